Background: an optimization exercise with open tools, aiming at small area, a short achievable clock period and few clock cycles. Do not read the settings as production practice. At most, simulation tests tie the RTL to the original design; equivalence was not proved. Runs are listed by start time; runs that overlapped did not see each other's results, and the first one shown may already differ from the original design. Some runs may be left out. An edit can pass the tests and still lose a function that they never use. The RTL of run 3 was laid out without a check of its function.

--- flow/run.sh ---
#!/bin/bash
# synth_recipe.tcl (not shown) runs the flow's synth.tcl, then flattens the netlist and writes it again
# the make line also repeats each setting of config.mk as NAME=value (left out here)
make -C /OpenROAD-flow-scripts/flow DESIGN_CONFIG=/design/flow/config.mk WORK_HOME=/design/flow/orfs CLKGATE_MAP_FILE= SYNTH_SCRIPT=/design/flow/synth_recipe.tcl finish
--- flow/config.mk ---
export PLATFORM = sky130hd
export DESIGN_NAME = mycpu_top
export DESIGN_NICKNAME = mycpu_top
export VERILOG_FILES = /design/flow/design.v
export SDC_FILE = /design/flow/constraint.sdc
export NUM_CORES = 4
export LEC_CHECK = 0
export CAP_MARGIN = 40
export CORE_MARGIN = 2
export CORE_UTILIZATION = 40
export SLEW_MARGIN = 30
--- flow/design.v ---
`timescale 1ns / 1ps
module mycpu_top(
       input [5:0] ext_int,   
       input aclk,
       input aresetn,    
       output  [3:0] arid,
       output  [31:0] araddr,
       output  [ 7:0] arlen,       
       output  [ 2:0] arsize,
       output  [ 1:0] arburst,     
       output  [ 1:0] arlock,      
       output  [ 3:0] arcache,     
       output  [ 2:0] arprot,      
       output         arvalid,     
       input          arready,     
       input   [ 3:0] rid,         
       input   [31:0] rdata,
       input   [ 1:0] rresp,       
       input          rlast,       
       input          rvalid,      
       output         rready,      
       output  [ 3:0] awid,        
       output  [31:0] awaddr,
       output  [ 7:0] awlen,       
       output  [ 2:0] awsize,
       output  [ 1:0] awburst,     
       output  [ 1:0] awlock,      
       output  [ 3:0] awcache,     
       output  [ 2:0] awprot,      
       output         awvalid,     
       input          awready,     
       output  [ 3:0] wid,         
       output  [31:0] wdata,
       output  [ 3:0] wstrb,
       output         wlast,       
       output         wvalid,      
       input          wready,      
       input   [ 3:0] bid,         
       input   [ 1:0] bresp,       
       input          bvalid,      
       output         bready,      
       output [31:0] debug_wb_pc,
       output [3:0] debug_wb_rf_wen,
       output [4:0] debug_wb_rf_wnum,
       output [31:0] debug_wb_rf_wdata
);    
wire clk, resetn;
assign clk = aclk;
assign resetn = aresetn;
wire inst_req;
wire inst_wr;
wire [1:0]inst_size;
wire [31:0]inst_addr;
wire [31:0]inst_wdata;
wire [31:0] inst_rdata;
wire inst_addr_ok;
wire inst_data_ok;
wire          data_req;
wire          data_wr;
wire   [ 1:0] data_size;
wire   [31:0] data_addr;
wire   [31:0] data_wdata;
wire  [31:0] data_rdata;
wire         data_addr_ok;
wire         data_data_ok;
wire [31:0] Read_data;
wire exception;
wire syscall, reserved_inst_exception, overflow_exception, break_exc, save_addr_error, load_addr_error, inst_addr_error;
wire [7:0]hardware_int;
reg inst_addr_error_mem, inst_addr_error_wb;
wire lw_sw;
wire lh_sh;
reg [31:0]cp0_count;
reg [31:0]cp0_compare;
reg [7:0] cp0_status_im;
reg cp0_status_exl;
reg cp0_status_ie;
wire Delay_fi;
reg [5:0]cp0_cause_ip_72;
reg [1:0]cp0_cause_ip_10;
wire [1:0] RegDst, RegDst_ex, RegDst_mem, RegDst_wb;
wire Branch, Branch_ex, Branch_mem, Branch_wb;
wire MemRead, MemRead_ex, MemRead_mem, MemRead_wb;
wire [2:0] MemtoReg, MemtoReg_ex, MemtoReg_mem, MemtoReg_wb;
wire [2:0] ALUOp, ALUOp_ex, ALUOp_mem, ALUOp_wb;
wire MemWrite, MemWrite_ex, MemWrite_mem, MemWrite_wb;
wire [1:0] ALUSrc, ALUSrc_ex, ALUSrc_mem, ALUSrc_wb;
wire regWrite, regWrite_ex, regWrite_mem, regWrite_wb;
wire Overflow;
reg [31:0] LO, HI;        
wire [31:0] LO_forward, HI_forward;  
wire [63:0]mul_result;    
wire [63:0]div_result;    
wire [31:0] ALU_result;   
wire [31:0] ALUOut_ex;    
reg [1:0] align;          
wire [31:0] read_data10, read_data20;
wire [31:0] read_data1, read_data2;
wire[31:0]               cp0_data_id;
wire CarryOut;
wire [4:0] write_register_id;
wire is_mul_id,  is_div_id, is_mfc0_id, is_mtc0_id;
wire is_eret_id;
wire RegWrite_id;
wire div_done;
reg mul_done;
wire fetch_HILO;
wire [31:0]IR_ID;
reg [1:0]FI_state, MEM_state;
reg [1:0]write_state;
wire write_done;
wire [5:0]i_mem;
reg Delay_fi_reg;
wire Delay_fi_wire;
wire [31:0] PC_exc_fi;
wire [13:0]                 control_id;  
reg [13:0]                                    control_ex,          control_mem,          control_wb;
reg [31:0]  PC_reg,         PC_ID,            PC_EX,               PC_MEM,               PC_WB;
wire        FI_done,        ID_done,          EX_done,             MEM_done,             WB_done;
wire        FI_ready_go,    ID_ready_go,      EX_ready_go,         MEM_ready_go,         WB_ready_go;
reg                         Delay_id,         Delay_ex,            Delay_mem,            Delay_wb;
wire                        ID_allow_in,      EX_allow_in,         MEM_allow_in,         WB_allow_in;
reg                         ID_valid,         EX_valid,            MEM_valid,            WB_valid;
wire [5:0]                  i1,               i1_ex,               i1_mem,               i1_wb;
wire                        cancel_id,        cancel_ex,           cancel_mem,           cancel_wb;
wire                        cancel_id_self,   cancel_ex_self,      cancel_mem_self,      cancel_wb_self;
reg                         cancel_id_reg,    cancel_ex_reg,       cancel_mem_reg,       cancel_wb_reg;
reg                         cancel_id_self_r, cancel_ex_self_r,    cancel_mem_self_r,    cancel_wb_self_r;
wire                        cancel_id_wire,   cancel_ex_wire,      cancel_mem_wire,      cancel_wb_wire;
wire                        cancel_id_self_w, cancel_ex_self_w,    cancel_mem_self_w,    cancel_wb_self_w;
reg                                           exc_block_ex,        exc_block_mem,        exc_block_wb;
reg[31:0]                                     cp0_data_ex,         cp0_data_mem,         cp0_data_wb;
wire[31:0]                                    write_data_ex,       write_data_mem,       write_data_wb;
reg                                           RegWrite_ex,         RegWrite_mem,         RegWrite_wb;
reg                                           is_eret_ex,          is_eret_mem,          is_eret_wb;
reg                                           is_mfc0_ex,          is_mfc0_mem,          is_mfc0_wb;
reg                                           is_mtc0_ex,          is_mtc0_mem,          is_mtc0_wb;
reg                                           is_div_ex,           is_div_mem,           is_div_wb;
reg                                           is_mul_ex,           is_mul_mem,           is_mul_wb;
reg [4:0]                                     write_register_ex,   write_register_mem,   write_register_wb;
reg [31:0]                                    IR_EX,               IR_MEM,               IR_WB;
reg [31:0]                                    read_data1_ex,       read_data1_mem,       read_data1_wb;
reg [31:0]                                    read_data2_ex,       read_data2_mem,       read_data2_wb;
reg [63:0]                                                         div_result_mem,       div_result_wb;
reg                                                                CarryOut_mem,         CarryOut_wb;
reg [31:0]                                                         ALUOut_mem,           ALUOut_wb;
reg [63:0]                                                                               mul_result_wb;
reg [31:0]                                                                              Read_data_wb;
assign WB_done = 1'b1;
assign MEM_done = (~MemRead_mem  | (data_data_ok & (MEM_state == 2'd2))) &
                  (~MemWrite_mem | (write_state==2'd2 && data_data_ok));
assign EX_done = (is_div_ex)? div_done:
                 (is_mul_ex)? mul_done:1'b1;
assign ID_done = ~((EX_valid & MemRead_ex) & (write_register_ex==IR_ID[25:21]||write_register_ex==IR_ID[20:16])) &
                 ~((MEM_valid & MemRead_mem) & (write_register_mem==IR_ID[25:21]||write_register_mem==IR_ID[20:16])) &
                 ~((EX_valid & is_mul_ex) & fetch_HILO);
assign FI_done = (FI_state==2'd3 || (FI_state==2'd2 && inst_data_ok));
assign WB_ready_go = WB_valid & WB_done;
assign WB_allow_in = WB_ready_go | ~WB_valid;
assign MEM_ready_go = MEM_valid & MEM_done & WB_allow_in;
assign MEM_allow_in = ~MEM_valid | MEM_ready_go;
assign EX_ready_go = EX_valid & EX_done & MEM_allow_in;
assign EX_allow_in = ~EX_valid | EX_ready_go;
assign ID_ready_go = ID_valid & ID_done & EX_allow_in;
assign ID_allow_in = ~ID_valid | ID_ready_go;
assign FI_ready_go = FI_done & ID_allow_in;
always @ (posedge clk or negedge resetn)
begin
    if(~resetn)
    begin
        ID_valid<=1'b0;
        EX_valid<=1'b0;
        MEM_valid<=1'b0;
        WB_valid<=1'b0;
    end
    else
    begin
        ID_valid <= (~cancel_id_self_w & cancel_id_wire)? 1'b0:
                    (FI_ready_go)? ~cancel_id_wire:
                    (ID_ready_go)? 1'b0:ID_valid;
        EX_valid <= (~cancel_ex_self_w & cancel_ex_wire)? 1'b0:
                    ((cancel_ex_self_w & ~EX_ready_go & EX_valid))? 1'b1:   
                    (ID_ready_go)? ~cancel_ex_wire:
                    (EX_ready_go)? 1'b0:EX_valid;
        MEM_valid <= (~cancel_mem_self_w & cancel_mem_wire)? 1'b0:
                     ((cancel_mem_self_w & ~MEM_ready_go) | exc_block_mem)? 1'b1:
                     (EX_ready_go)? ~cancel_mem_wire:
                     (MEM_ready_go)? 1'b0:MEM_valid;
        WB_valid <= (~cancel_wb_self_w & cancel_wb_wire)? 1'b0:
                    ((cancel_wb_self_w & ~WB_ready_go) | exc_block_wb)? 1'b1:
                    (MEM_ready_go)? ~cancel_wb_wire:
                    (WB_ready_go)? 1'b0:WB_valid;
    end
end    
reg [31:0] PC_exc_fi_reg;
always @(posedge clk)
begin
    if(FI_ready_go)
    begin
        PC_ID <= PC_reg;
        Delay_id <= Delay_fi;
    end
end
always @(posedge clk)
begin
    if(ID_ready_go)
	begin
        PC_EX <= PC_ID;
        Delay_ex <= Delay_id;
        IR_EX <= IR_ID;
        control_ex <= control_id;
        read_data1_ex <= read_data1;
        read_data2_ex <= read_data2;
		write_register_ex <= write_register_id;
		is_mul_ex <= is_mul_id;
		is_div_ex <= is_div_id;
		is_mfc0_ex <= is_mfc0_id;
		is_mtc0_ex <= is_mtc0_id;
		is_eret_ex <= is_eret_id;
		cp0_data_ex <= cp0_data_id;
		RegWrite_ex <= RegWrite_id;
	end
end
always @(posedge clk)
begin
    if(EX_ready_go)
	begin
        PC_MEM <= PC_EX;
        Delay_mem <= Delay_ex;
        inst_addr_error_mem <= (PC_reg[1:0] != 2'b00);   
        IR_MEM <= IR_EX;
        control_mem <= control_ex;
        read_data1_mem <= read_data1_ex;
        read_data2_mem <= read_data2_ex;
        ALUOut_mem <= ALUOut_ex;
        div_result_mem <= div_result;
        CarryOut_mem <= CarryOut;
		write_register_mem <= write_register_ex;
		is_mul_mem <= is_mul_ex;
        is_div_mem <= is_div_ex;
        is_mfc0_mem <= is_mfc0_ex;
        is_mtc0_mem <= is_mtc0_ex;
        is_eret_mem <= is_eret_ex;
        cp0_data_mem <= cp0_data_ex;
		RegWrite_mem <= RegWrite_ex;
	end
end
always @(posedge clk)
begin
    if(MEM_ready_go)
	begin
        PC_WB <= PC_MEM;
        Delay_wb <= Delay_mem;
        inst_addr_error_wb <= inst_addr_error_mem;
        IR_WB <= IR_MEM;
        control_wb <= control_mem;
        read_data1_wb <= read_data1_mem;
        read_data2_wb <= read_data2_mem;
        align <= ALUOut_mem[1:0];
        ALUOut_wb <= ALUOut_mem;
        div_result_wb <= div_result_mem;
        mul_result_wb <= mul_result;
        CarryOut_wb <= CarryOut_mem;
		write_register_wb <= write_register_mem;
		is_mul_wb <= is_mul_mem;
		is_div_wb <= is_div_mem;
        is_mfc0_wb <= is_mfc0_mem;
        is_mtc0_wb <= is_mtc0_mem;
        is_eret_wb <= is_eret_mem;
        cp0_data_wb <= cp0_data_mem;
		RegWrite_wb <= RegWrite_mem;
		Read_data_wb <= Read_data;
	end
end
wire [3:0]Write_strb;
wire [3:0]true_wstrb;
wire [3:0]false_wstrb;
assign true_wstrb = Write_strb;
assign wstrb = true_wstrb;
wire [31:0] Write_data;
assign inst_req  = resetn & ((FI_state == 2'd0) && ~(MemRead_mem & MEM_valid) && ~(MemWrite_mem & MEM_valid));   
assign inst_wr   = 1'b0;
assign inst_size = 2'd0;
assign inst_addr = PC_reg;
assign data_req = resetn & (((MemRead_mem & MEM_valid) && (FI_state == 2'd0 || FI_state == 2'd3)) | 
                            ((MemWrite_mem & MEM_valid) && (write_state==2'd0)));
assign data_wr = MemWrite_mem;
assign data_size = (Write_strb==4'd1||Write_strb==4'd2||Write_strb==4'd4||Write_strb==4'd8)? 2'b00:
                   (Write_strb==4'b1100||Write_strb==4'b0011)? 2'b01:
                   (Write_strb==4'b1110||Write_strb==4'b0111)? 2'b10:
                   2'b10;
assign data_addr = ALUOut_mem;
assign Read_data = data_rdata;
assign data_wdata = Write_data;
cpu_axi_interface u_axi_ifc(
    .clk           ( clk          ),
    .resetn        ( resetn       ),
    .inst_req      ( inst_req     ),
    .inst_wr       ( inst_wr      ),
    .inst_size     ( inst_size    ),
    .inst_addr     ( inst_addr    ),
    .inst_wdata    ( inst_wdata   ),
    .inst_rdata    ( inst_rdata   ),
    .inst_addr_ok  ( inst_addr_ok ),
    .inst_data_ok  ( inst_data_ok ),
    .data_req      ( data_req     ),
    .data_wr       ( data_wr      ),
    .data_size     ( data_size    ),
    .data_addr     ( data_addr    ),
    .data_wdata    ( data_wdata   ),
    .data_rdata    ( data_rdata   ),
    .data_addr_ok  ( data_addr_ok ),
    .data_data_ok  ( data_data_ok ),
    .arid      ( arid         ),
    .araddr    ( araddr       ),
    .arlen     ( arlen        ),
    .arsize    ( arsize       ),
    .arburst   ( arburst      ),
    .arlock    ( arlock       ),
    .arcache   ( arcache      ),
    .arprot    ( arprot       ),
    .arvalid   ( arvalid      ),
    .arready   ( arready      ),
    .rid       ( rid          ),
    .rdata     ( rdata        ),
    .rresp     ( rresp        ),
    .rlast     ( rlast        ),
    .rvalid    ( rvalid       ),
    .rready    ( rready       ),
    .awid      ( awid         ),
    .awaddr    ( awaddr       ),
    .awlen     ( awlen        ),
    .awsize    ( awsize       ),
    .awburst   ( awburst      ),
    .awlock    ( awlock       ),
    .awcache   ( awcache      ),
    .awprot    ( awprot       ),
    .awvalid   ( awvalid      ),
    .awready   ( awready      ),
    .wid       ( wid          ),
    .wdata     ( wdata        ),
    .wstrb     ( false_wstrb        ),
    .wlast     ( wlast        ),
    .wvalid    ( wvalid       ),
    .wready    ( wready       ),
    .bid       ( bid          ),
    .bresp     ( bresp        ),
    .bvalid    ( bvalid       ),
    .bready    ( bready       )
);
    always @(posedge clk or negedge resetn)
    begin
        if(~resetn)
            MEM_state <= 2'd0;
        else if(MEM_state == 2'd0 && (MemRead_mem & MEM_valid & (FI_state == 2'd0 || FI_state == 2'd3)))
            MEM_state <= (data_addr_ok)? 2'd2 : 2'd1;
        else if(MEM_state == 2'd1 && data_addr_ok)
            MEM_state <= 2'd2;
        else if(MEM_state == 2'd1 && data_data_ok)
            MEM_state <= 2'd0;
    end
    always @(posedge clk or negedge resetn)
    begin
        if(~resetn)
            write_state <= 2'd0;
        else if(MemWrite_mem && MEM_valid && awready && wready)
            write_state <= write_state + 2;
        else if(MemWrite_mem && MEM_valid && awready)
            write_state <= write_state + 1;
        else if(MemWrite_mem && MEM_valid && wready)
            write_state <= write_state + 1;
        else if(data_data_ok)
            write_state <= 2'd0;
    end
	assign i_mem=IR_MEM[31:26];
	assign i1_mem=IR_MEM[5:0];
	wire [3:0] write_strb_sb;   
	assign write_strb_sb=(ALUOut_mem[1:0]==2'b00)? 4'b0001:
		                 (ALUOut_mem[1:0]==2'b01)? 4'b0010:
						 (ALUOut_mem[1:0]==2'b10)? 4'b0100:
						 (ALUOut_mem[1:0]==2'b11)? 4'b1000:
						 4'b1111;
	wire [3:0] write_strb_sh;   
	assign write_strb_sh=(ALUOut_mem[1]==1'b0)? 4'b0011:
		                 (ALUOut_mem[1]==1'b1)? 4'b1100:
						 4'b1111;
	wire [3:0] write_strb_swl;  
	assign write_strb_swl=(ALUOut_mem[1:0]==2'b00)? 4'b0001:     
		                  (ALUOut_mem[1:0]==2'b01)? 4'b0011:     
						  (ALUOut_mem[1:0]==2'b10)? 4'b0111:     
						  (ALUOut_mem[1:0]==2'b11)? 4'b1111:     
						  4'b1111;
	wire [3:0] write_strb_swr;  
	assign write_strb_swr=(ALUOut_mem[1:0]==2'b00)? 4'b1111:     
		                  (ALUOut_mem[1:0]==2'b01)? 4'b1110:     
						  (ALUOut_mem[1:0]==2'b10)? 4'b1100:     
						  (ALUOut_mem[1:0]==2'b11)? 4'b1000:     
						  4'b1111;
    assign Write_strb=(i_mem==6'b101000)? write_strb_sb:   
                    (i_mem==6'b101001)? write_strb_sh:   
                    (i_mem==6'b101010)? write_strb_swl:  
                    (i_mem==6'b101110)? write_strb_swr:  
                    4'b1111;
	wire [31:0] write_data_swl;  
	assign write_data_swl=(ALUOut_mem[1:0]==2'b00)? {24'b0,read_data2_mem[31:24]}:
		                  (ALUOut_mem[1:0]==2'b01)? {16'b0,read_data2_mem[31:16]}:
						  (ALUOut_mem[1:0]==2'b10)? {8'b0,read_data2_mem[31:8]}:
						  (ALUOut_mem[1:0]==2'b11)? read_data2_mem:
						  read_data2_mem;
	wire [31:0] write_data_swr;  
	assign write_data_swr=(ALUOut_mem[1:0]==2'b00)? read_data2_mem:
		                  (ALUOut_mem[1:0]==2'b01)? {read_data2_mem[23:0],8'b0}:
						  (ALUOut_mem[1:0]==2'b10)? {read_data2_mem[15:0],16'b0}:
						  (ALUOut_mem[1:0]==2'b11)? {read_data2_mem[7:0],24'b0}:
						  read_data2_mem;
	wire [31:0] write_data_sb;  
	assign write_data_sb={4{read_data2_mem[7:0]}};
	wire [31:0] write_data_sh;  
	assign write_data_sh={2{read_data2_mem[15:0]}};
	assign Write_data=(i_mem==6'b101010)? write_data_swl:   
		              (i_mem==6'b101110)? write_data_swr:   
		              (i_mem==6'b101000)? write_data_sb:    
					  (i_mem==6'b101001)? write_data_sh:    
					  read_data2_mem;                       
	wire [4:0]i_20_16;
    wire [5:0]i, i_ex;
    assign i=IR_ID[31:26];
    assign i_ex = IR_EX[31:26];
    assign i1=IR_ID[5:0];
    assign i_20_16=IR_ID[20:16];
    assign lw_sw = (i_ex==6'b101011 | i_ex==6'b100011);
    assign lh_sh = (i_ex==6'b100001 | i_ex==6'b100101 | i_ex==6'b101001);
    assign syscall = ID_valid & (i == 6'b000000 && i1 == 6'b001100);
    assign reserved_inst_exception = ID_valid & (&control_id);
    assign overflow_exception = EX_valid & Overflow & ((i_ex==6'b001000) |                         
                                                       (RegDst_ex==2'b01 & (i1_ex==6'b100000 |     
                                                                            i1_ex==6'b100010 )));  
    assign break_exc = ID_valid & (i == 6'b000000 && i1 == 6'b001101);
    assign save_addr_error = MemWrite_ex & ((lw_sw & (ALUOut_ex[1:0] != 2'b00)) | (lh_sh & (ALUOut_ex[0] != 1'b0)));   
    assign load_addr_error = MemRead_ex & ((lw_sw & (ALUOut_ex[1:0] != 2'b00)) | (lh_sh & (ALUOut_ex[0] != 1'b0)));   
    assign inst_addr_error = (FI_ready_go & (PC_reg[1:0] != 2'b00));
    assign hardware_int = {8{cp0_status_ie & ~cp0_status_exl}} & |{cp0_status_im & {cp0_cause_ip_72, cp0_cause_ip_10}};
    assign exception = (~cp0_status_exl) &
                       (syscall |                   
                        break_exc   |                   
                        (|hardware_int) |           
                        save_addr_error |           
                        load_addr_error |           
                        inst_addr_error |           
                        reserved_inst_exception |   
                        overflow_exception          
                       );
    assign cancel_id =  exception | is_eret_id;
    assign cancel_ex  = save_addr_error | load_addr_error | overflow_exception | reserved_inst_exception | syscall | break_exc;
    assign cancel_mem = save_addr_error | load_addr_error | overflow_exception; 
    assign cancel_wb =  1'b0;
    assign cancel_id_self  = is_eret_id | (|hardware_int);
    assign cancel_ex_self  = inst_addr_error | reserved_inst_exception | syscall | break_exc;
    assign cancel_mem_self = 1'b0; 
    assign cancel_wb_self  = 1'b0;
    always @(posedge clk or negedge resetn)
    begin
        if(~resetn)
            cancel_id_reg <= 1'b0;
        else if (cancel_id & ~is_eret_id & ~FI_ready_go)
            cancel_id_reg <= 1'b1;
        else if (FI_ready_go)
            cancel_id_reg <= 1'b0;
    end
    always @(posedge clk or negedge resetn)
    begin
        if(~resetn)
            cancel_ex_reg <= 1'b0;
        else if (cancel_ex & ~ID_ready_go)
            cancel_ex_reg <= 1'b1;
        else if (ID_ready_go)
            cancel_ex_reg <= 1'b0;
    end
    always @(posedge clk or negedge resetn)
    begin
        if(~resetn)
            cancel_mem_reg <= 1'b0;
        else if (cancel_mem & ~EX_ready_go)
            cancel_mem_reg <= 1'b1;
        else if (EX_ready_go)
            cancel_mem_reg <= 1'b0;
    end
    always @(posedge clk or negedge resetn)
    begin
        if(~resetn)
            cancel_id_self_r <= 1'b0;
        else if (cancel_id_self & ~FI_ready_go)
            cancel_id_self_r <= 1'b1;
        else if (FI_ready_go)
            cancel_id_self_r <= 1'b0;
    end
    always @(posedge clk or negedge resetn)
    begin
        if(~resetn)
            cancel_ex_self_r <= 1'b0;
        else if (cancel_ex_self & ~ID_ready_go)
            cancel_ex_self_r <= 1'b1;
        else if (ID_ready_go)
            cancel_ex_self_r <= 1'b0;
    end
    always @(posedge clk or negedge resetn)
    begin
        if(~resetn)
            cancel_mem_self_r <= 1'b0;
        else if (cancel_mem_self & ~EX_ready_go)
            cancel_mem_self_r <= 1'b1;
        else if (EX_ready_go)
            cancel_mem_self_r <= 1'b0;
    end
    assign cancel_id_wire = cancel_id | cancel_id_reg;
    assign cancel_ex_wire = cancel_ex | cancel_ex_reg;
    assign cancel_mem_wire = cancel_mem | cancel_mem_reg;
    assign cancel_wb_wire = 1'b0;
    assign cancel_id_self_w = cancel_id_self | cancel_id_self_r;
    assign cancel_ex_self_w = cancel_ex_self | cancel_ex_self_r;
    assign cancel_mem_self_w = cancel_mem_self | cancel_mem_self_r;
    assign cancel_wb_self_w = 1'b0;
    wire write_cp0;
    assign write_cp0 = ((save_addr_error | load_addr_error | overflow_exception) & inst_addr_error_mem);
    always @(posedge clk or negedge resetn)
    begin
        if(~resetn)
            exc_block_ex <= 1'b0;
        else if(cancel_ex_self & ~EX_ready_go)
            exc_block_ex <= 1'b1;
        else if(EX_ready_go)
            exc_block_ex <= 1'b0;
    end
    always @(posedge clk or negedge resetn)
    begin
        if(~resetn)
            exc_block_mem <= 1'b0;
        else if(cancel_mem_self & ~MEM_ready_go)
            exc_block_mem <= 1'b1;
        else if(MEM_ready_go)
            exc_block_mem <= 1'b0;
    end
    always @(posedge clk or negedge resetn)
    begin
        if(~resetn)
            exc_block_wb <= 1'b0;
        else if(cancel_wb_self & ~WB_ready_go)
            exc_block_wb <= 1'b1;
        else if(WB_ready_go)
            exc_block_wb <= 1'b0;
    end
	assign control_id=  
                       (i==6'b001001)? 14'b00_______0_______0_______000_______000_______0_______01________1:  
                       (i==6'b000101)? 14'b00_______1_______0_______000_______001_______0_______00________0:  
                       (i==6'b100011)? 14'b00_______0_______1_______001_______000_______0_______01________1:  
                       (i==6'b101011)? 14'b00_______0_______0_______000_______000_______1_______01________0:  
                       (i==6'b000000)? 14'b01_______0_______0_______000_______010_______0_______00________1:  
                       (i==6'b000100)? 14'b00_______1_______0_______000_______001_______0_______00________0:  
                       (i==6'b000010)? 14'b00_______0_______0_______000_______000_______0_______00________0:  
                       (i==6'b000011)? 14'b10_______0_______0_______010_______000_______0_______00________1:  
                       (i==6'b001111)? 14'b00_______0_______0_______011_______000_______0_______00________1:  
                       (i==6'b001010)? 14'b00_______0_______0_______000_______011_______0_______01________1:  
                       (i==6'b001011)? 14'b00_______0_______0_______100_______100_______0_______01________1:  
                       (i==6'b001100)? 14'b00_______0_______0_______000_______101_______0_______10________1:  
                       (i==6'b000001)? 14'b00_______1_______0_______000_______000_______0_______11________0:  
                       (i==6'b000111)? 14'b00_______1_______0_______000_______000_______0_______11________0:  
                       (i==6'b000110)? 14'b00_______1_______0_______000_______000_______0_______11________0:  
                       (i==6'b100000)? 14'b00_______0_______1_______101_______000_______0_______01________1:  
                       (i==6'b100100)? 14'b00_______0_______1_______101_______000_______0_______01________1:  
                       (i==6'b100001)? 14'b00_______0_______1_______110_______000_______0_______01________1:  
                       (i==6'b100101)? 14'b00_______0_______1_______110_______000_______0_______01________1:  
                       (i==6'b100010)? 14'b00_______0_______1_______111_______000_______0_______01________1:  
                       (i==6'b100110)? 14'b00_______0_______1_______111_______000_______0_______01________1:  
                       (i==6'b001101)? 14'b00_______0_______0_______000_______110_______0_______10________1:  
                       (i==6'b101000)? 14'b00_______0_______0_______000_______000_______1_______01________0:  
                       (i==6'b101001)? 14'b00_______0_______0_______000_______000_______1_______01________0:  
                       (i==6'b101010)? 14'b00_______0_______0_______000_______000_______1_______01________0:  
                       (i==6'b101110)? 14'b00_______0_______0_______000_______000_______1_______01________0:  
                       (i==6'b001110)? 14'b00_______0_______0_______000_______111_______0_______10________1:  
                       (i==6'b001000)? 14'b00________0______0_______000_______000_______0_______01________1:  
                       (i==6'b010000)? 14'b00________0______0_______000_______000_______0_______00________0:  
                       14'b11_111_111_111_111;
	assign {RegDst,Branch,MemRead,MemtoReg,ALUOp,MemWrite,ALUSrc,regWrite} =                                 control_id  & {14{ID_valid}};
	assign {RegDst_ex,Branch_ex,MemRead_ex,MemtoReg_ex,ALUOp_ex,MemWrite_ex,ALUSrc_ex,regWrite_ex} =         control_ex  & {14{EX_valid}};
	assign {RegDst_mem,Branch_mem,MemRead_mem,MemtoReg_mem,ALUOp_mem,MemWrite_mem,ALUSrc_mem,regWrite_mem} = control_mem & {14{MEM_valid}};
	assign {RegDst_wb,Branch_wb,MemRead_wb,MemtoReg_wb,ALUOp_wb,MemWrite_wb,ALUSrc_wb,regWrite_wb} =         control_wb  & {14{WB_valid}};
	assign write_register_id=(i==6'b000001&&i_20_16==5'b10001)? 5'b11111:     
                             (i==6'b000001&&i_20_16==5'b10000)? 5'b11111:     
	                         (RegDst==2'b01)? {IR_ID[15:11]}:   
	                         (RegDst==2'b00)? {IR_ID[20:16]}:   
					         (RegDst==2'b10)? 5'b11111:         
						     5'b00000;
	assign is_mul_id = (i==6'b000000&&(i1==6'b011000||i1==6'b011001));  
	assign is_div_id = (i==6'b000000&&(i1==6'b011010||i1==6'b011011));  
	assign is_mfc0_id = (i==6'b010000&&IR_ID[25:21]==5'b00000);  
	assign is_mtc0_id = (i==6'b010000&&IR_ID[25:21]==5'b00100);  
	assign is_eret_id = (i==6'b010000&&IR_ID[25]==1'b1&&IR_ID[5:0]==6'b011000);   
    wire reg_write_condition;
    assign reg_write_condition=(is_mul_id)? 1'b0:   
                               (is_div_id)? 1'b0:   
                               (RegDst==2'b01&&i1==6'b001011&&read_data2==0)? 1'b0:   
                               (RegDst==2'b01&&i1==6'b001010&&read_data2!=0)? 1'b0:   
                               (RegDst==2'b01&&i1==6'b010001)? 1'b0:   
                               (RegDst==2'b01&&i1==6'b010011)? 1'b0:   
                               (RegDst==2'b01&&i1==6'b001000)? 1'b0:   
                               (write_register_id==5'b00000)?  1'b0:   
                               1'b1;
    assign RegWrite_id=((regWrite & reg_write_condition & (|IR_ID))
                       |(MemtoReg==3'b010)  
                       |(i==6'b000001&&i_20_16==5'b10001)  
                       |(i==6'b000001&&i_20_16==5'b10000)  
                       |(is_mfc0_id))   
                       ;
    reg [31:0]IR_ID_reg;
    reg [31:0]IR_ID_block;
    reg ID_block;
    reg [31:0]inst_rdata_reg;
    always @(posedge clk or negedge resetn)
    begin
        if(~resetn)
            inst_rdata_reg <= 32'd0;
        else if(inst_data_ok)
            inst_rdata_reg <= inst_rdata;
    end
    always @(posedge clk or negedge resetn)
    begin
        if(~resetn)
            IR_ID_reg <= 32'd0;
        else if(FI_ready_go)
            IR_ID_reg <= (inst_data_ok)? inst_rdata : inst_rdata_reg;
    end
    assign IR_ID =  
                                   IR_ID_reg;
    always @(posedge clk)
    begin
        ID_block <= ~ID_done;
    end
    always @(posedge clk)
    begin
        if(ID_done==1'b0&&ID_block==1'b0)
        begin
            IR_ID_block <= inst_rdata;
        end
    end
    assign fetch_HILO=(RegDst==2'b01&&(i1==6'b010000||i1==6'b010010));                   
    assign HI_forward=(is_div_ex)? div_result[63:32]:
                      (RegDst_ex==2'b01&&i1_ex==6'b010001)? read_data1_ex:   
                      (RegDst_mem==2'b01&&i1_mem==6'b010001)? read_data1_mem:   
                      (is_div_mem)? div_result_mem[63:32]:
                      (is_mul_mem)? mul_result[63:32]:
                      (RegDst_wb==2'b01&&i1_wb==6'b010001)? read_data1_wb:   
                      (is_div_wb)? div_result_wb[63:32]:
                      (is_mul_wb)? mul_result_wb[63:32]:
                      HI;
    assign LO_forward=(is_div_ex)? div_result[31:0]:
                      (RegDst_ex==2'b01&&i1_ex==6'b010011)? read_data1_ex:   
                      (RegDst_mem==2'b01&&i1_mem==6'b010011)? read_data1_mem:   
                      (is_div_mem)? div_result_mem[31:0]:
                      (is_mul_mem)? mul_result[31:0]:
                      (RegDst_wb==2'b01&&i1_wb==6'b010011)? read_data1_wb:   
                      (is_div_wb)? div_result_wb[31:0]:
                      (is_mul_wb)? mul_result_wb[31:0]:
                      LO;
    assign write_data_ex=(RegDst_ex==2'b01&&i1_ex==6'b001001)? PC_EX+8:               
                         (RegDst_ex==2'b01&&i1_ex==6'b001011)? read_data1_ex:         
                         (RegDst_ex==2'b01&&i1_ex==6'b101011)? {31'b0,CarryOut}:      
                         (RegDst_ex==2'b01&&i1_ex==6'b010000)? HI_forward:            
                         (RegDst_ex==2'b01&&i1_ex==6'b010010)? LO_forward:            
                         (is_mfc0_ex)? cp0_data_ex:                                   
                         (IR_EX[31:26]==6'b000001&&IR_EX[20:16]==5'b10001)? PC_EX+8:  
                         (IR_EX[31:26]==6'b000001&&IR_EX[20:16]==5'b10000)? PC_EX+8:  
                         (MemtoReg_ex==3'b000)? ALUOut_ex:                            
                         (MemtoReg_ex==3'b010)? PC_EX+8:                              
                         (MemtoReg_ex==3'b100)? {31'b0,CarryOut}:                     
                         (MemtoReg_ex==3'b011)? {IR_EX[15:0],16'b0}:                  
                          0;
    assign write_data_mem=(RegDst_mem==2'b01&&i1_mem==6'b001001)? PC_MEM+8:              
                          (RegDst_mem==2'b01&&i1_mem==6'b001011)? read_data1_mem:        
                          (RegDst_mem==2'b01&&i1_mem==6'b101011)? {31'b0,CarryOut_mem}:  
                          (RegDst_mem==2'b01&&i1_mem==6'b010000)? HI_forward:            
                          (RegDst_mem==2'b01&&i1_mem==6'b010010)? LO_forward:            
                          (is_mfc0_mem)? cp0_data_mem:                                   
                          (IR_MEM[31:26]==6'b000001&&IR_MEM[20:16]==5'b10001)? PC_MEM+8: 
                          (IR_MEM[31:26]==6'b000001&&IR_MEM[20:16]==5'b10000)? PC_MEM+8: 
                          (MemtoReg_mem==3'b000)? ALUOut_mem:                            
                          (MemtoReg_mem==3'b010)? PC_MEM+8:                              
                          (MemtoReg_mem==3'b100)? {31'b0,CarryOut_mem}:                  
                          (MemtoReg_mem==3'b011)? {IR_MEM[15:0],16'b0}:                  
                           0;
   assign read_data1 = (EX_valid & RegWrite_ex & (write_register_ex==IR_ID[25:21]))? write_data_ex:
                       (MEM_valid & RegWrite_mem & (write_register_mem==IR_ID[25:21]))? write_data_mem:
                       (WB_valid & RegWrite_wb & (write_register_wb==IR_ID[25:21]))? write_data_wb:
                       read_data10;
   assign read_data2 = (EX_valid & RegWrite_ex & (write_register_ex==IR_ID[20:16]))? write_data_ex:
                       (MEM_valid & RegWrite_mem & (write_register_mem==IR_ID[20:16]))? write_data_mem:
                       (WB_valid & RegWrite_wb & (write_register_wb==IR_ID[20:16]))? write_data_wb:
                       read_data20;
wire[31:0] cp0_status;
wire cp0_status_bev;
assign cp0_status_bev = 1'b1;
assign cp0_status = {9'd0, cp0_status_bev, 6'd0, cp0_status_im, 6'd0, cp0_status_exl, cp0_status_ie};
always @(posedge clk or negedge resetn)
begin
    if(~resetn)
        cp0_status_im <= 8'd0;
    else if(is_mtc0_id && IR_ID[15:11]==5'd12)
        cp0_status_im <= read_data2[15:8];
end
always @(posedge clk or negedge resetn)
begin
    if(~resetn)
        cp0_status_ie <= 1'b1;
    else if(is_mtc0_id && IR_ID[15:11]==5'd12)
        cp0_status_ie <= read_data2[0];
end
always @(posedge clk or negedge resetn)
begin
    if(~resetn)
        cp0_status_exl <= 1'b0;
    else if(is_mtc0_id && IR_ID[15:11]==5'd12)
        cp0_status_exl <= read_data2[1];
    else if(exception)
        cp0_status_exl <= 1'b1;
    else if(is_eret_id)
        cp0_status_exl <= 1'b0;
end
wire[31:0] cp0_cause;
reg cp0_cause_bd;
reg cp0_cause_ti;
reg [1:0]cp0_cause_ce;
reg [4:0]cp0_cause_exccode;
wire clk_int_cond;
assign cp0_cause = {cp0_cause_bd, cp0_cause_ti, cp0_cause_ce, 12'b0, cp0_cause_ip_72, cp0_cause_ip_10, 1'b0, cp0_cause_exccode, 2'b0};
always @(posedge clk or negedge resetn)
begin
    if(~resetn)
    begin
        cp0_cause_ti <= 1'b0;
        cp0_cause_ce <= 2'd0;
    end
end
always @(posedge clk or negedge resetn)
begin
    if(~resetn)
        cp0_cause_bd <= 1'b0;
    else if(exception | write_cp0)
    begin
        cp0_cause_bd <= (inst_addr_error & (syscall | break_exc))? Delay_id:
                        (inst_addr_error)? Delay_fi:    
                        (cancel_wb)? Delay_mem:
                        (cancel_mem)? Delay_ex:
                        (cancel_ex)? Delay_id:
                        (cancel_id)? Delay_fi:
                        1'b0;
    end
end
always @(posedge clk or negedge resetn)
begin
    if(~resetn)
        cp0_cause_ip_72 <= 6'd0;
    else if(ID_valid && is_mtc0_id && IR_ID[15:11]==5'd11)   
        cp0_cause_ip_72[5] <= 1'b0;
    else if(clk_int_cond & cp0_status_im[7] & ~cp0_status_exl & cp0_status_ie)   
        cp0_cause_ip_72[5] <= 1'b1;
end
always @(posedge clk or negedge resetn)
begin
    if(~resetn)
        cp0_cause_ip_10 <= 2'd0;
    else if(ID_valid && is_mtc0_id && IR_ID[15:11]==5'd13)   
        cp0_cause_ip_10 <= read_data2[9:8];
end
always @(posedge clk)
begin
    if(syscall)                        
        cp0_cause_exccode <= 5'd8;
    else if(break_exc)                     
        cp0_cause_exccode <= 5'd9;
    else if(reserved_inst_exception)   
        cp0_cause_exccode <= 5'd10;
    else if(overflow_exception)        
        cp0_cause_exccode <= 5'd12;
    else if(save_addr_error)           
        cp0_cause_exccode <= 5'd5;
    else if(load_addr_error | inst_addr_error)   
        cp0_cause_exccode <= 5'd4;
    else if(|cp0_cause_ip_72)          
        cp0_cause_exccode <= 5'd0; 
end
reg[31:0] cp0_epc;
wire [31:0]exception_pc;
wire id_exc;
assign id_exc = (syscall | break_exc | reserved_inst_exception);
assign exception_pc = (inst_addr_error & id_exc)? PC_ID:
                      (inst_addr_error)? PC_exc_fi:    
                      (cancel_wb)? (Delay_mem)? PC_MEM - 4 : PC_MEM:
                      (cancel_mem)? (Delay_ex)? PC_EX - 4 : PC_EX:
                      (cancel_ex)? (Delay_id)? PC_ID - 4 : PC_ID:
                      (cancel_id)? (Delay_fi_reg)? PC_reg - 4 : PC_reg:  
                      PC_ID;
always @(posedge clk)
begin
    if(exception | write_cp0)
        cp0_epc <= exception_pc;
    else if(ID_valid && is_mtc0_id && IR_ID[15:11]==5'd14)
        cp0_epc <= read_data2;
end
 reg [31:0] cp0_badvaddr;
 always @(posedge clk)
 begin
    if(save_addr_error | load_addr_error)
        cp0_badvaddr <= ALUOut_ex;
    else if(inst_addr_error)
        cp0_badvaddr <= inst_addr;
 end
 reg count_step;
 assign clk_int_cond = (cp0_count == cp0_compare);
 always @(posedge clk or negedge resetn)
 begin
    if(~resetn)
        count_step <= 1'b0;
    else if(ID_valid && is_mtc0_id && IR_ID[15:11]==5'd9)   
        count_step <= 1'b0;
    else
        count_step <= ~count_step;
 end
 always @(posedge clk or negedge resetn)
 begin
    if(~resetn)
        cp0_count <= 32'd0;
    else if(ID_valid && is_mtc0_id && IR_ID[15:11]==5'd9)   
        cp0_count <= read_data2;
    else if(count_step)
        cp0_count <= cp0_count + 1;
 end
 always @(posedge clk or negedge resetn)
 begin
    if(~resetn)
        cp0_compare <= 32'hffffffff;  
    else if(ID_valid && is_mtc0_id && IR_ID[15:11]==5'd11)   
        cp0_compare <= read_data2;
 end
assign cp0_data_id = (IR_ID[15:11]== 5'd8)? cp0_badvaddr:
                     (IR_ID[15:11]== 5'd9)? cp0_count:
                     (IR_ID[15:11]==5'd11)? cp0_compare:
                     (IR_ID[15:11]==5'd12)? cp0_status:
                     (IR_ID[15:11]==5'd13)? cp0_cause:
                     (IR_ID[15:11]==5'd14)? cp0_epc:
                     32'd0;
	always @(posedge clk or negedge resetn)
	begin
	   if(~resetn)
	       FI_state <= 2'd0;
	   else
	   begin
	       case(FI_state)
	           2'd0:
	           begin
                   if(~(MemRead_mem & MEM_valid) && ~(MemWrite_mem & MEM_valid))
                       FI_state <= (inst_addr_ok)? 2'd2 : 2'd1;
	           end
	           2'd1:
	           begin
                   if(inst_addr_ok)
                       FI_state <= 2'd2;
	           end
	           2'd2:
	           begin
                   if(FI_ready_go | (data_data_ok & MemRead_mem))  
                       FI_state <= 2'd0;     
                   else if(FI_done & ~ID_allow_in)
                       FI_state <= 2'd3;
	           end
	           2'd3:
	           begin
                   if(FI_ready_go)
                       FI_state <= 2'd0;
	           end
	       endcase
	   end
	end
    wire [31:0] PC;
    assign PC=PC_reg;
	wire [31:0] PC_next;         
	wire [31:0] PC_j_condition;  
	wire [31:0] PC_j;            
	wire [31:0] PC_no_j;         
	wire [31:0] PC_jr;           
	wire [31:0] offset;
	wire jump_condition;   
	wire jump;             
	wire jump_reg;         
	assign jump_reg=(RegDst==2'b01&&(i1==6'b001000||i1==6'b001001));   
	assign jump=(i==6'b000010)? 1'b1:   
	            (i==6'b000011)? 1'b1:   
				1'b0;
	assign jump_condition=(i==6'b000100&&(read_data1==read_data2))? 1'b1:             
		                  (i==6'b000101&&(read_data1!=read_data2))? 1'b1:             
						  (i==6'b000001&&i_20_16==5'b00001&&read_data1[31]==1'b0)? 1'b1:     
						  (i==6'b000001&&i_20_16==5'b10001&&read_data1[31]==1'b0)? 1'b1:     
						  (i==6'b000001&&i_20_16==5'b00000&&read_data1[31]==1'b1)? 1'b1:     
						  (i==6'b000001&&i_20_16==5'b10000&&read_data1[31]==1'b1)? 1'b1:     
						  (i==6'b000110&&(read_data1[31]==1'b1||read_data1==32'b0))? 1'b1:   
						  (i==6'b000111&&read_data1[31]==1'b0&&(|read_data1))? 1'b1:         
						  1'b0;
	assign offset={{14{IR_ID[15]}},IR_ID[15:0],2'b00};
	assign PC_j_condition=PC_ID+4+offset;
	assign PC_j={PC_no_j[31:28],IR_ID[25:0],2'b00};
	assign PC_no_j=PC+4;
	assign PC_jr=read_data1;
	wire PC_invalid;
	assign PC_invalid = PC_reg[31:20] != 12'hbfc || PC_reg[1:0]!=2'd0;
	assign PC_next= 
                   (exception)? 32'hbfc00380:                             
	               (~ID_valid)? PC_no_j:                                  
	               (is_eret_id)? cp0_epc:                                 
	               (jump)? PC_j:                                          
		           (Branch==1'b1&&jump_condition==1'b1)? PC_j_condition:  
				   (jump_reg)? PC_jr:                                     
				   PC_no_j;                                               
    reg [31:0] PC_next_reg;
    always @(posedge clk or negedge resetn)
    begin
        if(~resetn)
            PC_next_reg<=32'hbfc00004;
        else if(ID_valid | cancel_id)
            PC_next_reg<=PC_next;
    end
	always @(posedge clk or negedge resetn)
	begin
		if(~resetn)
		    PC_reg<=32'hbfc00000;
		else if(FI_ready_go | cancel_id)
			PC_reg<=(cancel_id  & ~is_eret_id)?  32'hbfc00380:
			        (PC_invalid & is_eret_id)?  32'hbfc00380:
			        (is_eret_id)? cp0_epc:
			        (ID_valid)? PC_next : 
			        PC_next_reg;
    end
    always @(posedge clk or negedge resetn)
    begin
        if(~resetn)
            PC_exc_fi_reg <= 32'hbfc00000;
        else if(inst_data_ok)
            PC_exc_fi_reg <= (Delay_fi)? PC_exc_fi-4 : PC_exc_fi;
    end
    always @(posedge clk or negedge resetn)
    begin
        if(~resetn)
            Delay_fi_reg <= 1'b0;
        else if(Delay_fi_wire)
            Delay_fi_reg <= 1'b1;
        else if(FI_ready_go)
            Delay_fi_reg <= 1'b0;
    end
	assign PC_exc_fi = (jump | (Branch==1'b1) | jump_reg)? PC_ID : PC_reg;
	assign Delay_fi_wire = (jump | (Branch==1'b1) | jump_reg);
	assign Delay_fi = Delay_fi_reg | Delay_fi_wire;
    assign i1_wb = IR_WB[5:0];
	wire [5:0]i_wb;
	assign i_wb = IR_WB[31:26];
	wire [7:0] Read_data_bit;
	wire [15:0] Read_data_half;
	assign Read_data_bit=(align==2'b00)? Read_data_wb[7:0]:     
		                 (align==2'b01)? Read_data_wb[15:8]:
						 (align==2'b10)? Read_data_wb[23:16]:
						 (align==2'b11)? Read_data_wb[31:24]:
						 0;
	assign Read_data_half=(align[1]==1'b0)? Read_data_wb[15:0]:      
		                  (align[1]==1'b1)? Read_data_wb[31:16]:
						  0;
	wire [31:0] RB_extend;
	assign RB_extend[31:0]=(i_wb==6'b100000)? {{24{Read_data_bit[7]}},Read_data_bit[7:0]}:  
		                   (i_wb==6'b100100)? {24'b0,Read_data_bit[7:0]}:                 
						   0;
	wire [31:0] RH_extend;
	assign RH_extend[31:0]=(i_wb==6'b100001)? {{16{Read_data_half[15]}},Read_data_half[15:0]}:  
		                   (i_wb==6'b100101)? {16'b0,Read_data_half[15:0]}:                   
						   0;
	wire [31:0] word_left;                                                       
	assign word_left=(align==2'b00)? {Read_data_wb[7:0],read_data2_wb[23:0]}:       
		             (align==2'b01)? {Read_data_wb[15:0],read_data2_wb[15:0]}:      
					 (align==2'b10)? {Read_data_wb[23:0],read_data2_wb[7:0]}:       
					 (align==2'b11)? Read_data_wb:                               
					 0;
	wire [31:0] word_right;                                                         
	assign word_right=(align==2'b00)? Read_data_wb:                                 
		              (align==2'b01)? {read_data2_wb[31:24],Read_data_wb[31:8]}:    
					  (align==2'b10)? {read_data2_wb[31:16],Read_data_wb[31:16]}:   
					  (align==2'b11)? {read_data2_wb[31:8],Read_data_wb[31:24]}:    
					  0;
	wire [31:0] LW_lr;
	assign LW_lr=(i_wb==6'b100010)? word_left:
		         (i_wb==6'b100110)? word_right:
				 0;
	wire [31:0] not_ALUOut_wb; assign not_ALUOut_wb=~ALUOut_wb;
	assign write_data_wb=(MemtoReg_wb==3'b001)? Read_data_wb:                         
   					     (RegDst_wb==2'b01&&i1_wb==6'b001001)? PC_WB+8:               
					     (RegDst_wb==2'b01&&i1_wb==6'b001011)? read_data1_wb:         
					     (RegDst_wb==2'b01&&i1_wb==6'b101011)? {31'b0,CarryOut_wb}:   
					     (RegDst_wb==2'b01&&i1_wb==6'b010000)? HI:                    
					     (RegDst_wb==2'b01&&i1_wb==6'b010010)? LO:                    
                         (is_mfc0_wb)? cp0_data_wb:                                   
					     (IR_WB[31:26]==6'b000001&&IR_WB[20:16]==5'b10001)? PC_WB+8:  
                         (IR_WB[31:26]==6'b000001&&IR_WB[20:16]==5'b10000)? PC_WB+8:  
		                 (MemtoReg_wb==3'b000)? ALUOut_wb:                            
					     (MemtoReg_wb==3'b010)? PC_WB+8:                              
					     (MemtoReg_wb==3'b100)? {31'b0,CarryOut_wb}:                  
					     (MemtoReg_wb==3'b011)? {IR_WB[15:0],16'b0}:                  
					     (MemtoReg_wb==3'b101)? RB_extend:                            
					     (MemtoReg_wb==3'b110)? RH_extend:                            
					     (MemtoReg_wb==3'b111)? LW_lr:                                
					     0;
	reg_file Registers(.clk(clk),.rst(~resetn),
		               .waddr(write_register_wb),
					   .raddr1(IR_ID[25:21]),
		               .raddr2(IR_ID[20:16]),
		               .wen(RegWrite_wb & WB_valid),
					   .wdata(write_data_wb),
					   .rdata1(read_data10),
					   .rdata2(read_data20));
   wire write_HI;
   wire write_LO;
   assign write_HI = (RegDst_wb==2'b01&&i1_wb==6'b010001);
   assign write_LO = (RegDst_wb==2'b01&&i1_wb==6'b010011);
   always @(posedge clk)
   begin
    if(is_mul_wb)
        HI <= mul_result_wb[63:32];
    else if(is_div_wb)
        HI <= div_result_wb[63:32];
    else if(write_HI)
        HI <= read_data1_wb;
   end
   always @(posedge clk)
   begin
    if(is_mul_wb)
        LO <= mul_result_wb[31:0];
    else if(is_div_wb)
        LO <= div_result_wb[31:0];
    else if(write_LO)
        LO <= read_data1_wb;
   end
    wire [31:0] alu_op1;
    assign i1_ex=IR_EX[5:0];
	wire [3:0]alf;
	assign alf=(i1_ex==6'b100001)? 4'b0010:   
	           (i1_ex==6'b100000)? 4'b0010:   
		       (i1_ex==6'b100101)? 4'b0001:   
			   (i1_ex==6'b101010)? 4'b0111:   
			   (i1_ex==6'b100011)? 4'b0110:   
			   (i1_ex==6'b100010)? 4'b0110:   
			   (i1_ex==6'b001000)? 4'b0001:   
			   (i1_ex==6'b000000)? 4'b0011:   
			   (i1_ex==6'b100100)? 4'b0000:   
			   (i1_ex==6'b001001)? 4'b0001:   
			   (i1_ex==6'b001010)? 4'b0001:   
			   (i1_ex==6'b100111)? 4'b0001:   
			   (i1_ex==6'b000100)? 4'b0011:   
			   (i1_ex==6'b101011)? 4'b0110:   
			   (i1_ex==6'b000011)? 4'b0100:   
			   (i1_ex==6'b000111)? 4'b0100:   
			   (i1_ex==6'b000010)? 4'b0101:   
			   (i1_ex==6'b000110)? 4'b0101:   
			   (i1_ex==6'b100110)? 4'b1000:   
		       4'b0000;                     
	wire [3:0] ALU_control;
	assign ALU_control=(ALUOp_ex==3'b000)? 4'b0010:   
		               (ALUOp_ex==3'b011)? 4'b0111:   
					   (ALUOp_ex==3'b100)? 4'b0110:   
					   (ALUOp_ex==3'b101)? 4'b0000:   
					   (ALUOp_ex==3'b110)? 4'b0001:   
					   (ALUOp_ex==3'b111)? 4'b1000:   
		               (ALUOp_ex==3'b001)? 4'b0110:   
					   (ALUOp_ex==3'b010)? alf:       
					   3'b010;
	assign alu_op1=(RegDst_ex==2'b01&&i1_ex==6'b000000)? {27'b0,IR_EX[10:6]}:   
		           (RegDst_ex==2'b01&&i1_ex==6'b000011)? {27'b0,IR_EX[10:6]}:   
				   (RegDst_ex==2'b01&&i1_ex==6'b000010)? {27'b0,IR_EX[10:6]}:   
		           read_data1_ex;      
	wire [31:0] alu_op2;
	wire [31:0] sign_extend;
	wire [15:0] sign;
	wire [31:0] zero_extend;
	assign sign={16{IR_EX[15]}};
	assign sign_extend={sign,IR_EX[15:0]};   
	assign zero_extend={16'b0,IR_EX[15:0]};  
	assign alu_op2=(ALUSrc_ex==2'b01)? sign_extend:
		           (ALUSrc_ex==2'b10)? zero_extend:
				   read_data2_ex;   
   assign ALUOut_ex=(RegDst_ex==2'b01&&i1_ex==6'b100111)? ~ALU_result:   
                     ALU_result;
	wire Zero;
	alu alu0(.A(alu_op1),
		     .B(alu_op2),
			 .ALUop(ALU_control),
             .Overflow(Overflow),
			 .CarryOut(CarryOut),
			 .Zero(Zero),
			 .Result(ALU_result));
	wire mul_signed = is_mul_ex & ~IR_EX[0];
	multiplier mul(.mul_clk(clk),
				   .resetn(resetn),
				   .mul_signed(mul_signed),
				   .x(read_data1_ex),
				   .y(read_data2_ex),
				   .result(mul_result));
    wire div_signed = is_div_ex & ~IR_EX[0];
    divider div(.div_clk(clk),
                .resetn(resetn),
                .div(is_div_ex),
                .div_signed(div_signed),
                .x(read_data1_ex),
                .y(read_data2_ex),
                .s(div_result[31:0]),
                .r(div_result[63:32]),
                .complete(div_done));
    always @(posedge clk or negedge resetn)
    begin
        if(~resetn)
            mul_done <= 1'b0;
        else if(is_mul_ex & ~mul_done)
            mul_done <= 1'b1;
        else if(ID_ready_go)
            mul_done <= 1'b0;
    end
    reg [31:0]old_debug_pc;
    always @(posedge clk or negedge resetn)
    begin
    	if(~resetn)
            old_debug_pc<=32'hbfc00000;
        else if(MEM_ready_go)
            old_debug_pc <= debug_wb_pc;
    end
    wire same;
    assign same = (old_debug_pc == debug_wb_pc) && (debug_wb_pc != 32'hbfc00000);
    assign debug_wb_pc = PC_WB;
    assign debug_wb_rf_wen ={4{RegWrite_wb & WB_valid & ~same}};
    assign debug_wb_rf_wnum = write_register_wb;
    assign debug_wb_rf_wdata = write_data_wb;
endmodule
`timescale 1ns / 1ps
module cpu_axi_interface(
    input          clk,
    input          resetn,
    input          inst_req,
    input          inst_wr,
    input   [ 1:0] inst_size,
    input   [31:0] inst_addr,
    input   [31:0] inst_wdata,
    output  [31:0] inst_rdata,
    output         inst_addr_ok,
    output         inst_data_ok,
    input          data_req,
    input          data_wr,
    input   [ 1:0] data_size,
    input   [31:0] data_addr,
    input   [31:0] data_wdata,
    output  [31:0] data_rdata,
    output         data_addr_ok,
    output         data_data_ok,
    output  [ 3:0] arid,        
    output  [31:0] araddr,
    output  [ 7:0] arlen,       
    output  [ 2:0] arsize,
    output  [ 1:0] arburst,     
    output  [ 1:0] arlock,      
    output  [ 3:0] arcache,     
    output  [ 2:0] arprot,      
    output         arvalid,     
    input          arready,     
    input   [ 3:0] rid,         
    input   [31:0] rdata,
    input   [ 1:0] rresp,       
    input          rlast,       
    input          rvalid,      
    output         rready,      
    output  [ 3:0] awid,        
    output  [31:0] awaddr,
    output  [ 7:0] awlen,       
    output  [ 2:0] awsize,
    output  [ 1:0] awburst,     
    output  [ 1:0] awlock,      
    output  [ 3:0] awcache,     
    output  [ 2:0] awprot,      
    output         awvalid,     
    input          awready,     
    output  [ 3:0] wid,         
    output  [31:0] wdata,
    output  [ 3:0] wstrb,
    output         wlast,       
    output         wvalid,      
    input          wready,      
    input   [ 3:0] bid,         
    input   [ 1:0] bresp,       
    input          bvalid,      
    output         bready       
);    
    assign arid    = 4'd0;
    assign arlen   = 8'd0;
    assign arburst = 2'b01;
    assign arlock  = 2'd0;
    assign arcache = 4'd0;
    assign arprot  = 3'd0;
    assign awid  = 4'd1;
    assign awlen = 8'd0;
    assign awburst = 2'b01;
    assign awlock  = 2'd0;
    assign awcache = 4'd0;
    assign awprot  = 3'd0;
    assign wid    = 4'd0;
    assign wlast  = 1'b1;
reg reading,    writing;
reg reading_data, writing_data;
reg [ 1:0] rsize_reg, wsize_reg;
reg [31:0] raddr_reg, waddr_reg;
reg [31:0] wdata_reg;
wire rdata_handshake, wdata_handshake;
assign inst_addr_ok = ~reading;
assign data_addr_ok = ~reading & ~writing;
always @(posedge clk or negedge resetn)
begin
    if(~resetn)
        reading <= 1'b0;
    else if(~reading & (inst_req & ~inst_wr | data_req & ~data_wr))  
        reading <= 1'b1;
    else if(rdata_handshake)
        reading <= 1'b0;
end
always @(posedge clk or negedge resetn)
begin
    if(~resetn)
        reading_data <= 1'b0;
    else if(~reading)
        reading_data <= data_req & ~data_wr;
end
always @(posedge clk)
begin
    if(data_req & ~data_wr & data_addr_ok)
    begin
        rsize_reg <= data_size;
        raddr_reg <= data_addr;
    end
    else if(inst_req & ~inst_wr & inst_addr_ok)
    begin
        rsize_reg <= inst_size;
        raddr_reg <= inst_addr;
    end
end
always @(posedge clk or negedge resetn)
begin
    if(~resetn)
        writing <= 1'b0;
    else if(~writing & (inst_req & inst_wr | data_req & data_wr))  
        writing <= 1'b1;
    else if(wdata_handshake)
        writing <= 1'b0;
end
always @(posedge clk or negedge resetn)
begin
    if(~resetn)
        writing_data <= 1'b0;
    else if(~writing) 
        writing_data <= data_req & data_wr;
end
always @(posedge clk)
begin
    if(data_req & data_wr)
    begin
        wsize_reg <= data_size;
        waddr_reg <= data_addr;
        wdata_reg <= data_wdata;
    end
    else if(inst_req & inst_wr)
    begin
        wsize_reg <= inst_size;
        waddr_reg <= inst_addr;
        wdata_reg <= inst_wdata;
    end
end
assign inst_data_ok = (reading & ~reading_data & rdata_handshake) | (writing & ~writing_data & wdata_handshake); 
assign data_data_ok = (reading &  reading_data & rdata_handshake) | (writing &  writing_data & wdata_handshake); 
assign inst_rdata   = rdata;
assign data_rdata   = rdata;
reg araddr_handshake, awdata_handshake;
reg written_handshake;
assign rdata_handshake = rvalid & rready;
assign wdata_handshake = bvalid & bready;
always @ (posedge clk or negedge resetn)
begin
    if(~resetn)
        araddr_handshake <= 1'b0;
    else if(arvalid & arready)
        araddr_handshake <= 1'b1;
    else if(rdata_handshake)
        araddr_handshake <= 1'b0;
end
always @(posedge clk or negedge resetn)
begin
    if(~resetn)
        awdata_handshake <= 1'b0;
    else if(awvalid & awready)
        awdata_handshake <= 1'b1;
    else if(wdata_handshake)
        awdata_handshake <= 1'b0;
end
always @(posedge clk or negedge resetn)
begin
    if(~resetn)
        written_handshake <= 1'b0;
    else if(wvalid & wready)
        written_handshake <= 1'b1;
    else if(wdata_handshake)
        written_handshake <= 1'b0;
end
assign araddr  = raddr_reg;
assign arsize  = rsize_reg;
assign arvalid = reading & ~araddr_handshake;
assign rready  = reading & araddr_handshake;
assign awaddr  = waddr_reg;
assign awsize  = wsize_reg;
assign awvalid = writing & ~awdata_handshake;
assign wdata  = wdata_reg;
assign wstrb  = (wsize_reg==2'd0) ? 4'b0001<<waddr_reg[1:0] :
                (wsize_reg==2'd1) ? 4'b0011<<waddr_reg[1:0] :
                 4'b1111;
assign wvalid = writing & ~written_handshake;
assign bready = writing & awdata_handshake;
endmodule
`timescale 1ns / 1ps
module alu(
	input [32 - 1:0] A,
	input [32 - 1:0] B,
	input [3:0] ALUop,
	output Overflow,
	output CarryOut,
	output Zero,
	output [32 - 1:0] Result
);
	wire choice[8:0];
	assign choice[0]=(ALUop==4'b0000);   
	assign choice[1]=(ALUop==4'b0001);   
	assign choice[2]=(ALUop==4'b0010);   
	assign choice[3]=(ALUop==4'b0110);   
    assign choice[4]=(ALUop==4'b0111);   
	assign choice[5]=(ALUop==4'b0011);   
	assign choice[6]=(ALUop==4'b0100);   
	assign choice[7]=(ALUop==4'b0101);   
	assign choice[8]=(ALUop==4'b1000);   
	wire [31:0]minus_B; assign minus_B=~B+1'b1;
	wire compare;		 
	wire [32:0]comp;	 
	assign comp=({1'b0,~A[31],A[30:0]}+(~{1'b0,~B[31],B[30:0]})+1);
	assign compare=comp[32];	 
	wire [31:0] shift_l;
	assign shift_l=B<<(A[4:0]);
	wire [31:0] shift_r;
	wire [31:0] ones;
	assign ones=32'b11111111_11111111_11111111_11111111>>(A[4:0]);
	wire [31:0] n_ones;
	assign n_ones=~ones;
	wire [31:0] n_shift_right;
	assign n_shift_right=(shift_r_logical)|n_ones;
	assign shift_r=(B[31]==0)? shift_r_logical:
		                       n_shift_right;
	wire [31:0] shift_r_logical;
	assign shift_r_logical=B>>(A[4:0]);
	wire [31:0] A_xor_B;
	assign A_xor_B=A^B;
	assign Result=({32{choice[0]}}&(A&B))|
		({32{choice[1]}}&(A|B))|
		({32{choice[2]}}&(A+B))|
		({32{choice[3]}}&(A+minus_B))|
		({32{choice[4]}}&{31'b0,compare})|
		({32{choice[5]}}&shift_l)|
		({32{choice[6]}}&shift_r)|
		({32{choice[7]}}&shift_r_logical)|
		({32{choice[8]}}&A_xor_B);
	wire [32:0]sum;	assign sum=({1'b0,A}+{1'b0,B});	
	wire [32:0]sub;	assign sub=({1'b0,A}+(~{1'b0,B})+1);
	assign CarryOut=(choice[2]&sum[32])|(choice[3]&sub[32]);
	wire [32:0]h1;	assign h1=({1'b0,A[31:0]}+{1'b0,B[31:0]});
	wire [31:0]h2;	assign h2=({1'b0,A[30:0]}+{1'b0,B[30:0]});
	wire [32:0]h3;	assign h3=({1'b0,A[31:0]}+(~{1'b0,B[31:0]})+1);
	wire [31:0]h4;	assign h4=({1'b0,A[30:0]}+(~{1'b0,B[30:0]})+1);
	wire Overflow_add; assign Overflow_add=h1[32]^h2[31];
	wire Overflow_sub; assign Overflow_sub=h3[32]^h4[31];
	assign Overflow=(choice[2]&Overflow_add)|(choice[3]&Overflow_sub);
	assign Zero= (Result==0);
endmodule
`timescale 1ns / 1ps
module reg_file(
	input clk,
	input rst,
	input [5 - 1:0] waddr,
	input [5 - 1:0] raddr1,
	input [5 - 1:0] raddr2,
	input wen,
	input [32 - 1:0] wdata,
	output [32 - 1:0] rdata1,
	output [32 - 1:0] rdata2
);
	reg [31:0]register[31:0]; 
	always @(posedge clk)
	begin
		if(wen && waddr!=5'b0)	 register[waddr]<=wdata; 
	end
	assign rdata1=(raddr1==5'b0)? 32'b0 : register[raddr1]; 
	assign rdata2=(raddr2==5'b0)? 32'b0 : register[raddr2];
endmodule
`timescale 1ns / 1ps
module multiplier(
    input mul_clk,
    input resetn,
    input mul_signed,
    input [31:0]x,
    input [31:0]y,
    output [63:0]result
    );
    wire x_sign;
    wire y_sign;
    assign x_sign = mul_signed & x[31];
    assign y_sign = mul_signed & y[31];
    wire [65:0]x_extend;
    wire [33:0]y_extend;
    assign x_extend = {{34{x_sign}}, x};
    assign y_extend = {{2{y_sign}}, y};
    wire [1121:0] sum;    
    wire [1121:0] mid_sum;
    wire [16:0] c;
    booth booth_module_0(x_extend, {y_extend[1:0], 1'b0}, sum[65:0], c[0]);
    genvar i;
    generate
        for (i = 1;i < 17; i = i + 1)
        begin: label1
            booth booth_module(x_extend, y_extend[2*i+1:2*i-1], mid_sum[66*i+65:66*i], c[i]);
            assign sum[66*i+65:66*i] = {mid_sum[64*i+65:66*i], {2*i{c[i]}}};
        end
    endgenerate
    wire [1121:0] swi;
    genvar index_i, index_j;
    generate
        for (index_i = 0; index_i < 66; index_i = index_i + 1)
        begin: label2
            for (index_j = 0; index_j < 17; index_j = index_j + 1)
                begin: label3
                    assign swi[17 * index_i + index_j] = sum[66 * index_j + index_i];
                end
        end
    endgenerate
    wire [923:0]hand_in_hand;
    wire [66:0] C;   
    wire [65:0] S;
    wallace tree0(swi[16:0], c[13:0], hand_in_hand[13:0], C[1], S[0]);
    generate
        for(i = 1; i < 66; i = i + 1)
        begin: label4
            wallace tree(swi[17*i+16:17*i], hand_in_hand[14*i-1:14*i-14], hand_in_hand[14*i+13:14*i], C[i+1], S[i]);
        end
    endgenerate
    assign C[0] = c[14];
reg [65:0] C_mem;
reg [65:0] S_mem;
reg cin_mem;
always @ (posedge mul_clk or negedge resetn)
begin
    if(~resetn)
    begin
        C_mem <= 66'd0;
        S_mem <= 66'd0;
        cin_mem <= 1'b0;
    end
    else
    begin
        C_mem <= C[65:0];
        S_mem <= S;
        cin_mem <= c[15];
    end
end
wire [65:0]add_result_l;
wire [63:0] add_result;
assign add_result_l = C_mem + S_mem + cin_mem;
assign result = add_result_l[63:0];
wire [63:0]result_reference;
assign result_reference = C[65:0] + S + c[15];
endmodule
module booth(
    input [65:0]x,
    input [2:0]y,
    output [65:0]p,
    output c
);
    wire [65:0]twice_x;
    assign twice_x = x << 1;
    assign {c, p} = (y == 3'b000)? {1'b0, 66'b0}:
                         (y == 3'b001)? {1'b0, x}:
                         (y == 3'b010)? {1'b0, x}:
                         (y == 3'b011)? {1'b0, twice_x}:
                         (y == 3'b100)? {1'b1, ~twice_x}:
                         (y == 3'b101)? {1'b1, ~x}:
                         (y == 3'b110)? {1'b1, ~x}:
                         (y == 3'b111)? {1'b0, 66'b0}:
                         66'b0;
endmodule
module wallace(
    input [16:0] op,
    input [13:0] cin,
    output [13:0]cout,
    output C,
    output S
);
    wire [13:0]s;
    one_bit_wallace w00(op[16], op[15], op[14], cout[0], s[0]);
    one_bit_wallace w01(op[13], op[12], op[11], cout[1], s[1]);
    one_bit_wallace w02(op[10], op[9], op[8], cout[2], s[2]);
    one_bit_wallace w03(op[7], op[6], op[5], cout[3], s[3]);
    one_bit_wallace w04(op[4], op[3], op[2], cout[4], s[4]);
    one_bit_wallace w10(s[0], s[1], s[2], cout[5], s[5]);
    one_bit_wallace w11(s[3], s[4], op[1], cout[6], s[6]);
    one_bit_wallace w12(op[0], cin[0], cin[1], cout[7], s[7]);
    one_bit_wallace w13(cin[2], cin[3], cin[4], cout[8], s[8]);
    one_bit_wallace w20(s[5], s[6], s[7], cout[9], s[9]);
    one_bit_wallace w21(s[8], cin[5], cin[6], cout[10], s[10]);
    one_bit_wallace w30(s[9], s[10], cin[7], cout[11], s[11]);
    one_bit_wallace w31(cin[8], cin[9], cin[10], cout[12], s[12]);
    one_bit_wallace w40(s[11], s[12], cin[11], cout[13], s[13]);
    one_bit_wallace w50(s[13], cin[12], cin[13], C, S);
endmodule
module one_bit_wallace(
    input A,
    input B,
    input cin,
    output C,
    output S
);
assign S = A ^ B ^ cin;
assign C = A & cin | B & (A ^ cin);
endmodule
`timescale 1ns / 1ps
module divider(
    input div_clk,
    input resetn,
    input div,
    input div_signed,
    input [31:0]x,
    input [31:0]y,
    output [31:0]s,
    output [31:0]r,
    output complete
    );
    reg [5:0]count;
    always @(posedge div_clk or negedge resetn)
    begin
        if(~resetn)
            count <= 6'd0;
        else if(~div)
            count <= 6'd0;
        else if(count  == 6'd33)
            count <= 6'd0;
        else
            count <= count + 1;
    end
    wire s_is_minus;
    assign s_is_minus = (div_signed & (x[31] ^ y[31]));
    wire r_is_minus;
    assign r_is_minus = div_signed & x[31];
    wire [31:0] dividend_pos;
    wire [63:0] first_next;
    wire [32:0] divider;
    wire [32:0] first_sum;
    assign dividend_pos = (div_signed & x[31])? ~x+1'b1 : x;
    assign divider[32] = 1'b0;
    assign divider[31:0] = (div_signed & y[31])? ~y+1'b1 : y;
    assign first_sum = {31'd0, dividend_pos[31]} + ~divider + 1'b1;
    assign first_next = (first_sum[32])? {31'd0, dividend_pos, 1'b0}:
                                         {first_sum[31:0], dividend_pos[30:0], 1'b1};
    wire [32:0] sum;
    wire [63:0] dividend_next;
    reg [63:0] dividend;
    assign sum = dividend[63:31] + ~divider + 1'b1;
    assign dividend_next = (sum[32])? {dividend[62:0], 1'b0}:
                                      {sum[31:0], dividend[30:0], 1'b1};
    always @(posedge div_clk)
    begin
        if(count == 6'd0)
            dividend <= first_next;
        else
           dividend <= dividend_next;
    end
    reg [63:0]result;
    always @(posedge div_clk or negedge resetn)
    begin
        if(~resetn)
            result <= 64'd0;
        else if(count == 6'd32)
        begin
            result[31:0] <= (s_is_minus)? ~dividend[31:0] + 1'b1 : dividend[31:0];
            result[63:32] <= (r_is_minus)? ~dividend[63:32] + 1'b1 : dividend[63:32];
        end
    end
    assign complete = (count == 6'd33);
    assign r = result[63:32];
    assign s = result[31:0];
endmodule
--- flow/constraint.sdc ---
create_clock -name core_clock -period 15.0 [get_ports {aclk}]
set_input_delay 3.0000 -clock core_clock [delete_from_list [all_inputs] [get_ports {aclk}]]
set_output_delay 3.0000 -clock core_clock [all_outputs]
set_load 0.01 [all_outputs]
==> results.py, run 1 <==
metrics = {
    "status": {
        "status": "no timing/DRC/antenna violations",
    },
    "logic_synthesis": {
        "synth_common_cells": "sky130_fd_sc_hd__edfxtp_1 (2090), sky130_fd_sc_hd__nor2_1 (1801), sky130_fd_sc_hd__nand2_1 (1375), sky130_fd_sc_hd__a21oi_1 (1086), sky130_fd_sc_hd__o21ai_0 (1083)",
        "ys_seq_area_frac": 0.4086,
        "syn_area_um2": 185400,
        "synth_enable_flop_cells": 2090,
        "post_synth_inst_count": 17670,
        "post-synth-top-area-cell": "sky130_fd_sc_hd__edfxtp_1",
        "share_of_yosys_cell_area_claimed_by_the_top_area_cell_type": 0.3385,
        "ys_types": 134,
        "asyncSetResetFlopFracSynth": 0.1763,
        "ys.flop_type": "sky130_fd_sc_hd__edfxtp_1",
        "yosysMostFrequentCell": "sky130_fd_sc_hd__edfxtp_1",
        "total_of_warnings_raised_by_yosys": 6,
        "synth-seq-cells": 2620,
        "syn-mean-instance-area_um2": 10.49,
        "largest_cells_by_area_after_synthesis": "sky130_fd_sc_hd__edfxtp_1 (34%), sky130_fd_sc_hd__fa_1 (8.5%), sky130_fd_sc_hd__mux4_2 (7.8%)",
    },
    "global_route": {
        "first_global_vias": 149100,
        "grt_start_max_net_pins": 162,
        "grt_first_pass_wirelength_um": 1290000,
        "gr-usage-all-layers": 0.3967,
        "globalRouteMet3Util": 0.1251,
        "gr-total-overflow": 0,
        "number_of_antenna_violations_at_the_first_check_in_global_routing": 134,
        "met1_usage": 0.5230,
        "globalRouteMet2Util": 0.5539,
        "grt-busiest-layer": "met2",
    },
    "floorplanning": {
        "starting_density_of_the_core": 0.4008,
        "top_level_ports": 293,
        "chipWidth_um": 684.8,
        "die_extent_in_y_um": 684.8,
        "fp.coreArea_um2": 462600,
        "die_area_um2": 469000,
        "placement_rows": 250,
    },
    "routing": {
        "wl_per_cell_um": 39.58,
        "route.final.wire_length_um": 956500,
        "antenna_violating_nets_post_route": 0,
        "detail_route.vias_per_cell": 6.678,
        "num_vias": 161400,
        "drt_pass1_iterations": 7,
        "number_of_remaining_drc_errors": 0,
        "drt_first_iter_violations": 27050,
    },
    "worst_setup_path": {
        "end_kind": "register",
        "crit_path_top_delay_cell": "sky130_fd_sc_hd__a221oi_2",
        "timing_worst_setup_path_type": "reg2reg",
        "worstPathArrival_ps": 12430,
        "worst-endpoint-required_ps": 15900,
        "start_kind": "register",
        "path_common_cell": "sky130_fd_sc_hd__buf_4",
        "critical-path-max-stage-delay_ps": 710,
        "worstPathMaxFanout": 36,
    },
    "clock_tree": {
        "cts_hold_buf": 0,
        "tritoncts_num_sinks": 2620,
        "post_cts_sizing_count": 0,
        "postCtsSetupRepairBufs": 0,
        "clock_tree.buffer_depth": 4,
        "cts_max_level": 5,
        "cts_tree": "done",
        "tritoncts.num_buffers": 300,
        "clock_insertion_delay_worst_skew_ps": 1030,
        "worst_setup_hold_path_clk_slew_ps": 60,
        "clk_root_buffer_cell": "sky130_fd_sc_hd__clkbuf_16",
    },
    "placed_design": {
        "place_hpwl_um": 708500,
        "port_buffers": 220,
        "place_congestion": 1.062,
    },
    "min_path": {
        "worst_hold_path_type": "reg2reg",
    },
    "timing": {
        "timing.slew.headroom": 0.2079,
        "fmax_mhz": 86.67,
        "report.final.slew_viol_count": 0,
        "worst-slew-pin-transition_ps": 1188,
        "tns_ps": 0,
        "period_share": 0.7692,
        "skew_ps": 98.14,
        "hold_viol": 0,
        "grt_setup_unrepaired": "no",
        "final_count_of_negative_setup_slack_endpoints": 0,
        "finalCriticalPeriod_ps": 11540,
    },
    "cells_and_area": {
        "largest_reg_flops": 1024,
        "fillerInstances": 43270,
        "registers.top_by_ff_count": "Registers.register",
        "drive_above_1_share": 0.1434,
        "area_growth_syn_to_layout_pct": 12.33,
        "nNetsFinal": 18770,
    },
    "flow_run": {
        "drv.max_cap_violation_count": 0,
    },
}
==> final cells by class <==
type,count,area [um2],share of cell area
Antenna cell,88,220.2,0.001057
Clock buffer,378,7964,0.03824
Clock inverter,173,1906,0.009150
Inverter,1037,3906,0.01876
Multi-Input combinational cell,12650,101600,0.4876
Sequential cell,2620,75800,0.3640
Tap cell,6174,7725,0.03709
Timing Repair Buffer,1050,9190,0.04413
==> metrics by stage <==
stage,std cells,utilization,cell area [um2],setup slack (ps),hold WS (ps)
final,24170,0.4502,208300,3462,425.5
after global routing,24090,0.4498,208100,3226,432.1
after CTS,24030,0.4484,207400,3774,420.7
after detailed placement,23470,0.4271,197600,3805,434.2
after global placement,23370,0.4237,196000,3612,427.4
after floorplan,17760,-,185700,1648,416.8
==> critical path: cells and delay by family (launching register included) <==
kind | cells | cell delay (ps)
xor+xnor | 1 | 200
buf+inv | 6 | 2040
compound gates | 13 | 4470
simple gates | 8 | 2020
fa+ha+maj | 2 | 800
flops | 1 | 700
mux | 3 | 1130
==> kinds of logic after synthesis <==
group                      Yosys count  share of synthesized area
AOI/OAI and AO/OA                 4435                     0.1563
xor gates and xnor gates          1098                    0.05187
adders and majority gates         1060                     0.1032
buffers and inverters             2490                    0.05285
DFF                               2620                     0.4086
muxes                             1234                     0.1115
other                                2                 0.00004051
and+or+nand+nor                   4729                     0.1156
==> layer usage <==
| layer | vias to the layer above | routed length, um |
|---|---|---|
| li1 | 64700 | - |
| met1 | 81740 | 358800 |
| met2 | 12300 | 389800 |
| met3 | 2562 | 125500 |
| met4 | 68 | 81620 |
| met5 | - | 705 |
==> layout by cell type, fill, tap and decap left out, types with 68 or more instances in the layout <==
cell	netlist	final
sky130_fd_sc_hd__nor2b_1	91	91
sky130_fd_sc_hd__nor3_1	261	242
sky130_fd_sc_hd__nand2b_1	116	116
sky130_fd_sc_hd__o21a_1	71	71
sky130_fd_sc_hd__o21ai_0	1083	1063
sky130_fd_sc_hd__buf_4	70	706
sky130_fd_sc_hd__ha_1	277	276
sky130_fd_sc_hd__a221oi_1	120	118
sky130_fd_sc_hd__dfxtp_1	68	68
sky130_fd_sc_hd__clkdlybuf4s50_1	0	219
sky130_fd_sc_hd__conb_1	2	90
sky130_fd_sc_hd__and3_1	116	112
sky130_fd_sc_hd__a21o_1	112	112
sky130_fd_sc_hd__o211ai_1	178	178
sky130_fd_sc_hd__mux2i_1	389	384
sky130_fd_sc_hd__fa_1	783	780
sky130_fd_sc_hd__a211oi_1	481	471
sky130_fd_sc_hd__a31oi_1	119	114
sky130_fd_sc_hd__diode_2	0	88
sky130_fd_sc_hd__mux4_2	644	644
sky130_fd_sc_hd__nand4_1	119	119
sky130_fd_sc_hd__edfxtp_1	2090	2090
sky130_fd_sc_hd__dfrtp_1	401	390
sky130_fd_sc_hd__nor2_1	1801	1736
sky130_fd_sc_hd__inv_1	1029	1023
sky130_fd_sc_hd__o22ai_1	129	126
sky130_fd_sc_hd__nand2_1	1375	1358
sky130_fd_sc_hd__nand3_1	325	318
sky130_fd_sc_hd__nor4_1	96	92
sky130_fd_sc_hd__mux2_2	199	199
sky130_fd_sc_hd__xor2_1	397	387
sky130_fd_sc_hd__or3_1	97	97
sky130_fd_sc_hd__a22oi_1	195	195
sky130_fd_sc_hd__clkbuf_16	0	303
sky130_fd_sc_hd__o221ai_1	99	99
sky130_fd_sc_hd__a21oi_1	1086	1069
sky130_fd_sc_hd__xnor2_1	701	681
==> worst paths after layout <==
kind                                         startpoint                          end  slack, ps  cells after the start
max                                EX_valid$_DFFE_PN0P_  PC_next_reg[26]$_DFFE_PN1P_       3460                     33
min                        div_result_mem[18]$_DFFE_PP_  div_result_wb[18]$_DFFE_PP_        430                      0
max reg2reg                        EX_valid$_DFFE_PN0P_  PC_next_reg[26]$_DFFE_PN1P_       3460                     33
min reg2reg                div_result_mem[18]$_DFFE_PP_  div_result_wb[18]$_DFFE_PP_        430                      0
max in group asynchronous                       aresetn      mul.C_mem[43]$_DFF_PN0_      10410                      7
min in group asynchronous                       aresetn  PC_next_reg[14]$_DFFE_PN0P_       1960                      1
Testbench counts, summed over its fixed seeds: cycles 213,787.
Power of run 1 is left out: the tool's default activity adds up to more than one toggle a clock period on the data nets, which glitch-free logic cannot reach.
==> run 2, diff against run 1 <==
--- a/flow/design.v
+++ b/flow/design.v
@@ -130,5 +130,5 @@
 wire                        cancel_id_self_w, cancel_ex_self_w,    cancel_mem_self_w,    cancel_wb_self_w;
 reg                                           exc_block_ex,        exc_block_mem,        exc_block_wb;
-reg[31:0]                                     cp0_data_ex,         cp0_data_mem,         cp0_data_wb;
+reg[31:0]                                     cp0_data_ex;
 wire[31:0]                                    write_data_ex,       write_data_mem,       write_data_wb;
 reg                                           RegWrite_ex,         RegWrite_mem,         RegWrite_wb;
@@ -142,5 +142,4 @@
 reg [31:0]                                    read_data1_ex,       read_data1_mem,       read_data1_wb;
 reg [31:0]                                    read_data2_ex,       read_data2_mem,       read_data2_wb;
-reg [63:0]                                                         div_result_mem,       div_result_wb;
 reg                                                                CarryOut_mem,         CarryOut_wb;
 reg [31:0]                                                         ALUOut_mem,           ALUOut_wb;
@@ -233,6 +232,5 @@
         read_data1_mem <= read_data1_ex;
         read_data2_mem <= read_data2_ex;
-        ALUOut_mem <= ALUOut_ex;
-        div_result_mem <= div_result;
+        ALUOut_mem <= (is_mfc0_ex)? cp0_data_ex : ALUOut_ex;   
         CarryOut_mem <= CarryOut;
 		write_register_mem <= write_register_ex;
@@ -242,5 +240,4 @@
         is_mtc0_mem <= is_mtc0_ex;
         is_eret_mem <= is_eret_ex;
-        cp0_data_mem <= cp0_data_ex;
 		RegWrite_mem <= RegWrite_ex;
 	end
@@ -259,5 +256,4 @@
         align <= ALUOut_mem[1:0];
         ALUOut_wb <= ALUOut_mem;
-        div_result_wb <= div_result_mem;
         mul_result_wb <= mul_result;
         CarryOut_wb <= CarryOut_mem;
@@ -268,5 +264,4 @@
         is_mtc0_wb <= is_mtc0_mem;
         is_eret_wb <= is_eret_mem;
-        cp0_data_wb <= cp0_data_mem;
 		RegWrite_wb <= RegWrite_mem;
 		Read_data_wb <= Read_data;
@@ -647,8 +642,8 @@
                       (RegDst_ex==2'b01&&i1_ex==6'b010001)? read_data1_ex:   
                       (RegDst_mem==2'b01&&i1_mem==6'b010001)? read_data1_mem:   
-                      (is_div_mem)? div_result_mem[63:32]:
+                      (is_div_mem)? div_result[63:32]:
                       (is_mul_mem)? mul_result[63:32]:
                       (RegDst_wb==2'b01&&i1_wb==6'b010001)? read_data1_wb:   
-                      (is_div_wb)? div_result_wb[63:32]:
+                      (is_div_wb)? div_result[63:32]:
                       (is_mul_wb)? mul_result_wb[63:32]:
                       HI;
@@ -656,8 +651,8 @@
                       (RegDst_ex==2'b01&&i1_ex==6'b010011)? read_data1_ex:   
                       (RegDst_mem==2'b01&&i1_mem==6'b010011)? read_data1_mem:   
-                      (is_div_mem)? div_result_mem[31:0]:
+                      (is_div_mem)? div_result[31:0]:
                       (is_mul_mem)? mul_result[31:0]:
                       (RegDst_wb==2'b01&&i1_wb==6'b010011)? read_data1_wb:   
-                      (is_div_wb)? div_result_wb[31:0]:
+                      (is_div_wb)? div_result[31:0]:
                       (is_mul_wb)? mul_result_wb[31:0]:
                       LO;
@@ -680,5 +675,5 @@
                           (RegDst_mem==2'b01&&i1_mem==6'b010000)? HI_forward:            
                           (RegDst_mem==2'b01&&i1_mem==6'b010010)? LO_forward:            
-                          (is_mfc0_mem)? cp0_data_mem:                                   
+                          (is_mfc0_mem)? ALUOut_mem:                                     
                           (IR_MEM[31:26]==6'b000001&&IR_MEM[20:16]==5'b10001)? PC_MEM+8: 
                           (IR_MEM[31:26]==6'b000001&&IR_MEM[20:16]==5'b10000)? PC_MEM+8: 
@@ -1001,5 +996,5 @@
 					     (RegDst_wb==2'b01&&i1_wb==6'b010000)? HI:                    
 					     (RegDst_wb==2'b01&&i1_wb==6'b010010)? LO:                    
-                         (is_mfc0_wb)? cp0_data_wb:                                   
+                         (is_mfc0_wb)? ALUOut_wb:                                     
 					     (IR_WB[31:26]==6'b000001&&IR_WB[20:16]==5'b10001)? PC_WB+8:  
                          (IR_WB[31:26]==6'b000001&&IR_WB[20:16]==5'b10000)? PC_WB+8:  
@@ -1029,5 +1024,5 @@
         HI <= mul_result_wb[63:32];
     else if(is_div_wb)
-        HI <= div_result_wb[63:32];
+        HI <= div_result[63:32];
     else if(write_HI)
         HI <= read_data1_wb;
@@ -1038,5 +1033,5 @@
         LO <= mul_result_wb[31:0];
     else if(is_div_wb)
-        LO <= div_result_wb[31:0];
+        LO <= div_result[31:0];
     else if(write_LO)
         LO <= read_data1_wb;
@@ -1103,4 +1098,6 @@
 				   .resetn(resetn),
 				   .mul_signed(mul_signed),
+				   .first(is_mul_ex & ~mul_done),
+				   .second(is_mul_ex & mul_done),
 				   .x(read_data1_ex),
 				   .y(read_data2_ex),
@@ -1338,54 +1335,31 @@
 	output [32 - 1:0] Result
 );
-	wire choice[8:0];
-	assign choice[0]=(ALUop==4'b0000);   
-	assign choice[1]=(ALUop==4'b0001);   
-	assign choice[2]=(ALUop==4'b0010);   
-	assign choice[3]=(ALUop==4'b0110);   
-    assign choice[4]=(ALUop==4'b0111);   
-	assign choice[5]=(ALUop==4'b0011);   
-	assign choice[6]=(ALUop==4'b0100);   
-	assign choice[7]=(ALUop==4'b0101);   
-	assign choice[8]=(ALUop==4'b1000);   
-	wire [31:0]minus_B; assign minus_B=~B+1'b1;
-	wire compare;		 
-	wire [32:0]comp;	 
-	assign comp=({1'b0,~A[31],A[30:0]}+(~{1'b0,~B[31],B[30:0]})+1);
-	assign compare=comp[32];	 
-	wire [31:0] shift_l;
-	assign shift_l=B<<(A[4:0]);
-	wire [31:0] shift_r;
-	wire [31:0] ones;
-	assign ones=32'b11111111_11111111_11111111_11111111>>(A[4:0]);
-	wire [31:0] n_ones;
-	assign n_ones=~ones;
-	wire [31:0] n_shift_right;
-	assign n_shift_right=(shift_r_logical)|n_ones;
-	assign shift_r=(B[31]==0)? shift_r_logical:
-		                       n_shift_right;
-	wire [31:0] shift_r_logical;
-	assign shift_r_logical=B>>(A[4:0]);
-	wire [31:0] A_xor_B;
-	assign A_xor_B=A^B;
-	assign Result=({32{choice[0]}}&(A&B))|
-		({32{choice[1]}}&(A|B))|
-		({32{choice[2]}}&(A+B))|
-		({32{choice[3]}}&(A+minus_B))|
-		({32{choice[4]}}&{31'b0,compare})|
-		({32{choice[5]}}&shift_l)|
-		({32{choice[6]}}&shift_r)|
-		({32{choice[7]}}&shift_r_logical)|
-		({32{choice[8]}}&A_xor_B);
-	wire [32:0]sum;	assign sum=({1'b0,A}+{1'b0,B});	
-	wire [32:0]sub;	assign sub=({1'b0,A}+(~{1'b0,B})+1);
-	assign CarryOut=(choice[2]&sum[32])|(choice[3]&sub[32]);
-	wire [32:0]h1;	assign h1=({1'b0,A[31:0]}+{1'b0,B[31:0]});
-	wire [31:0]h2;	assign h2=({1'b0,A[30:0]}+{1'b0,B[30:0]});
-	wire [32:0]h3;	assign h3=({1'b0,A[31:0]}+(~{1'b0,B[31:0]})+1);
-	wire [31:0]h4;	assign h4=({1'b0,A[30:0]}+(~{1'b0,B[30:0]})+1);
-	wire Overflow_add; assign Overflow_add=h1[32]^h2[31];
-	wire Overflow_sub; assign Overflow_sub=h3[32]^h4[31];
-	assign Overflow=(choice[2]&Overflow_add)|(choice[3]&Overflow_sub);
-	assign Zero= (Result==0);
+	wire c_and = (ALUop == 4'b0000);
+	wire c_or  = (ALUop == 4'b0001);
+	wire c_add = (ALUop == 4'b0010);
+	wire c_sub = (ALUop == 4'b0110);
+	wire c_slt = (ALUop == 4'b0111);
+	wire c_sll = (ALUop == 4'b0011);
+	wire c_sra = (ALUop == 4'b0100);
+	wire c_srl = (ALUop == 4'b0101);
+	wire c_xor = (ALUop == 4'b1000);
+	wire        sub = ~c_add;
+	wire [32:0] sum = {1'b0, A} + {1'b0, sub ? ~B : B} + {32'd0, sub};
+	wire        less = (A[31] ^ B[31]) ? A[31] : sum[31];
+	wire [31:0] shift_l = B << A[4:0];
+	wire [31:0] shift_r_logical = B >> A[4:0];
+	wire [31:0] shift_r = shift_r_logical | ((B[31]) ? ~(32'hffffffff >> A[4:0]) : 32'd0);
+	assign Result = ({32{c_and}} & (A & B)) |
+	                ({32{c_or}}  & (A | B)) |
+	                ({32{c_add | c_sub}} & sum[31:0]) |
+	                ({32{c_slt}} & {31'b0, less}) |
+	                ({32{c_sll}} & shift_l) |
+	                ({32{c_sra}} & shift_r) |
+	                ({32{c_srl}} & shift_r_logical) |
+	                ({32{c_xor}} & (A ^ B));
+	assign CarryOut = (c_add & sum[32]) | (c_sub & ~sum[32]);
+	wire ovf = (A[31] == (B[31] ^ sub)) & (sum[31] != A[31]);
+	assign Overflow = (c_add | c_sub) & ovf;
+	assign Zero = (Result == 0);
 endmodule
 `timescale 1ns / 1ps
@@ -1401,5 +1375,5 @@
 	output [32 - 1:0] rdata2
 );
-	reg [31:0]register[31:0]; 
+	reg [31:0]register[31:1]; 
 	always @(posedge clk)
 	begin
@@ -1414,126 +1388,22 @@
     input resetn,
     input mul_signed,
+    input first,
+    input second,
     input [31:0]x,
     input [31:0]y,
     output [63:0]result
     );
-    wire x_sign;
-    wire y_sign;
-    assign x_sign = mul_signed & x[31];
-    assign y_sign = mul_signed & y[31];
-    wire [65:0]x_extend;
-    wire [33:0]y_extend;
-    assign x_extend = {{34{x_sign}}, x};
-    assign y_extend = {{2{y_sign}}, y};
-    wire [1121:0] sum;    
-    wire [1121:0] mid_sum;
-    wire [16:0] c;
-    booth booth_module_0(x_extend, {y_extend[1:0], 1'b0}, sum[65:0], c[0]);
-    genvar i;
-    generate
-        for (i = 1;i < 17; i = i + 1)
-        begin: label1
-            booth booth_module(x_extend, y_extend[2*i+1:2*i-1], mid_sum[66*i+65:66*i], c[i]);
-            assign sum[66*i+65:66*i] = {mid_sum[64*i+65:66*i], {2*i{c[i]}}};
-        end
-    endgenerate
-    wire [1121:0] swi;
-    genvar index_i, index_j;
-    generate
-        for (index_i = 0; index_i < 66; index_i = index_i + 1)
-        begin: label2
-            for (index_j = 0; index_j < 17; index_j = index_j + 1)
-                begin: label3
-                    assign swi[17 * index_i + index_j] = sum[66 * index_j + index_i];
-                end
-        end
-    endgenerate
-    wire [923:0]hand_in_hand;
-    wire [66:0] C;   
-    wire [65:0] S;
-    wallace tree0(swi[16:0], c[13:0], hand_in_hand[13:0], C[1], S[0]);
-    generate
-        for(i = 1; i < 66; i = i + 1)
-        begin: label4
-            wallace tree(swi[17*i+16:17*i], hand_in_hand[14*i-1:14*i-14], hand_in_hand[14*i+13:14*i], C[i+1], S[i]);
-        end
-    endgenerate
-    assign C[0] = c[14];
-reg [65:0] C_mem;
-reg [65:0] S_mem;
-reg cin_mem;
-always @ (posedge mul_clk or negedge resetn)
-begin
-    if(~resetn)
-    begin
-        C_mem <= 66'd0;
-        S_mem <= 66'd0;
-        cin_mem <= 1'b0;
-    end
-    else
-    begin
-        C_mem <= C[65:0];
-        S_mem <= S;
-        cin_mem <= c[15];
+    wire signed [32:0] xs = {mul_signed & x[31], x};
+    wire signed [16:0] ys = first ? {1'b0, y[15:0]} : {mul_signed & y[31], y[31:16]};
+    wire signed [49:0] m  = xs * ys;
+    reg [49:0] p1;
+    reg [63:0] r;
+    always @(posedge mul_clk) begin
+        if (first)
+            p1 <= m;
+        if (second)
+            r <= {{{14{p1[49]}}, p1[49:16]} + m[47:0], p1[15:0]};
     end
-end
-wire [65:0]add_result_l;
-wire [63:0] add_result;
-assign add_result_l = C_mem + S_mem + cin_mem;
-assign result = add_result_l[63:0];
-wire [63:0]result_reference;
-assign result_reference = C[65:0] + S + c[15];
-endmodule
-module booth(
-    input [65:0]x,
-    input [2:0]y,
-    output [65:0]p,
-    output c
-);
-    wire [65:0]twice_x;
-    assign twice_x = x << 1;
-    assign {c, p} = (y == 3'b000)? {1'b0, 66'b0}:
-                         (y == 3'b001)? {1'b0, x}:
-                         (y == 3'b010)? {1'b0, x}:
-                         (y == 3'b011)? {1'b0, twice_x}:
-                         (y == 3'b100)? {1'b1, ~twice_x}:
-                         (y == 3'b101)? {1'b1, ~x}:
-                         (y == 3'b110)? {1'b1, ~x}:
-                         (y == 3'b111)? {1'b0, 66'b0}:
-                         66'b0;
-endmodule
-module wallace(
-    input [16:0] op,
-    input [13:0] cin,
-    output [13:0]cout,
-    output C,
-    output S
-);
-    wire [13:0]s;
-    one_bit_wallace w00(op[16], op[15], op[14], cout[0], s[0]);
-    one_bit_wallace w01(op[13], op[12], op[11], cout[1], s[1]);
-    one_bit_wallace w02(op[10], op[9], op[8], cout[2], s[2]);
-    one_bit_wallace w03(op[7], op[6], op[5], cout[3], s[3]);
-    one_bit_wallace w04(op[4], op[3], op[2], cout[4], s[4]);
-    one_bit_wallace w10(s[0], s[1], s[2], cout[5], s[5]);
-    one_bit_wallace w11(s[3], s[4], op[1], cout[6], s[6]);
-    one_bit_wallace w12(op[0], cin[0], cin[1], cout[7], s[7]);
-    one_bit_wallace w13(cin[2], cin[3], cin[4], cout[8], s[8]);
-    one_bit_wallace w20(s[5], s[6], s[7], cout[9], s[9]);
-    one_bit_wallace w21(s[8], cin[5], cin[6], cout[10], s[10]);
-    one_bit_wallace w30(s[9], s[10], cin[7], cout[11], s[11]);
-    one_bit_wallace w31(cin[8], cin[9], cin[10], cout[12], s[12]);
-    one_bit_wallace w40(s[11], s[12], cin[11], cout[13], s[13]);
-    one_bit_wallace w50(s[13], cin[12], cin[13], C, S);
-endmodule
-module one_bit_wallace(
-    input A,
-    input B,
-    input cin,
-    output C,
-    output S
-);
-assign S = A ^ B ^ cin;
-assign C = A & cin | B & (A ^ cin);
+    assign result = r;
 endmodule
 `timescale 1ns / 1ps
--- a/flow/config.mk
+++ b/flow/config.mk
@@ -6,6 +6,8 @@
 export NUM_CORES = 4
 export LEC_CHECK = 0
+export ABC_CLOCK_PERIOD_IN_PS = 9000
 export CAP_MARGIN = 40
 export CORE_MARGIN = 2
 export CORE_UTILIZATION = 40
+export SETUP_SLACK_MARGIN = 5
 export SLEW_MARGIN = 30
==> results.py, run 2 <==
metrics = {
    "timing": {
        "fmax_mhz": 97.50,
        "finalCriticalPeriod_ps": 10260,
        "timing.slew.headroom": 0.2046,
        "post-route-worst-setup-slack_ps": 4743,
        "tns_ps": 0,
        "grt_setup_unrepaired": "yes",
        "report.final.slew_viol_count": 0,
        "skew_ps": 62.19,
        "hold_viol": 0,
        "worst-slew-pin-transition_ps": 1193,
        "period_share": 0.6838,
        "final_count_of_negative_setup_slack_endpoints": 0,
    },
    "logic_synthesis": {
        "total_of_warnings_raised_by_yosys": 5,
        "yosysMostFrequentCell": "sky130_fd_sc_hd__edfxtp_1",
        "ys_seq_area_frac": 0.4266,
        "share_of_yosys_cell_area_claimed_by_the_top_area_cell_type": 0.3664,
        "synth_enable_flop_cells": 1980,
        "largest_cells_by_area_after_synthesis": "sky130_fd_sc_hd__edfxtp_1 (37%), sky130_fd_sc_hd__mux4_2 (7.7%), sky130_fd_sc_hd__fa_1 (6.7%)",
        "synth_common_cells": "sky130_fd_sc_hd__edfxtp_1 (1980), sky130_fd_sc_hd__nand2_1 (1713), sky130_fd_sc_hd__nor2_1 (1056), sky130_fd_sc_hd__o21ai_0 (983), sky130_fd_sc_hd__a21oi_1 (905)",
        "ys.flop_type": "sky130_fd_sc_hd__edfxtp_1",
        "syn_area_um2": 162300,
        "synth_top_family_by_area": "compound AO/OA/AOI/OAI gates",
        "ys_types": 117,
        "synth_simple_gate_area_frac": 0.1315,
        "post_synth_xor_area_fraction": 0.03589,
        "multiplexer_area_fraction_after_synthesis": 0.1188,
        "synth_compound_gate_area_share": 0.1439,
        "post_synth_inst_count": 15220,
        "syn-mean-instance-area_um2": 10.66,
        "synth-seq-cells": 2381,
        "post_synth_fa_ha_maj_area_fraction": 0.09551,
        "post-synth-top-area-cell": "sky130_fd_sc_hd__edfxtp_1",
        "asyncSetResetFlopFracSynth": 0.1399,
    },
    "status": {
        "status": "no timing/DRC/antenna violations",
    },
    "clock_tree": {
        "clock_tree.buffer_depth": 4,
        "cts_hold_buf": 0,
        "clk_root_buffer_cell": "sky130_fd_sc_hd__clkbuf_16",
        "clock_insertion_delay_worst_skew_ps": 970,
        "tritoncts_num_sinks": 2381,
        "worst_setup_hold_path_clk_slew_ps": 70,
        "cts_max_level": 5,
        "tritoncts.num_buffers": 285,
        "cts_tree": "done",
    },
    "worst_setup_path": {
        "timing_worst_setup_path_type": "reg2reg",
        "worstPathArrival_ps": 10910,
        "start_kind": "register",
        "critical-path-max-stage-delay_ps": 840,
        "worstPathMaxFanout": 14,
        "worst-endpoint-required_ps": 15650,
        "end_kind": "register",
        "crit_path_top_delay_cell": "sky130_fd_sc_hd__nor4_4",
    },
    "routing": {
        "drt_first_iter_violations": 25320,
        "detail_route.vias_per_cell": 6.819,
        "number_of_remaining_drc_errors": 0,
        "route.final.wire_length_um": 924500,
        "num_vias": 145500,
        "drt_pass1_iterations": 9,
        "wl_per_cell_um": 43.33,
        "antenna_violating_nets_post_route": 0,
    },
    "placed_design": {
        "dp_worst_setup_slack_ps": 3468,
        "port_buffers": 220,
        "place_congestion": 1.111,
        "place_hpwl_um": 696900,
        "detailed_place.area_um2": 175400,
    },
    "cells_and_area": {
        "area_growth_syn_to_layout_pct": 15.54,
        "largest_reg_flops": 992,
        "drive_above_1_share": 0.1735,
        "layout.cells.most_common_list": "sky130_fd_sc_hd__edfxtp_1 (1980), sky130_fd_sc_hd__nand2_1 (1692), sky130_fd_sc_hd__nor2_1 (989)",
        "registers.top_by_ff_count": "Registers.register",
        "final_design_area_no_fill_um2": 187500,
        "nNetsFinal": 16590,
        "commonest_non_fill_non_tap_cell_in_the_layout": "sky130_fd_sc_hd__edfxtp_1",
    },
    "global_route": {
        "first_global_vias": 132500,
        "gr-total-overflow": 0,
        "number_of_antenna_violations_at_the_first_check_in_global_routing": 121,
        "grt_start_max_net_pins": 177,
        "grt_first_pass_wirelength_um": 1215000,
        "gr-usage-all-layers": 0.4391,
    },
    "min_path": {
        "worst_hold_path_type": "reg2reg",
    },
    "floorplanning": {
        "die_extent_in_y_um": 640.9,
        "placement_rows": 233,
        "fp.coreArea_um2": 403200,
        "die_area_um2": 410800,
        "chipWidth_um": 640.9,
        "top_level_ports": 293,
        "starting_density_of_the_core": 0.4025,
    },
    "flow_run": {
        "drv.max_cap_violation_count": 0,
    },
}
[run 2: final cells by class]
cell class	count	area (um2)
antenna	85	212.7
clock inverter	151	1737
multi-input combinational	11020	88220
sequential	2381	69270
tap	5405	6763
timing repair buffer	1184	10730
clock buffer	360	7735
fill	37360	215700
inverter	746	2819
[run 2: kinds of logic after synthesis]
logic type	after synthesis
other	2
muxes	1208
DFF	2381
adders and majority gates	914
AOI/OAI and AO/OA	3625
xor gates and xnor gates	665
and+or+nand+nor	4557
buffers and inverters	1864
[run 2: routing by layer]
| layer | up-vias | share of wire | track usage |
|---|---|---|---|
| li1 | 57370 | - | - |
| met3 | 2254 | 0.15 | 0.1742 |
| met5 | - | 0.00063 | 0 |
| met2 | 11560 | 0.40 | 0.5945 |
| met1 | 74250 | 0.38 | 0.5874 |
| met4 | 52 | 0.073 | 0.2597 |
[run 2: critical path: cells and delay by family (launching register included)]
| family | cells | cell delay [ps] |
|---|---|---|
| AND/OR/NAND/NOR | 8 | 4440 |
| AO/OA/AOI/OAI | 11 | 3040 |
| buffers and inverters | 4 | 890 |
| multiplexers | 2 | 590 |
| flip-flops | 1 | 360 |
| adder cells (fa/ha/maj) | 1 | 360 |
| XOR/XNOR | 2 | 230 |
[run 2: final timing paths]
path / cells after the start / slack, ps / startpoint / end
max in group asynchronous: 5 / 10580 / aresetn / PC_reg[31]$_DFFE_PN1P_
worst max-delay path: 28 / 4740 / IR_EX[0]$_DFFE_PP_ / RegWrite_ex$_DFFE_PP_
min in group asynchronous: 1 / 2030 / aresetn / cancel_id_reg$_DFFE_PN0P_
worst max register to register: 28 / 4740 / IR_EX[0]$_DFFE_PP_ / RegWrite_ex$_DFFE_PP_
worst min register to register: 0 / 410 / mul.p1[5]$_DFFE_PP_ / mul.r[5]$_DFFE_PP_
worst min-delay path: 0 / 410 / mul.p1[5]$_DFFE_PP_ / mul.r[5]$_DFFE_PP_
[run 2: timing repair]
action / in CTS / in global routing
buffers inserted: 45 / 29
gates resized for setup: 120 / 105
cloned: 6 / 2
pin swaps: 26 / 48
setup endpoints to repair: 152 / 79
[run 2: stage by stage]
step           std cells  hold slack, ps    util
5_1_grt            21270           426.3  0.4646
3_5_place_dp       20620           404.5  0.4350
4_1_cts            21180           414.1  0.4614
6_report           21340           410.0  0.4650
3_3_place_gp       20480           400.4  0.4305
2_1_floorplan      15270           400.3       -
Testbench counts for the RTL of run 2, summed over its fixed seeds: cycles 213,787.
Power of run 2 is left out for the same reason.
==> run 3, diff against run 2 <==
--- a/flow/design.v
+++ b/flow/design.v
@@ -94,9 +94,7 @@
 wire [31:0] ALU_result;   
 wire [31:0] ALUOut_ex;    
-reg [1:0] align;          
 wire [31:0] read_data10, read_data20;
 wire [31:0] read_data1, read_data2;
 wire[31:0]               cp0_data_id;
-wire CarryOut;
 wire [4:0] write_register_id;
 wire is_mul_id,  is_div_id, is_mfc0_id, is_mtc0_id;
@@ -130,5 +128,4 @@
 wire                        cancel_id_self_w, cancel_ex_self_w,    cancel_mem_self_w,    cancel_wb_self_w;
 reg                                           exc_block_ex,        exc_block_mem,        exc_block_wb;
-reg[31:0]                                     cp0_data_ex;
 wire[31:0]                                    write_data_ex,       write_data_mem,       write_data_wb;
 reg                                           RegWrite_ex,         RegWrite_mem,         RegWrite_wb;
@@ -140,10 +137,7 @@
 reg [4:0]                                     write_register_ex,   write_register_mem,   write_register_wb;
 reg [31:0]                                    IR_EX,               IR_MEM,               IR_WB;
-reg [31:0]                                    read_data1_ex,       read_data1_mem,       read_data1_wb;
-reg [31:0]                                    read_data2_ex,       read_data2_mem,       read_data2_wb;
-reg                                                                CarryOut_mem,         CarryOut_wb;
-reg [31:0]                                                         ALUOut_mem,           ALUOut_wb;
-reg [63:0]                                                                               mul_result_wb;
-reg [31:0]                                                                              Read_data_wb;
+reg [31:0]                                    read_data1_ex;
+reg [31:0]                                    read_data2_ex,       read_data2_mem;
+reg [31:0]                                                         ALUOut_mem,           ALUOut_wb;   
 assign WB_done = 1'b1;
 assign MEM_done = (~MemRead_mem  | (data_data_ok & (MEM_state == 2'd2))) &
@@ -192,4 +186,5 @@
     end
 end    
+wire [2:0] MemtoReg_m = control_mem[9:7];   
 reg [31:0] PC_exc_fi_reg;
 always @(posedge clk)
@@ -217,5 +212,4 @@
 		is_mtc0_ex <= is_mtc0_id;
 		is_eret_ex <= is_eret_id;
-		cp0_data_ex <= cp0_data_id;
 		RegWrite_ex <= RegWrite_id;
 	end
@@ -230,8 +224,6 @@
         IR_MEM <= IR_EX;
         control_mem <= control_ex;
-        read_data1_mem <= read_data1_ex;
         read_data2_mem <= read_data2_ex;
-        ALUOut_mem <= (is_mfc0_ex)? cp0_data_ex : ALUOut_ex;   
-        CarryOut_mem <= CarryOut;
+        ALUOut_mem <= ALUOut_ex;
 		write_register_mem <= write_register_ex;
 		is_mul_mem <= is_mul_ex;
@@ -252,10 +244,4 @@
         IR_WB <= IR_MEM;
         control_wb <= control_mem;
-        read_data1_wb <= read_data1_mem;
-        read_data2_wb <= read_data2_mem;
-        align <= ALUOut_mem[1:0];
-        ALUOut_wb <= ALUOut_mem;
-        mul_result_wb <= mul_result;
-        CarryOut_wb <= CarryOut_mem;
 		write_register_wb <= write_register_mem;
 		is_mul_wb <= is_mul_mem;
@@ -265,5 +251,5 @@
         is_eret_wb <= is_eret_mem;
 		RegWrite_wb <= RegWrite_mem;
-		Read_data_wb <= Read_data;
+		ALUOut_wb <= (MemtoReg_m==3'b001||MemtoReg_m==3'b101||MemtoReg_m==3'b110||MemtoReg_m==3'b111)? Load_mem : ALUOut_mem;
 	end
 end
@@ -641,46 +627,28 @@
     assign HI_forward=(is_div_ex)? div_result[63:32]:
                       (RegDst_ex==2'b01&&i1_ex==6'b010001)? read_data1_ex:   
-                      (RegDst_mem==2'b01&&i1_mem==6'b010001)? read_data1_mem:   
+                      (RegDst_mem==2'b01&&i1_mem==6'b010001)? ALUOut_mem:   
                       (is_div_mem)? div_result[63:32]:
                       (is_mul_mem)? mul_result[63:32]:
-                      (RegDst_wb==2'b01&&i1_wb==6'b010001)? read_data1_wb:   
+                      (RegDst_wb==2'b01&&i1_wb==6'b010001)? ALUOut_wb:   
                       (is_div_wb)? div_result[63:32]:
-                      (is_mul_wb)? mul_result_wb[63:32]:
+                      (is_mul_wb)? mul_result[63:32]:
                       HI;
     assign LO_forward=(is_div_ex)? div_result[31:0]:
                       (RegDst_ex==2'b01&&i1_ex==6'b010011)? read_data1_ex:   
-                      (RegDst_mem==2'b01&&i1_mem==6'b010011)? read_data1_mem:   
+                      (RegDst_mem==2'b01&&i1_mem==6'b010011)? ALUOut_mem:   
                       (is_div_mem)? div_result[31:0]:
                       (is_mul_mem)? mul_result[31:0]:
-                      (RegDst_wb==2'b01&&i1_wb==6'b010011)? read_data1_wb:   
+                      (RegDst_wb==2'b01&&i1_wb==6'b010011)? ALUOut_wb:   
                       (is_div_wb)? div_result[31:0]:
-                      (is_mul_wb)? mul_result_wb[31:0]:
+                      (is_mul_wb)? mul_result[31:0]:
                       LO;
-    assign write_data_ex=(RegDst_ex==2'b01&&i1_ex==6'b001001)? PC_EX+8:               
-                         (RegDst_ex==2'b01&&i1_ex==6'b001011)? read_data1_ex:         
-                         (RegDst_ex==2'b01&&i1_ex==6'b101011)? {31'b0,CarryOut}:      
-                         (RegDst_ex==2'b01&&i1_ex==6'b010000)? HI_forward:            
+    assign write_data_ex=(RegDst_ex==2'b01&&i1_ex==6'b010000)? HI_forward:            
                          (RegDst_ex==2'b01&&i1_ex==6'b010010)? LO_forward:            
-                         (is_mfc0_ex)? cp0_data_ex:                                   
-                         (IR_EX[31:26]==6'b000001&&IR_EX[20:16]==5'b10001)? PC_EX+8:  
-                         (IR_EX[31:26]==6'b000001&&IR_EX[20:16]==5'b10000)? PC_EX+8:  
-                         (MemtoReg_ex==3'b000)? ALUOut_ex:                            
-                         (MemtoReg_ex==3'b010)? PC_EX+8:                              
-                         (MemtoReg_ex==3'b100)? {31'b0,CarryOut}:                     
-                         (MemtoReg_ex==3'b011)? {IR_EX[15:0],16'b0}:                  
-                          0;
-    assign write_data_mem=(RegDst_mem==2'b01&&i1_mem==6'b001001)? PC_MEM+8:              
-                          (RegDst_mem==2'b01&&i1_mem==6'b001011)? read_data1_mem:        
-                          (RegDst_mem==2'b01&&i1_mem==6'b101011)? {31'b0,CarryOut_mem}:  
-                          (RegDst_mem==2'b01&&i1_mem==6'b010000)? HI_forward:            
+                         (MemtoReg_ex==3'b001||MemtoReg_ex==3'b101||MemtoReg_ex==3'b110||MemtoReg_ex==3'b111)? 32'd0:
+                         ALUOut_ex;
+    assign write_data_mem=(RegDst_mem==2'b01&&i1_mem==6'b010000)? HI_forward:            
                           (RegDst_mem==2'b01&&i1_mem==6'b010010)? LO_forward:            
-                          (is_mfc0_mem)? ALUOut_mem:                                     
-                          (IR_MEM[31:26]==6'b000001&&IR_MEM[20:16]==5'b10001)? PC_MEM+8: 
-                          (IR_MEM[31:26]==6'b000001&&IR_MEM[20:16]==5'b10000)? PC_MEM+8: 
-                          (MemtoReg_mem==3'b000)? ALUOut_mem:                            
-                          (MemtoReg_mem==3'b010)? PC_MEM+8:                              
-                          (MemtoReg_mem==3'b100)? {31'b0,CarryOut_mem}:                  
-                          (MemtoReg_mem==3'b011)? {IR_MEM[15:0],16'b0}:                  
-                           0;
+                          (MemtoReg_mem==3'b001||MemtoReg_mem==3'b101||MemtoReg_mem==3'b110||MemtoReg_mem==3'b111)? 32'd0:
+                          ALUOut_mem;
    assign read_data1 = (EX_valid & RegWrite_ex & (write_register_ex==IR_ID[25:21]))? write_data_ex:
                        (MEM_valid & RegWrite_mem & (write_register_mem==IR_ID[25:21]))? write_data_mem:
@@ -691,4 +659,74 @@
                        (WB_valid & RegWrite_wb & (write_register_wb==IR_ID[20:16]))? write_data_wb:
                        read_data20;
+    wire [1:0] RegDst_u   = control_id[13:12];
+    wire [2:0] ALUOp_u    = control_id[6:4];
+    wire [1:0] ALUSrc_u   = control_id[2:1];
+	wire [3:0]alf;
+	assign alf=(i1==6'b100001)? 4'b0010:   
+	           (i1==6'b100000)? 4'b0010:   
+		       (i1==6'b100101)? 4'b0001:   
+			   (i1==6'b101010)? 4'b0111:   
+			   (i1==6'b100011)? 4'b0110:   
+			   (i1==6'b100010)? 4'b0110:   
+			   (i1==6'b001000)? 4'b0001:   
+			   (i1==6'b000000)? 4'b0011:   
+			   (i1==6'b100100)? 4'b0000:   
+			   (i1==6'b001001)? 4'b0001:   
+			   (i1==6'b001010)? 4'b0001:   
+			   (i1==6'b100111)? 4'b0001:   
+			   (i1==6'b000100)? 4'b0011:   
+			   (i1==6'b101011)? 4'b0110:   
+			   (i1==6'b000011)? 4'b0100:   
+			   (i1==6'b000111)? 4'b0100:   
+			   (i1==6'b000010)? 4'b0101:   
+			   (i1==6'b000110)? 4'b0101:   
+			   (i1==6'b100110)? 4'b1000:   
+		       4'b0000;                     
+	wire [3:0] ALU_control;
+	assign ALU_control=(ALUOp_u==3'b000)? 4'b0010:   
+		               (ALUOp_u==3'b011)? 4'b0111:   
+					   (ALUOp_u==3'b100)? 4'b0110:   
+					   (ALUOp_u==3'b101)? 4'b0000:   
+					   (ALUOp_u==3'b110)? 4'b0001:   
+					   (ALUOp_u==3'b111)? 4'b1000:   
+		               (ALUOp_u==3'b001)? 4'b0110:   
+					   alf;                          
+    wire [31:0] alu_op1;
+	assign alu_op1=(RegDst_u==2'b01&&(i1==6'b000000||i1==6'b000011||i1==6'b000010))? {27'b0,IR_ID[10:6]}:   
+		           read_data1;
+	wire [31:0] alu_op2;
+	assign alu_op2=(ALUSrc_u==2'b01)? {{16{IR_ID[15]}},IR_ID[15:0]}:
+		           (ALUSrc_u==2'b10)? {16'b0,IR_ID[15:0]}:
+				   read_data2;
+	wire Zero, Overflow_id, CarryOut_id;
+	alu alu0(.A(alu_op1),
+		     .B(alu_op2),
+			 .ALUop(ALU_control),
+             .Overflow(Overflow_id),
+			 .CarryOut(CarryOut_id),
+			 .Zero(Zero),
+			 .Result(ALU_result));
+    wire [2:0]  MemtoReg_u = control_id[9:7];
+    wire [31:0] PC_ID_8 = PC_ID + 8;
+    wire [31:0] ALUOut_id = (RegDst_u==2'b01&&i1==6'b100111)? ~ALU_result : ALU_result;   
+    wire [31:0] res_id = (RegDst_u==2'b01&&i1==6'b001001)? PC_ID_8:               
+                         (RegDst_u==2'b01&&(i1==6'b001011||i1==6'b010001||i1==6'b010011))? read_data1:   
+                         (RegDst_u==2'b01&&i1==6'b101011)? {31'b0,CarryOut_id}:   
+                         (is_mfc0_id)? cp0_data_id:                                
+                         (i==6'b000001&&(i_20_16==5'b10001||i_20_16==5'b10000))? PC_ID_8:   
+                         (MemtoReg_u==3'b010)? PC_ID_8:                            
+                         (MemtoReg_u==3'b100)? {31'b0,CarryOut_id}:                
+                         (MemtoReg_u==3'b011)? {IR_ID[15:0],16'b0}:                
+                         ALUOut_id;
+    reg [31:0] ALUOut_exr;
+    reg        Overflow_exr;
+    always @(posedge clk)
+    begin
+        if(ID_ready_go)
+        begin
+            ALUOut_exr   <= res_id;
+            Overflow_exr <= Overflow_id;
+        end
+    end
 wire[31:0] cp0_status;
 wire cp0_status_bev;
@@ -955,56 +993,42 @@
 	wire [5:0]i_wb;
 	assign i_wb = IR_WB[31:26];
+	wire [1:0] align = ALUOut_mem[1:0];
 	wire [7:0] Read_data_bit;
 	wire [15:0] Read_data_half;
-	assign Read_data_bit=(align==2'b00)? Read_data_wb[7:0]:     
-		                 (align==2'b01)? Read_data_wb[15:8]:
-						 (align==2'b10)? Read_data_wb[23:16]:
-						 (align==2'b11)? Read_data_wb[31:24]:
-						 0;
-	assign Read_data_half=(align[1]==1'b0)? Read_data_wb[15:0]:      
-		                  (align[1]==1'b1)? Read_data_wb[31:16]:
-						  0;
+	assign Read_data_bit=(align==2'b00)? Read_data[7:0]:
+		                 (align==2'b01)? Read_data[15:8]:
+						 (align==2'b10)? Read_data[23:16]:
+						 Read_data[31:24];
+	assign Read_data_half=(align[1]==1'b0)? Read_data[15:0]: Read_data[31:16];
 	wire [31:0] RB_extend;
-	assign RB_extend[31:0]=(i_wb==6'b100000)? {{24{Read_data_bit[7]}},Read_data_bit[7:0]}:  
-		                   (i_wb==6'b100100)? {24'b0,Read_data_bit[7:0]}:                 
+	assign RB_extend[31:0]=(i_mem==6'b100000)? {{24{Read_data_bit[7]}},Read_data_bit[7:0]}:  
+		                   (i_mem==6'b100100)? {24'b0,Read_data_bit[7:0]}:                 
 						   0;
 	wire [31:0] RH_extend;
-	assign RH_extend[31:0]=(i_wb==6'b100001)? {{16{Read_data_half[15]}},Read_data_half[15:0]}:  
-		                   (i_wb==6'b100101)? {16'b0,Read_data_half[15:0]}:                   
+	assign RH_extend[31:0]=(i_mem==6'b100001)? {{16{Read_data_half[15]}},Read_data_half[15:0]}:  
+		                   (i_mem==6'b100101)? {16'b0,Read_data_half[15:0]}:                   
 						   0;
-	wire [31:0] word_left;                                                       
-	assign word_left=(align==2'b00)? {Read_data_wb[7:0],read_data2_wb[23:0]}:       
-		             (align==2'b01)? {Read_data_wb[15:0],read_data2_wb[15:0]}:      
-					 (align==2'b10)? {Read_data_wb[23:0],read_data2_wb[7:0]}:       
-					 (align==2'b11)? Read_data_wb:                               
-					 0;
-	wire [31:0] word_right;                                                         
-	assign word_right=(align==2'b00)? Read_data_wb:                                 
-		              (align==2'b01)? {read_data2_wb[31:24],Read_data_wb[31:8]}:    
-					  (align==2'b10)? {read_data2_wb[31:16],Read_data_wb[31:16]}:   
-					  (align==2'b11)? {read_data2_wb[31:8],Read_data_wb[31:24]}:    
-					  0;
+	wire [31:0] word_left;
+	assign word_left=(align==2'b00)? {Read_data[7:0],read_data2_mem[23:0]}:
+		             (align==2'b01)? {Read_data[15:0],read_data2_mem[15:0]}:
+					 (align==2'b10)? {Read_data[23:0],read_data2_mem[7:0]}:
+					 Read_data;
+	wire [31:0] word_right;
+	assign word_right=(align==2'b00)? Read_data:
+		              (align==2'b01)? {read_data2_mem[31:24],Read_data[31:8]}:
+					  (align==2'b10)? {read_data2_mem[31:16],Read_data[31:16]}:
+					  {read_data2_mem[31:8],Read_data[31:24]};
 	wire [31:0] LW_lr;
-	assign LW_lr=(i_wb==6'b100010)? word_left:
-		         (i_wb==6'b100110)? word_right:
+	assign LW_lr=(i_mem==6'b100010)? word_left:
+		         (i_mem==6'b100110)? word_right:
 				 0;
-	wire [31:0] not_ALUOut_wb; assign not_ALUOut_wb=~ALUOut_wb;
-	assign write_data_wb=(MemtoReg_wb==3'b001)? Read_data_wb:                         
-   					     (RegDst_wb==2'b01&&i1_wb==6'b001001)? PC_WB+8:               
-					     (RegDst_wb==2'b01&&i1_wb==6'b001011)? read_data1_wb:         
-					     (RegDst_wb==2'b01&&i1_wb==6'b101011)? {31'b0,CarryOut_wb}:   
-					     (RegDst_wb==2'b01&&i1_wb==6'b010000)? HI:                    
+	wire [31:0] Load_mem = (MemtoReg_m==3'b001)? Read_data:
+	                       (MemtoReg_m==3'b101)? RB_extend:
+	                       (MemtoReg_m==3'b110)? RH_extend:
+	                       (MemtoReg_m==3'b111)? LW_lr:
+	                       32'd0;
+	assign write_data_wb=(RegDst_wb==2'b01&&i1_wb==6'b010000)? HI:                    
 					     (RegDst_wb==2'b01&&i1_wb==6'b010010)? LO:                    
-                         (is_mfc0_wb)? ALUOut_wb:                                     
-					     (IR_WB[31:26]==6'b000001&&IR_WB[20:16]==5'b10001)? PC_WB+8:  
-                         (IR_WB[31:26]==6'b000001&&IR_WB[20:16]==5'b10000)? PC_WB+8:  
-		                 (MemtoReg_wb==3'b000)? ALUOut_wb:                            
-					     (MemtoReg_wb==3'b010)? PC_WB+8:                              
-					     (MemtoReg_wb==3'b100)? {31'b0,CarryOut_wb}:                  
-					     (MemtoReg_wb==3'b011)? {IR_WB[15:0],16'b0}:                  
-					     (MemtoReg_wb==3'b101)? RB_extend:                            
-					     (MemtoReg_wb==3'b110)? RH_extend:                            
-					     (MemtoReg_wb==3'b111)? LW_lr:                                
-					     0;
+					     ALUOut_wb;
 	reg_file Registers(.clk(clk),.rst(~resetn),
 		               .waddr(write_register_wb),
@@ -1022,81 +1046,36 @@
    begin
     if(is_mul_wb)
-        HI <= mul_result_wb[63:32];
+        HI <= mul_result[63:32];
     else if(is_div_wb)
         HI <= div_result[63:32];
     else if(write_HI)
-        HI <= read_data1_wb;
+        HI <= ALUOut_wb;
    end
    always @(posedge clk)
    begin
     if(is_mul_wb)
-        LO <= mul_result_wb[31:0];
+        LO <= mul_result[31:0];
     else if(is_div_wb)
         LO <= div_result[31:0];
     else if(write_LO)
-        LO <= read_data1_wb;
+        LO <= ALUOut_wb;
    end
-    wire [31:0] alu_op1;
     assign i1_ex=IR_EX[5:0];
-	wire [3:0]alf;
-	assign alf=(i1_ex==6'b100001)? 4'b0010:   
-	           (i1_ex==6'b100000)? 4'b0010:   
-		       (i1_ex==6'b100101)? 4'b0001:   
-			   (i1_ex==6'b101010)? 4'b0111:   
-			   (i1_ex==6'b100011)? 4'b0110:   
-			   (i1_ex==6'b100010)? 4'b0110:   
-			   (i1_ex==6'b001000)? 4'b0001:   
-			   (i1_ex==6'b000000)? 4'b0011:   
-			   (i1_ex==6'b100100)? 4'b0000:   
-			   (i1_ex==6'b001001)? 4'b0001:   
-			   (i1_ex==6'b001010)? 4'b0001:   
-			   (i1_ex==6'b100111)? 4'b0001:   
-			   (i1_ex==6'b000100)? 4'b0011:   
-			   (i1_ex==6'b101011)? 4'b0110:   
-			   (i1_ex==6'b000011)? 4'b0100:   
-			   (i1_ex==6'b000111)? 4'b0100:   
-			   (i1_ex==6'b000010)? 4'b0101:   
-			   (i1_ex==6'b000110)? 4'b0101:   
-			   (i1_ex==6'b100110)? 4'b1000:   
-		       4'b0000;                     
-	wire [3:0] ALU_control;
-	assign ALU_control=(ALUOp_ex==3'b000)? 4'b0010:   
-		               (ALUOp_ex==3'b011)? 4'b0111:   
-					   (ALUOp_ex==3'b100)? 4'b0110:   
-					   (ALUOp_ex==3'b101)? 4'b0000:   
-					   (ALUOp_ex==3'b110)? 4'b0001:   
-					   (ALUOp_ex==3'b111)? 4'b1000:   
-		               (ALUOp_ex==3'b001)? 4'b0110:   
-					   (ALUOp_ex==3'b010)? alf:       
-					   3'b010;
-	assign alu_op1=(RegDst_ex==2'b01&&i1_ex==6'b000000)? {27'b0,IR_EX[10:6]}:   
-		           (RegDst_ex==2'b01&&i1_ex==6'b000011)? {27'b0,IR_EX[10:6]}:   
-				   (RegDst_ex==2'b01&&i1_ex==6'b000010)? {27'b0,IR_EX[10:6]}:   
-		           read_data1_ex;      
-	wire [31:0] alu_op2;
-	wire [31:0] sign_extend;
-	wire [15:0] sign;
-	wire [31:0] zero_extend;
-	assign sign={16{IR_EX[15]}};
-	assign sign_extend={sign,IR_EX[15:0]};   
-	assign zero_extend={16'b0,IR_EX[15:0]};  
-	assign alu_op2=(ALUSrc_ex==2'b01)? sign_extend:
-		           (ALUSrc_ex==2'b10)? zero_extend:
-				   read_data2_ex;   
-   assign ALUOut_ex=(RegDst_ex==2'b01&&i1_ex==6'b100111)? ~ALU_result:   
-                     ALU_result;
-	wire Zero;
-	alu alu0(.A(alu_op1),
-		     .B(alu_op2),
-			 .ALUop(ALU_control),
-             .Overflow(Overflow),
-			 .CarryOut(CarryOut),
-			 .Zero(Zero),
-			 .Result(ALU_result));
+	assign ALUOut_ex = ALUOut_exr;
+	assign Overflow  = Overflow_exr;
 	wire mul_signed = is_mul_ex & ~IR_EX[0];
+	reg [16:0] mul_ysel;
+	always @(posedge clk)
+	begin
+	    if(ID_ready_go)
+	        mul_ysel <= {1'b0, read_data2[15:0]};
+	    else
+	        mul_ysel <= {mul_signed & read_data2_ex[31], read_data2_ex[31:16]};
+	end
 	multiplier mul(.mul_clk(clk),
 				   .resetn(resetn),
 				   .mul_signed(mul_signed),
 				   .first(is_mul_ex & ~mul_done),
+				   .ysel(mul_ysel),
 				   .second(is_mul_ex & mul_done),
 				   .x(read_data1_ex),
@@ -1345,5 +1324,6 @@
 	wire c_xor = (ALUop == 4'b1000);
 	wire        sub = ~c_add;
-	wire [32:0] sum = {1'b0, A} + {1'b0, sub ? ~B : B} + {32'd0, sub};
+	wire [32:0] sum;
+	ks_add #(.W(32)) adder(.a(A), .b(sub ? ~B : B), .cin(sub), .sum(sum[31:0]), .cout(sum[32]));
 	wire        less = (A[31] ^ B[31]) ? A[31] : sum[31];
 	wire [31:0] shift_l = B << A[4:0];
@@ -1363,4 +1343,33 @@
 	assign Zero = (Result == 0);
 endmodule
+module ks_add #(parameter W = 32) (
+	input  [W-1:0] a,
+	input  [W-1:0] b,
+	input          cin,
+	output [W-1:0] sum,
+	output         cout
+);
+	localparam L = $clog2(W);
+	wire [W-1:0] g [0:L];
+	wire [W-1:0] p [0:L];
+	assign g[0] = (a & b) | {{(W-1){1'b0}}, (a[0] ^ b[0]) & cin};
+	assign p[0] = a ^ b;
+	genvar l, k;
+	generate
+		for (l = 0; l < L; l = l + 1) begin : lvl
+			for (k = 0; k < W; k = k + 1) begin : bt
+				if (k >= (1 << l)) begin : cb
+					assign g[l+1][k] = g[l][k] | (p[l][k] & g[l][k-(1<<l)]);
+					assign p[l+1][k] = p[l][k] & p[l][k-(1<<l)];
+				end else begin : ps
+					assign g[l+1][k] = g[l][k];
+					assign p[l+1][k] = p[l][k];
+				end
+			end
+		end
+	endgenerate
+	assign sum  = p[0] ^ {g[L][W-2:0], cin};
+	assign cout = g[L][W-1];
+endmodule
 `timescale 1ns / 1ps
 module reg_file(
@@ -1389,4 +1398,5 @@
     input mul_signed,
     input first,
+    input [16:0] ysel,    
     input second,
     input [31:0]x,
@@ -1394,14 +1404,52 @@
     output [63:0]result
     );
-    wire signed [32:0] xs = {mul_signed & x[31], x};
-    wire signed [16:0] ys = first ? {1'b0, y[15:0]} : {mul_signed & y[31], y[31:16]};
-    wire signed [49:0] m  = xs * ys;
+    function [99:0] csa;
+        input [49:0] a, b, c;
+        begin
+            csa[49:0]  = a ^ b ^ c;
+            csa[99:50] = {(a[48:0] & b[48:0]) | (a[48:0] & c[48:0]) | (b[48:0] & c[48:0]), 1'b0};
+        end
+    endfunction
     reg [49:0] p1;
     reg [63:0] r;
+    wire [32:0] xs = {mul_signed & x[31], x};
+    wire [16:0] ys = ysel;
+    wire [49:0] row [0:18];
+    genvar i;
+    generate
+        for (i = 0; i < 16; i = i + 1) begin : pp
+            wire [32:0] w = ys[i] ? xs : 33'd0;
+            assign row[i] = {17'd0, w ^ 33'h100000000} << i;
+        end
+    endgenerate
+    wire [32:0] w16 = ys[16] ? ~xs : {33{1'b1}};
+    assign row[16] = {17'd0, w16 ^ 33'h100000000} << 16;
+    assign row[17] = 50'h2000100010000;
+    assign row[18] = second ? {{16{p1[49]}}, p1[49:16]} : 50'd0;
+    wire [99:0] a0 = csa(row[0],  row[1],  row[2]);
+    wire [99:0] a1 = csa(row[3],  row[4],  row[5]);
+    wire [99:0] a2 = csa(row[6],  row[7],  row[8]);
+    wire [99:0] a3 = csa(row[9],  row[10], row[11]);
+    wire [99:0] a4 = csa(row[12], row[13], row[14]);
+    wire [99:0] a5 = csa(row[15], row[16], row[17]);
+    wire [99:0] b0 = csa(a0[49:0], a0[99:50], a1[49:0]);
+    wire [99:0] b1 = csa(a1[99:50], a2[49:0], a2[99:50]);
+    wire [99:0] b2 = csa(a3[49:0], a3[99:50], a4[49:0]);
+    wire [99:0] b3 = csa(a4[99:50], a5[49:0], a5[99:50]);
+    wire [99:0] c0 = csa(b0[49:0], b0[99:50], b1[49:0]);
+    wire [99:0] c1 = csa(b1[99:50], b2[49:0], b2[99:50]);
+    wire [99:0] c2 = csa(b3[49:0], b3[99:50], row[18]);
+    wire [99:0] d0 = csa(c0[49:0], c0[99:50], c1[49:0]);
+    wire [99:0] d1 = csa(c1[99:50], c2[49:0], c2[99:50]);
+    wire [99:0] e0 = csa(d0[49:0], d0[99:50], d1[49:0]);
+    wire [99:0] f0 = csa(e0[49:0], e0[99:50], d1[99:50]);
+    wire [49:0] m;
+    wire        m_co;
+    ks_add #(.W(50)) fin(.a(f0[49:0]), .b(f0[99:50]), .cin(1'b0), .sum(m), .cout(m_co));
     always @(posedge mul_clk) begin
         if (first)
             p1 <= m;
         if (second)
-            r <= {{{14{p1[49]}}, p1[49:16]} + m[47:0], p1[15:0]};
+            r <= {m[47:0], p1[15:0]};
     end
     assign result = r;
@@ -1435,12 +1483,15 @@
     wire r_is_minus;
     assign r_is_minus = div_signed & x[31];
+    wire x_minus = div_signed & x[31];
+    wire y_minus = div_signed & y[31];
     wire [31:0] dividend_pos;
     wire [63:0] first_next;
-    wire [32:0] divider;
+    wire [32:0] neg_divider = {1'b1, y_minus ? y : ~y};
     wire [32:0] first_sum;
-    assign dividend_pos = (div_signed & x[31])? ~x+1'b1 : x;
-    assign divider[32] = 1'b0;
-    assign divider[31:0] = (div_signed & y[31])? ~y+1'b1 : y;
-    assign first_sum = {31'd0, dividend_pos[31]} + ~divider + 1'b1;
+    wire        first_co, sum_co;
+    assign dividend_pos = x_minus ? ~x+1'b1 : x;
+    wire   dividend_pos31 = x_minus ? (x[30:0] == 31'd0) : x[31];
+    ks_add #(.W(33)) first_add(.a({32'd0, dividend_pos31}), .b(neg_divider), .cin(~y_minus),
+                               .sum(first_sum), .cout(first_co));
     assign first_next = (first_sum[32])? {31'd0, dividend_pos, 1'b0}:
                                          {first_sum[31:0], dividend_pos[30:0], 1'b1};
@@ -1448,5 +1499,6 @@
     wire [63:0] dividend_next;
     reg [63:0] dividend;
-    assign sum = dividend[63:31] + ~divider + 1'b1;
+    ks_add #(.W(33)) step_add(.a(dividend[63:31]), .b(neg_divider), .cin(~y_minus),
+                              .sum(sum), .cout(sum_co));
     assign dividend_next = (sum[32])? {dividend[62:0], 1'b0}:
                                       {sum[31:0], dividend[30:0], 1'b1};
==> flow/flow/run.sh (new file) <==
#!/bin/bash
# The standard layout (standard.sh: standard synthesis, floorplan, place, CTS, route),
# with ORFS's timing repair aiming for more setup slack than config.mk may ask for. The clock,
# its period and the constraints are the standard flow's, unchanged.
set -euo pipefail
bash standard.sh SETUP_SLACK_MARGIN=9 finish > standard.log 2>&1
==> flow/standard.sh (new file) <==
#!/bin/bash
# synth_recipe.tcl (not shown) runs the flow's synth.tcl, then flattens the netlist and writes it again
# the make line also repeats each setting of config.mk as NAME=value (left out here)
make -C /OpenROAD-flow-scripts/flow DESIGN_CONFIG=/design/flow/config.mk WORK_HOME=/design/flow/orfs CLKGATE_MAP_FILE= SYNTH_SCRIPT=/design/flow/synth_recipe.tcl "${@:-finish}"
--- a/flow/config.mk
+++ b/flow/config.mk
@@ -6,8 +6,6 @@
 export NUM_CORES = 4
 export LEC_CHECK = 0
-export ABC_CLOCK_PERIOD_IN_PS = 9000
 export CAP_MARGIN = 40
 export CORE_MARGIN = 2
 export CORE_UTILIZATION = 40
-export SETUP_SLACK_MARGIN = 5
 export SLEW_MARGIN = 30
removed: flow/run.sh
==> results.py, run 3 <==
metrics = {
    "status": {
        "status": "no timing/DRC/antenna violations",
    },
    "min_path": {
        "worst_hold_path_type": "reg2reg",
    },
    "logic_synthesis": {
        "yosysMostFrequentCell": "sky130_fd_sc_hd__edfxtp_1",
        "ys.flop_type": "sky130_fd_sc_hd__edfxtp_1",
        "synth_enable_flop_cells": 1728,
        "syn-mean-instance-area_um2": 11.01,
        "syn_area_um2": 145700,
        "largest_cells_by_area_after_synthesis": "sky130_fd_sc_hd__edfxtp_1 (36%), sky130_fd_sc_hd__mux4_2 (8.6%), sky130_fd_sc_hd__fa_1 (7.1%)",
        "post_synth_inst_count": 13230,
        "ys_types": 120,
        "asyncSetResetFlopFracSynth": 0.1552,
        "ys_seq_area_frac": 0.4254,
        "share_of_yosys_cell_area_claimed_by_the_top_area_cell_type": 0.3561,
        "post-synth-top-area-cell": "sky130_fd_sc_hd__edfxtp_1",
        "total_of_warnings_raised_by_yosys": 8,
        "synth_common_cells": "sky130_fd_sc_hd__edfxtp_1 (1728), sky130_fd_sc_hd__nand2_1 (1326), sky130_fd_sc_hd__inv_1 (795), sky130_fd_sc_hd__nor2_1 (790), sky130_fd_sc_hd__a21oi_1 (767)",
        "synth-seq-cells": 2146,
    },
    "routing": {
        "detail_route.vias_per_cell": 6.744,
        "antenna_violating_nets_post_route": 0,
        "num_vias": 128600,
        "number_of_remaining_drc_errors": 0,
        "drt_pass1_iterations": 10,
        "drt_first_iter_violations": 23730,
        "wl_per_cell_um": 36.91,
        "route.final.wire_length_um": 704100,
    },
    "worst_setup_path": {
        "timing_worst_setup_path_type": "reg2reg",
        "end_kind": "register",
        "worstPathMaxFanout": 8,
        "worst-endpoint-required_ps": 15600,
        "start_kind": "register",
        "rrSetupSlack_ps": 7600,
        "worstPathArrival_ps": 8000,
    },
    "placed_design": {
        "port_buffers": 220,
        "place_hpwl_um": 451300,
        "place_congestion": 1.069,
    },
    "global_route": {
        "first_global_vias": 116200,
        "gr-usage-all-layers": 0.3633,
        "gr-total-overflow": 0,
        "number_of_antenna_violations_at_the_first_check_in_global_routing": 93,
        "grt_start_max_net_pins": 81,
        "grt_first_pass_wirelength_um": 944700,
    },
    "clock_tree": {
        "clock_tree.buffer_depth": 4,
        "cts_hold_buf": 0,
        "clock_insertion_delay_worst_skew_ps": 950,
        "tritoncts_num_sinks": 2146,
        "cts_tree": "done",
        "tritoncts.num_buffers": 232,
        "cts_max_level": 4,
        "worst_setup_hold_path_clk_slew_ps": 70,
        "clk_root_buffer_cell": "sky130_fd_sc_hd__clkbuf_16",
    },
    "floorplanning": {
        "top_level_ports": 293,
        "chipWidth_um": 607.6,
        "starting_density_of_the_core": 0.4020,
        "die_area_um2": 369200,
        "die_extent_in_y_um": 607.6,
        "fp.coreArea_um2": 362500,
        "placement_rows": 221,
    },
    "timing": {
        "period_share": 0.4931,
        "grt_setup_unrepaired": "yes",
        "finalCriticalPeriod_ps": 7396,
        "fmax_mhz": 135.2,
        "report.final.slew_viol_count": 0,
        "hold_viol": 0,
        "worst-slew-pin-transition_ps": 1029,
        "tns_ps": 0,
        "timing.slew.headroom": 0.3138,
        "skew_ps": 98.31,
        "final_count_of_negative_setup_slack_endpoints": 0,
    },
    "flow_run": {
        "drv.max_cap_violation_count": 0,
    },
    "cells_and_area": {
        "area_growth_syn_to_layout_pct": 22.69,
        "layout.cells.most_common_list": "sky130_fd_sc_hd__edfxtp_1 (1728), sky130_fd_sc_hd__nand2_1 (1283), sky130_fd_sc_hd__inv_1 (766)",
        "drive_above_1_share": 0.2404,
        "registers.top_by_ff_count": "Registers.register",
        "largest_reg_flops": 992,
        "nNetsFinal": 14920,
        "commonest_non_fill_non_tap_cell_in_the_layout": "sky130_fd_sc_hd__edfxtp_1",
    },
}
==> run 3: critical path, cell delays in order (launching register included) <==
cell and delay (ps):
sky130_fd_sc_hd__dfrtp_2 470, sky130_fd_sc_hd__nor4bb_4 410, sky130_fd_sc_hd__buf_12 190, sky130_fd_sc_hd__buf_16 140, sky130_fd_sc_hd__buf_12 100, sky130_fd_sc_hd__buf_4 190
sky130_fd_sc_hd__nand4_1 120, sky130_fd_sc_hd__o211ai_1 310, sky130_fd_sc_hd__nand2_1 250, sky130_fd_sc_hd__a311oi_4 530, sky130_fd_sc_hd__o221ai_1 520, sky130_fd_sc_hd__a31o_4 460
sky130_fd_sc_hd__xnor2_1 160, sky130_fd_sc_hd__ha_1 370, sky130_fd_sc_hd__and3_4 240, sky130_fd_sc_hd__nand3_4 120, sky130_fd_sc_hd__a211o_4 370, sky130_fd_sc_hd__a31oi_4 240
sky130_fd_sc_hd__a31oi_4 130, sky130_fd_sc_hd__nand2b_4 190, sky130_fd_sc_hd__a21oi_4 180, sky130_fd_sc_hd__nand4_1 100, sky130_fd_sc_hd__and4b_2 270, sky130_fd_sc_hd__o21ai_4 450
sky130_fd_sc_hd__mux2i_1 270, sky130_fd_sc_hd__nor4_1 70, sky130_fd_sc_hd__a211o_1 250
==> run 3: final cells by class <==
| type | instances | area, um2 |
|---|---|---|
| Antenna cell | 95 | 237.7 |
| Clock buffer | 290 | 6178 |
| Clock inverter | 136 | 1762 |
| Fill cell | 31800 | 183700 |
| Inverter | 805 | 3201 |
| Multi-Input combinational cell | 9334 | 81950 |
| Sequential cell | 2146 | 62060 |
| Tap cell | 4794 | 5998 |
| Timing Repair Buffer | 1470 | 17370 |
| Timing Repair inverter | 4 | 37.54 |
==> run 3: what timing repair did <==
| item | 4_1_cts | 5_1_grt |
|---|---|---|
| buffers inserted | 371 | 240 |
| cloned | 92 | 28 |
| pin swaps | 192 | 264 |
| setup endpoints to repair | 496 | 273 |
| gates resized for setup | 1142 | 610 |
==> run 3: metal layers <==
metal | GRT usage | wire length, um | up-vias
li1 | - | - | 50450
met1 | 0.4658 | 250100 | 64020
met2 | 0.4907 | 275000 | 11350
met3 | 0.1679 | 119800 | 2778
met4 | 0.2263 | 58070 | 42
met5 | 0.01371 | 1037 | -
==> run 3: path summary, 6_finish.rpt <==
path | from | cells after the start | to
max in group asynchronous | aresetn | 5 | cp0_compare[1]$_DFFE_PN1P_
max reg2reg | WB_valid$_DFF_PN0_ | 26 | ALUOut_exr[0]$_DFFE_PP_
min in group asynchronous | aresetn | 1 | old_debug_pc[2]$_DFFE_PN0P_
min | PC_MEM[29]$_DFFE_PP_ | 0 | PC_WB[29]$_DFFE_PP_
min reg2reg | PC_MEM[29]$_DFFE_PP_ | 0 | PC_WB[29]$_DFFE_PP_
max | WB_valid$_DFF_PN0_ | 26 | ALUOut_exr[0]$_DFFE_PP_
==> run 3: through the flow <==
stage	hold WS, ps	cells	worst slack (ps)	cell area (um2)	util
global route	425.0	19000	7482	178600	0.4927
CTS	414.7	18700	7710	173000	0.4773
global placement	400.4	17760	5430	154300	0.4256
finish	412.3	19070	7604	178800	0.4932
detailed placement	404.5	17810	5768	155000	0.4277
floorplan	400.3	13280	7288	146800	-
==> run 3: cell families after synthesis <==
| kind of cell | Yosys count | synth area share |
|---|---|---|
| and+or+nand+nor | 3655 | 0.1189 |
| xor gates and xnor gates | 571 | 0.03432 |
| AOI/OAI and AO/OA | 2902 | 0.1282 |
| DFF | 2146 | 0.4254 |
| adders and majority gates | 866 | 0.1008 |
| muxes | 1273 | 0.1395 |
| other | 2 | 0.00005153 |
| buffers and inverters | 1817 | 0.05272 |
Power of run 3 is left out for the same reason.
==> run 4, diff against run 3 <==
--- a/flow/design.v
+++ b/flow/design.v
@@ -1325,5 +1325,5 @@
 	wire        sub = ~c_add;
 	wire [32:0] sum;
-	ks_add #(.W(32)) adder(.a(A), .b(sub ? ~B : B), .cin(sub), .sum(sum[31:0]), .cout(sum[32]));
+	ks_add #(.W(32), .L(5)) adder(.a(A), .b(sub ? ~B : B), .cin(sub), .sum(sum[31:0]), .cout(sum[32]));
 	wire        less = (A[31] ^ B[31]) ? A[31] : sum[31];
 	wire [31:0] shift_l = B << A[4:0];
@@ -1343,5 +1343,5 @@
 	assign Zero = (Result == 0);
 endmodule
-module ks_add #(parameter W = 32) (
+module ks_add #(parameter W = 32, parameter L = 5) (   
 	input  [W-1:0] a,
 	input  [W-1:0] b,
@@ -1350,5 +1350,4 @@
 	output         cout
 );
-	localparam L = $clog2(W);
 	wire [W-1:0] g [0:L];
 	wire [W-1:0] p [0:L];
@@ -1446,5 +1445,5 @@
     wire [49:0] m;
     wire        m_co;
-    ks_add #(.W(50)) fin(.a(f0[49:0]), .b(f0[99:50]), .cin(1'b0), .sum(m), .cout(m_co));
+    ks_add #(.W(50), .L(6)) fin(.a(f0[49:0]), .b(f0[99:50]), .cin(1'b0), .sum(m), .cout(m_co));
     always @(posedge mul_clk) begin
         if (first)
@@ -1492,5 +1491,5 @@
     assign dividend_pos = x_minus ? ~x+1'b1 : x;
     wire   dividend_pos31 = x_minus ? (x[30:0] == 31'd0) : x[31];
-    ks_add #(.W(33)) first_add(.a({32'd0, dividend_pos31}), .b(neg_divider), .cin(~y_minus),
+    ks_add #(.W(33), .L(6)) first_add(.a({32'd0, dividend_pos31}), .b(neg_divider), .cin(~y_minus),
                                .sum(first_sum), .cout(first_co));
     assign first_next = (first_sum[32])? {31'd0, dividend_pos, 1'b0}:
@@ -1499,5 +1498,5 @@
     wire [63:0] dividend_next;
     reg [63:0] dividend;
-    ks_add #(.W(33)) step_add(.a(dividend[63:31]), .b(neg_divider), .cin(~y_minus),
+    ks_add #(.W(33), .L(6)) step_add(.a(dividend[63:31]), .b(neg_divider), .cin(~y_minus),
                               .sum(sum), .cout(sum_co));
     assign dividend_next = (sum[32])? {dividend[62:0], 1'b0}:
==> flow/run.sh (new file) <==
#!/bin/bash
# synth_recipe.tcl (not shown) runs the flow's synth.tcl, then flattens the netlist and writes it again
# the make line also repeats each setting of config.mk as NAME=value (left out here)
make -C /OpenROAD-flow-scripts/flow DESIGN_CONFIG=/design/flow/config.mk WORK_HOME=/design/flow/orfs CLKGATE_MAP_FILE= SYNTH_SCRIPT=/design/flow/synth_recipe.tcl finish
--- a/flow/config.mk
+++ b/flow/config.mk
@@ -9,3 +9,4 @@
 export CORE_MARGIN = 2
 export CORE_UTILIZATION = 40
+export SETUP_SLACK_MARGIN = 5
 export SLEW_MARGIN = 30
removed: flow/flow/run.sh
removed: flow/standard.sh
==> results.py, run 4 <==
metrics = {
    "status": {
        "status": "no timing/DRC/antenna violations",
    },
    "worst_setup_path": {
        "crit_path_cell_count": 29,
        "worstPathArrival_ps": 10290,
        "worstPathMaxFanout": 35,
        "timing_worst_setup_path_type": "reg2reg",
        "path_common_cell": "sky130_fd_sc_hd__a21oi_1",
        "r2r-start": "WB_valid$_DFF_PN0_",
        "critical_path.reg2reg.endpoint": "ALUOut_exr[0]$_DFFE_PP_",
        "worst-endpoint-required_ps": 15710,
        "critical_path.top_delay_family": "compound AO/OA/AOI/OAI gates",
        "critPathBufInv": 3,
        "crit_path_top_delay_cell": "sky130_fd_sc_hd__dfrtp_1",
        "rrSetupSlack_ps": 5420,
        "start_kind": "register",
        "end_kind": "register",
        "worstRegToRegCells": 29,
        "critical-path-max-stage-delay_ps": 730,
    },
    "logic_synthesis": {
        "ys.flop_type": "sky130_fd_sc_hd__edfxtp_1",
        "total_of_warnings_raised_by_yosys": 8,
        "post_synth_inst_count": 13230,
        "synth_enable_flop_cells": 1728,
        "ys_seq_area_frac": 0.4254,
        "syn-mean-instance-area_um2": 11.01,
        "yosysMostFrequentCell": "sky130_fd_sc_hd__edfxtp_1",
        "synth-seq-cells": 2146,
        "asyncSetResetFlopFracSynth": 0.1552,
        "syn_area_um2": 145700,
        "post-synth-top-area-cell": "sky130_fd_sc_hd__edfxtp_1",
        "ys_types": 120,
        "synth_common_cells": "sky130_fd_sc_hd__edfxtp_1 (1728), sky130_fd_sc_hd__nand2_1 (1326), sky130_fd_sc_hd__inv_1 (795), sky130_fd_sc_hd__nor2_1 (790), sky130_fd_sc_hd__a21oi_1 (767)",
        "largest_cells_by_area_after_synthesis": "sky130_fd_sc_hd__edfxtp_1 (36%), sky130_fd_sc_hd__mux4_2 (8.6%), sky130_fd_sc_hd__fa_1 (7.1%)",
        "share_of_yosys_cell_area_claimed_by_the_top_area_cell_type": 0.3561,
    },
    "cells_and_area": {
        "nNetsFinal": 14220,
        "layout.cells.most_common_list": "sky130_fd_sc_hd__edfxtp_1 (1728), sky130_fd_sc_hd__nand2_1 (1318), sky130_fd_sc_hd__inv_1 (788)",
        "area_growth_syn_to_layout_pct": 11.83,
        "registers.top_by_ff_count": "Registers.register",
        "drive_above_1_share": 0.1508,
        "commonest_non_fill_non_tap_cell_in_the_layout": "sky130_fd_sc_hd__edfxtp_1",
        "largest_reg_flops": 992,
        "utilization_after_layout": 0.4495,
        "final_design_area_no_fill_um2": 163000,
    },
    "routing": {
        "detail_route.vias_per_cell": 6.566,
        "highest_routed_layer": "met5",
        "drt_first_iter_violations": 20050,
        "wl_per_cell_um": 34.67,
        "m1_wl_um": 239100,
        "route.met3.wl_um": 92140,
        "drt_pass1_iterations": 8,
        "antenna_violating_nets_post_route": 0,
        "dr_wl_met2_um": 258900,
        "number_of_remaining_drc_errors": 0,
        "num_vias": 120500,
        "route.final.wire_length_um": 636200,
    },
    "clock_tree": {
        "cts_tree": "done",
        "cts_hold_buf": 0,
        "clk_root_buffer_cell": "sky130_fd_sc_hd__clkbuf_16",
        "postCtsSetupRepairBufs": 0,
        "worst_setup_hold_path_clk_slew_ps": 60,
        "cts_max_level": 4,
        "clock_tree.buffer_depth": 4,
        "clock_insertion_delay_worst_skew_ps": 980,
        "tritoncts.num_buffers": 234,
        "tritoncts_num_sinks": 2146,
    },
    "min_path": {
        "hold_path.startpoint": "mul.p1[8]$_DFFE_PP_",
        "min_path_cells": 0,
        "worst_hold_path_type": "reg2reg",
        "min_delay_worst_endpoint": "mul.r[8]$_DFFE_PP_",
    },
    "global_route": {
        "first_global_vias": 111100,
        "grt_start_max_net_pins": 163,
        "gr-usage-all-layers": 0.3346,
        "gr-total-overflow": 0,
        "grt_first_pass_wirelength_um": 879400,
        "number_of_antenna_violations_at_the_first_check_in_global_routing": 43,
    },
    "floorplanning": {
        "chipWidth_um": 607.6,
        "die_extent_in_y_um": 607.6,
        "fp.coreArea_um2": 362500,
        "die_area_um2": 369200,
        "placement_rows": 221,
        "top_level_ports": 293,
        "starting_density_of_the_core": 0.4020,
    },
    "timing": {
        "hold_viol": 0,
        "finalCriticalPeriod_ps": 9583,
        "report.final.slew_viol_count": 0,
        "final_count_of_negative_setup_slack_endpoints": 0,
        "tns_ps": 0,
        "period_share": 0.6389,
        "timing.slew.headroom": 0.2248,
        "skew_ps": 120.2,
        "fmax_mhz": 104.4,
        "grt_setup_unrepaired": "no",
        "worst-slew-pin-transition_ps": 1163,
    },
    "placed_design": {
        "port_buffers": 220,
        "place_hpwl_um": 451600,
        "place_congestion": 1.099,
        "detailed_place.area_um2": 154500,
    },
    "flow_run": {
        "drv.max_cap_violation_count": 0,
    },
}
## run 4: kinds of logic (layout without fill, tap and decap cells)
kind of cell    after synthesis  in the layout  share of synthesized area
xor+xnor                    571            571                    0.03432
simple gates               3655           3655                     0.1189
buf+inv                    1817           2018                    0.05272
mux                        1273           1273                     0.1395
compound gates             2902           2902                     0.1282
flops                      2146           2146                     0.4254
fa+ha+maj                   866            866                     0.1008
other cells                   2            122                 0.00005153
## run 4: worst max path at each step
stage | slack [ps] | from | endpoint
floorplan | 6120 | bvalid | mul_ysel[13]$_DFF_P_
global placement | 5110 | rvalid | cp0_epc[24]$_DFFE_PP_
detailed placement | 5100 | rvalid | cp0_epc[24]$_DFFE_PP_
CTS | 5230 | WB_valid$_DFF_PN0_ | ALUOut_exr[0]$_DFFE_PP_
global route | 5160 | WB_valid$_DFF_PN0_ | ALUOut_exr[0]$_DFFE_PP_
finish | 5420 | WB_valid$_DFF_PN0_ | ALUOut_exr[0]$_DFFE_PP_
## run 4: cell type report
type	count	area [um2]
fillers	33620	199500
multi-input cells	9320	76950
flip-flops and latches	2146	62030
repair buffers	788	6979
clock buffers	288	6275
well taps	4794	5998
inverters	805	3035
clock inverters	137	1521
diodes	69	172.7
## run 4: layer usage
metal  track usage  up-vias
li1              -    48910
met5             0        -
met3        0.1246     1986
met2        0.4695     9084
met1        0.4411    60460
met4        0.1929       20
## run 4: timing repair
action / CTS / global route
endpoints found under the setup margin: 0 / 1
endpoints found under the hold margin: 0 / 0
resized for setup: 0 / 2
## run 4: worst register-to-register path: cells and delay by family, from the launching register on
| family | cells | cell delay [ps] |
|---|---|---|
| muxes | 2 | 400 |
| xor gates and xnor gates | 1 | 200 |
| DFF | 1 | 730 |
| AOI/OAI and AO/OA | 14 | 4020 |
| buffers and inverters | 3 | 1400 |
| adders and majority gates | 1 | 350 |
| and+or+nand+nor | 8 | 2300 |
## run 4: stage by stage
stage	setup WS, ps	cells	hold WS, ps
final	5417	18350	416.0
after floorplan	6120	13280	400.3
after global routing	5160	18290	406.9
after global placement	5112	17770	400.4
after CTS	5231	18240	400.6
after detailed placement	5101	17820	404.5
Testbench counts for the RTL of run 4, summed over its fixed seeds: cycles 213,787.
Power of run 4 is left out for the same reason.
==> run 5, diff against run 4 <==
==> flow/flow/run.sh (new file) <==
#!/bin/bash
# The standard layout (standard.sh: standard synthesis, floorplan, place, CTS, route),
# with ORFS's timing repair aiming for more setup slack than config.mk may ask for. The clock,
# its period and the constraints are the standard flow's, unchanged.
set -euo pipefail
bash standard.sh SETUP_SLACK_MARGIN=9 finish > standard.log 2>&1
==> flow/standard.sh (new file) <==
#!/bin/bash
# synth_recipe.tcl (not shown) runs the flow's synth.tcl, then flattens the netlist and writes it again
# the make line also repeats each setting of config.mk as NAME=value (left out here)
make -C /OpenROAD-flow-scripts/flow DESIGN_CONFIG=/design/flow/config.mk WORK_HOME=/design/flow/orfs CLKGATE_MAP_FILE= SYNTH_SCRIPT=/design/flow/synth_recipe.tcl "${@:-finish}"
--- a/flow/config.mk
+++ b/flow/config.mk
@@ -9,4 +9,3 @@
 export CORE_MARGIN = 2
 export CORE_UTILIZATION = 40
-export SETUP_SLACK_MARGIN = 5
 export SLEW_MARGIN = 30
removed: flow/run.sh
==> results.py, run 5 <==
metrics = {
    "status": {
        "status": "no timing/DRC/antenna violations",
    },
    "placed_design": {
        "port_buffers": 220,
        "dp_cells": 17810,
        "place_congestion": 1.069,
        "dp_worst_setup_slack_ps": 5768,
        "place_hpwl_um": 451300,
    },
    "logic_synthesis": {
        "total_of_warnings_raised_by_yosys": 8,
        "synth_enable_flop_cells": 1728,
        "yosysMostFrequentCell": "sky130_fd_sc_hd__edfxtp_1",
        "syn_area_um2": 145700,
        "post_synth_inst_count": 13230,
        "synth-seq-cells": 2146,
        "synth_common_cells": "sky130_fd_sc_hd__edfxtp_1 (1728), sky130_fd_sc_hd__nand2_1 (1326), sky130_fd_sc_hd__inv_1 (795), sky130_fd_sc_hd__nor2_1 (790), sky130_fd_sc_hd__a21oi_1 (767)",
        "ys_types": 120,
        "post-synth-top-area-cell": "sky130_fd_sc_hd__edfxtp_1",
        "share_of_yosys_cell_area_claimed_by_the_top_area_cell_type": 0.3561,
        "largest_cells_by_area_after_synthesis": "sky130_fd_sc_hd__edfxtp_1 (36%), sky130_fd_sc_hd__mux4_2 (8.6%), sky130_fd_sc_hd__fa_1 (7.1%)",
        "syn-mean-instance-area_um2": 11.01,
        "asyncSetResetFlopFracSynth": 0.1552,
        "ys_seq_area_frac": 0.4254,
        "ys.flop_type": "sky130_fd_sc_hd__edfxtp_1",
    },
    "timing": {
        "finalCriticalPeriod_ps": 7396,
        "worst-slew-pin-transition_ps": 1029,
        "post-route-worst-setup-slack_ps": 7604,
        "timing.slew.headroom": 0.3138,
        "final_count_of_negative_setup_slack_endpoints": 0,
        "fmax_mhz": 135.2,
        "hold_viol": 0,
        "grt_setup_unrepaired": "yes",
        "report.final.slew_viol_count": 0,
        "period_share": 0.4931,
        "skew_ps": 98.31,
        "tns_ps": 0,
    },
    "routing": {
        "num_vias": 128600,
        "wl_per_cell_um": 36.91,
        "drt_first_iter_violations": 23730,
        "antenna_violating_nets_post_route": 0,
        "number_of_remaining_drc_errors": 0,
        "route.final.wire_length_um": 704100,
        "detail_route.vias_per_cell": 6.744,
        "drt_pass1_iterations": 10,
    },
    "worst_setup_path": {
        "start_kind": "register",
        "timing_worst_setup_path_type": "reg2reg",
        "critical-path-max-stage-delay_ps": 530,
        "worst-endpoint-required_ps": 15600,
        "end_kind": "register",
        "worstPathArrival_ps": 8000,
        "crit_path_top_delay_cell": "sky130_fd_sc_hd__a311oi_4",
        "worstPathMaxFanout": 8,
    },
    "global_route": {
        "grt_first_pass_wirelength_um": 944700,
        "grt_start_max_net_pins": 81,
        "gr-usage-all-layers": 0.3633,
        "gr-total-overflow": 0,
        "number_of_antenna_violations_at_the_first_check_in_global_routing": 93,
        "first_global_vias": 116200,
    },
    "flow_run": {
        "drv.max_cap_violation_count": 0,
    },
    "clock_tree": {
        "clock_tree.buffer_depth": 4,
        "clk_root_buffer_cell": "sky130_fd_sc_hd__clkbuf_16",
        "cts_max_level": 4,
        "worst_setup_hold_path_clk_slew_ps": 70,
        "tritoncts_num_sinks": 2146,
        "cts_tree": "done",
        "tritoncts.num_buffers": 232,
        "cts_hold_buf": 0,
        "clock_insertion_delay_worst_skew_ps": 950,
    },
    "cells_and_area": {
        "drive_above_1_share": 0.2404,
        "commonest_non_fill_non_tap_cell_in_the_layout": "sky130_fd_sc_hd__edfxtp_1",
        "nNetsFinal": 14920,
        "area_growth_syn_to_layout_pct": 22.69,
        "finalNonFillerCells": 19070,
        "registers.top_by_ff_count": "Registers.register",
        "largest_reg_flops": 992,
        "layout.cells.most_common_list": "sky130_fd_sc_hd__edfxtp_1 (1728), sky130_fd_sc_hd__nand2_1 (1283), sky130_fd_sc_hd__inv_1 (766)",
    },
    "floorplanning": {
        "fp.coreArea_um2": 362500,
        "starting_density_of_the_core": 0.4020,
        "die_area_um2": 369200,
        "die_extent_in_y_um": 607.6,
        "placement_rows": 221,
        "top_level_ports": 293,
        "chipWidth_um": 607.6,
    },
    "min_path": {
        "worst_hold_path_type": "reg2reg",
    },
}
run 5: cell counts after synthesis:
Identical to the previous run, type by type.
run 5: worst max-delay path: cells and delay by family (launching register included):
kind / cells / cell delay (ps)
XOR/XNOR: 1 / 160
adder cells (fa/ha/maj): 1 / 370
buffers and inverters: 4 / 620
AND/OR/NAND/NOR: 9 / 1770
flip-flops: 1 / 470
multiplexers: 1 / 270
AO/OA/AOI/OAI: 10 / 3440
run 5: stage by stage:
| stage | hold WS, ps | util | cell area [um2] |
|---|---|---|---|
| floorplan | 400.3 | - | 146800 |
| global placement | 400.4 | 0.4256 | 154300 |
| detailed placement | 404.5 | 0.4277 | 155000 |
| CTS | 414.7 | 0.4773 | 173000 |
| global route | 425.0 | 0.4927 | 178600 |
| finish | 412.3 | 0.4932 | 178800 |
run 5: timing repair:
| item | 4_1_cts | 5_1_grt |
|---|---|---|
| resized for setup | 1142 | 610 |
| endpoints found under the setup margin | 496 | 273 |
| buffers inserted | 371 | 240 |
| gates cloned | 92 | 28 |
| pin swaps | 192 | 264 |
run 5: area by class of cell:
cell class	count	area, um2
inverters	805	3201
repair inverters	4	37.54
diodes	95	237.7
flip-flops and latches	2146	62060
clock buffers	290	6178
well taps	4794	5998
clock inverters	136	1762
repair buffers	1470	17370
fillers	31800	183700
multi-input cells	9334	81950
run 5: final timing paths:
path                            slack, ps                     endpoint            startpoint  cells after the start
worst max-delay path                 7600      ALUOut_exr[0]$_DFFE_PP_    WB_valid$_DFF_PN0_                     26
max in group asynchronous           10440   cp0_compare[1]$_DFFE_PN1P_               aresetn                      5
min in group asynchronous            2010  old_debug_pc[2]$_DFFE_PN0P_               aresetn                      1
worst min-delay path                  410          PC_WB[29]$_DFFE_PP_  PC_MEM[29]$_DFFE_PP_                      0
worst min register to register        410          PC_WB[29]$_DFFE_PP_  PC_MEM[29]$_DFFE_PP_                      0
worst max register to register       7600      ALUOut_exr[0]$_DFFE_PP_    WB_valid$_DFF_PN0_                     26
run 5: per-layer routing:
layer / up-vias / track usage / part of all wire / wire length, um
met5: - / 0.01371 / 0.0015 / 1037
met4: 42 / 0.2263 / 0.082 / 58070
met3: 2778 / 0.1679 / 0.17 / 119800
met2: 11350 / 0.4907 / 0.39 / 275000
met1: 64020 / 0.4658 / 0.36 / 250100
li1: 50450 / - / - / -
run 5: logic make-up after synthesis:
kind of cell,synth area share
multiplexers,0.1395
XOR/XNOR,0.03432
AO/OA/AOI/OAI,0.1282
flip-flops,0.4254
buffers and inverters,0.05272
adder cells (fa/ha/maj),0.1008
AND/OR/NAND/NOR,0.1189
other,0.00005153
Power of run 5 is left out for the same reason.
==> run 6, diff against run 5 <==
--- a/flow/config.mk
+++ b/flow/config.mk
@@ -6,6 +6,6 @@
 export NUM_CORES = 4
 export LEC_CHECK = 0
-export CAP_MARGIN = 40
+export CAP_MARGIN = 20
 export CORE_MARGIN = 2
 export CORE_UTILIZATION = 40
-export SLEW_MARGIN = 30
+export SLEW_MARGIN = 20
==> results.py, run 6 <==
metrics = {
    "worst_setup_path": {
        "crit_path_top_delay_cell": "sky130_fd_sc_hd__fa_2",
        "timing_worst_setup_path_type": "reg2reg",
        "rrSetupSlack_ps": 7640,
        "path_common_cell": "sky130_fd_sc_hd__fa_1",
        "end_kind": "register",
        "r2r-start": "read_data1_ex[13]$_DFFE_PP_",
        "critical-path-max-stage-delay_ps": 570,
        "critical_path.reg2reg.endpoint": "mul.r[63]$_DFFE_PP_",
        "start_kind": "register",
        "worstPathArrival_ps": 7980,
        "worstPathMaxFanout": 9,
        "worst-endpoint-required_ps": 15630,
        "worstRegToRegCells": 25,
    },
    "logic_synthesis": {
        "yosysMostFrequentCell": "sky130_fd_sc_hd__edfxtp_1",
        "largest_cells_by_area_after_synthesis": "sky130_fd_sc_hd__edfxtp_1 (36%), sky130_fd_sc_hd__mux4_2 (8.6%), sky130_fd_sc_hd__fa_1 (7.1%)",
        "post-synth-top-area-cell": "sky130_fd_sc_hd__edfxtp_1",
        "syn_area_um2": 145700,
        "synth-seq-cells": 2146,
        "total_of_warnings_raised_by_yosys": 8,
        "ys_types": 120,
        "ys.flop_type": "sky130_fd_sc_hd__edfxtp_1",
        "share_of_yosys_cell_area_claimed_by_the_top_area_cell_type": 0.3561,
        "synth_common_cells": "sky130_fd_sc_hd__edfxtp_1 (1728), sky130_fd_sc_hd__nand2_1 (1326), sky130_fd_sc_hd__inv_1 (795), sky130_fd_sc_hd__nor2_1 (790), sky130_fd_sc_hd__a21oi_1 (767)",
        "asyncSetResetFlopFracSynth": 0.1552,
        "ys_seq_area_frac": 0.4254,
        "post_synth_inst_count": 13230,
        "syn-mean-instance-area_um2": 11.01,
        "synth_enable_flop_cells": 1728,
    },
    "floorplanning": {
        "fp.coreArea_um2": 362500,
        "chipWidth_um": 607.6,
        "starting_density_of_the_core": 0.4020,
        "placement_rows": 221,
        "die_area_um2": 369200,
        "top_level_ports": 293,
        "die_extent_in_y_um": 607.6,
    },
    "placed_design": {
        "place_hpwl_um": 448200,
        "dp_worst_setup_slack_ps": 5400,
        "place_congestion": 1.069,
        "port_buffers": 220,
    },
    "global_route": {
        "grt_first_pass_wirelength_um": 947200,
        "number_of_antenna_violations_at_the_first_check_in_global_routing": 79,
        "grt_start_max_net_pins": 129,
        "gr-usage-all-layers": 0.3651,
        "gr-total-overflow": 0,
        "first_global_vias": 116200,
    },
    "timing": {
        "tns_ps": 0,
        "finalCriticalPeriod_ps": 7358,
        "grt_setup_unrepaired": "yes",
        "skew_ps": 99.96,
        "fmax_mhz": 135.9,
        "worst-slew-pin-transition_ps": 1231,
        "hold_viol": 0,
        "timing.slew.headroom": 0.1758,
        "period_share": 0.4905,
        "final_count_of_negative_setup_slack_endpoints": 0,
        "report.final.slew_viol_count": 0,
        "post-route-worst-setup-slack_ps": 7642,
    },
    "min_path": {
        "min_delay_worst_endpoint": "PC_WB[8]$_DFFE_PP_",
        "hold_path.startpoint": "PC_MEM[8]$_DFFE_PP_",
        "min_path_cells": 0,
        "worst_hold_path_type": "reg2reg",
    },
    "clock_tree": {
        "cts_tree": "done",
        "clk_root_buffer_cell": "sky130_fd_sc_hd__clkbuf_16",
        "tritoncts_num_sinks": 2146,
        "tritoncts.num_buffers": 234,
        "worst_setup_hold_path_clk_slew_ps": 70,
        "cts_hold_buf": 0,
        "clock_tree.buffer_depth": 4,
        "cts_max_level": 4,
        "clock_insertion_delay_worst_skew_ps": 960,
    },
    "routing": {
        "detail_route.vias_per_cell": 6.750,
        "wl_per_cell_um": 37.33,
        "drt_first_iter_violations": 22880,
        "num_vias": 127600,
        "route.final.wire_length_um": 705600,
        "antenna_violating_nets_post_route": 0,
        "number_of_remaining_drc_errors": 0,
        "drt_pass1_iterations": 12,
    },
    "cells_and_area": {
        "largest_reg_flops": 992,
        "register_area_um2": 62060,
        "commonest_non_fill_non_tap_cell_in_the_layout": "sky130_fd_sc_hd__edfxtp_1",
        "nNetsFinal": 14770,
        "registers.top_by_ff_count": "Registers.register",
        "area_growth_syn_to_layout_pct": 21.32,
        "area_occupied_by_multi_input_gates_um2": 82260,
        "fillerInstances": 32100,
        "layout.cells.most_common_list": "sky130_fd_sc_hd__edfxtp_1 (1728), sky130_fd_sc_hd__nand2_1 (1280), sky130_fd_sc_hd__inv_1 (770)",
        "drive_above_1_share": 0.2350,
    },
    "flow_run": {
        "drv.max_cap_violation_count": 0,
    },
    "status": {
        "status": "no timing/DRC/antenna violations",
    },
}
## run 6: changes by cell type in the layout (fill, tap and decap cells not counted), sizes merged, moves of 5 or more
cell / delta
buf: -151
bufinv: -18
clkbuf: -22
clkinv: +14
clkinvlp: +8
diode: -23
inv: +6
mux2: +5
## run 6: area by class of cell
cell class | count | area share
Antenna cell | 72 | 0.001019
Clock buffer | 282 | 0.03542
Clock inverter | 145 | 0.007933
Inverter | 805 | 0.01781
Multi-Input combinational cell | 9342 | 0.4653
Sequential cell | 2146 | 0.3510
Tap cell | 4794 | 0.03393
Timing Repair Buffer | 1311 | 0.08741
Timing Repair inverter | 5 | 0.0002052
## run 6: timing repair
action	in CTS	in global routing
cloned	99	22
endpoints found under the setup margin	586	312
pin swaps	225	313
setup buffers	318	204
resized for setup	1162	580
## run 6: cells by family after synthesis
group	synth area share
xor+xnor	0.03432
other cells	0.00005153
fa+ha+maj	0.1008
mux	0.1395
flops	0.4254
simple gates	0.1189
compound gates	0.1282
buf+inv	0.05272
## run 6: worst max path at each step
stage,from,end,slack (ps)
final,read_data1_ex[13]$_DFFE_PP_,mul.r[63]$_DFFE_PP_,7640
after global routing,read_data1_ex[13]$_DFFE_PP_,mul.p1[47]$_DFFE_PP_,7450
after CTS,read_data1_ex[13]$_DFFE_PP_,mul.r[63]$_DFFE_PP_,7700
after detailed placement,rvalid,cp0_epc[2]$_DFFE_PP_,5400
after global placement,rvalid,cp0_epc[2]$_DFFE_PP_,5430
after floorplan,rvalid,PC_reg[7]$_DFFE_PN0P_,7290
## run 6: metrics by stage
stage / utilization / cell area [um2] / cells / hold slack (ps)
6_report: 0.4877 / 176800 / 18900 / 414.9
3_3_place_gp: 0.4256 / 154300 / 17760 / 400.4
4_1_cts: 0.4740 / 171800 / 18600 / 417.6
2_1_floorplan: - / 146800 / 13280 / 400.3
5_1_grt: 0.4873 / 176600 / 18840 / 425.6
3_5_place_dp: 0.4256 / 154300 / 17760 / 404.5
## run 6: metal layers
| metal | global-route usage | up-vias | wire length, um |
|---|---|---|---|
| met5 | 0.01437 | - | 1586 |
| met4 | 0.2299 | 64 | 57980 |
| met3 | 0.1807 | 2762 | 120100 |
| met2 | 0.4910 | 10980 | 276300 |
| met1 | 0.4613 | 63660 | 249600 |
| li1 | - | 50130 | - |
## run 6: worst max-delay path, delay by kind of cell (launching register included)
kind            cells  cell delay, ps
buf+inv             3             300
flops               1             470
fa+ha+maj           7            3340
xor+xnor            1             100
compound gates     11            2320
simple gates        3             480
Power of run 6 is left out for the same reason.

-- static timing again, ports no longer ideal --
The results above use ideal ports. As a check the final layouts listed here were re-extracted and re-timed, cells and wires unchanged.
Step 1 (the two cells are an assumption about what drives the block):
set clk [get_ports {aclk}]
set_driving_cell -lib_cell sky130_fd_sc_hd__clkbuf_16 $clk
set_driving_cell -lib_cell sky130_fd_sc_hd__buf_2 [delete_from_list [all_inputs] $clk]
Step 2 moves the port delays by t, midway between the first and last clock arrival at a register: inputs arrive t later, outputs are due t later. That takes back most of the time a late clock gives input paths.
a / b / c = no drivers / after step 1 / after step 2; a / b = the first two.
run | shift t [ns] | slack for setup (ns) | worst setup path at the end | pins driven straight from the clock port
run 1 | 1.107 | 3.462 / 3.462 / 3.462 | register to register | 1
run 2 | 1.054 | 4.743 / 4.743 / 4.474 | input to register | 1
run 3 | 1.014 | 7.604 / 7.604 / 7.604 | register to register | 1
run 4 | 1.032 | 5.417 / 5.417 / 4.938 | input to register | 1
run 5 | 1.014 | 7.604 / 7.604 / 7.604 | register to register | 1
run 6 | 1.022 | 7.642 / 7.642 / 7.642 | register to register | 1
After both steps setup and hold are still met in every run listed. The setup slack of run 4, which loses most, moves by 0.000 ns with the drivers and by -0.479 ns with both steps.
